This design comes from an exercise in tuning for small area, a short achievable clock period and few clock cycles on the open sky130 flow, not from production work. In this exercise RTL edits were held to simulation tests only and were not proved equivalent to the original. Runs are listed by start time; runs that overlapped did not see each other's results, and the first one shown may already differ from the original design. Some runs may be left out. An edit can pass the tests and still lose a function that they never use. Power figures rest on the tool's default switching activity, not on a simulated workload.

## design.v

```verilog
module QUEEN(
    clk,
    rst_n,
    in_valid,
    col,
    row,
    in_valid_num,
    in_num,
    out_valid,
    out,
    );
input               clk, rst_n, in_valid,in_valid_num;
input       [3:0]   col,row;
input       [2:0]   in_num;
output reg          out_valid;
output reg  [3:0]   out;
parameter s_idle = 3'd0;
parameter s_input = 3'd1;
parameter s_cul = 3'd2;
parameter s_output = 3'd3;
parameter s_rst = 3'd4;
genvar NN;
genvar MM;
integer i;
wire [3:0] Row [11:0];
wire [3:0] Col [11:0];
wire [4:0] slash1[11:0][11:0];
wire [4:0] slash2[11:0][11:0];
assign Row[0] = 4'd0;
assign Row[1] = 4'd1;
assign Row[2] = 4'd2;
assign Row[3] = 4'd3;
assign Row[4] = 4'd4;
assign Row[5] = 4'd5;
assign Row[6] = 4'd6;
assign Row[7] = 4'd7;
assign Row[8] = 4'd8;
assign Row[9] = 4'd9;
assign Row[10] = 4'd10;
assign Row[11] = 4'd11;
assign Col[0] = 4'd0;
assign Col[1] = 4'd1;
assign Col[2] = 4'd2;
assign Col[3] = 4'd3;
assign Col[4] = 4'd4;
assign Col[5] = 4'd5;
assign Col[6] = 4'd6;
assign Col[7] = 4'd7;
assign Col[8] = 4'd8;
assign Col[9] = 4'd9;
assign Col[10] = 4'd10;
assign Col[11] = 4'd11;
assign slash1[0][0] = 5'd0;
assign slash1[0][1] = 5'd1;
assign slash1[1][0] = 5'd1;
assign slash1[0][2] = 5'd2;
assign slash1[1][1] = 5'd2;
assign slash1[2][0] = 5'd2;
assign slash1[0][3] = 5'd3;
assign slash1[2][1] = 5'd3;
assign slash1[1][2] = 5'd3;
assign slash1[3][0] = 5'd3;
assign slash1[0][4] = 5'd4;
assign slash1[1][3] = 5'd4;
assign slash1[2][2] = 5'd4;
assign slash1[3][1] = 5'd4;
assign slash1[4][0] = 5'd4;
assign slash1[0][5] = 5'd5;
assign slash1[1][4] = 5'd5;
assign slash1[2][3] = 5'd5;
assign slash1[3][2] = 5'd5;
assign slash1[4][1] = 5'd5;
assign slash1[5][0] = 5'd5;
assign slash1[0][6] = 5'd6;
assign slash1[1][5] = 5'd6;
assign slash1[2][4] = 5'd6;
assign slash1[3][3] = 5'd6;
assign slash1[4][2] = 5'd6;
assign slash1[5][1] = 5'd6;
assign slash1[6][0] = 5'd6;
assign slash1[0][7] = 5'd7;
assign slash1[1][6] = 5'd7;
assign slash1[2][5] = 5'd7;
assign slash1[3][4] = 5'd7;
assign slash1[4][3] = 5'd7;
assign slash1[5][2] = 5'd7;
assign slash1[6][1] = 5'd7;
assign slash1[7][0] = 5'd7;
assign slash1[0][8] = 5'd8;
assign slash1[1][7] = 5'd8;
assign slash1[2][6] = 5'd8;
assign slash1[3][5] = 5'd8;
assign slash1[4][4] = 5'd8;
assign slash1[5][3] = 5'd8;
assign slash1[6][2] = 5'd8;
assign slash1[7][1] = 5'd8;
assign slash1[8][0] = 5'd8;
assign slash1[0][9] = 5'd9;
assign slash1[1][8] = 5'd9;
assign slash1[2][7] = 5'd9;
assign slash1[3][6] = 5'd9;
assign slash1[4][5] = 5'd9;
assign slash1[5][4] = 5'd9;
assign slash1[6][3] = 5'd9;
assign slash1[7][2] = 5'd9;
assign slash1[8][1] = 5'd9;
assign slash1[9][0] = 5'd9;
assign slash1[0][10] = 5'd10;
assign slash1[1][9] = 5'd10;
assign slash1[2][8] = 5'd10;
assign slash1[3][7] = 5'd10;
assign slash1[4][6] = 5'd10;
assign slash1[5][5] = 5'd10;
assign slash1[6][4] = 5'd10;
assign slash1[7][3] = 5'd10;
assign slash1[8][2] = 5'd10;
assign slash1[9][1] = 5'd10;
assign slash1[10][0] = 5'd10;
assign slash1[0][11] = 5'd11;
assign slash1[1][10] = 5'd11;
assign slash1[2][9] = 5'd11;
assign slash1[3][8] = 5'd11;
assign slash1[4][7] = 5'd11;
assign slash1[5][6] = 5'd11;
assign slash1[6][5] = 5'd11;
assign slash1[7][4] = 5'd11;
assign slash1[8][3] = 5'd11;
assign slash1[9][2] = 5'd11;
assign slash1[10][1] = 5'd11;
assign slash1[11][0] = 5'd11;
assign slash1[1][11] = 5'd12;
assign slash1[2][10] = 5'd12;
assign slash1[3][9] = 5'd12;
assign slash1[4][8] = 5'd12;
assign slash1[5][7] = 5'd12;
assign slash1[6][6] = 5'd12;
assign slash1[7][5] = 5'd12;
assign slash1[8][4] = 5'd12;
assign slash1[9][3] = 5'd12;
assign slash1[10][2] = 5'd12;
assign slash1[11][1] = 5'd12;
assign slash1[2][11] = 5'd13;
assign slash1[3][10] = 5'd13;
assign slash1[4][9] = 5'd13;
assign slash1[5][8] = 5'd13;
assign slash1[6][7] = 5'd13;
assign slash1[7][6] = 5'd13;
assign slash1[8][5] = 5'd13;
assign slash1[9][4] = 5'd13;
assign slash1[10][3] = 5'd13;
assign slash1[11][2] = 5'd13;
assign slash1[3][11] = 5'd14;
assign slash1[4][10] = 5'd14;
assign slash1[5][9] = 5'd14;
assign slash1[6][8] = 5'd14;
assign slash1[7][7] = 5'd14;
assign slash1[8][6] = 5'd14;
assign slash1[9][5] = 5'd14;
assign slash1[10][4] = 5'd14;
assign slash1[11][3] = 5'd14;
assign slash1[4][11] = 5'd15;
assign slash1[5][10] = 5'd15;
assign slash1[6][9] = 5'd15;
assign slash1[7][8] = 5'd15;
assign slash1[8][7] = 5'd15;
assign slash1[9][6] = 5'd15;
assign slash1[10][5] = 5'd15;
assign slash1[11][4] = 5'd15;
assign slash1[5][11] = 5'd16;
assign slash1[6][10] = 5'd16;
assign slash1[7][9] = 5'd16;
assign slash1[8][8] = 5'd16;
assign slash1[9][7] = 5'd16;
assign slash1[10][6] = 5'd16;
assign slash1[11][5] = 5'd16;
assign slash1[6][11] = 5'd17;
assign slash1[7][10] = 5'd17;
assign slash1[8][9] = 5'd17;
assign slash1[9][8] = 5'd17;
assign slash1[10][7] = 5'd17;
assign slash1[11][6] = 5'd17;
assign slash1[7][11] = 5'd18;
assign slash1[8][10] = 5'd18;
assign slash1[9][9] = 5'd18;
assign slash1[10][8] = 5'd18;
assign slash1[11][7] = 5'd18;
assign slash1[8][11] = 5'd19;
assign slash1[9][10] = 5'd19;
assign slash1[10][9] = 5'd19;
assign slash1[11][8] = 5'd19;
assign slash1[9][11] = 5'd20;
assign slash1[10][10] = 5'd20;
assign slash1[11][9] = 5'd20;
assign slash1[10][11] = 5'd21;
assign slash1[11][10] = 5'd21;
assign slash1[11][11] = 5'd22;
assign slash2[0][11] = 5'd0;
assign slash2[0][10] = 5'd1;
assign slash2[1][11] = 5'd1;
assign slash2[0][9] = 5'd2;
assign slash2[1][10] = 5'd2;
assign slash2[2][11] = 5'd2;
assign slash2[0][8] = 5'd3;
assign slash2[1][9] = 5'd3;
assign slash2[2][10] = 5'd3;
assign slash2[3][11] = 5'd3;
assign slash2[0][7] = 5'd4;
assign slash2[1][8] = 5'd4;
assign slash2[2][9] = 5'd4;
assign slash2[3][10] = 5'd4;
assign slash2[4][11] = 5'd4;
assign slash2[0][6] = 5'd5;
assign slash2[1][7] = 5'd5;
assign slash2[2][8] = 5'd5;
assign slash2[3][9] = 5'd5;
assign slash2[4][10] = 5'd5;
assign slash2[5][11] = 5'd5;
assign slash2[0][5] = 5'd6;
assign slash2[1][6] = 5'd6;
assign slash2[2][7] = 5'd6;
assign slash2[3][8] = 5'd6;
assign slash2[4][9] = 5'd6;
assign slash2[5][10] = 5'd6;
assign slash2[6][11] = 5'd6;
assign slash2[0][4] = 5'd7;
assign slash2[1][5] = 5'd7;
assign slash2[2][6] = 5'd7;
assign slash2[3][7] = 5'd7;
assign slash2[4][8] = 5'd7;
assign slash2[5][9] = 5'd7;
assign slash2[6][10] = 5'd7;
assign slash2[7][11] = 5'd7;
assign slash2[0][3] = 5'd8;
assign slash2[1][4] = 5'd8;
assign slash2[2][5] = 5'd8;
assign slash2[3][6] = 5'd8;
assign slash2[4][7] = 5'd8;
assign slash2[5][8] = 5'd8;
assign slash2[6][9] = 5'd8;
assign slash2[7][10] = 5'd8;
assign slash2[8][11] = 5'd8;
assign slash2[0][2] = 5'd9;
assign slash2[1][3] = 5'd9;
assign slash2[2][4] = 5'd9;
assign slash2[3][5] = 5'd9;
assign slash2[4][6] = 5'd9;
assign slash2[5][7] = 5'd9;
assign slash2[6][8] = 5'd9;
assign slash2[7][9] = 5'd9;
assign slash2[8][10] = 5'd9;
assign slash2[9][11] = 5'd9;
assign slash2[0][1] = 5'd10;
assign slash2[1][2] = 5'd10;
assign slash2[2][3] = 5'd10;
assign slash2[3][4] = 5'd10;
assign slash2[4][5] = 5'd10;
assign slash2[5][6] = 5'd10;
assign slash2[6][7] = 5'd10;
assign slash2[7][8] = 5'd10;
assign slash2[8][9] = 5'd10;
assign slash2[9][10] = 5'd10;
assign slash2[10][11] = 5'd10;
assign slash2[0][0] = 5'd11;
assign slash2[1][1] = 5'd11;
assign slash2[2][2] = 5'd11;
assign slash2[3][3] = 5'd11;
assign slash2[4][4] = 5'd11;
assign slash2[5][5] = 5'd11;
assign slash2[6][6] = 5'd11;
assign slash2[7][7] = 5'd11;
assign slash2[8][8] = 5'd11;
assign slash2[9][9] = 5'd11;
assign slash2[10][10] = 5'd11;
assign slash2[11][11] = 5'd11;
assign slash2[1][0] = 5'd12;
assign slash2[2][1] = 5'd12;
assign slash2[3][2] = 5'd12;
assign slash2[4][3] = 5'd12;
assign slash2[5][4] = 5'd12;
assign slash2[6][5] = 5'd12;
assign slash2[7][6] = 5'd12;
assign slash2[8][7] = 5'd12;
assign slash2[9][8] = 5'd12;
assign slash2[10][9] = 5'd12;
assign slash2[11][10] = 5'd12;
assign slash2[2][0] = 5'd13;
assign slash2[3][1] = 5'd13;
assign slash2[4][2] = 5'd13;
assign slash2[5][3] = 5'd13;
assign slash2[6][4] = 5'd13;
assign slash2[7][5] = 5'd13;
assign slash2[8][6] = 5'd13;
assign slash2[9][7] = 5'd13;
assign slash2[10][8] = 5'd13;
assign slash2[11][9] = 5'd13;
assign slash2[3][0] = 5'd14;
assign slash2[4][1] = 5'd14;
assign slash2[5][2] = 5'd14;
assign slash2[6][3] = 5'd14;
assign slash2[7][4] = 5'd14;
assign slash2[8][5] = 5'd14;
assign slash2[9][6] = 5'd14;
assign slash2[10][7] = 5'd14;
assign slash2[11][8] = 5'd14;
assign slash2[4][0] = 5'd15;
assign slash2[5][1] = 5'd15;
assign slash2[6][2] = 5'd15;
assign slash2[7][3] = 5'd15;
assign slash2[8][4] = 5'd15;
assign slash2[9][5] = 5'd15;
assign slash2[10][6] = 5'd15;
assign slash2[11][7] = 5'd15;
assign slash2[5][0] = 5'd16;
assign slash2[6][1] = 5'd16;
assign slash2[7][2] = 5'd16;
assign slash2[8][3] = 5'd16;
assign slash2[9][4] = 5'd16;
assign slash2[10][5] = 5'd16;
assign slash2[11][6] = 5'd16;
assign slash2[6][0] = 5'd17;
assign slash2[7][1] = 5'd17;
assign slash2[8][2] = 5'd17;
assign slash2[9][3] = 5'd17;
assign slash2[10][4] = 5'd17;
assign slash2[11][5] = 5'd17;
assign slash2[7][0] = 5'd18;
assign slash2[8][1] = 5'd18;
assign slash2[9][2] = 5'd18;
assign slash2[10][3] = 5'd18;
assign slash2[11][4] = 5'd18;
assign slash2[8][0] = 5'd19;
assign slash2[9][1] = 5'd19;
assign slash2[10][2] = 5'd19;
assign slash2[11][3] = 5'd19;
assign slash2[9][0] = 5'd20;
assign slash2[10][1] = 5'd20;
assign slash2[11][2] = 5'd20;
assign slash2[10][0] = 5'd21;
assign slash2[11][1] = 5'd21;
assign slash2[11][0] = 5'd22;
reg [2:0] R_in_num;
reg [3:0] cnt; 
reg [3:0] Col_In [5:0];
reg [3:0] Row_In [5:0];
reg [3:0] Col_out[11:0];
reg [2:0] current_state;
reg [2:0] next_state;
wire able_[11:0][11:0];
reg [3:0]c_sel[11:0];
reg [4:0]slash1_sel[11:0];
reg [4:0]slash2_sel[11:0];
wire slash1_check_In_1[11:0][11:0];
wire slash1_check_In_2[11:0][11:0];
wire slash1_check_In_3[11:0][11:0];
wire slash1_check_In_4[11:0][11:0];
wire slash1_check_In_5[11:0][11:0];
wire slash1_check_In_6[11:0][11:0];
wire slash1_check_In[11:0][11:0];
wire slash1_check[11:0][11:0];
wire slash2_check_In_1[11:0][11:0];
wire slash2_check_In_2[11:0][11:0];
wire slash2_check_In_3[11:0][11:0];
wire slash2_check_In_4[11:0][11:0];
wire slash2_check_In_5[11:0][11:0];
wire slash2_check_In_6[11:0][11:0];
wire slash2_check_In[11:0][11:0];
wire slash2_check[11:0][11:0];
wire Mask_able[11:0][11:0];
wire stage1_able[11:0][10:0];
wire stage2_able[11:0][9:0];
wire stage3_able[11:0][8:0];
wire stage4_able[11:0][7:0];
wire stage5_able[11:0][6:0];
wire stage6_able[11:0][5:0];
wire stage7_able[11:0][4:0];
wire stage8_able[11:0][3:0];
wire stage9_able[11:0][2:0];
wire stage10_able[11:0][1:0];
wire stage11_able[11:0];
wire [3:0]c_ans[11:0];
wire able_1_slash1[11:0][10:0];
wire able_2_slash1[11:0][9:0];
wire able_3_slash1[11:0][8:0];
wire able_4_slash1[11:0][7:0];
wire able_5_slash1[11:0][6:0];
wire able_6_slash1[11:0][5:0];
wire able_7_slash1[11:0][4:0];
wire able_8_slash1[11:0][3:0];
wire able_9_slash1[11:0][2:0];
wire able_10_slash1[11:0][1:0];
wire able_11_slash1[11:0];
wire able_1_slash2[11:0][10:0];
wire able_2_slash2[11:0][9:0];
wire able_3_slash2[11:0][8:0];
wire able_4_slash2[11:0][7:0];
wire able_5_slash2[11:0][6:0];
wire able_6_slash2[11:0][5:0];
wire able_7_slash2[11:0][4:0];
wire able_8_slash2[11:0][3:0];
wire able_9_slash2[11:0][2:0];
wire able_10_slash2[11:0][1:0];
wire able_11_slash2[11:0];
wire able_row1[11:0][10:0];
wire able_row2[11:0][9:0];
wire able_row3[11:0][8:0];
wire able_row4[11:0][7:0];
wire able_row5[11:0][6:0];
wire able_row6[11:0][5:0];
wire able_row7[11:0][4:0];
wire able_row8[11:0][3:0];
wire able_row9[11:0][2:0];
wire able_row10[11:0][1:0];
wire able_row11[11:0];
wire [4:0] slash1_In[5:0];
wire [4:0] slash2_In[5:0];
wire r_in1[11:0];
wire r_in2[11:0];
wire r_in3[11:0];
wire r_in4[11:0];
wire r_in5[11:0];
wire r_in6[11:0];
wire c_in1[11:0];
wire c_in2[11:0];
wire c_in3[11:0];
wire c_in4[11:0];
wire c_in5[11:0];
wire c_in6[11:0];
wire r[11:0];
wire c[11:0];
wire [3:0]c_In[11:0];
reg [3:0]col_line[11:0];
reg [3:0]change_col;
reg [3:0]col_sel;
wire [4:0]s1_In[11:0];
wire [4:0]s2_In[11:0];
wire [4:0]s1_ans[11:0];
wire [4:0]s2_ans[11:0];
reg  [4:0]slash1_Ans_reg[11:0];
reg  [4:0]slash2_Ans_reg[11:0];
reg  [3:0]c_Ans_reg[11:0];
reg [3:0]row_sel[11:0];
reg [3:0]r_row_sel[11:0];
reg able_reg[11:0][11:0];
reg next_forword;
reg forword;
reg [11:0]loc_mask[11:0];
wire r_stage0[11:0];
wire slash1_check_stage0[11:0][10:0];
wire slash2_check_stage0[11:0][10:0];
wire col1_map[11:0][10:0];
reg able_reg1[11:0][10:0];
wire r_stage1[11:0];
wire slash1_check_stage1[11:0][9:0];
wire slash2_check_stage1[11:0][9:0];
wire col2_map[11:0][9:0];
reg able_reg2[11:0][9:0];
wire r_stage2[11:0];
wire slash1_check_stage2[11:0][8:0];
wire slash2_check_stage2[11:0][8:0];
wire col3_map[11:0][8:0];
reg able_reg3[11:0][8:0];
wire r_stage3[11:0];
wire slash1_check_stage3[11:0][7:0];
wire slash2_check_stage3[11:0][7:0];
wire col4_map[11:0][7:0];
reg able_reg4[11:0][7:0];
wire r_stage4[11:0];
wire slash1_check_stage4[11:0][6:0];
wire slash2_check_stage4[11:0][6:0];
wire col5_map[11:0][6:0];
reg able_reg5[11:0][6:0];
wire r_stage5[11:0];
wire slash1_check_stage5[11:0][5:0];
wire slash2_check_stage5[11:0][5:0];
wire col6_map[11:0][5:0];
reg able_reg6[11:0][5:0];
wire r_stage6[11:0];
wire slash1_check_stage6[11:0][4:0];
wire slash2_check_stage6[11:0][4:0];
wire col7_map[11:0][4:0];
reg able_reg7[11:0][4:0];
wire r_stage7[11:0];
wire slash1_check_stage7[11:0][3:0];
wire slash2_check_stage7[11:0][3:0];
wire col8_map[11:0][3:0];
reg able_reg8[11:0][3:0];
wire r_stage8[11:0];
wire slash1_check_stage8[11:0][2:0];
wire slash2_check_stage8[11:0][2:0];
wire col9_map[11:0][2:0];
reg able_reg9[11:0][2:0];
wire r_stage9[11:0];
wire slash1_check_stage9[11:0][1:0];
wire slash2_check_stage9[11:0][1:0];
wire col10_map[11:0][1:0];
reg able_reg10[11:0][1:0];
wire r_stage10[11:0];
wire slash1_check_stage10[11:0][0:0];
wire slash2_check_stage10[11:0][0:0];
wire col11_map[11:0][0:0];
reg able_reg11[11:0][0:0];
reg [3:0]next_col_sel;
reg in_rst;
wire [11:0]col_mask[11:0];
wire [2:0]check[11:0];
wire [11:0]Select_Mask[11:0];
wire T_S_L[11:0][11:0];
wire T_Select_Mask[11:0][11:0];
reg [15:0]spcnt;
always@(posedge clk or negedge rst_n)begin
	if(!rst_n)
        current_state <= s_idle;
    else
        current_state <= next_state;
end
always@(*)begin
	case(current_state)
		s_idle: if(in_valid) next_state = s_input;
				else next_state = s_idle;
		s_input:if (cnt == R_in_num) next_state = s_cul;
				else next_state = s_input;
		s_cul: if (col_sel == 4'd12) next_state = s_output;
				else next_state = s_cul;
		s_output:if (cnt == 4'd12) next_state = s_idle;
				else next_state = s_output;
		default: next_state = current_state;
	endcase 
end
always@(posedge clk or negedge rst_n)begin
	if(!rst_n)
        cnt <= 4'b0;
    else
		case(current_state)
			s_idle: cnt <= 4'd0;
			s_input: if(cnt == R_in_num) cnt <= 4'd0;
					else cnt <= cnt + 4'd1;
			s_cul:cnt <= 4'd0;
			s_output: if (cnt == 4'd12) cnt <= 4'd0;
					else cnt <= cnt + 4'd1;
			default: cnt <= cnt;
		endcase
end
always@(posedge clk or negedge rst_n)begin
	if(!rst_n)
        in_rst <= 1'b1;
    else
		case(current_state)
			s_idle: in_rst <= 4'd1;
			s_output: if (cnt == 4'd12) in_rst<= 1'd0;
					else in_rst<= 1'd1;			
			default: in_rst <= 4'd1;
		endcase
end
always@(posedge clk or negedge rst_n)begin
    if(!rst_n)
        R_in_num <= 3'b0;
    else
		case(current_state)
			s_idle: if(in_valid_num) R_in_num <= in_num;
					else R_in_num <= R_in_num;
			default: R_in_num <= R_in_num;
		endcase
end
always @(posedge clk or negedge rst_n) begin
    if(!rst_n )begin
        Col_In[0] <= 4'd15;
        Col_In[1] <= 4'd15;
        Col_In[2] <= 4'd15;
        Col_In[3] <= 4'd15;
		Col_In[4] <= 4'd15;
		Col_In[5] <= 4'd15;
    end
	else if (!in_rst) begin
		Col_In[0] <= 4'd15;
        Col_In[1] <= 4'd15;
        Col_In[2] <= 4'd15;
        Col_In[3] <= 4'd15;
		Col_In[4] <= 4'd15;
		Col_In[5] <= 4'd15;
	end
    else
		case(current_state)
			s_idle: if(in_valid)begin
						Col_In[0] <= col;
						Col_In[1] <= Col_In[0];
						Col_In[2] <= Col_In[1];
						Col_In[3] <= Col_In[2];
						Col_In[4] <= Col_In[3];
						Col_In[5] <= Col_In[4];
					end
					else begin 
						Col_In[0] <= Col_In[0];
						Col_In[1] <= Col_In[1];
						Col_In[2] <= Col_In[2];
						Col_In[3] <= Col_In[3];
						Col_In[4] <= Col_In[4];
						Col_In[5] <= Col_In[5];
					end
			s_input:if(in_valid)begin
						Col_In[0] <= col;
						Col_In[1] <= Col_In[0];
						Col_In[2] <= Col_In[1];
						Col_In[3] <= Col_In[2];
						Col_In[4] <= Col_In[3];
						Col_In[5] <= Col_In[4];
					end
					else begin 
						Col_In[0] <= Col_In[0];
						Col_In[1] <= Col_In[1];
						Col_In[2] <= Col_In[2];
						Col_In[3] <= Col_In[3];
						Col_In[4] <= Col_In[4];
						Col_In[5] <= Col_In[5];
					end
			default: begin 
						Col_In[0] <= Col_In[0];
						Col_In[1] <= Col_In[1];
						Col_In[2] <= Col_In[2];
						Col_In[3] <= Col_In[3];
						Col_In[4] <= Col_In[4];
						Col_In[5] <= Col_In[5];
					end
		endcase
end
always @(posedge clk or negedge rst_n) begin
    if(!rst_n)begin
        Row_In[0] <= 4'd15;
        Row_In[1] <= 4'd15;
        Row_In[2] <= 4'd15;
        Row_In[3] <= 4'd15;
		Row_In[4] <= 4'd15;
		Row_In[5] <= 4'd15;
    end   
	else if (!in_rst)begin
		Row_In[0] <= 4'd15;
        Row_In[1] <= 4'd15;
        Row_In[2] <= 4'd15;
        Row_In[3] <= 4'd15;
		Row_In[4] <= 4'd15;
		Row_In[5] <= 4'd15;
	end
    else
		case(current_state)
			s_idle: if(in_valid)begin
						Row_In[0] <= row;
						Row_In[1] <= Row_In[0];
						Row_In[2] <= Row_In[1];
						Row_In[3] <= Row_In[2];
						Row_In[4] <= Row_In[3];
						Row_In[5] <= Row_In[4];
					end
					else begin 
						Row_In[0] <= Row_In[0];
						Row_In[1] <= Row_In[1];
						Row_In[2] <= Row_In[2];
						Row_In[3] <= Row_In[3];
						Row_In[4] <= Row_In[4];
						Row_In[5] <= Row_In[5];
					end
			s_input:if(in_valid)begin
						Row_In[0] <= row;
						Row_In[1] <= Row_In[0];
						Row_In[2] <= Row_In[1];
						Row_In[3] <= Row_In[2];
						Row_In[4] <= Row_In[3];
						Row_In[5] <= Row_In[4];
					end
					else begin 
						Row_In[0] <= Row_In[0];
						Row_In[1] <= Row_In[1];
						Row_In[2] <= Row_In[2];
						Row_In[3] <= Row_In[3];
						Row_In[4] <= Row_In[4];
						Row_In[5] <= Row_In[5];
					end
			default: begin 
						Row_In[0] <= Row_In[0];
						Row_In[1] <= Row_In[1];
						Row_In[2] <= Row_In[2];
						Row_In[3] <= Row_In[3];
						Row_In[4] <= Row_In[4];
						Row_In[5] <= Row_In[5];
					end
		endcase
end
always@(posedge clk or negedge rst_n)begin
	if(!rst_n)begin
		out_valid <= 1'd0;
    end
	else if (!in_rst)
		out_valid <= 1'd0;
	else 	
	case(current_state)
		s_output : if (cnt == 4'd12) out_valid <= 1'd0;
			else out_valid <= 1'd1;
		default: out_valid <= 1'd0;
	endcase
end
reg [3:0]outdata[11:0];
always@(posedge clk or negedge rst_n)begin
	if(!rst_n)begin
		for (i = 0; i<12;i=i+1)
			outdata[i] <= 4'd15;
    end
	else if(!in_rst)begin
		for (i = 0; i<12;i=i+1)
			outdata[i] <= 4'd15;
    end
	else begin
		case(current_state)
		s_cul:
		for (i = 0; i<12;i=i+1)
			outdata[i] <= c_ans[i];
		default:
		for (i = 0; i<12;i=i+1)
			outdata[i] <= outdata[i] ;
		endcase
	end
end
always@(posedge clk or negedge rst_n)begin
	if (!rst_n)begin
		out <= 4'd0;
	end
	else if (!in_rst)begin
		out <= 4'd0;
	end
	else begin
		case(current_state)
			s_output : 
				case(cnt) 
					4'd0: out <= outdata[0];
					4'd1: out <= outdata[1];
					4'd2: out <= outdata[2];
					4'd3: out <= outdata[3];
					4'd4: out <= outdata[4];
					4'd5: out <= outdata[5];
					4'd6: out <= outdata[6];
					4'd7: out <= outdata[7];
					4'd8: out <= outdata[8];
					4'd9: out <= outdata[9];
					4'd10: out <= outdata[10];
					4'd11: out <= outdata[11];
					default:out <= 4'd0;
				endcase
			default: out <= 4'd0;
		endcase
	end
end
generate
for (NN=0 ; NN<12;NN=NN+1)begin
assign Select_Mask[0][NN] = able_[NN][0];
assign Select_Mask[1][NN] = col1_map[NN][0];
assign Select_Mask[2][NN] = col2_map[NN][0];
assign Select_Mask[3][NN] = col3_map[NN][0];
assign Select_Mask[4][NN] = col4_map[NN][0];
assign Select_Mask[5][NN] = col5_map[NN][0];
assign Select_Mask[6][NN] = col6_map[NN][0];
assign Select_Mask[7][NN] = col7_map[NN][0];
assign Select_Mask[8][NN] = col8_map[NN][0];
assign Select_Mask[9][NN] = col9_map[NN][0];
assign Select_Mask[10][NN] = col10_map[NN][0];
assign Select_Mask[11][NN] = col11_map[NN][0];
end 
endgenerate
generate
for (NN = 0;NN<12;NN=NN+1)begin
always@(*)begin
		case(current_state)
			s_cul:
			if (c[NN] == 1'd1)begin
				row_sel[NN]=4'd15;
			end
			else if (col_sel == Col[NN])begin
				if (T_Select_Mask[NN][0] == 1'b0)begin
					if (T_S_L[NN][0] == 1'd0)begin
						row_sel[NN] = 4'd0;
					end 
					else if (T_S_L[NN][1] == 1'd0)begin
						row_sel[NN] = 4'd1;
					end 
					else if (T_S_L[NN][2] == 1'd0)begin
						row_sel[NN] = 4'd2;
					end 
					else begin
						row_sel[NN] = 4'd3;
					end 
				end 
				else if (T_Select_Mask[NN][1] == 1'b0)begin
					if (T_S_L[NN][4] == 1'd0)begin
						row_sel[NN] = 4'd4;
					end 
					else if (T_S_L[NN][5] == 1'd0)begin
						row_sel[NN] = 4'd5;
					end 
					else if (T_S_L[NN][6] == 1'd0)begin
						row_sel[NN] = 4'd6; 
					end 
					else begin
						row_sel[NN] = 4'd7;
					end 
				end 
				else if (T_Select_Mask[NN][2] == 1'b0)begin
					if (T_S_L[NN][8] == 1'd0)begin
						row_sel[NN] = 4'd8;
					end 
					else if (T_S_L[NN][9] == 1'd0)begin
						row_sel[NN] = 4'd9;
					end 
					else if (T_S_L[NN][10] == 1'd0)begin
						row_sel[NN] = 4'd10;
					end 
					else begin
						row_sel[NN] = 4'd11;
					end 
				end 
				else 
					row_sel[NN] = 4'd12;
			end
			else begin
				row_sel[NN] =r_row_sel[NN];
			end
			default: row_sel[NN] = r_row_sel[NN];
		endcase
end
end
endgenerate
generate
for (NN=0;NN<12;NN=NN+1)begin
always@(posedge clk or negedge rst_n)begin
	if (!rst_n)begin
		r_row_sel[NN] <= 4'd15;
	end
	else if (!in_rst)begin
		r_row_sel[NN] <= 4'd15;
	end
	else begin
		case(current_state)
			s_cul:
			if (c[NN] == 1'd1)begin
				r_row_sel[NN]<=4'd15;
			end
			else if (col_sel == Col[NN])begin
				r_row_sel[NN] <= row_sel[NN];
			end
			else begin
				r_row_sel[NN] <= r_row_sel[NN];
			end
			default: r_row_sel[NN] <= r_row_sel[NN];
		endcase
	end
end
end
endgenerate
generate
for (MM=0; MM<12;MM=MM+1)begin
	for (NN=0; NN<12;NN=NN+1)begin
	assign T_S_L[NN][MM] = Select_Mask[NN][MM]|loc_mask[NN][MM];
	end
end
endgenerate
generate
for (NN=0; NN<12;NN=NN+1)begin
	assign T_Select_Mask[NN][0]= T_S_L[NN][0]&T_S_L[NN][1]&T_S_L[NN][2]&T_S_L[NN][3];
	assign T_Select_Mask[NN][1]= T_S_L[NN][4]&T_S_L[NN][5]&T_S_L[NN][6]&T_S_L[NN][7];
	assign T_Select_Mask[NN][2]= T_S_L[NN][8]&T_S_L[NN][9]&T_S_L[NN][10]&T_S_L[NN][11];
end
endgenerate
generate
for (NN=0; NN<12;NN=NN+1)begin
always@(posedge clk or negedge rst_n)begin
	if (!rst_n)begin
		slash1_sel[NN] <= 5'd31;
	end
	else if (!in_rst)begin
		slash1_sel[NN] <= 5'd31;
	end
	else begin
		case(current_state)
			s_cul:
			if (c[NN] == 1'd1)begin
				slash1_sel[NN]<=5'd31;
			end
			else if (col_sel == Col[NN])begin
				if (T_Select_Mask[NN][0] == 1'b0)begin
					if (T_S_L[NN][0] == 1'd0)begin
						slash1_sel[NN]<= slash1[0][NN]; 
					end 
					else if (T_S_L[NN][1] == 1'd0)begin
						slash1_sel[NN]<= slash1[1][NN]; 
					end 
					else if (T_S_L[NN][2] == 1'd0)begin
						slash1_sel[NN]<= slash1[2][NN]; 
					end 
					else begin
						slash1_sel[NN]<= slash1[3][NN]; 
					end 
				end 
				else if (T_Select_Mask[NN][1] == 1'b0)begin
					if (T_S_L[NN][4] == 1'd0)begin
						slash1_sel[NN]<= slash1[4][NN]; 
					end 
					else if (T_S_L[NN][5] == 1'd0)begin
						slash1_sel[NN]<= slash1[5][NN]; 
					end 
					else if (T_S_L[NN][6] == 1'd0)begin
						slash1_sel[NN]<= slash1[6][NN]; 
					end 
					else begin
						slash1_sel[NN]<= slash1[7][NN]; 
					end 
				end 
				else if (T_Select_Mask[NN][2] == 1'b0)begin
					if (T_S_L[NN][8] == 1'd0)begin
						slash1_sel[NN]<= slash1[8][NN]; 
					end 
					else if (T_S_L[NN][9] == 1'd0)begin
						slash1_sel[NN]<= slash1[9][NN]; 
					end 
					else if (T_S_L[NN][10] == 1'd0)begin
						slash1_sel[NN]<= slash1[10][NN]; 
					end 
					else begin
						slash1_sel[NN]<= slash1[11][NN]; 
					end 
				end 
				else 
					slash1_sel[NN]<= 5'd31; 
			end
			else begin
				slash1_sel[NN] <= slash1_sel[NN];
			end
			default: slash1_sel[NN] <= slash1_sel[NN];
		endcase
	end
end
end
endgenerate
generate
for (NN=0; NN<12;NN=NN+1)begin
always@(posedge clk or negedge rst_n)begin
	if (!rst_n )begin
		slash2_sel[NN] <= 5'd31;
	end
	else if (!in_rst)begin
		slash2_sel[NN] <= 5'd31;
	end
	else begin
		case(current_state)
			s_cul:
			if (c[NN] == 1'd1)begin
				slash2_sel[NN]<=5'd31;
			end
			else if (col_sel == Col[NN])begin
				if (T_Select_Mask[NN][0] == 1'b0)begin
					if (T_S_L[NN][0] == 1'd0)begin
						slash2_sel[NN]<= slash2[0][NN]; 
					end 
					else if (T_S_L[NN][1] == 1'd0)begin
						slash2_sel[NN]<= slash2[1][NN]; 
					end 
					else if (T_S_L[NN][2] == 1'd0)begin
						slash2_sel[NN]<= slash2[2][NN]; 
					end 
					else begin
						slash2_sel[NN]<= slash2[3][NN]; 
					end 
				end 
				else if (T_Select_Mask[NN][1] == 1'b0)begin
					if (T_S_L[NN][4] == 1'd0)begin
						slash2_sel[NN]<= slash2[4][NN]; 
					end 
					else if (T_S_L[NN][5] == 1'd0)begin
						slash2_sel[NN]<= slash2[5][NN]; 
					end 
					else if (T_S_L[NN][6] == 1'd0)begin
						slash2_sel[NN]<= slash2[6][NN]; 
					end 
					else begin
						slash2_sel[NN]<= slash2[7][NN]; 
					end 
				end 
				else if (T_Select_Mask[NN][2] == 1'b0)begin
					if (T_S_L[NN][8] == 1'd0)begin
						slash2_sel[NN]<= slash2[8][NN]; 
					end 
					else if (T_S_L[NN][9] == 1'd0)begin
						slash2_sel[NN]<= slash2[9][NN]; 
					end 
					else if (T_S_L[NN][10] == 1'd0)begin
						slash2_sel[NN]<= slash2[10][NN]; 
					end 
					else begin
						slash2_sel[NN]<= slash2[11][NN]; 
					end 
				end 
				else 
					slash2_sel[NN]<= 5'd31; 
			end
			else begin
				slash2_sel[NN] <= slash2_sel[NN];
			end
			default: slash2_sel[NN] <= slash2_sel[NN];
		endcase
	end
end
end
endgenerate
always@(posedge clk or negedge rst_n)begin
	if (!rst_n)begin
		col_sel <= 4'd15;
	end
	else if ( !in_rst)begin
		col_sel <= 4'd15;
	end
	else begin
		case(current_state)
			s_cul: col_sel <= next_col_sel;
			default col_sel <= col_sel ;
		endcase
	end
end
always@(*)begin
	case(col_sel)
	4'd0:begin
		next_col_sel = 4'd1;
	end
	4'd1:begin
		if(c[1]==1'd1)begin
			if (forword == 1'd0)
				next_col_sel = 4'd0;
			else 
				next_col_sel = 4'd2;
		end
		else if (row_sel[1] == 4'd12)
			next_col_sel = 4'd0;
		else 
			next_col_sel = 4'd2;
	end
	4'd2:begin
		if(c[2]==1'd1)begin
			if (forword == 1'd0)
				next_col_sel = 4'd1;
			else 
				next_col_sel = 4'd3;
		end
		else if (row_sel[2] == 4'd12)
			next_col_sel = 4'd1;
		else
			next_col_sel = 4'd3;
	end
	4'd3:begin
		if(c[3]==1'd1)begin
			if (forword == 1'd0)
				next_col_sel = 4'd2;
			else 
				next_col_sel = 4'd4;
		end
		else if (row_sel[3] == 4'd12)
			next_col_sel = 4'd2;
		else
			next_col_sel = 4'd4;
	end
	4'd4:begin
		if(c[4]==1'd1)begin
			if (forword == 1'd0)
				next_col_sel = 4'd3;
			else 
				next_col_sel = 4'd5;
		end
		else if (row_sel[4] == 4'd12)
			next_col_sel = 4'd3;
		else
			next_col_sel = 4'd5;
	end
	4'd5:begin
		if(c[5]==1'd1)begin
			if (forword == 1'd0)
				next_col_sel = 4'd4;
			else 
				next_col_sel = 4'd6;
		end
		else if (row_sel[5] == 4'd12)
			next_col_sel = 4'd4;
		else
			next_col_sel = 4'd6;
	end
	4'd6:begin
		if(c[6]==1'd1)begin
			if (forword == 1'd0)
				next_col_sel = 4'd5;
			else 
				next_col_sel = 4'd7;
		end
		else if (row_sel[6] == 4'd12)
			next_col_sel = 4'd5;
		else
			next_col_sel = 4'd7;
	end
	4'd7:begin
		if(c[7]==1'd1)begin
			if (forword == 1'd0)
				next_col_sel = 4'd6;
			else 
				next_col_sel = 4'd8;
		end
		else if (row_sel[7] == 4'd12)
			next_col_sel = 4'd6;
		else
			next_col_sel = 4'd8;
	end
	4'd8:begin
		if(c[8]==1'd1)begin
			if (forword == 1'd0)
				next_col_sel = 4'd7;
			else 
				next_col_sel = 4'd9;
		end
		else if (row_sel[8] == 4'd12)
			next_col_sel = 4'd7;
		else
			next_col_sel = 4'd9;
	end
	4'd9:begin
		if(c[9]==1'd1)begin
			if (forword == 1'd0)
				next_col_sel = 4'd8;
			else 
				next_col_sel = 4'd10;
		end
		else if (row_sel[9] == 4'd12)
			next_col_sel = 4'd8;
		else
			next_col_sel = 4'd10;
	end
	4'd10:begin
		if(c[10]==1'd1)begin
			if (forword == 1'd0)
				next_col_sel = 4'd9;
			else 
				next_col_sel = 4'd11;
		end
		else if (row_sel[10] == 4'd12)
			next_col_sel = 4'd9;
		else
			next_col_sel = 4'd11;
	end
	4'd11:begin
		if(c[11]==1'd1)begin
			if (forword == 1'd0)
				next_col_sel = 4'd12;
			else 
				next_col_sel = 4'd12;
		end
		else if (row_sel[11] == 4'd12)
			next_col_sel = 4'd10;
		else
			next_col_sel = 4'd12;
	end
	4'd15:begin
		next_col_sel = 4'd0;
	end
	default: next_col_sel = col_sel;
	endcase
end
always@(posedge clk or negedge rst_n)begin
	if (!rst_n )begin
		forword <= 1'd1;
	end
	else if (!in_rst)begin
		forword <= 1'd1;
	end
	else begin
		case(current_state)
			s_cul: forword <= next_forword;
			default: forword <= forword ;
		endcase
	end
end
always@(*)begin
	case(col_sel)
	4'd0:begin
		next_forword = 1'd1;
	end
	4'd1:begin
		if (c[1]==1'd1)
			next_forword = forword;
		else if (row_sel[1] == 4'd12)
			next_forword = 1'd0;
		else 
			next_forword = 1'd1;
	end
	4'd2:begin
		if (c[2]==1'd1)
			next_forword = forword;
		else if (row_sel[2] == 4'd12)
			next_forword = 1'd0;
		else
			next_forword = 1'd1;
	end
	4'd3:begin
		if (c[3]==1'd1)
			next_forword = forword;
		else if (row_sel[3] == 4'd12)
			next_forword = 1'd0;
		else 
			next_forword = 1'd1;
	end
	4'd4:begin
		if (c[4]==1'd1)
			next_forword = forword;
		else if (row_sel[4] == 4'd12)
			next_forword = 1'd0;
		else 
			next_forword = 1'd1;
	end
	4'd5:begin
		if (c[5]==1'd1)
			next_forword = forword;
		else if (row_sel[5] == 4'd12)
			next_forword = 1'd0;
		else 
			next_forword = 1'd1;
	end
	4'd6:begin
		if (c[6]==1'd1)
			next_forword = forword;
		else if (row_sel[6] == 4'd12)
			next_forword = 1'd0;
		else 
			next_forword = 1'd1;
	end
	4'd7:begin
		if (c[7]==1'd1)
			next_forword = forword;
		else if (row_sel[7] == 4'd12)
			next_forword = 1'd0;
		else 
			next_forword = 1'd1;
	end
	4'd8:begin
		if (c[8]==1'd1)
			next_forword = forword;
		else if (row_sel[8] == 4'd12)
			next_forword = 1'd0;
		else 
			next_forword = 1'd1;
	end
	4'd9:begin
		if (c[9]==1'd1)
			next_forword = forword;
		else if (row_sel[9] == 4'd12)
			next_forword = 1'd0;
		else 
			next_forword = 1'd1;
	end
	4'd10:begin
		if (c[10]==1'd1)
			next_forword = forword;
		else if (row_sel[10] == 4'd12)
			next_forword = 1'd0;
		else 
			next_forword = 1'd1;
	end
	4'd11:begin
		if (c[11]==1'd1)
			next_forword = forword;
		else if (row_sel[11] == 4'd12)
			next_forword = 1'd0;
		else 
			next_forword = 1'd1;
	end
	default: next_forword = forword;
	endcase
end
assign slash1_In[0] = Row_In[0] + Col_In[0];
assign slash1_In[1] = Row_In[1] + Col_In[1];
assign slash1_In[2] = Row_In[2] + Col_In[2];
assign slash1_In[3] = Row_In[3] + Col_In[3];
assign slash1_In[4] = Row_In[4] + Col_In[4];
assign slash1_In[5] = Row_In[5] + Col_In[5];
assign slash2_In[0] = (Row_In[0]==4'd15)? 5'd31:((5'd11 + {1'd0,Row_In[0]}) - {1'd0,Col_In[0]});
assign slash2_In[1] = (Row_In[1]==4'd15)? 5'd31:((5'd11 + {1'd0,Row_In[1]}) - {1'd0,Col_In[1]});
assign slash2_In[2] = (Row_In[2]==4'd15)? 5'd31:((5'd11 + {1'd0,Row_In[2]}) - {1'd0,Col_In[2]});
assign slash2_In[3] = (Row_In[3]==4'd15)? 5'd31:((5'd11 + {1'd0,Row_In[3]}) - {1'd0,Col_In[3]});
assign slash2_In[4] = (Row_In[4]==4'd15)? 5'd31:((5'd11 + {1'd0,Row_In[4]}) - {1'd0,Col_In[4]});
assign slash2_In[5] = (Row_In[5]==4'd15)? 5'd31:((5'd11 + {1'd0,Row_In[5]}) - {1'd0,Col_In[5]});
generate
for(MM=0;MM<12;MM=MM+1)begin
	assign c_in1[MM] = (Col_In[0] == Col[MM])? 1'd1:1'd0;
	assign c_in2[MM] = (Col_In[1] == Col[MM])? 1'd1:1'd0;
	assign c_in3[MM] = (Col_In[2] == Col[MM])? 1'd1:1'd0;
	assign c_in4[MM] = (Col_In[3] == Col[MM])? 1'd1:1'd0;
	assign c_in5[MM] = (Col_In[4] == Col[MM])? 1'd1:1'd0;
	assign c_in6[MM] = (Col_In[5] == Col[MM])? 1'd1:1'd0;
	assign c_In[MM] = ({4{c_in1[MM]}}&Row_In[0])|({4{c_in2[MM]}}&Row_In[1])|({4{c_in3[MM]}}&Row_In[2])|({4{c_in4[MM]}}&Row_In[3])|({4{c_in5[MM]}}&Row_In[4])|({4{c_in6[MM]}}&Row_In[5]);
	assign s1_In[MM] = ({5{c_in1[MM]}}&slash1_In[0])|({5{c_in2[MM]}}&slash1_In[1])|({5{c_in3[MM]}}&slash1_In[2])|({5{c_in4[MM]}}&slash1_In[3])|({5{c_in5[MM]}}&slash1_In[4])|({5{c_in6[MM]}}&slash1_In[5]);
	assign s2_In[MM] = ({5{c_in1[MM]}}&slash2_In[0])|({5{c_in2[MM]}}&slash2_In[1])|({5{c_in3[MM]}}&slash2_In[2])|({5{c_in4[MM]}}&slash2_In[3])|({5{c_in5[MM]}}&slash2_In[4])|({5{c_in6[MM]}}&slash2_In[5]);
	assign c[MM] = c_in1[MM]|c_in2[MM]|c_in3[MM]|c_in4[MM]|c_in5[MM]|c_in6[MM];
	assign c_ans[MM] = (c[MM] == 1'd1)? c_In[MM]:r_row_sel[MM];
	assign s1_ans[MM] = (c[MM] == 1'd1)? s1_In[MM]:slash1_sel[MM];
	assign s2_ans[MM] = (c[MM] == 1'd1)? s2_In[MM]:slash2_sel[MM];
end
endgenerate
generate
for(NN=0;NN<12;NN=NN+1)begin:Row_Check
	assign r_in1[NN] = (Row_In[0] == Row[NN])? 1'd1:1'd0;
	assign r_in2[NN] = (Row_In[1] == Row[NN])? 1'd1:1'd0;
	assign r_in3[NN] = (Row_In[2] == Row[NN])? 1'd1:1'd0;
	assign r_in4[NN] = (Row_In[3] == Row[NN])? 1'd1:1'd0;
	assign r_in5[NN] = (Row_In[4] == Row[NN])? 1'd1:1'd0;
	assign r_in6[NN] = (Row_In[5] == Row[NN])? 1'd1:1'd0;
	assign r[NN] = r_in1[NN]|r_in2[NN]|r_in3[NN]|r_in4[NN]|r_in5[NN]|r_in6[NN];
end
endgenerate
generate 
for (NN=0;NN<12;NN=NN+1) begin
always@(posedge clk or negedge rst_n)begin
	if(!rst_n)begin
		for (i=0;i<12;i=i+1)begin
			loc_mask[NN] <= 12'd0;
		end
    end
	else if(!in_rst)begin
		for (i=0;i<12;i=i+1)begin
			loc_mask[NN] <= 12'd0;
		end
    end
	else begin
		case(current_state)
		s_cul:
			case(r_row_sel[NN])
			4'd0:
				loc_mask[NN] <= 12'b0000_0000_0001;
			4'd1:
				loc_mask[NN] <= 12'b0000_0000_0011;
			4'd2:
				loc_mask[NN] <= 12'b0000_0000_0111;
			4'd3:
				loc_mask[NN] <= 12'b0000_0000_1111;
			4'd4:
				loc_mask[NN] <= 12'b0000_0001_1111;
			4'd5:
				loc_mask[NN] <= 12'b0000_0011_1111;
			4'd6:
				loc_mask[NN] <= 12'b0000_0111_1111;
			4'd7:
				loc_mask[NN] <= 12'b0000_1111_1111;
			4'd8:
				loc_mask[NN] <= 12'b0001_1111_1111;
			4'd9:
				loc_mask[NN] <= 12'b0011_1111_1111;
			4'd10:
				loc_mask[NN] <= 12'b0111_1111_1111;
			4'd11:
				loc_mask[NN] <= 12'b1111_1111_1111;
			4'd12:
				loc_mask[NN] <= 12'b0000_0000_0000;
			4'd15:
				loc_mask[NN] <= 12'b0000_0000_0000;
			default:loc_mask[NN]<=loc_mask[NN];
			endcase
		default:loc_mask[NN]<=loc_mask[NN];	
		endcase
	end
end
end
endgenerate
generate
for (NN=0;NN<12;NN=NN+1) begin: col_able
	for (MM=0;MM<12;MM=MM+1)begin: row_able
		assign slash1_check_In_1[NN][MM] = (slash1_In[0] == slash1[NN][MM])?1'd1:1'd0;
		assign slash1_check_In_2[NN][MM] = (slash1_In[1] == slash1[NN][MM])?1'd1:1'd0;
		assign slash1_check_In_3[NN][MM] = (slash1_In[2] == slash1[NN][MM])?1'd1:1'd0;
		assign slash1_check_In_4[NN][MM] = (slash1_In[3] == slash1[NN][MM])?1'd1:1'd0;
		assign slash1_check_In_5[NN][MM] = (slash1_In[4] == slash1[NN][MM])?1'd1:1'd0;
		assign slash1_check_In_6[NN][MM] = (slash1_In[5] == slash1[NN][MM])?1'd1:1'd0;
		assign slash1_check[NN][MM] = slash1_check_In_1[NN][MM]|slash1_check_In_2[NN][MM]|slash1_check_In_3[NN][MM]|slash1_check_In_4[NN][MM]|slash1_check_In_5[NN][MM]|slash1_check_In_6[NN][MM];
		assign slash2_check_In_1[NN][MM] = (slash2_In[0] == slash2[NN][MM])?1'd1:1'd0;
		assign slash2_check_In_2[NN][MM] = (slash2_In[1] == slash2[NN][MM])?1'd1:1'd0;
		assign slash2_check_In_3[NN][MM] = (slash2_In[2] == slash2[NN][MM])?1'd1:1'd0;
		assign slash2_check_In_4[NN][MM] = (slash2_In[3] == slash2[NN][MM])?1'd1:1'd0;
		assign slash2_check_In_5[NN][MM] = (slash2_In[4] == slash2[NN][MM])?1'd1:1'd0;
		assign slash2_check_In_6[NN][MM] = (slash2_In[5] == slash2[NN][MM])?1'd1:1'd0;
		assign slash2_check[NN][MM] = slash2_check_In_1[NN][MM]|slash2_check_In_2[NN][MM]|slash2_check_In_3[NN][MM]|slash2_check_In_4[NN][MM]|slash2_check_In_5[NN][MM]|slash2_check_In_6[NN][MM];
		assign able_[NN][MM] = slash1_check[NN][MM]|slash2_check[NN][MM]|r[NN]|c[MM];
	end
end
endgenerate
generate
for (NN=0;NN<12;NN=NN+1) begin
	for (MM=0;MM<12;MM=MM+1)begin
		always@(posedge clk or negedge rst_n)begin
			if(!rst_n)begin
				able_reg[NN][MM] <= 1'd0;
			end
			else if(!in_rst)begin
				able_reg[NN][MM] <= 1'd0;
			end
			else begin
				case(current_state)
				s_cul:
						able_reg[NN][MM] <= able_[NN][MM];
				default: able_reg[NN][MM] <= able_reg[NN][MM];
				endcase
			end
		end
	end
end
endgenerate
generate
for (MM=0;MM<12;MM=MM+1)begin :row_1
	assign r_stage0[MM] = (r_row_sel[0] == Row[MM])?1'd1:1'd0;
end
for (NN=0;NN<12;NN=NN+1) begin:col_1
	for (MM=0;MM<11;MM=MM+1)begin:col_1_0
		assign slash1_check_stage0[NN][MM] = (slash1_sel[0] == slash1[NN][MM+1])?1'd1:1'd0;
		assign slash2_check_stage0[NN][MM] = (slash2_sel[0] == slash2[NN][MM+1])?1'd1:1'd0;
		assign col1_map[NN][MM] = slash1_check_stage0[NN][MM]|slash2_check_stage0[NN][MM]|r_stage0[NN]|able_reg[NN][MM+1];
	end
end
for (NN=0;NN<12;NN=NN+1) begin
	for (MM=0;MM<11;MM=MM+1)begin
always@(posedge clk or negedge rst_n)begin
	if(!rst_n)begin
		able_reg1[NN][MM] <= 1'd0;
    end
	else if( !in_rst)begin
		able_reg1[NN][MM] <= 1'd0;
    end
	else begin
		case(current_state)
		s_cul:
			able_reg1[NN][MM] <= col1_map[NN][MM];
		default: able_reg1[NN][MM] <= able_reg1[NN][MM];
		endcase
	end
end
	end
end
endgenerate
generate
for (MM=0;MM<12;MM=MM+1)begin
	assign r_stage1[MM] = (r_row_sel[1] == Row[MM])?1'd1:1'd0;
end
endgenerate
generate
for (NN=0;NN<12;NN=NN+1) begin
	for (MM=0;MM<10;MM=MM+1)begin
		assign slash1_check_stage1[NN][MM] = (slash1_sel[1] == slash1[NN][MM+2])?1'd1:1'd0;
		assign slash2_check_stage1[NN][MM] = (slash2_sel[1] == slash2[NN][MM+2])?1'd1:1'd0;
		assign col2_map[NN][MM] = slash1_check_stage1[NN][MM]|slash2_check_stage1[NN][MM]|r_stage1[NN]|able_reg1[NN][MM+1];
	end
end
endgenerate
generate
for (NN=0;NN<12;NN=NN+1) begin
	for (MM=0;MM<10;MM=MM+1)begin
always@(posedge clk or negedge rst_n)begin
	if(!rst_n)begin
		able_reg2[NN][MM] <= 1'd0;
    end
	else if( !in_rst)begin
		able_reg2[NN][MM] <= 1'd0;
    end
	else begin
		case(current_state)
		s_cul:
			able_reg2[NN][MM] <= col2_map[NN][MM];
		default: able_reg2[NN][MM] <= able_reg2[NN][MM];
		endcase
	end
end
	end
end
endgenerate
generate
for (MM=0;MM<12;MM=MM+1)begin
	assign r_stage2[MM] = (r_row_sel[2] == Row[MM])?1'd1:1'd0;
end
endgenerate
generate
for (NN=0;NN<12;NN=NN+1) begin
	for (MM=0;MM<9;MM=MM+1)begin: row_able
		assign slash1_check_stage2[NN][MM] = (slash1_sel[2] == slash1[NN][MM+3])?1'd1:1'd0;
		assign slash2_check_stage2[NN][MM] = (slash2_sel[2] == slash2[NN][MM+3])?1'd1:1'd0;
		assign col3_map[NN][MM] = slash1_check_stage2[NN][MM]|slash2_check_stage2[NN][MM]|r_stage2[NN]|able_reg2[NN][MM+1];
	end
end
endgenerate
generate
for (NN=0;NN<12;NN=NN+1) begin
	for (MM=0;MM<9;MM=MM+1)begin
always@(posedge clk or negedge rst_n)begin
	if(!rst_n)begin
		able_reg3[NN][MM] <= 1'd0;
    end
	else if( !in_rst)begin
		able_reg3[NN][MM] <= 1'd0;
    end
	else begin
		case(current_state)
		s_cul:
			able_reg3[NN][MM] <= col3_map[NN][MM];
		default: able_reg3[NN][MM] <= able_reg3[NN][MM];
		endcase
	end
end
	end
end
endgenerate
generate
for (MM=0;MM<12;MM=MM+1)begin
	assign r_stage3[MM] = (r_row_sel[3] == Row[MM])?1'd1:1'd0;
end
endgenerate
generate
for (NN=0;NN<12;NN=NN+1) begin
	for (MM=0;MM<8;MM=MM+1)begin: row_able
		assign slash1_check_stage3[NN][MM] = (slash1_sel[3] == slash1[NN][MM+4])?1'd1:1'd0;
		assign slash2_check_stage3[NN][MM] = (slash2_sel[3] == slash2[NN][MM+4])?1'd1:1'd0;
		assign col4_map[NN][MM] = slash1_check_stage3[NN][MM]|slash2_check_stage3[NN][MM]|r_stage3[NN]|able_reg3[NN][MM+1];
	end
end
endgenerate
generate
for (NN=0;NN<12;NN=NN+1) begin
	for (MM=0;MM<8;MM=MM+1)begin
always@(posedge clk or negedge rst_n)begin
	if(!rst_n)begin
		able_reg4[NN][MM] <= 1'd0;
    end
	else if(!in_rst)begin
		able_reg4[NN][MM] <= 1'd0;
    end
	else begin
		case(current_state)
		s_cul:
			able_reg4[NN][MM] <= col4_map[NN][MM];
		default: able_reg4[NN][MM] <= able_reg4[NN][MM];
		endcase
	end
end
	end
end
endgenerate
generate
for (MM=0;MM<12;MM=MM+1)begin
	assign r_stage4[MM] = (r_row_sel[4] == Row[MM])?1'd1:1'd0;
end
endgenerate
generate
for (NN=0;NN<12;NN=NN+1) begin
	for (MM=0;MM<7;MM=MM+1)begin: row_able
		assign slash1_check_stage4[NN][MM] = (slash1_sel[4] == slash1[NN][MM+5])?1'd1:1'd0;
		assign slash2_check_stage4[NN][MM] = (slash2_sel[4] == slash2[NN][MM+5])?1'd1:1'd0;
		assign col5_map[NN][MM] = slash1_check_stage4[NN][MM]|slash2_check_stage4[NN][MM]|r_stage4[NN]|able_reg4[NN][MM+1];
	end
end
endgenerate
generate
for (NN=0;NN<12;NN=NN+1) begin
	for (MM=0;MM<7;MM=MM+1)begin
always@(posedge clk or negedge rst_n)begin
	if(!rst_n )begin
		able_reg5[NN][MM] <= 1'd0;
    end
	else if(!in_rst)begin
		able_reg5[NN][MM] <= 1'd0;
    end
	else begin
		case(current_state)
		s_cul:
			able_reg5[NN][MM] <= col5_map[NN][MM];
		default: able_reg5[NN][MM] <= able_reg5[NN][MM];
		endcase
	end
end
	end
end
endgenerate
generate
for (MM=0;MM<12;MM=MM+1)begin
	assign r_stage5[MM] = (r_row_sel[5] == Row[MM])?1'd1:1'd0;
end
endgenerate
generate
for (NN=0;NN<12;NN=NN+1) begin
	for (MM=0;MM<6;MM=MM+1)begin: row_able
		assign slash1_check_stage5[NN][MM] = (slash1_sel[5] == slash1[NN][MM+6])?1'd1:1'd0;
		assign slash2_check_stage5[NN][MM] = (slash2_sel[5] == slash2[NN][MM+6])?1'd1:1'd0;
		assign col6_map[NN][MM] = slash1_check_stage5[NN][MM]|slash2_check_stage5[NN][MM]|r_stage5[NN]|able_reg5[NN][MM+1];
	end
end
endgenerate
generate
for (NN=0;NN<12;NN=NN+1) begin
	for (MM=0;MM<6;MM=MM+1)begin
always@(posedge clk or negedge rst_n)begin
	if(!rst_n)begin
		able_reg6[NN][MM] <= 1'd0;
    end
	else if(!in_rst)begin
		able_reg6[NN][MM] <= 1'd0;
    end
	else begin
		case(current_state)
		s_cul:
			able_reg6[NN][MM] <= col6_map[NN][MM];
		default: able_reg6[NN][MM] <= able_reg6[NN][MM];
		endcase
	end
end
	end
end
endgenerate
generate
for (MM=0;MM<12;MM=MM+1)begin
	assign r_stage6[MM] = (r_row_sel[6] == Row[MM])?1'd1:1'd0;
end
endgenerate
generate
for (NN=0;NN<12;NN=NN+1) begin
	for (MM=0;MM<5;MM=MM+1)begin: row_able
		assign slash1_check_stage6[NN][MM] = (slash1_sel[6] == slash1[NN][MM+7])?1'd1:1'd0;
		assign slash2_check_stage6[NN][MM] = (slash2_sel[6] == slash2[NN][MM+7])?1'd1:1'd0;
		assign col7_map[NN][MM] = slash1_check_stage6[NN][MM]|slash2_check_stage6[NN][MM]|r_stage6[NN]|able_reg6[NN][MM+1];
	end
end
endgenerate
generate
for (NN=0;NN<12;NN=NN+1) begin
	for (MM=0;MM<5;MM=MM+1)begin
always@(posedge clk or negedge rst_n)begin
	if(!rst_n)begin
		able_reg7[NN][MM] <= 1'd0;
    end
	else if(!in_rst)begin
		able_reg7[NN][MM] <= 1'd0;
    end
	else begin
		case(current_state)
		s_cul:
			able_reg7[NN][MM] <= col7_map[NN][MM];
		default: able_reg7[NN][MM] <= able_reg7[NN][MM];
		endcase
	end
end
	end
end
endgenerate
generate
for (MM=0;MM<12;MM=MM+1)begin
	assign r_stage7[MM] = (r_row_sel[7] == Row[MM])?1'd1:1'd0;
end
endgenerate
generate
for (NN=0;NN<12;NN=NN+1) begin
	for (MM=0;MM<4;MM=MM+1)begin: row_able
		assign slash1_check_stage7[NN][MM] = (slash1_sel[7] == slash1[NN][MM+8])?1'd1:1'd0;
		assign slash2_check_stage7[NN][MM] = (slash2_sel[7] == slash2[NN][MM+8])?1'd1:1'd0;
		assign col8_map[NN][MM] = slash1_check_stage7[NN][MM]|slash2_check_stage7[NN][MM]|r_stage7[NN]|able_reg7[NN][MM+1];
	end
end
endgenerate
generate
for (NN=0;NN<12;NN=NN+1) begin
	for (MM=0;MM<4;MM=MM+1)begin
always@(posedge clk or negedge rst_n)begin
	if(!rst_n)begin
		able_reg8[NN][MM] <= 1'd0;
    end
	else if(!in_rst)begin
		able_reg8[NN][MM] <= 1'd0;
    end
	else begin
		case(current_state)
		s_cul:
			able_reg8[NN][MM] <= col8_map[NN][MM];
		default: able_reg8[NN][MM] <= able_reg8[NN][MM];
		endcase
	end
end
	end
end
endgenerate
generate
for (MM=0;MM<12;MM=MM+1)begin
	assign r_stage8[MM] = (r_row_sel[8] == Row[MM])?1'd1:1'd0;
end
endgenerate
generate
for (NN=0;NN<12;NN=NN+1) begin
	for (MM=0;MM<3;MM=MM+1)begin: row_able
		assign slash1_check_stage8[NN][MM] = (slash1_sel[8] == slash1[NN][MM+9])?1'd1:1'd0;
		assign slash2_check_stage8[NN][MM] = (slash2_sel[8] == slash2[NN][MM+9])?1'd1:1'd0;
		assign col9_map[NN][MM] = slash1_check_stage8[NN][MM]|slash2_check_stage8[NN][MM]|r_stage8[NN]|able_reg8[NN][MM+1];
	end
end
endgenerate
generate
for (NN=0;NN<12;NN=NN+1) begin
	for (MM=0;MM<3;MM=MM+1)begin
always@(posedge clk or negedge rst_n)begin
	if(!rst_n)begin
		able_reg9[NN][MM] <= 1'd0;
    end
	else if(!in_rst)begin
		able_reg9[NN][MM] <= 1'd0;
    end
	else begin
		case(current_state)
		s_cul:
			able_reg9[NN][MM] <= col9_map[NN][MM];
		default: able_reg9[NN][MM] <= able_reg9[NN][MM];
		endcase
	end
end
	end
end
endgenerate
generate
for (MM=0;MM<12;MM=MM+1)begin
	assign r_stage9[MM] = (r_row_sel[9] == Row[MM])?1'd1:1'd0;
end
endgenerate
generate
for (NN=0;NN<12;NN=NN+1) begin
	for (MM=0;MM<2;MM=MM+1)begin: row_able
		assign slash1_check_stage9[NN][MM] = (slash1_sel[9] == slash1[NN][MM+10])?1'd1:1'd0;
		assign slash2_check_stage9[NN][MM] = (slash2_sel[9] == slash2[NN][MM+10])?1'd1:1'd0;
		assign col10_map[NN][MM] = slash1_check_stage9[NN][MM]|slash2_check_stage9[NN][MM]|r_stage9[NN]|able_reg9[NN][MM+1];
	end
end
endgenerate
generate
for (NN=0;NN<12;NN=NN+1) begin
	for (MM=0;MM<2;MM=MM+1)begin
always@(posedge clk or negedge rst_n)begin
	if(!rst_n)begin
		able_reg10[NN][MM] <= 1'd0;
    end
	else if(!in_rst)begin
		able_reg10[NN][MM] <= 1'd0;
    end
	else begin
		case(current_state)
		s_cul:
			able_reg10[NN][MM] <= col10_map[NN][MM];
		default: able_reg10[NN][MM] <= able_reg10[NN][MM];
		endcase
	end
end
	end
end
endgenerate
generate
for (MM=0;MM<12;MM=MM+1)begin
	assign r_stage10[MM] = (r_row_sel[10] == Row[MM])?1'd1:1'd0;
end
endgenerate
generate
for (NN=0;NN<12;NN=NN+1) begin
	for (MM=0;MM<1;MM=MM+1)begin: row_able
		assign slash1_check_stage10[NN][MM] = (slash1_sel[10] == slash1[NN][MM+11])?1'd1:1'd0;
		assign slash2_check_stage10[NN][MM] = (slash2_sel[10] == slash2[NN][MM+11])?1'd1:1'd0;
		assign col11_map[NN][MM] = slash1_check_stage10[NN][MM]|slash2_check_stage10[NN][MM]|r_stage10[NN]|able_reg10[NN][MM+1];
	end
end
endgenerate
generate
for (NN=0;NN<12;NN=NN+1) begin
	for (MM=0;MM<1;MM=MM+1)begin
always@(posedge clk or negedge rst_n)begin
	if(!rst_n)begin
		able_reg11[NN][MM] <= 1'd0;
    end
	else if(!in_rst)begin
		able_reg11[NN][MM] <= 1'd0;
    end
	else begin
		case(current_state)
		s_cul:
			able_reg11[NN][MM] <= col11_map[NN][MM];
		default: able_reg11[NN][MM] <= able_reg11[NN][MM];
		endcase
	end
end
	end
end
endgenerate
endmodule 
```

## run.sh

```bash
#!/bin/bash
# synth_recipe.tcl (not shown) runs the flow's synth.tcl, then flattens the netlist and writes it again
# the make line also repeats each setting of config.mk as NAME=value (left out here)
make -C /OpenROAD-flow-scripts/flow DESIGN_CONFIG=/design/flow/config.mk WORK_HOME=/design/flow/orfs CLKGATE_MAP_FILE= SYNTH_SCRIPT=/design/flow/synth_recipe.tcl finish
```

## config.mk

```make
export PLATFORM = sky130hd
export DESIGN_NAME = QUEEN
export DESIGN_NICKNAME = QUEEN
export VERILOG_FILES = /design/flow/design.v
export SDC_FILE = /design/flow/constraint.sdc
export NUM_CORES = 4
export LEC_CHECK = 0
export CAP_MARGIN = 20
export CORE_MARGIN = 2
export CORE_UTILIZATION = 40
export SLEW_MARGIN = 20
```

## constraint.sdc

```tcl
create_clock -name core_clock -period 6.0 [get_ports {clk}]
set_input_delay 1.2000 -clock core_clock [delete_from_list [all_inputs] [get_ports {clk}]]
set_output_delay 1.2000 -clock core_clock [all_outputs]
set_load 0.01 [all_outputs]
```

==> results by group, run 1 <==
Critical path
  – Largest stage delay, worst path: 840 ps
  – Cell Chain, Critical Path: inv_1, ha_1, inv_1, ha_1, a21o_1, a21oi_1, xnor2_1, or4b_2, nand4_1, nor3_1, a21oi_1, nand2_1, o221ai_1, o22a_1
  – Crit-path slowest cell: dfstp_2
  – Maximum fanout along the worst path: 20
  – Crit end category: flop
  – Startpoint types: flop
  – Worst Path Required: between 6000 and 7000 ps
  – Setup CP Type: flop to flop
  – Arr. time, crit path: 5470 ps
  – FF-to-FF path depth: 14

Synthesis
  – Syn. warnings: 21
  – Mapped Nets: 8422
  – Number of synthesized register bits: 1208
  – Post-synthesis sequential area ratio: 0.433
  – Synth top area share: 0.337
  – Syn avg cell area: 8.49 sq um
  – Post-synth top area cell: dfrtp_1
  – Post-Synthesis Cells: 8303
  – Post-synth EDFFs: 0
  – Primary FF master, synth: dfrtp_1
  – Synth unique cells: 120
  – Cell Area, Synth: between 70000 and 80000 sq um
  – Area contributors post-synth: dfrtp_1 (34%), dfstp_2 (9.6%), nor2_1 (6.1%), o21ai_0 (6.1%), a31oi_1 (4.4%)
  – Async SR Flop Fraction: 1.00

STA
  – Setup Skew: between 30 and 40 ps
  – Worst slew pin tran: around 1200 ps
  – Slew headroom: 0.173
  – # setup viols final: 0
  – Final Hold Vio Count: 0
  – Fmax: around 0.21 GHz
  – Tcrit/Tclk final: 0.788
  – RSZ-0062 raised after global routing: no
  – Setup TNS: 0 ps
  – Post-layout min period: approximately 4700 ps
  – Pins Over Slew Limit: 0

CTS
  – Total CTS buffers: about 140
  – Sink Count: around 1200
  – Setup bufs post-CTS: 0
  – CTS resizes: 0
  – TritonCTS clock tree: done
  – Worst-Skew Late Latency: about 800 ps
  – Max clock buf depth: 3
  – H-tree lvl count: 4
  – Reg clk slew, reported paths: 60 ps
  – CTS root buffer: clkbuf_16
  – Hold Buf Count CTS: 0

Place
  – HPWL Detailed: 252000 um
  – PortBufs: 19
  – Final GP Congestion: between 1 and 1.5

Die
  – Die Y: 424 um
  – CORE AREA: 176000 sq um
  – Initial Util: 0.401
  – DIE AREA: 180000 sq um
  – Top Ports: 20
  – Rows: 154
  – Die Wd: 424 um

Detailed routing
  – Initial DRC Count: 10700
  – Final antenna-violating net count: 0
  – Residual DRC: 0
  – Via density: roughly 7
  – First-pass DRT Iterations: 12
  – Routed length per instance: 32.5 um
  – DR vias: between 70000 and 80000
  – Final WL: ~340000 um

Job
  – Max-cap violation count: 0

Finish
  – Share of cells above drive strength 1: 0.107
  – Layout Nets: around 8000
  – Area Overhead vs Synth: 10.5%
  – Max reg flops: 144

Global route
  – First-pass GRT wire length: 492000 um
  – Largest net degree at the start of global routing: 196
  – Antenna violations before repair: 7
  – Vias in the first global route: 68600
  – Gr ovfl total: 0
  – Total GRT Usage: 0.369

Hold path
  – Worst hold path class: input pin to asynchronous set/reset pin

Run status
  – Status: finished clean
-- through the flow --
| step | worst slack [ps] | std cells | utilization | hold WS (ps) | cell area (sq um) |
|---|---|---|---|---|---|
| 6_report | 1270 | 10500 | 0.443 | 434 | 77900 |
| 5_1_grt | 965 | 10500 | 0.443 | 491 | 77900 |
| 4_1_cts | 1330 | 10500 | 0.443 | 461 | 77900 |
| 3_5_place_dp | 1320 | 10200 | 0.415 | 459 | 73000 |
| 3_3_place_gp | 1350 | 10200 | 0.415 | 457 | 73000 |
| 2_1_floorplan | 1810 | 8303 | - | 433 | 70500 |
-- cells in the mapped netlist (92+ instances only) --
cell / instances
nand2b_1: 137
dfstp_2: 258
nor3_1: 289
o21ai_0: 856
nor2_1: 1147
a22oi_1: 176
nand4_1: 103
inv_1: 116
nor2b_1: 130
clkbuf_1: 506
a21oi_1: 396
nor4_1: 131
dfrtp_1: 950
o211ai_1: 107
nand2_1: 691
a31oi_1: 498
ha_1: 92
nand3_1: 212
-- metal layers --
metal	share of wire	vias to the layer above	global-route usage
li1	-	30600	-
met1	0.40	35900	0.492
met2	0.43	4685	0.548
met3	0.10	1059	0.0848
met4	0.069	8	0.214
met5	0.00016	-	0
-- layout make-up --
type	instances	area [sq um]
timing repair buffer	197	1740
fill	17600	97800
clock buffer	203	4200
tap	2340	2930
multi-input combinational	6373	37400
antenna	3	7.51
sequential	1208	30600
clock inverter	58	662
inverter	117	444
-- critical path, delay by kind of cell, from the launching register on --
kind	cells	cell delay, ps
DFF	1	840
buffers and inverters	2	320
adders and majority gates	2	760
AOI/OAI and AO/OA	5	1270
and+or+nand+nor	4	1320
xor gates and xnor gates	1	170
-- kinds of logic (layout without fill, tap and decap cells) --
logic type / after synthesis / after routing / synth area share
other: 0 / 3 / 0
XOR/XNOR: 28 / 28 / 0.00348
adder cells (fa/ha/maj): 104 / 104 / 0.0197
AO/OA/AOI/OAI: 2764 / 2764 / 0.252
AND/OR/NAND/NOR: 3463 / 3463 / 0.250
multiplexers: 14 / 14 / 0.00213
flip-flops: 1208 / 1208 / 0.433
buffers and inverters: 722 / 575 / 0.0398
-- cell usage in the layout (no fill, tap or decap), types with 56 or more instances in the layout --
cell | netlist | final
dfrtp_1 | 950 | 950
o211ai_1 | 107 | 107
nor2b_1 | 130 | 128
o41ai_1 | 79 | 79
nand2_1 | 691 | 689
nor4b_1 | 79 | 75
nand2b_1 | 137 | 137
a31oi_1 | 498 | 496
nand3_1 | 212 | 212
a211oi_1 | 66 | 64
nand4_1 | 103 | 103
a22oi_1 | 176 | 176
nor4_1 | 131 | 125
buf_4 | 3 | 160
nor2_1 | 1147 | 1145
clkbuf_16 | 0 | 150
dfstp_2 | 258 | 257
o21ai_0 | 856 | 856
o22ai_1 | 56 | 56
or3_1 | 70 | 70
a41oi_1 | 77 | 77
inv_1 | 116 | 116
and3_1 | 69 | 69
ha_1 | 92 | 92
a21oi_1 | 396 | 394
nor3_1 | 289 | 288
-- final timing paths --
check | from | endpoint | slack, ps
worst max-delay path | Row_In[4][2]$_DFFE_PN1P_ | slash2_sel[0][0]$_DFFE_PN1P_ | 1270
worst min-delay path | rst_n | able_reg5[2]$_DFFE_PN0N_ | 430
worst max register to register | Row_In[4][2]$_DFFE_PN1P_ | slash2_sel[0][0]$_DFFE_PN1P_ | 1270
worst min register to register | outdata[6][0]$_DFFE_PN1N_ | outdata[6][0]$_DFFE_PN1N_ | 480
max in group asynchronous | rst_n | out[0]$_DFF_PN0_ | 4090
min in group core_clock | outdata[6][0]$_DFFE_PN1N_ | outdata[6][0]$_DFFE_PN1N_ | 480
Testbench counts, summed over its fixed seeds: cycles 477,553.
Power of run 1 is not shown: the default activity estimate is doubtful for this run.
==> run 2: changes to the inputs <==
==> design.v (replaced) <==
module QUEEN(
    clk,
    rst_n,
    in_valid,
    col,
    row,
    in_valid_num,
    in_num,
    out_valid,
    out
);
input               clk, rst_n, in_valid, in_valid_num;
input       [3:0]   col, row;
input       [2:0]   in_num;
output reg          out_valid;
output reg  [3:0]   out;
localparam S_IDLE = 2'd0, S_IN = 2'd1, S_SRCH = 2'd2, S_OUT = 2'd3;
reg  [1:0]  state;
reg  [2:0]  left;             
reg  [11:0] given;
reg  [11:0] M [0:11];
reg  [11:0] c;                
reg  [11:0] n;                
integer i, j, k;
reg [11:0] q  [0:11];
reg [11:0] nx [0:11];
reg [11:0] more;
reg [11:0] R;
reg [22:0] D1, D2;
always @(*) begin
    for (j = 0; j < 12; j = j + 1) begin
        q[j][0] = M[j][0];
        for (i = 1; i < 12; i = i + 1)
            q[j][i] = M[j][i] & ~|(M[j] & ((12'd1 << i) - 12'd1));
        nx[j] = M[j] & ~q[j];
        more[j] = |nx[j];
    end
    R = 12'd0; D1 = 23'd0; D2 = 23'd0;
    for (j = 0; j < 12; j = j + 1)
        for (i = 0; i < 12; i = i + 1) begin
            R[i] = R[i] | q[j][i];
            D1[i + j] = D1[i + j] | q[j][i];
            D2[i - j + 11] = D2[i - j + 11] | q[j][i];
        end
end
reg [11:0] avc, avn;
reg [11:0] attk;
always @(*) begin
    avc = 12'hfff; avn = 12'hfff;
    for (k = 0; k < 12; k = k + 1) begin
        for (i = 0; i < 12; i = i + 1)
            attk[i] = R[i] | D1[i + k] | D2[i - k + 11];
        if (c[k]) avc = avc & ~attk;
        if (n[k]) avn = avn & ~attk;
    end
end
reg [11:0] dsel;
always @(*) begin
    dsel = 12'd0;
    for (k = 0; k < 12; k = k + 1)
        for (i = k + 1; i < 12; i = i + 1)
            if (c[k] & n[i]) dsel[i - k] = 1'b1;
end
reg [11:0] ok;
reg        okr;
always @(*) begin
    for (i = 0; i < 12; i = i + 1) begin
        okr = 1'b0;
        for (j = 0; j < 12; j = j + 1)
            if (j != i)
                okr = okr | (avn[j] & ~dsel[(j > i) ? (j - i) : (i - j)]);
        ok[i] = okr | ~|n;
    end
end
wire [11:0] cand = avc & ok;
wire        has  = |cand;
reg [11:0] nf  [0:11];
reg [11:0] nf2 [0:11];
reg [11:0] rest;
always @(*) begin
    for (i = 0; i < 12; i = i + 1) begin
        rest = ~given & ~((12'd2 << i) - 12'd1);
        nf[i]  = rest & ~(rest - 12'd1);
        rest = rest & ~nf[i];
        nf2[i] = rest & ~(rest - 12'd1);
    end
end
reg [11:0] given_nx;
reg [11:0] f1, f2, restf;
always @(*) begin
    restf = ~given_nx;
    f1 = restf & ~(restf - 12'd1);
    restf = restf & ~f1;
    f2 = restf & ~(restf - 12'd1);
end
reg [11:0] below, popv, jsel, above_j;
reg [11:0] c_pop, n_pop, n_adv;
always @(*) begin
    below = 12'd0;
    for (k = 0; k < 12; k = k + 1)
        for (i = 0; i < k; i = i + 1)
            if (c[k]) below[i] = 1'b1;
    popv = more & below & ~given;
    jsel = 12'd0;
    for (i = 0; i < 12; i = i + 1)
        if (popv[i]) jsel = 12'd1 << i;
    above_j = 12'd0;
    for (k = 0; k < 12; k = k + 1)
        for (i = k + 1; i < 12; i = i + 1)
            if (jsel[k]) above_j[i] = 1'b1;
    c_pop = 12'd0; n_pop = 12'd0; n_adv = 12'd0;
    for (k = 0; k < 12; k = k + 1) begin
        if (jsel[k]) begin c_pop = c_pop | nf[k]; n_pop = n_pop | nf2[k]; end
        if (n[k]) n_adv = n_adv | nf[k];
    end
end
reg [11:0] qo;
reg [3:0]  qenc;
always @(*) begin
    qo = 12'd0;
    for (k = 0; k < 12; k = k + 1)
        if (c[k]) qo = qo | q[k];
    qenc = 4'd0;
    for (i = 0; i < 12; i = i + 1)
        if (qo[i]) qenc = qenc | i[3:0];
end
wire [3:0] q0enc = {q[0][8]|q[0][9]|q[0][10]|q[0][11],
                    q[0][4]|q[0][5]|q[0][6]|q[0][7],
                    q[0][2]|q[0][3]|q[0][6]|q[0][7]|q[0][10]|q[0][11],
                    q[0][1]|q[0][3]|q[0][5]|q[0][7]|q[0][9]|q[0][11]};
wire [11:0] col_oh = 12'd1 << col;
wire [11:0] row_oh = 12'd1 << row;
wire        first  = (state == S_IDLE || state == S_IN) && in_valid && in_valid_num;
wire        take   = (state == S_IN) && in_valid;
always @(*) given_nx = first ? col_oh : (given | col_oh);
wire        last_in = first ? (in_num == 3'd1) : (left == 3'd1);
wire done = (state == S_SRCH) && has && ~|n;
always @(posedge clk or negedge rst_n) begin
    if (!rst_n) begin
        state <= S_IDLE;
        out_valid <= 1'b0;
        out <= 4'd0;
    end else begin
        case (state)
        S_IDLE: if (first) state <= (in_num == 3'd1) ? S_SRCH : S_IN;
        S_IN:   if (in_valid && last_in) state <= S_SRCH;
        S_SRCH: if (done) begin
                    state <= S_OUT;
                    out_valid <= 1'b1;
                    out <= q0enc;
                end
        S_OUT:  if (~|c) begin
                    state <= S_IDLE;
                    out_valid <= 1'b0;
                    out <= 4'd0;
                end else
                    out <= qenc;
        endcase
    end
end
always @(posedge clk) begin
    if (first || take) begin
        left <= first ? in_num - 3'd1 : left - 3'd1;
        given <= given_nx;
        c <= f1;
        n <= f2;
    end else if (state == S_SRCH) begin
        if (has) begin
            c <= done ? 12'd2 : n;
            n <= n_adv;
        end else begin
            c <= c_pop;
            n <= n_pop;
        end
    end else if (state == S_OUT)
        c <= {c[10:0], 1'b0};
end
genvar g;
generate
for (g = 0; g < 12; g = g + 1) begin : col_g
    always @(posedge clk) begin
        if (first)
            M[g] <= col_oh[g] ? row_oh : 12'd0;
        else if (take) begin
            if (col_oh[g]) M[g] <= row_oh;
        end else if (state == S_SRCH) begin
            if (has) begin
                if (c[g]) M[g] <= cand;
            end else if (jsel[g])
                M[g] <= nx[g];
            else if (above_j[g] & ~given[g])
                M[g] <= 12'd0;
        end
    end
end
endgenerate
endmodule
==> run 2 against run 1 <==
Against the previous run: the layout now fails its checks (setup timing); worst hold slack better by 83 ps; sequential share of layout area is 20 points lower; fmax is 22% lower; routed wire length is 57% lower; final cell count is 62% lower; worst setup slack worse by 1300 ps; critical endpoint is now M[7][8]$_DFFE_PP_; largest cell class unchanged.
==> results by group, run 2 <==
Finish
  – Most common cell after layout, fill and taps aside: buf_4
  – Reg area: 5640 sq um (-82%)
  – Share of cells above drive strength 1: 0.323 (+0.216)
  – Fill count: 4657 (-73%)
  – Util after Layout: 0.568 (+0.125)
  – Most frequent cells in the layout: buf_4 (771), nor2_1 (187), nand2_1 (186)
  – Layout Nets: 3283 (-60%)
  – Area Overhead vs Synth: 40.4%
  – Top reg by flops: M
  – Max reg flops: 144 (unchanged)
  – Area occupied by multi-input gates: 14500 sq um (-61%)
  – Final instance area: 29200 sq um (-63%)

Synthesis
  – Synth unique cells: 109 (-9.2%)
  – Post-synthesis sequential area ratio: 0.271 (-0.162)
  – Cell Area, Synth: 20800 sq um (-71%)
  – Syn avg cell area: 7.93 sq um (-6.7%)
  – Post-Synthesis Cells: 2624 (-68%)
  – Area contributors post-synth: edfxtp_1 (26%), o31ai_1 (4.4%), o221ai_1 (3.8%), o21ai_0 (3.6%), nor2_1 (3.4%)
  – Synth top area share: 0.263 (-0.0743)
  – Most common library cells after synthesis: nor2_1 (189), nand2_1 (186), edfxtp_1 (182), clkbuf_1 (150), o21ai_0 (150)
  – Syn. warnings: 6 (-71%)
  – Primary FF master, synth: edfxtp_1
  – Mapped Nets: 2647 (-69%)
  – Post-synth top area cell: edfxtp_1
  – Count leader, synth: nor2_1
  – Post-synth EDFFs: 182 (+182)
  – Number of synthesized register bits: 189 (-84%)
  – Async SR Flop Fraction: 0.0370 (-0.963)

CTS
  – H-tree lvl count: 4 (unchanged)
  – Sink Count: 189 (-84%)
  – Reg clk slew, reported paths: 100 ps (+40 ps)
  – Total CTS buffers: 17 (-88%)
  – TritonCTS clock tree: done
  – CTS root buffer: clkbuf_16
  – Max clock buf depth: 2 (-1)
  – Hold Buf Count CTS: 0 (unchanged)
  – Worst-Skew Late Latency: 530 ps (-290 ps)

Die
  – Top Ports: 20 (unchanged)
  – DIE AREA: 53800 sq um (-70%)
  – Die Wd: 232 um (-45%)
  – Rows: 83 (-46%)
  – CORE AREA: 51400 sq um (-71%)
  – Initial Util: 0.405 (+0.00329)
  – Die Y: 232 um (-45%)

Run status
  – Failing Checks: setup timing
  – Status: finished with violations

Place
  – HPWL Detailed: 110000 um (-56%)
  – Final GP Congestion: 1.14 (+12%)
  – Area post-placement: 27300 sq um (-63%)
  – PortBufs: 19 (unchanged)

Detailed routing
  – Via density: 7.61 (+11%)
  – Final WL: 146000 um (-57%)
  – Initial DRC Count: 5699 (-47%)
  – First-pass DRT Iterations: 22 (+10)
  – Final antenna-violating net count: 0 (unchanged)
  – Residual DRC: 0 (unchanged)
  – Routed length per instance: 36.8 um (+13%)
  – DR vias: 30200 (-58%)

STA
  – Worst slew pin tran: 1290 ps (+59.3 ps)
  – Setup TNS: -594 ps (-594 ps)
  – Post-layout min period: 6060 ps (+1340 ps)
  – Setup ws final: -63.2 ps (-1340 ps)
  – # setup viols final: 24 (+24)
  – Min Hold Slack: 517 ps (+83.2 ps)
  – Tcrit/Tclk final: 1.01 (+0.223)
  – Final Hold Vio Count: 0 (unchanged)
  – Fmax: 0.165 GHz (-22%)
  – Setup Skew: 25.8 ps (-7.79 ps)
  – Slew headroom: 0.130 (-0.0430)
  – Pins Over Slew Limit: 0 (unchanged)

Critical path
  – Cell Chain, Critical Path: or4_4, buf_4, or3_4, nand4_1, buf_4, or2_4, buf_6, nor3_1, o2111a_1, and3_4, a222oi_1, nor4b_2, a31oi_2, buf_4, nor4_4, nand3_4, buf_12, or4_4, a32oi_4, buf_6
  – Startpoint types: flop
  – CP startpoint: M[4][2]$_DFFE_PP_
  – CP top delay family: simple AND/OR/NAND/NOR gates
  – Crit end category: flop
  – Bufs and invs on worst path: 6 (+4)
  – Most numerous cell on the critical path: buf_4
  – Maximum fanout along the worst path: 9 (-55%)
  – Worst Path Required: 6230 ps (-510 ps)
  – R2R Path Start: M[4][2]$_DFFE_PP_
  – Arr. time, crit path: 6290 ps (+820 ps)
  – Setup CP Type: flop to flop
  – Largest stage delay, worst path: 570 ps (-270 ps)
  – Crit-path slowest cell: or4_4

Hold path
  – Worst hold path class: flop to flop
  – HP Start: out[2]$_DFFE_PN0P_

Global route
  – Antenna violations before repair: 9 (+2)
  – Largest net degree at the start of global routing: 43 (-78%)
  – Vias in the first global route: 27800 (-59%)
  – Gr ovfl total: 0 (unchanged)
  – Total GRT Usage: 0.526 (+0.157)
  – First-pass GRT wire length: 202000 um (-59%)

Power and ir drop
  – Lkg Pwr: 11.3 nW
  – Max VDD drop: around 0.35 mV
  – Final Power: about 0.019 W
  – Power Density: 638 nW/um^2

Job
  – Max-cap violation count: 0 (unchanged)
==> run 2: cell types whose count changed in the layout (fill, tap and decap cells not counted), moves of 100 or more <==
cell,previous run,this run
dfrtp_1,950,7
a21oi_1,394,101
a22oi_1,176,36
nand2_1,689,186
clkbuf_16,150,18
edfxtp_1,0,182
buf_4,160,771
a31oi_1,496,30
o211ai_1,107,7
nand2b_1,137,20
dfstp_2,257,0
nor2_1,1145,187
nor3_1,288,110
o21ai_0,856,148
==> run 2: repair_timing <==
item	CTS	global route
pin swaps	5	40
buffers inserted	11	51
endpoints found under the setup margin	274	281
gates resized for setup	47	106
cloned	1	1
==> run 2: final timing paths <==
kind / slack (ps) / to / cells after the start
max: -60 / M[7][8]$_DFFE_PP_ / 20
min: 520 / out[2]$_DFFE_PN0P_ / 1
max reg2reg: -60 / M[7][8]$_DFFE_PP_ / 20
min reg2reg: 520 / out[2]$_DFFE_PN0P_ / 1
max in group asynchronous: 4700 / state[0]$_DFFE_PN0P_ / 1
min in group asynchronous: 980 / out[2]$_DFFE_PN0P_ / 1
==> run 2: area by class of cell <==
type	count	share of cell area
multi-input cells	2114	0.498
repair buffers	858	0.247
flip-flops and latches	189	0.193
well taps	680	0.0291
clock buffers	17	0.0146
inverters	80	0.0103
clock inverters	15	0.00797
diodes	9	0.000771
==> run 2: per-layer routing <==
metal	GRT usage	share of wire	vias to the layer above
met2	0.733	0.39	3015
met4	0.434	0.11	4
met5	0	0.00053	-
li1	-	-	12000
met3	0.233	0.16	988
met1	0.619	0.34	14200
==> run 2: where the power goes <==
part	internal (W)	total (W)	switching (W)
combinational	0.00555	0.0143	0.00871
clock	0.000620	0.00134	0.000715
sequential	0.00230	0.00305	0.000747
total	0.00847	0.0186	0.0102
==> run 2: through the flow <==
step | std cells | setup slack (ps)
floorplan | 2624 | 270
global placement | 3858 | -968
detailed placement | 3858 | -907
CTS | 3902 | 2.08
global route | 3953 | -51.9
finish | 3962 | -63.2
==> run 2: logic make-up (layout without fill, tap and decap cells) <==
family / after synthesis / count (layout) / synth area share
and+or+nand+nor: 1128 / 1128 / 0.306
other: 0 / 9 / 0
xor gates and xnor gates: 17 / 17 / 0.00716
AOI/OAI and AO/OA: 912 / 912 / 0.322
muxes: 20 / 20 / 0.0102
adders and majority gates: 37 / 37 / 0.0188
DFF: 189 / 189 / 0.271
buffers and inverters: 321 / 970 / 0.0643
Testbench counts for the RTL of run 2, summed over its fixed seeds: cycles 150,352.
==> run 3: changes to the inputs <==
--- a/design.v
+++ b/design.v
@@ -16,2 +16,3 @@
 output reg  [3:0]   out;
+localparam FC2 = 1;
 localparam S_IDLE = 2'd0, S_IN = 2'd1, S_SRCH = 2'd2, S_OUT = 2'd3;
@@ -23,3 +24,16 @@
 reg  [11:0] n;                
+reg  [11:0] n2;               
 integer i, j, k;
+function [11:0] lowbit;
+    input [11:0] x;
+    integer b;
+    reg seen;
+    begin
+        seen = 1'b0;
+        for (b = 0; b < 12; b = b + 1) begin
+            lowbit[b] = x[b] & ~seen;
+            seen = seen | x[b];
+        end
+    end
+endfunction
 reg [11:0] q  [0:11];
@@ -31,5 +45,3 @@
     for (j = 0; j < 12; j = j + 1) begin
-        q[j][0] = M[j][0];
-        for (i = 1; i < 12; i = i + 1)
-            q[j][i] = M[j][i] & ~|(M[j] & ((12'd1 << i) - 12'd1));
+        q[j] = lowbit(M[j]);
         nx[j] = M[j] & ~q[j];
@@ -45,6 +57,6 @@
 end
-reg [11:0] avc, avn;
+reg [11:0] avc, avn, avn2;
 reg [11:0] attk;
 always @(*) begin
-    avc = 12'hfff; avn = 12'hfff;
+    avc = 12'hfff; avn = 12'hfff; avn2 = 12'hfff;
     for (k = 0; k < 12; k = k + 1) begin
@@ -54,20 +66,25 @@
         if (n[k]) avn = avn & ~attk;
-    end
-end
-reg [11:0] dsel;
-always @(*) begin
-    dsel = 12'd0;
+        if (n2[k]) avn2 = avn2 & ~attk;
+    end
+end
+reg [11:0] dsel, dsel2;
+always @(*) begin
+    dsel = 12'd0; dsel2 = 12'd0;
     for (k = 0; k < 12; k = k + 1)
-        for (i = k + 1; i < 12; i = i + 1)
+        for (i = k + 1; i < 12; i = i + 1) begin
             if (c[k] & n[i]) dsel[i - k] = 1'b1;
+            if (c[k] & n2[i]) dsel2[i - k] = 1'b1;
+        end
 end
 reg [11:0] ok;
-reg        okr;
+reg        okr, okr2;
 always @(*) begin
     for (i = 0; i < 12; i = i + 1) begin
-        okr = 1'b0;
+        okr = 1'b0; okr2 = 1'b0;
         for (j = 0; j < 12; j = j + 1)
-            if (j != i)
+            if (j != i) begin
                 okr = okr | (avn[j] & ~dsel[(j > i) ? (j - i) : (i - j)]);
-        ok[i] = okr | ~|n;
+                okr2 = okr2 | (avn2[j] & ~dsel2[(j > i) ? (j - i) : (i - j)]);
+            end
+        ok[i] = (okr | ~|n) & (FC2 == 0 || okr2 || ~|n2);
     end
@@ -76,41 +93,27 @@
 wire        has  = |cand;
-reg [11:0] nf  [0:11];
-reg [11:0] nf2 [0:11];
-reg [11:0] rest;
-always @(*) begin
-    for (i = 0; i < 12; i = i + 1) begin
-        rest = ~given & ~((12'd2 << i) - 12'd1);
-        nf[i]  = rest & ~(rest - 12'd1);
-        rest = rest & ~nf[i];
-        nf2[i] = rest & ~(rest - 12'd1);
-    end
-end
-reg [11:0] given_nx;
-reg [11:0] f1, f2, restf;
-always @(*) begin
-    restf = ~given_nx;
-    f1 = restf & ~(restf - 12'd1);
-    restf = restf & ~f1;
-    f2 = restf & ~(restf - 12'd1);
-end
-reg [11:0] below, popv, jsel, above_j;
-reg [11:0] c_pop, n_pop, n_adv;
-always @(*) begin
-    below = 12'd0;
-    for (k = 0; k < 12; k = k + 1)
-        for (i = 0; i < k; i = i + 1)
-            if (c[k]) below[i] = 1'b1;
-    popv = more & below & ~given;
-    jsel = 12'd0;
-    for (i = 0; i < 12; i = i + 1)
-        if (popv[i]) jsel = 12'd1 << i;
-    above_j = 12'd0;
-    for (k = 0; k < 12; k = k + 1)
-        for (i = k + 1; i < 12; i = i + 1)
-            if (jsel[k]) above_j[i] = 1'b1;
-    c_pop = 12'd0; n_pop = 12'd0; n_adv = 12'd0;
-    for (k = 0; k < 12; k = k + 1) begin
-        if (jsel[k]) begin c_pop = c_pop | nf[k]; n_pop = n_pop | nf2[k]; end
-        if (n[k]) n_adv = n_adv | nf[k];
-    end
+wire [11:0] free = ~given;
+reg  [11:0] above_n, n_adv;
+always @(*) begin
+    above_n = 12'd0;
+    for (i = 1; i < 12; i = i + 1)
+        above_n[i] = above_n[i - 1] | n[i - 1];
+    n_adv = lowbit(free & above_n & ~n2);
+end
+reg [11:0] below, popv, jsel, above_j, A, c_pop, n_pop, n2_pop;
+reg        hi;
+always @(*) begin
+    below[11] = 1'b0;
+    for (i = 10; i >= 0; i = i - 1)
+        below[i] = below[i + 1] | c[i + 1];
+    popv = more & below & free;
+    hi = 1'b0;
+    for (i = 11; i >= 0; i = i - 1) begin
+        above_j[i] = ~hi & ~popv[i];
+        jsel[i] = popv[i] & ~hi;
+        hi = hi | popv[i];
+    end
+    A = free & above_j;
+    c_pop = lowbit(A);
+    n_pop = lowbit(A & ~c_pop);
+    n2_pop = lowbit(A & ~c_pop & ~n_pop);
 end
@@ -134,3 +137,6 @@
 wire        take   = (state == S_IN) && in_valid;
-always @(*) given_nx = first ? col_oh : (given | col_oh);
+wire [11:0] given_nx = first ? col_oh : (given | col_oh);
+wire [11:0] f1 = lowbit(~given_nx);
+wire [11:0] f2 = lowbit(~given_nx & ~f1);
+wire [11:0] f3 = lowbit(~given_nx & ~f1 & ~f2);
 wire        last_in = first ? (in_num == 3'd1) : (left == 3'd1);
@@ -166,2 +172,3 @@
         n <= f2;
+        n2 <= f3;
     end else if (state == S_SRCH) begin
@@ -169,3 +176,4 @@
             c <= done ? 12'd2 : n;
-            n <= n_adv;
+            n <= n2;
+            n2 <= n_adv;
         end else begin
@@ -173,2 +181,3 @@
             n <= n_pop;
+            n2 <= n2_pop;
         end
@@ -190,3 +199,3 @@
                 M[g] <= nx[g];
-            else if (above_j[g] & ~given[g])
+            else if (above_j[g] & free[g])
                 M[g] <= 12'd0;
==> run 3 against run 2 <==
Against the previous run: still fails the layout checks on setup timing; clock power hardly changed; worst hold slack better by 10 ps; die area is 12% higher; core utilization is 3.5 points lower; synthesized cell count is 14% higher; sequential share of layout area hardly changed; routed wire length is 15% higher; register-to-register slack worse by 40 ps; sequential power is 8.2% higher; critical endpoint is now M[8][2]$_DFFE_PP_; critical path type unchanged.
==> results by group, run 3 <==
Finish
  – Fill count: 5362 (+15%)
  – Max reg flops: 144 (unchanged)
  – Reg area: 5940 sq um (+5.3%)
  – Area occupied by multi-input gates: 16400 sq um (+13%)
  – Layout Nets: 3520 (+7.2%)
  – Final instance area: 30800 sq um (+5.3%)
  – Share of cells above drive strength 1: 0.282 (-0.0409)
  – Most common cell after layout, fill and taps aside: buf_4
  – Most frequent cells in the layout: buf_4 (690), nand2_1 (246), o21ai_0 (199)
  – Util after Layout: 0.533 (-0.0353)
  – Top reg by flops: M
  – Area Overhead vs Synth: 31.6%

STA
  – Min Hold Slack: 527 ps (+9.97 ps)
  – Slew headroom: 0.102 (-0.0280)
  – Fmax: 0.164 GHz (-0.66%)
  – Tcrit/Tclk final: 1.02 (+0.00672)
  – Setup Skew: 20.5 ps (-5.28 ps)
  – Final Hold Vio Count: 0 (unchanged)
  – # setup viols final: 84 (+250%)
  – RSZ-0062 raised after global routing: yes
  – Worst slew pin tran: 1350 ps (+54.0 ps)
  – Pins Over Slew Limit: 0 (unchanged)
  – Setup ws final: -103 ps (-40.3 ps)
  – Post-layout min period: 6100 ps (+40.3 ps)

Global route
  – Gr ovfl total: 0 (unchanged)
  – Total GRT Usage: 0.536 (+0.00928)
  – Vias in the first global route: 30700 (+10%)
  – First-pass GRT wire length: 230000 um (+14%)
  – Antenna violations before repair: 10 (+1)
  – Largest net degree at the start of global routing: 62 (+44%)

CTS
  – TritonCTS clock tree: done
  – Total CTS buffers: 17 (unchanged)
  – Sink Count: 199 (+5.3%)
  – H-tree lvl count: 4 (unchanged)
  – Hold Buf Count CTS: 0 (unchanged)
  – Reg clk slew, reported paths: 100 ps (about the same)
  – Worst-Skew Late Latency: 520 ps (about the same)
  – Max clock buf depth: 2 (unchanged)
  – CTS root buffer: clkbuf_16

Critical path
  – R2R Path Start: M[5][2]$_DFFE_PP_
  – Reg2reg setup slack: -100 ps (-40 ps)
  – Maximum fanout along the worst path: 12 (+3)
  – Worst Path Required: 6290 ps (+60 ps)
  – Setup CP Type: flop to flop
  – CP startpoint: M[5][2]$_DFFE_PP_
  – Crit end category: flop
  – Arr. time, crit path: 6400 ps (+110 ps)
  – Startpoint types: flop
  – R2r endpoint: M[8][2]$_DFFE_PP_
  – FF-to-FF path depth: 24 (+20%)

Synthesis
  – Post-synth top area cell: edfxtp_1
  – Async SR Flop Fraction: 0.0352 (-0.00186)
  – Post-synth EDFFs: 192 (+5.5%)
  – Primary FF master, synth: edfxtp_1
  – Post-synthesis sequential area ratio: 0.254 (-0.0170)
  – Post-Synthesis Cells: 2992 (+14%)
  – Most common library cells after synthesis: nand2_1 (248), o21ai_0 (203), nor2_1 (201), edfxtp_1 (192), clkbuf_1 (165)
  – Syn. warnings: 4 (-2)
  – Count leader, synth: nand2_1
  – Number of synthesized register bits: 199 (+5.3%)
  – Mapped Nets: 3015 (+14%)
  – Synth top area share: 0.247 (-0.0161)
  – Synth unique cells: 108 (-0.92%)
  – Cell Area, Synth: 23400 sq um (+12%)
  – Syn avg cell area: 7.81 sq um (-1.4%)
  – Area contributors post-synth: edfxtp_1 (25%), o21ai_0 (4.3%), nand2_1 (4.0%), a21oi_1 (3.2%), nor2_1 (3.2%)

Place
  – HPWL Detailed: 129000 um (+17%)
  – Area post-placement: 29100 sq um (+6.7%)
  – Final GP Congestion: 1.16 (+1.8%)
  – PortBufs: 19 (unchanged)
  – Pre-CTS WS: -509 ps (+398 ps)

Detailed routing
  – Final antenna-violating net count: 0 (unchanged)
  – Via density: 7.81 (+2.6%)
  – Residual DRC: 0 (unchanged)
  – DR vias: 33500 (+11%)
  – Initial DRC Count: 7519 (+32%)
  – First-pass DRT Iterations: 14 (-36%)
  – Routed length per instance: 39.1 um (+6.1%)
  – Final WL: 167000 um (+15%)

Hold path
  – Worst Hold Depth: 1 (unchanged)
  – Worst hold endpoint: out[1]$_DFFE_PN0P_
  – Worst hold path class: flop to flop
  – HP Start: out[1]$_DFFE_PN0P_

Die
  – DIE AREA: 60400 sq um (+12%)
  – Die Y: 246 um (+5.9%)
  – Initial Util: 0.405 (+0.000492)
  – Die Wd: 246 um (+5.9%)
  – Top Ports: 20 (unchanged)
  – Rows: 88 (+6.0%)
  – CORE AREA: 57700 sq um (+12%)

Job
  – Max-cap violation count: 0 (unchanged)

Power and ir drop
  – Lkg Pwr: 11.5 nW (+1.6%)
  – Power Density: 583 nW/um^2 (-8.7%)
  – Max VDD drop: 0.390 mV (+10%)

Run status
  – Status: finished with violations
  – Failing Checks: setup timing
run 3: worst max-delay path, stage by stage (launching register included):
cell and delay, ps:
edfxtp_1 360, buf_4 160, nor4_4 40, buf_4 160, buf_4 130, and4_2 330, or4b_4 570, or2_4 320
or4_4 570, buf_4 180, a221oi_2 260, nand3_2 210, buf_4 220, buf_4 150, o221a_2 310, a41oi_2 190
buf_4 170, o21ai_0 160, and4_1 240, nand2_2 90, buf_12 160, buf_4 130, nor4_1 40, o32a_2 520
buf_12 190
run 3: through the flow:
step	TNS [ps]	power, W	std cells
3_5_place_dp	-64930	0.0151	4191
6_report	-3700	0.0179	4283
4_1_cts	-34.7	0.0165	4237
3_3_place_gp	-72580	0.0150	4190
2_1_floorplan	0	0.00890	2992
5_1_grt	-5490	0.0180	4276
run 3: layout make-up:
| cell class | count | area share |
|---|---|---|
| multi-input cells | 2422 | 0.534 |
| repair buffers | 767 | 0.210 |
| flip-flops and latches | 199 | 0.193 |
| well taps | 765 | 0.0311 |
| clock buffers | 17 | 0.0138 |
| inverters | 90 | 0.0110 |
| clock inverters | 15 | 0.00708 |
| diodes | 8 | 0.000651 |
run 3: how the worst max path moves through the flow:
| stage | slack [ps] | end |
|---|---|---|
| after floorplan | 390 | M[7][0]$_DFFE_PP_ |
| after global placement | -570 | M[5][1]$_DFFE_PP_ |
| after detailed placement | -510 | M[5][5]$_DFFE_PP_ |
| after CTS | -4 | M[9][9]$_DFFE_PP_ |
| after global routing | -160 | M[5][1]$_DFFE_PP_ |
| final | -100 | M[8][2]$_DFFE_PP_ |
run 3: cells by family after synthesis:
kind of cell,synth area share
adders and majority gates,0.0158
DFF,0.254
and+or+nand+nor,0.316
xor gates and xnor gates,0.00674
AOI/OAI and AO/OA,0.326
buffers and inverters,0.0716
muxes,0.00979
run 3: repair_timing:
action / 4_1_cts / 5_1_grt
buffers inserted: 14 / 37
gates cloned: 0 / 1
pin swaps: 12 / 30
endpoints found under the setup margin: 299 / 301
gates resized for setup: 37 / 87
run 3: routing by layer:
layer	global-route usage	routed length, um
met3	0.237	28800
met2	0.728	64100
met4	0.381	15400
met1	0.668	59100
met5	0	69
run 3: power breakdown:
part           total (W)  switching (W)  internal, W  leakage, nW
clock            0.00132       0.000731     0.000585        0.308
sequential       0.00330        0.00102      0.00228         1.95
combinational     0.0133        0.00859      0.00471         9.24
total             0.0179         0.0103      0.00758         11.5
Testbench counts for the RTL of run 3, summed over its fixed seeds: cycles 123,316.
==> run 4: changes to the inputs <==
--- a/design.v
+++ b/design.v
@@ -23,2 +23,3 @@
 reg  [11:0] c;                
+reg  [11:0] act;              
 reg  [11:0] n;                
@@ -52,5 +53,5 @@
         for (i = 0; i < 12; i = i + 1) begin
-            R[i] = R[i] | q[j][i];
-            D1[i + j] = D1[i + j] | q[j][i];
-            D2[i - j + 11] = D2[i - j + 11] | q[j][i];
+            R[i] = R[i] | (q[j][i] & act[j]);
+            D1[i + j] = D1[i + j] | (q[j][i] & act[j]);
+            D2[i - j + 11] = D2[i - j + 11] | (q[j][i] & act[j]);
         end
@@ -101,9 +102,6 @@
 end
-reg [11:0] below, popv, jsel, above_j, A, c_pop, n_pop, n2_pop;
+reg [11:0] popv, jsel, above_j, A, c_pop, n_pop, n2_pop;
 reg        hi;
 always @(*) begin
-    below[11] = 1'b0;
-    for (i = 10; i >= 0; i = i - 1)
-        below[i] = below[i + 1] | c[i + 1];
-    popv = more & below & free;
+    popv = more & act & free;
     hi = 1'b0;
@@ -119,11 +117,7 @@
 end
-reg [11:0] qo;
 reg [3:0]  qenc;
 always @(*) begin
-    qo = 12'd0;
-    for (k = 0; k < 12; k = k + 1)
-        if (c[k]) qo = qo | q[k];
     qenc = 4'd0;
     for (i = 0; i < 12; i = i + 1)
-        if (qo[i]) qenc = qenc | i[3:0];
+        if (R[i]) qenc = qenc | i[3:0];
 end
@@ -157,3 +151,3 @@
                 end
-        S_OUT:  if (~|c) begin
+        S_OUT:  if (~|act) begin
                     state <= S_IDLE;
@@ -173,7 +167,9 @@
         n2 <= f3;
+        act <= given_nx;
     end else if (state == S_SRCH) begin
         if (has) begin
-            c <= done ? 12'd2 : n;
+            c <= n;
             n <= n2;
             n2 <= n_adv;
+            act <= done ? 12'd2 : (act | c);
         end else begin
@@ -182,5 +178,6 @@
             n2 <= n2_pop;
+            act <= given | ~above_j;
         end
     end else if (state == S_OUT)
-        c <= {c[10:0], 1'b0};
+        act <= {act[10:0], 1'b0};
 end
@@ -190,13 +187,9 @@
     always @(posedge clk) begin
-        if (first)
-            M[g] <= col_oh[g] ? row_oh : 12'd0;
-        else if (take) begin
+        if (first || take) begin
             if (col_oh[g]) M[g] <= row_oh;
         end else if (state == S_SRCH) begin
-            if (has) begin
-                if (c[g]) M[g] <= cand;
-            end else if (jsel[g])
+            if (c[g])
+                M[g] <= cand;
+            else if (jsel[g] & ~has)
                 M[g] <= nx[g];
-            else if (above_j[g] & free[g])
-                M[g] <= 12'd0;
         end
--- a/config.mk
+++ b/config.mk
@@ -7,2 +7,3 @@
 export LEC_CHECK = 0
+export ABC_AREA = 1
 export CAP_MARGIN = 20
@@ -10,2 +11,3 @@
 export CORE_UTILIZATION = 40
+export SETUP_SLACK_MARGIN = 0.15
 export SLEW_MARGIN = 20
==> run 4 against run 3 <==
Against the previous run: the run now finishes clean; synthesized cell count rose by 21%; core utilization fell by 7.6 points; critical endpoint is now M[1][9]$_DFFE_PP_; global-route usage fell by 8.6 points; sequential share of layout area rose by 5.0 points; worst setup slack improved by 450 ps; via count fell by 13%; sequential cell count rose by 12; count of clock-buffer cells in the layout rose by 22; critical path depth rose by 1; clock skew rose by 41 ps; die area fell by 1.8%.
==> results by group, run 4 <==
Run status
  – Status: finished clean

Place
  – Pre-CTS WS: 351 ps (+860 ps)
  – Area post-placement: 25000 sq um (-14%)
  – PortBufs: 19 (unchanged)
  – Final GP Congestion: 1.11 (-4.4%)
  – HPWL Detailed: 107000 um (-17%)

Detailed routing
  – First-pass DRT Iterations: 7 (-7)
  – Routed length per instance: 30.5 um (-22%)
  – Via density: 6.49 (-17%)
  – Residual DRC: 0 (unchanged)
  – DR vias: 29000 (-13%)
  – Final antenna-violating net count: 0 (unchanged)
  – Final WL: 136000 um (-18%)
  – Initial DRC Count: 4607 (-39%)

Synthesis
  – Most common library cells after synthesis: nand2_1 (927), nor2_1 (492), nand3_1 (428), inv_1 (383), edfxtp_1 (204)
  – Post-Synthesis Cells: 3612 (+21%)
  – Async SR Flop Fraction: 0.0332 (-0.00200)
  – Number of synthesized register bits: 211 (+6.0%)
  – Cell Area, Synth: 23000 sq um (-1.8%)
  – Post-synth EDFFs: 204 (+6.3%)
  – Area contributors post-synth: edfxtp_1 (27%), nand2_1 (15%), nand3_1 (9.3%), nor2_1 (8.0%), inv_1 (6.3%)
  – Syn. warnings: 4 (unchanged)
  – Mapped Nets: 3635 (+21%)
  – Count leader, synth: nand2_1
  – Primary FF master, synth: edfxtp_1
  – Synth top area share: 0.267 (+0.0203)
  – Post-synth top area cell: edfxtp_1
  – Post-synthesis sequential area ratio: 0.275 (+0.0204)
  – Synth unique cells: 66 (-39%)
  – Syn avg cell area: 6.35 sq um (-19%)

Finish
  – Most common cell after layout, fill and taps aside: nand2_1
  – Share of cells above drive strength 1: 0.128 (-0.154)
  – Area Overhead vs Synth: 12.8%
  – Most frequent cells in the layout: nand2_1 (926), nor2_1 (486), nand3_1 (425)
  – Final instance area: 25900 sq um (-16%)
  – Layout Nets: 3725 (+5.8%)
  – Top reg by flops: M
  – Max reg flops: 144 (unchanged)
  – Util after Layout: 0.457 (-0.0758)

STA
  – Fmax: 0.177 GHz (+8.0%)
  – RSZ-0062 raised after global routing: no
  – Pins Over Slew Limit: 0 (unchanged)
  – # setup viols final: 0 (-100%)
  – Setup ws final: 350 ps (+454 ps)
  – Setup Skew: 61.9 ps (+41.4 ps)
  – Final Hold Vio Count: 0 (unchanged)
  – Setup TNS: 0 ps (+3700 ps)
  – Slew headroom: 0.175 (+0.0728)
  – Tcrit/Tclk final: 0.942 (-0.0757)
  – Worst slew pin tran: 1230 ps (-113 ps)
  – Post-layout min period: 5650 ps (-454 ps)

Global route
  – Vias in the first global route: 27000 (-12%)
  – Gr ovfl total: 0 (unchanged)
  – Largest net degree at the start of global routing: 40 (-35%)
  – Total GRT Usage: 0.449 (-0.0865)
  – First-pass GRT wire length: 193000 um (-16%)
  – Antenna violations before repair: 6 (-4)

Hold path
  – Worst hold path class: flop to flop

Job
  – Max-cap violation count: 0 (unchanged)

Die
  – Die Y: 244 um (-0.90%)
  – Top Ports: 20 (unchanged)
  – Die Wd: 244 um (-0.90%)
  – Rows: 87 (-1.1%)
  – CORE AREA: 56600 sq um (-1.9%)
  – Initial Util: 0.405 (about the same)
  – DIE AREA: 59300 sq um (-1.8%)

CTS
  – Reg clk slew, reported paths: 60 ps (-40 ps)
  – H-tree lvl count: 1 (-3)
  – CTS root buffer: clkbuf_16
  – TritonCTS clock tree: done
  – Worst-Skew Late Latency: 620 ps (+100 ps)
  – Total CTS buffers: 26 (+9)
  – Hold Buf Count CTS: 0 (unchanged)
  – Sink Count: 211 (+6.0%)
  – Max clock buf depth: 3 (+1)

Critical path
  – Crit end category: flop
  – Setup CP Type: flop to flop
  – Startpoint types: flop
  – Arr. time, crit path: 5930 ps (-470 ps)
  – Worst Path Required: 6280 ps (about the same)
  – Reg2reg setup slack: 350 ps (+450 ps)
  – Maximum fanout along the worst path: 15 (+3)
## run 4: changes by cell type after synthesis, sizes merged, moves of 82 or more
cell and delta:
nand3 +320, inv +323, or3 -83, a22oi -82, nand2 +720, nor2 +383
## run 4: area by class of cell
cell class              instances  area, sq um
repair buffers                217         1800
inverters                     416         1570
fillers                      6147        30700
multi-input cells            2830        14500
diodes                          2         5.00
clock buffers                  39          709
flip-flops and latches        211         6300
well taps                     756          946
clock inverters                 6         43.8
## run 4: final timing paths
kind,startpoint,cells after the start,endpoint
hold reg to reg,out[1]$_DFFE_PN0P_,2,out[1]$_DFFE_PN0P_
hold / removal,out[1]$_DFFE_PN0P_,2,out[1]$_DFFE_PN0P_
setup reg to reg,M[8][1]$_DFFE_PP_,25,M[1][9]$_DFFE_PP_
min in group asynchronous,rst_n,1,out[2]$_DFFE_PN0P_
setup / recovery,M[8][1]$_DFFE_PP_,25,M[1][9]$_DFFE_PP_
max in group asynchronous,rst_n,1,out[1]$_DFFE_PN0P_
## run 4: timing repair
item                       in CTS  in global routing
buffers inserted                0                  4
gates resized for setup         0                 19
setup endpoints to repair       0                121
## run 4: cell families (layout without fill, tap and decap cells)
group                    after synthesis  count (layout)  synth area share
multiplexers                           1               1          0.000436
XOR/XNOR                               2               2          0.000763
AO/OA/AOI/OAI                        506             506             0.148
buffers and inverters                571             678            0.0977
other                                  0               2                 0
AND/OR/NAND/NOR                     2313            2313             0.474
adder cells (fa/ha/maj)                8               8           0.00436
flip-flops                           211             211             0.275
## run 4: routing by layer
metal,track usage,part of all wire,vias up
met5,0.00817,0.00061,-
met4,0.229,0.062,4
met3,0.145,0.15,539
met2,0.648,0.40,2335
met1,0.598,0.39,13500
li1,-,-,12600
## run 4: worst max-delay path: stages (launching register included)
cell and delay [ps]:
edfxtp_1 440, nor2_2 220, nand4_2 150, nor2_2 230, nand4_1 180, nor2_1 170
nand4_1 410, nand3_1 560, nor2_1 240, a21oi_1 300, nor2_4 120, nand2_2 130
nor2_1 50, nor3_1 260, nand2_1 150, nand3_2 140, nand2_1 70, nor2_2 120
buf_12 110, nand3_2 180, inv_2 130, buf_12 180, buf_4 200, a31oi_1 90
nor2_1 270, buf_12 190
## run 4: stage by stage
step	instances	hold slack [ps]
global placement	4426	481
finish	4477	494
floorplan	3612	500
detailed placement	4426	478
CTS	4471	495
global route	4475	516
Testbench counts for the RTL of run 4, summed over its fixed seeds: cycles 123,316.
Power of run 4 is not shown: the default activity estimate is doubtful for this run.
==> run 5: changes to the inputs <==
--- a/design.v
+++ b/design.v
@@ -58,6 +58,6 @@
 end
-reg [11:0] avc, avn, avn2;
+reg [11:0] avc, avn, avn2, rowok;
 reg [11:0] attk;
 always @(*) begin
-    avc = 12'hfff; avn = 12'hfff; avn2 = 12'hfff;
+    avc = 12'hfff; avn = 12'hfff; avn2 = 12'hfff; rowok = 12'd0;
     for (k = 0; k < 12; k = k + 1) begin
@@ -68,4 +68,6 @@
         if (n2[k]) avn2 = avn2 & ~attk;
-    end
-end
+        if (~act[k] & ~given[k]) rowok = rowok | ~attk;
+    end
+end
+wire dead = |(~R & ~rowok);
 reg [11:0] dsel, dsel2;
@@ -93,3 +95,3 @@
 wire [11:0] cand = avc & ok;
-wire        has  = |cand;
+wire        has  = |cand & ~dead;
 wire [11:0] free = ~given;
@@ -136,3 +138,4 @@
 wire        last_in = first ? (in_num == 3'd1) : (left == 3'd1);
-wire done = (state == S_SRCH) && has && ~|n;
+wire srch = (state == S_SRCH);
+wire done = srch && has && ~|n;
 always @(posedge clk or negedge rst_n) begin
@@ -183,2 +186,4 @@
 end
+wire [11:0] wsel = srch ? c : ((first || take) ? col_oh : 12'd0);
+wire [11:0] wbus = srch ? cand : row_oh;
 genvar g;
@@ -187,10 +192,6 @@
     always @(posedge clk) begin
-        if (first || take) begin
-            if (col_oh[g]) M[g] <= row_oh;
-        end else if (state == S_SRCH) begin
-            if (c[g])
-                M[g] <= cand;
-            else if (jsel[g] & ~has)
-                M[g] <= nx[g];
-        end
+        if (wsel[g])
+            M[g] <= wbus;
+        else if (srch & jsel[g] & ~has)
+            M[g] <= nx[g];
     end
--- a/config.mk
+++ b/config.mk
@@ -11,3 +11,3 @@
 export CORE_UTILIZATION = 40
-export SETUP_SLACK_MARGIN = 0.15
+export SETUP_SLACK_MARGIN = 1.0
 export SLEW_MARGIN = 20
==> run 5 against run 4 <==
Against the previous run: clock skew is 22 ps lower; still clean on timing, DRC and antenna; area after synthesis is 6.5% higher; critical path depth is 7 lower; design area is 13% higher; routed wire length is 10% higher; fmax is 11% higher; die area is 6.4% higher; final cell count is 12% higher; count of clock-buffer cells in the layout is 7 lower; register-to-register slack better by 580 ps; worst setup slack better by 580 ps.
==> results by group, run 5 <==
Critical path
  – Setup CP Type: flop to flop
  – Bufs and invs on worst path: 8 (+3)
  – Crit-path slowest cell: clkinv_1
  – CP startpoint: act[2]$_DFFE_PP_
  – Worst Path Required: 6350 ps (+70 ps)
  – CP top delay family: buffers and inverters
  – WP depth: 18 (-28%)
  – Maximum fanout along the worst path: 10 (-5)
  – Arr. time, crit path: 5420 ps (-510 ps)
  – R2r endpoint: M[7][6]$_DFFE_PP_
  – FF-to-FF path depth: 18 (-28%)
  – Cell Chain, Critical Path: buf_4, buf_4, nor2_1, clkinv_1, o22ai_1, nor3_1, o21ai_0, o32ai_1, buf_4, nor3_1, nand2_1, nor2_2, nand2_8, inv_4, buf_12, o41ai_4, buf_4, clkbuf_16
  – Crit end category: flop
  – R2R Path Start: act[2]$_DFFE_PP_
  – Most numerous cell on the critical path: buf_4
  – Startpoint types: flop
  – Largest stage delay, worst path: 820 ps (+260 ps)
  – Reg2reg setup slack: 930 ps (+580 ps)

Synthesis
  – Post-synth top area cell: edfxtp_1
  – Syn avg cell area: 6.11 sq um (-3.9%)
  – Async SR Flop Fraction: 0.0332 (unchanged)
  – Syn. warnings: 4 (unchanged)
  – Post-Synthesis Cells: 4001 (+11%)
  – Count leader, synth: nand2_1
  – Most common library cells after synthesis: nand2_1 (1130), nor2_1 (529), inv_1 (468), nand3_1 (429), o21ai_0 (240)
  – Cell Area, Synth: 24400 sq um (+6.5%)
  – Primary FF master, synth: edfxtp_1
  – Post-synth EDFFs: 204 (unchanged)
  – Area contributors post-synth: edfxtp_1 (25%), nand2_1 (17%), nand3_1 (8.8%), nor2_1 (8.1%), inv_1 (7.2%)
  – Synth unique cells: 68 (+3.0%)
  – Mapped Nets: 4024 (+11%)
  – Synth top area share: 0.251 (-0.0162)
  – Post-synthesis sequential area ratio: 0.258 (-0.0167)
  – Number of synthesized register bits: 211 (unchanged)

Global route
  – Met3 usage: 0.159 (+0.0142)
  – Antenna violations before repair: 9 (+3)
  – Vias in the first global route: 28900 (+7.1%)
  – Total GRT Usage: 0.462 (+0.0125)
  – First-pass GRT wire length: 210000 um (+8.5%)
  – Gr ovfl total: 0 (unchanged)
  – Largest net degree at the start of global routing: 65 (+63%)
  – Global route hottest layer: met2
  – Global-route met1 utilization: 0.606 (+0.00868)
  – M2 GR Usage: 0.658 (+0.00994)

Hold path
  – Worst hold endpoint: out[2]$_DFFE_PN0P_
  – HP Start: out[2]$_DFFE_PN0P_
  – Worst hold path class: flop to flop
  – Worst Hold Depth: 2 (unchanged)

Place
  – HPWL Detailed: 117000 um (+9.9%)
  – Final GP Congestion: 1.11 (+0.38%)
  – PortBufs: 19 (unchanged)
  – Placed Instances: 4816 (+8.8%)

STA
  – Post-layout min period: 5070 ps (-580 ps)
  – Pins Over Slew Limit: 0 (unchanged)
  – Worst slew pin tran: 1260 ps (+26.7 ps)
  – Setup Skew: 39.9 ps (-22.0 ps)
  – Slew headroom: 0.160 (-0.0155)
  – RSZ-0062 raised after global routing: yes
  – Setup TNS: 0 ps (unchanged)
  – Fmax: 0.197 GHz (+11%)
  – Tcrit/Tclk final: 0.845 (-0.0966)
  – # setup viols final: 0 (unchanged)
  – Final Hold Vio Count: 0 (unchanged)

CTS
  – Sink Count: 211 (unchanged)
  – H-tree lvl count: 1 (unchanged)
  – Hold Buf Count CTS: 0 (unchanged)
  – Worst-Skew Late Latency: 620 ps (about the same)
  – Reg clk slew, reported paths: 70 ps (about the same)
  – Max clock buf depth: 3 (unchanged)
  – CTS root buffer: clkbuf_16
  – TritonCTS clock tree: done
  – Total CTS buffers: 26 (unchanged)

Die
  – Initial Util: 0.405 (-0.000568)
  – Rows: 90 (+3.4%)
  – CORE AREA: 60400 sq um (+6.6%)
  – Die Y: 251 um (+3.1%)
  – Die Wd: 251 um (+3.1%)
  – DIE AREA: 63100 sq um (+6.4%)
  – Top Ports: 20 (unchanged)

Detailed routing
  – Residual DRC: 0 (unchanged)
  – First-pass DRT Iterations: 10 (+3)
  – Final WL: 150000 um (+10%)
  – Routed length per instance: 30.1 um (-1.2%)
  – Via density: 6.39 (-1.4%)
  – Initial DRC Count: 5407 (+17%)
  – DR vias: 31900 (+9.9%)
  – Final antenna-violating net count: 0 (unchanged)

Finish
  – Max reg flops: 144 (unchanged)
  – Most common cell after layout, fill and taps aside: nand2_1
  – Area Overhead vs Synth: 20.1%
  – Fill count: 6390 (+4.0%)
  – Share of cells above drive strength 1: 0.163 (+0.0344)
  – Reg area: 6300 sq um (unchanged)
  – Layout Nets: 4211 (+13%)
  – Top reg by flops: M
  – Post-route insts no fill: 4992 (+12%)
  – Area occupied by multi-input gates: 16500 sq um (+14%)
  – Most frequent cells in the layout: nand2_1 (1105), nor2_1 (499), inv_1 (460)

Job
  – Max-cap violation count: 0 (unchanged)

Run status
  – Status: finished clean
-- run 5: cell types whose count changed after synthesis, sizes merged, moves of 9 or more --
cell     delta
nor3       -13
o2111ai     +9
nand2     +188
o221ai    -106
o211ai     -12
clkbuf     -11
inv        +83
o22ai      +41
o21ai     +107
nand4       +9
nor2       +50
a22o       -10
-- run 5: timing repair --
action	CTS	global route
pin swaps	8	48
cloned	0	3
setup endpoints to repair	229	292
resized for setup	30	167
buffers inserted	31	92
hold endpoints to repair	0	0
-- run 5: kinds of logic (layout without fill, tap and decap cells) --
family / Yosys count / in the layout / share of synthesized area
DFF: 211 / 211 / 0.258
muxes: 2 / 2 / 0.000819
xor gates and xnor gates: 2 / 2 / 0.000717
adders and majority gates: 8 / 8 / 0.00410
buffers and inverters: 650 / 855 / 0.105
and+or+nand+nor: 2549 / 2549 / 0.486
other: 0 / 4 / 0
AOI/OAI and AO/OA: 579 / 579 / 0.146
-- run 5: worst min-delay path, stage by stage, from the launching register on --
cell and delay [ps]:
dfrtp_1 340, nand2_1 50, o21ai_0 60
-- run 5: worst max path at each step --
stage / end / slack [ps]
after floorplan: M[7][0]$_SDFFCE_PN0P_ / 1770
after CTS: out_valid$_DFFE_PN0P_ / 990
after global routing: M[7][6]$_DFFE_PP_ / 940
after detailed placement: out_valid$_DFFE_PN0P_ / 590
after global placement: act[2]$_DFFE_PP_ / 630
final: M[7][6]$_DFFE_PP_ / 930
-- run 5: routing by layer --
layer  wire length, um  vias up
met3             22200      660
met4             10900        6
met5               261        -
met1             57300    14700
li1                  -    13900
met2             59700     2627
-- run 5: area by class of cell --
class                      instances  area share
tap                              782      0.0333
inverter                         503      0.0651
clock buffer                      32      0.0229
timing repair buffer             306      0.0944
sequential                       211       0.215
antenna                            4    0.000341
multi-input combinational       3140       0.563
clock inverter                    14     0.00635
-- run 5: stage by stage --
stage,instance area (sq um),worst slack (ps),hold slack [ps],util
finish,29400,930,494,0.486
global route,29300,945,529,0.486
CTS,27700,995,501,0.459
detailed placement,26300,595,480,0.437
global placement,26300,630,489,0.436
floorplan,24400,1770,513,-
Testbench counts for the RTL of run 5, summed over its fixed seeds: cycles 113,035.
Power of run 5 is not shown: the default activity estimate is doubtful for this run.
==> run 6: changes to the inputs <==
--- a/config.mk
+++ b/config.mk
@@ -11,3 +11,3 @@
 export CORE_UTILIZATION = 40
-export SETUP_SLACK_MARGIN = 1.0
+export SETUP_SLACK_MARGIN = 0.6
 export SLEW_MARGIN = 20
==> run 6 against run 5 <==
Against the previous run: count of clock-buffer cells in the layout did not move; via count fell by 2.0%; global-route usage fell by 0.093 points; core utilization fell by 2.6 points; synthesized cell count did not move; fmax fell by 3.6%; first-iteration DRC count fell by 7.7%; routed wire length fell by 0.89%; non-clock buffer count fell by 85; sequential share of layout area rose by 1.2 points; die area did not move; largest cell class unchanged.
==> results by group, run 6 <==
Synthesis
  – Count leader, synth: nand2_1
  – Synth unique cells: 68 (unchanged)
  – Synth top area share: 0.251 (unchanged)
  – Cell Area, Synth: 24400 sq um (unchanged)
  – Post-Synthesis Cells: 4001 (unchanged)
  – Post-synth EDFFs: 204 (unchanged)
  – Mapped Nets: 4024 (unchanged)
  – Post-synthesis sequential area ratio: 0.258 (unchanged)
  – Post-synth top area cell: edfxtp_1
  – Area contributors post-synth: edfxtp_1 (25%), nand2_1 (17%), nand3_1 (8.8%), nor2_1 (8.1%), inv_1 (7.2%)
  – Primary FF master, synth: edfxtp_1
  – Syn avg cell area: 6.11 sq um (unchanged)
  – Most common library cells after synthesis: nand2_1 (1130), nor2_1 (529), inv_1 (468), nand3_1 (429), o21ai_0 (240)
  – Async SR Flop Fraction: 0.0332 (unchanged)
  – Syn. warnings: 4 (unchanged)
  – Number of synthesized register bits: 211 (unchanged)

Die
  – Die Y: 251 um (unchanged)
  – Rows: 90 (unchanged)
  – Top Ports: 20 (unchanged)
  – Die Wd: 251 um (unchanged)
  – Initial Util: 0.405 (unchanged)
  – CORE AREA: 60400 sq um (unchanged)
  – DIE AREA: 63100 sq um (unchanged)

STA
  – Post-layout min period: 5260 ps (+190 ps)
  – Fmax: 0.190 GHz (-3.6%)
  – Worst slew pin tran: 1190 ps (-74.9 ps)
  – Tcrit/Tclk final: 0.877 (+0.0317)
  – Setup TNS: 0 ps (unchanged)
  – # setup viols final: 0 (unchanged)
  – Setup Skew: 40.3 ps (+0.397 ps)
  – Slew headroom: 0.210 (+0.0499)
  – Pins Over Slew Limit: 0 (unchanged)
  – RSZ-0062 raised after global routing: yes
  – Final Hold Vio Count: 0 (unchanged)

CTS
  – H-tree lvl count: 1 (unchanged)
  – Hold Buf Count CTS: 0 (unchanged)
  – Reg clk slew, reported paths: 60 ps (about the same)
  – TritonCTS clock tree: done
  – CTS root buffer: clkbuf_16
  – Worst-Skew Late Latency: 620 ps (about the same)
  – Total CTS buffers: 26 (unchanged)
  – Max clock buf depth: 3 (unchanged)
  – Sink Count: 211 (unchanged)

Finish
  – Layout Nets: 4126 (-2.0%)
  – Share of cells above drive strength 1: 0.123 (-0.0394)
  – Most common cell after layout, fill and taps aside: nand2_1
  – Max reg flops: 144 (unchanged)
  – Most frequent cells in the layout: nand2_1 (1124), nor2_1 (523), inv_1 (466)
  – Area occupied by multi-input gates: 15800 sq um (-4.4%)
  – Fill count: 6515 (+2.0%)
  – Reg area: 6300 sq um (unchanged)
  – Final instance area: 27800 sq um (-5.4%)
  – Top reg by flops: M
  – Area Overhead vs Synth: 13.6%

Detailed routing
  – Routed length per instance: 30.3 um (+0.76%)
  – Via density: 6.37 (-0.38%)
  – Residual DRC: 0 (unchanged)
  – Initial DRC Count: 4992 (-7.7%)
  – DR vias: 31300 (-2.0%)
  – First-pass DRT Iterations: 9 (-1)
  – Final antenna-violating net count: 0 (unchanged)
  – Final WL: 149000 um (-0.89%)

Global route
  – Total GRT Usage: 0.461 (-0.000934)
  – First-pass GRT wire length: 209000 um (-0.25%)
  – Antenna violations before repair: 3 (-6)
  – Largest net degree at the start of global routing: 65 (unchanged)
  – Gr ovfl total: 0 (unchanged)
  – Vias in the first global route: 28700 (-0.68%)

Run status
  – Status: finished clean

Critical path
  – Reg2reg setup slack: 740 ps (-190 ps)
  – Crit end category: flop
  – Arr. time, crit path: 5590 ps (+170 ps)
  – R2R Path Start: act[8]$_DFFE_PP_
  – Maximum fanout along the worst path: 16 (+6)
  – CP startpoint: act[8]$_DFFE_PP_
  – Setup CP Type: flop to flop
  – Worst Path Required: 6330 ps (-20 ps)
  – Startpoint types: flop

Place
  – PortBufs: 19 (unchanged)
  – Area post-placement: 26300 sq um (unchanged)
  – HPWL Detailed: 117000 um (unchanged)
  – Final GP Congestion: 1.11 (unchanged)

Hold path
  – Worst hold path class: flop to flop
  – HP Start: out[2]$_DFFE_PN0P_

Job
  – Max-cap violation count: 0 (unchanged)
## run 6: cell types whose count changed in the layout (fill, tap and decap cells not counted), moves of 12 or more
cell / before / now
nand3_1: 385 / 422
nand2_2: 43 / 26
nor2_4: 76 / 49
nand3_2: 59 / 40
nand3_4: 25 / 7
nand2_1: 1105 / 1124
buf_4: 253 / 184
buf_12: 30 / 18
nor2_1: 499 / 523
## run 6: kinds of logic (layout without fill, tap and decap cells)
| logic type | count (synthesis) | in the layout | share of synthesized area |
|---|---|---|---|
| fa+ha+maj | 8 | 8 | 0.00410 |
| mux | 2 | 2 | 0.000819 |
| simple gates | 2549 | 2549 | 0.486 |
| buf+inv | 650 | 770 | 0.105 |
| xor+xnor | 2 | 2 | 0.000717 |
| other cells | 0 | 7 | 0 |
| compound gates | 579 | 579 | 0.146 |
| flops | 211 | 211 | 0.258 |
## run 6: final cells by class
type                       count  area share
sequential                   211       0.227
tap                          782      0.0352
clock inverter                14     0.00671
antenna                        7    0.000631
timing repair buffer         221      0.0696
inverter                     503      0.0681
clock buffer                  32      0.0242
multi-input combinational   3140       0.569
## run 6: final timing paths
kind | depth (start not counted) | to
worst max-delay path | 21 | M[10][2]$_DFFE_PP_
worst min-delay path | 2 | out[2]$_DFFE_PN0P_
worst max register to register | 21 | M[10][2]$_DFFE_PP_
worst min register to register | 2 | out[2]$_DFFE_PN0P_
max in group asynchronous | 1 | state[0]$_DFFE_PN0P_
min in group asynchronous | 1 | out[0]$_DFFE_PN0P_
## run 6: worst max-delay path, stage by stage (launching register included)
cell and delay (ps):
edfxtp_1 550, buf_4 270, nand2_1 150, nand2_1 70, nor3_1 150, nand4_1 260
inv_1 450, nand4_1 420, buf_4 290, o22ai_1 140, nor3_1 80, o21ai_0 210
o32ai_1 220, buf_4 200, nor3_1 150, nand2_1 100, nor2_1 380, nand2_4 210
inv_2 170, buf_12 200, o21ai_1 70, buf_4 200
## run 6: metrics by stage
step	setup WS, ps	hold slack, ps	utilization	instances
after global routing	596	529	0.460	4903
after floorplan	1770	513	-	4001
after CTS	673	501	0.451	4862
final	740	495	0.460	4910
after detailed placement	595	480	0.437	4816
after global placement	630	489	0.436	4816
## run 6: per-layer routing
layer	wire [um]	part of all wire	global-route usage
met4	10200	0.069	0.256
met1	57400	0.39	0.607
met5	115	0.00077	0
met2	59100	0.40	0.657
met3	22100	0.15	0.156
## run 6: timing repair
action / in CTS / in global routing
resized for setup: 1 / 36
endpoints found under the setup margin: 18 / 227
pin swaps: 0 / 10
setup buffers: 0 / 41
Power of run 6 is not shown: the default activity estimate is doubtful for this run.
==> run 7: changes to the inputs <==
--- a/design.v
+++ b/design.v
@@ -24,4 +24,3 @@
 reg  [11:0] act;              
-reg  [11:0] n;                
-reg  [11:0] n2;               
+wire [11:0] n, n2;            
 integer i, j, k;
@@ -97,10 +96,11 @@
 wire [11:0] free = ~given;
-reg  [11:0] above_n, n_adv;
+reg  [11:0] above_c;
 always @(*) begin
-    above_n = 12'd0;
+    above_c = 12'd0;
     for (i = 1; i < 12; i = i + 1)
-        above_n[i] = above_n[i - 1] | n[i - 1];
-    n_adv = lowbit(free & above_n & ~n2);
+        above_c[i] = above_c[i - 1] | c[i - 1];
 end
-reg [11:0] popv, jsel, above_j, A, c_pop, n_pop, n2_pop;
+assign n  = lowbit(free & above_c);
+assign n2 = lowbit(free & above_c & ~n);
+reg [11:0] popv, jsel, above_j, A, c_pop;
 reg        hi;
@@ -116,4 +116,2 @@
     c_pop = lowbit(A);
-    n_pop = lowbit(A & ~c_pop);
-    n2_pop = lowbit(A & ~c_pop & ~n_pop);
 end
@@ -135,4 +133,2 @@
 wire [11:0] f1 = lowbit(~given_nx);
-wire [11:0] f2 = lowbit(~given_nx & ~f1);
-wire [11:0] f3 = lowbit(~given_nx & ~f1 & ~f2);
 wire        last_in = first ? (in_num == 3'd1) : (left == 3'd1);
@@ -168,4 +164,2 @@
         c <= f1;
-        n <= f2;
-        n2 <= f3;
         act <= given_nx;
@@ -174,4 +168,2 @@
             c <= n;
-            n <= n2;
-            n2 <= n_adv;
             act <= done ? 12'd2 : (act | c);
@@ -179,4 +171,2 @@
             c <= c_pop;
-            n <= n_pop;
-            n2 <= n2_pop;
             act <= given | ~above_j;
==> run 7 against run 6 <==
Against the previous run: still clean; global-route usage is 2.6 points higher; register-to-register slack got worse by 140 ps; worst setup slack worse by 140 ps; critical path type unchanged; critical endpoint is now act[6]$_DFFE_PP_.
==> results by group, run 7 <==
Run status
  – Status: finished clean

Die
  – DIE AREA: 60800 sq um (-3.7%)
  – Die Y: 246 um (-1.9%)
  – Rows: 88 (-2.2%)
  – Top Ports: 20 (unchanged)
  – Initial Util: 0.406 (+0.00122)
  – Die Wd: 246 um (-1.9%)
  – CORE AREA: 57900 sq um (-4.0%)

STA
  – Final Hold Vio Count: 0 (unchanged)
  – # setup viols final: 0 (unchanged)
  – RSZ-0062 raised after global routing: no
  – Slew headroom: 0.181 (-0.0288)
  – Pins Over Slew Limit: 0 (unchanged)
  – Fmax: 0.185 GHz (-2.6%)
  – Worst slew pin tran: 1210 ps (+27.3 ps)
  – Post-layout min period: 5400 ps (+142 ps)
  – Min Hold Slack: 484 ps (-11.3 ps)
  – Setup TNS: 0 ps (unchanged)
  – Tcrit/Tclk final: 0.900 (+0.0237)
  – Setup Skew: 25.7 ps (-14.5 ps)

Job
  – Max-cap violation count: 0 (unchanged)

Synthesis
  – Post-synth top area cell: edfxtp_1
  – Count leader, synth: nand2_1
  – Post-Synthesis Cells: 4158 (+3.9%)
  – Area contributors post-synth: edfxtp_1 (23%), nand2_1 (21%), nand3_1 (11%), nor2_1 (11%), inv_1 (8.0%)
  – Primary FF master, synth: edfxtp_1
  – Most common library cells after synthesis: nand2_1 (1291), nor2_1 (661), nand3_1 (508), inv_1 (503), o21ai_0 (220)
  – Async SR Flop Fraction: 0.0368 (+0.00367)
  – Syn. warnings: 4 (unchanged)
  – Synth unique cells: 57 (-16%)
  – Mapped Nets: 4181 (+3.9%)
  – Number of synthesized register bits: 190 (-10%)
  – Cell Area, Synth: 23500 sq um (-3.8%)
  – Post-synthesis sequential area ratio: 0.241 (-0.0167)
  – Synth top area share: 0.234 (-0.0170)
  – Syn avg cell area: 5.66 sq um (-7.4%)
  – Post-synth EDFFs: 183 (-10%)

CTS
  – Max clock buf depth: 2 (-1)
  – Worst-Skew Late Latency: 520 ps (-100 ps)
  – H-tree lvl count: 4 (+3)
  – Reg clk slew, reported paths: 80 ps (+20 ps)
  – CTS root buffer: clkbuf_16
  – Total CTS buffers: 17 (-35%)
  – TritonCTS clock tree: done
  – Hold Buf Count CTS: 0 (unchanged)
  – Sink Count: 190 (-10%)

Detailed routing
  – Metal2 WL: 59200 um (+0.17%)
  – Highest Signal Layer: met5
  – Via density: 6.31 (-0.97%)
  – Final antenna-violating net count: 0 (unchanged)
  – Routed length per instance: 29.5 um (-2.9%)
  – Initial DRC Count: 5704 (+14%)
  – Metal1 wirelength: 57100 um (-0.56%)
  – First-pass DRT Iterations: 8 (-1)
  – DR vias: 32200 (+3.1%)
  – Residual DRC: 0 (unchanged)
  – Final WL: 151000 um (+1.1%)
  – Met3 Routed Length: 22900 um (+3.3%)

Finish
  – Top reg by flops: M
  – Area Overhead vs Synth: 16.0%
  – Most frequent cells in the layout: nand2_1 (1276), nor2_1 (621), inv_1 (501)
  – Share of cells above drive strength 1: 0.124 (+0.000348)
  – Most common cell after layout, fill and taps aside: nand2_1
  – Max reg flops: 144 (unchanged)
  – Layout Nets: 4355 (+5.6%)
  – Util after Layout: 0.471 (+0.0110)

Critical path
  – Most numerous cell on the critical path: nand2_1
  – Maximum fanout along the worst path: 10 (-6)
  – Largest stage delay, worst path: 580 ps (+30 ps)
  – Crit-path slowest cell: nor3_1
  – Arr. time, crit path: 5580 ps (about the same)
  – Crit end category: flop
  – Worst Path Required: 6180 ps (-150 ps)
  – Startpoint types: flop
  – Setup CP Type: flop to flop

Place
  – PortBufs: 19 (unchanged)
  – Final GP Congestion: 1.17 (+5.3%)
  – HPWL Detailed: 121000 um (+2.9%)

Global route
  – Largest net degree at the start of global routing: 38 (-42%)
  – Gr ovfl total: 0 (unchanged)
  – Total GRT Usage: 0.487 (+0.0259)
  – Antenna violations before repair: 4 (+1)
  – Vias in the first global route: 29200 (+1.6%)
  – First-pass GRT wire length: 210000 um (+0.32%)

Hold path
  – Worst hold path class: flop to flop
==> run 7: path summary, 6_finish.rpt <==
kind / start / endpoint / slack (ps) / cells past startpoint
min in group asynchronous: rst_n / out[1]$_DFFE_PN0P_ / 960 / 1
worst max register to register: act[4]$_DFFE_PP_ / act[6]$_DFFE_PP_ / 600 / 28
worst min-delay path: out_valid$_DFFE_PN0P_ / out_valid$_DFFE_PN0P_ / 480 / 2
worst min register to register: out_valid$_DFFE_PN0P_ / out_valid$_DFFE_PN0P_ / 480 / 2
max in group asynchronous: rst_n / out[2]$_DFFE_PN0P_ / 4810 / 1
worst max-delay path: act[4]$_DFFE_PP_ / act[6]$_DFFE_PP_ / 600 / 28
==> run 7: through the flow <==
step	cells	worst slack [ps]	cell area [sq um]
CTS	5067	635	26400
finish	5113	598	27300
detailed placement	5033	534	25800
floorplan	4158	1880	23500
global route	5109	626	27300
global placement	5033	466	25800
==> run 7: critical path, delay by kind of cell, from the launching register on <==
family	cells	cell delay, ps
buf+inv	4	710
simple gates	24	3780
flops	1	560
==> run 7: cells by family after synthesis <==
logic type | share of synthesized area
compound gates | 0.115
xor+xnor | 0.000745
fa+ha+maj | 0.00426
buf+inv | 0.114
flops | 0.241
mux | 0.000426
simple gates | 0.525
==> run 7: cell type report <==
cell class / count / area [sq um]
Clock buffer: 18 / 429
Sequential cell: 190 / 5670
Timing Repair Buffer: 290 / 2340
Fill cell: 6334 / 30600
Tap cell: 765 / 957
Antenna cell: 4 / 10.0
Clock inverter: 13 / 153
Inverter: 536 / 2020
Multi-Input combinational cell: 3297 / 15700
==> run 7: what timing repair did <==
item / CTS / global route
endpoints found under the setup margin: 30 / 242
gates resized for setup: 2 / 127
pin swaps: 1 / 20
buffers inserted: 3 / 42
==> run 7: per-layer routing <==
layer,up-vias,GRT usage
li1,14100,-
met1,14800,0.632
met2,2707,0.684
met3,682,0.175
met4,8,0.293
met5,-,0.00735
Testbench counts for the RTL of run 7, summed over its fixed seeds: cycles 113,035.
Power of run 7 is not shown: the default activity estimate is doubtful for this run.
==> run 8: changes to the inputs <==
--- a/config.mk
+++ b/config.mk
@@ -11,3 +11,3 @@
 export CORE_UTILIZATION = 40
-export SETUP_SLACK_MARGIN = 0.6
+export SETUP_SLACK_MARGIN = 0.8
 export SLEW_MARGIN = 20
==> run 8 against run 7 <==
Against the previous run: critical endpoint unchanged; critical path depth stayed put; clock skew is 0.56 ps higher; final cell count is 0.82% higher; design area is 1.9% higher; global-route usage is 0.070 points higher; synthesized cell count stayed put; largest cell class unchanged; sequential cell count stayed put; non-clock buffer count is 44 higher; worst hold slack better by 4.6 ps; via count is 1.1% higher; die area stayed put; core utilization is 0.91 points higher.
==> results by group, run 8 <==
Run status
  – Status: finished clean

Die
  – Initial Util: 0.406 (unchanged)
  – Die Y: 246 um (unchanged)
  – Rows: 88 (unchanged)
  – Die Wd: 246 um (unchanged)
  – Top Ports: 20 (unchanged)
  – CORE AREA: 57900 sq um (unchanged)
  – DIE AREA: 60800 sq um (unchanged)

Place
  – Final GP Congestion: 1.17 (unchanged)
  – HPWL Detailed: 121000 um (unchanged)
  – Area post-placement: 25800 sq um (unchanged)
  – PortBufs: 19 (unchanged)

Synthesis
  – Syn avg cell area: 5.66 sq um (unchanged)
  – Primary FF master, synth: edfxtp_1
  – Most common library cells after synthesis: nand2_1 (1291), nor2_1 (661), nand3_1 (508), inv_1 (503), o21ai_0 (220)
  – Post-Synthesis Cells: 4158 (unchanged)
  – Synth top area share: 0.234 (unchanged)
  – Post-synth EDFFs: 183 (unchanged)
  – Syn. warnings: 4 (unchanged)
  – Count leader, synth: nand2_1
  – Synth unique cells: 57 (unchanged)
  – Async SR Flop Fraction: 0.0368 (unchanged)
  – Post-synth top area cell: edfxtp_1
  – Post-synthesis sequential area ratio: 0.241 (unchanged)
  – Mapped Nets: 4181 (unchanged)
  – Cell Area, Synth: 23500 sq um (unchanged)
  – Number of synthesized register bits: 190 (unchanged)
  – Area contributors post-synth: edfxtp_1 (23%), nand2_1 (21%), nand3_1 (11%), nor2_1 (11%), inv_1 (8.0%)

Global route
  – Gr ovfl total: 0 (unchanged)
  – Largest net degree at the start of global routing: 38 (unchanged)
  – Antenna violations before repair: 2 (-2)
  – First-pass GRT wire length: 211000 um (+0.31%)
  – Vias in the first global route: 29300 (+0.49%)
  – Total GRT Usage: 0.487 (+0.000698)

CTS
  – Max clock buf depth: 2 (unchanged)
  – Total CTS buffers: 17 (unchanged)
  – Reg clk slew, reported paths: 80 ps (about the same)
  – Worst-Skew Late Latency: 510 ps (about the same)
  – TritonCTS clock tree: done
  – Sink Count: 190 (unchanged)
  – Hold Buf Count CTS: 0 (unchanged)
  – CTS root buffer: clkbuf_16
  – H-tree lvl count: 4 (unchanged)

Detailed routing
  – First-pass DRT Iterations: 8 (unchanged)
  – Final antenna-violating net count: 0 (unchanged)
  – DR vias: 32600 (+1.1%)
  – Initial DRC Count: 5342 (-6.3%)
  – Via density: 6.33 (+0.30%)
  – Final WL: 151000 um (+0.57%)
  – Routed length per instance: 29.4 um (-0.25%)
  – Residual DRC: 0 (unchanged)

Finish
  – Area Overhead vs Synth: 18.3%
  – Top reg by flops: M
  – Share of cells above drive strength 1: 0.141 (+0.0170)
  – Max reg flops: 144 (unchanged)
  – Layout Nets: 4399 (+1.0%)
  – Most common cell after layout, fill and taps aside: nand2_1
  – Most frequent cells in the layout: nand2_1 (1272), nor2_1 (602), inv_1 (499)
  – Fill count: 6301 (-0.52%)
  – Final instance area: 27800 sq um (+1.9%)

Critical path
  – Arr. time, crit path: 5380 ps (-200 ps)
  – Maximum fanout along the worst path: 10 (unchanged)
  – Crit end category: flop
  – Crit-path slowest cell: edfxtp_1
  – Largest stage delay, worst path: 620 ps (+40 ps)
  – Most numerous cell on the critical path: nand2_1
  – Setup CP Type: flop to flop
  – Worst Path Required: 6170 ps (about the same)
  – Startpoint types: flop
  – Reg2reg setup slack: 790 ps (+190 ps)

STA
  – Final Hold Vio Count: 0 (unchanged)
  – Pins Over Slew Limit: 0 (unchanged)
  – Worst slew pin tran: 1230 ps (+17.3 ps)
  – Slew headroom: 0.169 (-0.0117)
  – Fmax: 0.192 GHz (+3.7%)
  – Setup TNS: 0 ps (unchanged)
  – Setup Skew: 26.3 ps (+0.558 ps)
  – Post-layout min period: 5210 ps (-193 ps)
  – RSZ-0062 raised after global routing: no
  – Tcrit/Tclk final: 0.868 (-0.0321)
  – # setup viols final: 0 (unchanged)

Job
  – Max-cap violation count: 0 (unchanged)

Hold path
  – Worst hold path class: flop to flop
[run 8: cell types whose count changed in the layout (fill, tap and decap cells not counted), sizes merged]
cell,before,now
clkinvlp,1,3
inv,532,529
diode,4,2
buf,271,315
clkinv,15,16
[run 8: path summary, 6_finish.rpt]
path / cells after the start / startpoint / endpoint
worst max register to register: 28 / act[9]$_DFFE_PP_ / act[6]$_DFFE_PP_
max in group asynchronous: 1 / rst_n / out[2]$_DFFE_PN0P_
worst min-delay path: 2 / out_valid$_DFFE_PN0P_ / out_valid$_DFFE_PN0P_
worst min register to register: 2 / out_valid$_DFFE_PN0P_ / out_valid$_DFFE_PN0P_
min in group asynchronous: 1 / rst_n / out[1]$_DFFE_PN0P_
worst max-delay path: 28 / act[9]$_DFFE_PP_ / act[6]$_DFFE_PP_
[run 8: layout make-up]
class / count / area, sq um / area share
flip-flops and latches: 190 / 5670 / 0.204
inverters: 536 / 2030 / 0.0731
clock inverters: 13 / 153 / 0.00549
well taps: 765 / 957 / 0.0344
repair buffers: 334 / 2650 / 0.0953
clock buffers: 18 / 429 / 0.0154
diodes: 2 / 5.00 / 0.000180
multi-input cells: 3297 / 15900 / 0.572
[run 8: timing repair]
action,CTS,global route
gates resized for setup,31,156
setup endpoints to repair,170,301
pin swaps,4,31
setup buffers,12,77
[run 8: worst max-delay path, delay by kind of cell (launching register included)]
family / cells / cell delay [ps]
simple gates: 25 / 3750
flops: 1 / 620
buf+inv: 3 / 460
[run 8: layer usage]
| layer | part of all wire | vias up | global-route usage | routed length [um] |
|---|---|---|---|---|
| li1 | - | 14200 | - | - |
| met1 | 0.37 | 15000 | 0.628 | 56700 |
| met2 | 0.39 | 2782 | 0.688 | 59700 |
| met3 | 0.15 | 671 | 0.177 | 23200 |
| met4 | 0.078 | 2 | 0.295 | 11800 |
| met5 | 0.00040 | - | 0.0114 | 60 |
[run 8: logic make-up after synthesis]
logic type	count (synthesis)	synth area share
flops	190	0.241
fa+ha+maj	8	0.00426
buf+inv	671	0.114
xor+xnor	2	0.000745
mux	1	0.000426
compound gates	463	0.115
simple gates	2823	0.525
[run 8: through the flow]
stage	instances	setup WS [ps]	hold WS, ps	util
finish	5155	790	489	0.480
global route	5153	729	507	0.480
CTS	5076	807	486	0.459
detailed placement	5033	534	463	0.445
global placement	5033	466	465	0.445
floorplan	4158	1880	492	-
Power of run 8 is not shown: the default activity estimate is doubtful for this run.
==> run 9: changes to the inputs <==
--- a/design.v
+++ b/design.v
@@ -24,3 +24,3 @@
 reg  [11:0] act;              
-wire [11:0] n, n2;            
+wire [11:0] n;                
 integer i, j, k;
@@ -57,6 +57,7 @@
 end
-reg [11:0] avc, avn, avn2, rowok;
+reg [11:0] avc, rowok;
 reg [11:0] attk;
+reg        colx;
 always @(*) begin
-    avc = 12'hfff; avn = 12'hfff; avn2 = 12'hfff; rowok = 12'd0;
+    avc = 12'hfff; rowok = 12'd0; colx = 1'b0;
     for (k = 0; k < 12; k = k + 1) begin
@@ -65,31 +66,10 @@
         if (c[k]) avc = avc & ~attk;
-        if (n[k]) avn = avn & ~attk;
-        if (n2[k]) avn2 = avn2 & ~attk;
-        if (~act[k] & ~given[k]) rowok = rowok | ~attk;
+        if (~act[k] & ~given[k]) begin
+            rowok = rowok | ~attk;
+            colx = colx | &attk;
+        end
     end
 end
-wire dead = |(~R & ~rowok);
-reg [11:0] dsel, dsel2;
-always @(*) begin
-    dsel = 12'd0; dsel2 = 12'd0;
-    for (k = 0; k < 12; k = k + 1)
-        for (i = k + 1; i < 12; i = i + 1) begin
-            if (c[k] & n[i]) dsel[i - k] = 1'b1;
-            if (c[k] & n2[i]) dsel2[i - k] = 1'b1;
-        end
-end
-reg [11:0] ok;
-reg        okr, okr2;
-always @(*) begin
-    for (i = 0; i < 12; i = i + 1) begin
-        okr = 1'b0; okr2 = 1'b0;
-        for (j = 0; j < 12; j = j + 1)
-            if (j != i) begin
-                okr = okr | (avn[j] & ~dsel[(j > i) ? (j - i) : (i - j)]);
-                okr2 = okr2 | (avn2[j] & ~dsel2[(j > i) ? (j - i) : (i - j)]);
-            end
-        ok[i] = (okr | ~|n) & (FC2 == 0 || okr2 || ~|n2);
-    end
-end
-wire [11:0] cand = avc & ok;
+wire dead = |(~R & ~rowok) | colx;
+wire [11:0] cand = avc;
 wire        has  = |cand & ~dead;
@@ -103,3 +83,2 @@
 assign n  = lowbit(free & above_c);
-assign n2 = lowbit(free & above_c & ~n);
 reg [11:0] popv, jsel, above_j, A, c_pop;
--- a/config.mk
+++ b/config.mk
@@ -11,3 +11,3 @@
 export CORE_UTILIZATION = 40
-export SETUP_SLACK_MARGIN = 0.8
+export SETUP_SLACK_MARGIN = 1.5
 export SLEW_MARGIN = 20
==> run 9 against run 8 <==
Against the previous run: still clean; critical path type unchanged; count of clock-buffer cells in the layout unchanged; design area is 20% lower; first-iteration DRC count fell by 20%; fmax grew 12%; largest cell class unchanged; sequential cell count stayed put.
==> results by group, run 9 <==
Critical path
  – Worst Path Required: 6310 ps (+140 ps)
  – Startpoint types: flop
  – CP top delay family: simple AND/OR/NAND/NOR gates
  – Most numerous cell on the critical path: nand2_1
  – Largest stage delay, worst path: 460 ps (-160 ps)
  – Arr. time, crit path: 4960 ps (-420 ps)
  – Setup CP Type: flop to flop
  – Crit-path slowest cell: edfxtp_1
  – Bufs and invs on worst path: 4 (+1)
  – Maximum fanout along the worst path: 8 (-2)
  – Crit end category: flop

STA
  – Setup TNS: 0 ps (unchanged)
  – Setup ws final: 1350 ps (+564 ps)
  – Tcrit/Tclk final: 0.774 (-0.0940)
  – Pins Over Slew Limit: 0 (unchanged)
  – # setup viols final: 0 (unchanged)
  – Slew headroom: 0.271 (+0.102)
  – Fmax: 0.215 GHz (+12%)
  – Post-layout min period: 4650 ps (-564 ps)
  – Setup Skew: 20.9 ps (-5.40 ps)
  – Worst slew pin tran: 1090 ps (-140 ps)
  – RSZ-0062 raised after global routing: yes
  – Final Hold Vio Count: 0 (unchanged)

Global route
  – Total GRT Usage: 0.459 (-0.0287)
  – First-pass GRT wire length: 162000 um (-23%)
  – Vias in the first global route: 22300 (-24%)
  – Largest net degree at the start of global routing: 39 (+2.6%)
  – Gr ovfl total: 0 (unchanged)
  – Antenna violations before repair: 8 (+6)

Run status
  – Status: finished clean

Power and ir drop
  – Lkg Pwr: 10.9 nW
  – Power Density: 616 nW/um^2
  – Max VDD drop: 0.323 mV

CTS
  – Hold Buf Count CTS: 0 (unchanged)
  – Sink Count: 190 (unchanged)
  – Max clock buf depth: 2 (unchanged)
  – Total CTS buffers: 17 (unchanged)
  – H-tree lvl count: 4 (unchanged)
  – Reg clk slew, reported paths: 80 ps (about the same)
  – Worst-Skew Late Latency: 510 ps (about the same)
  – CTS root buffer: clkbuf_16
  – TritonCTS clock tree: done

Place
  – HPWL Detailed: 90800 um (-25%)
  – Pre-CTS WS: 797 ps (+262 ps)
  – PortBufs: 19 (unchanged)
  – Final GP Congestion: 1.25 (+7.1%)
  – Area post-placement: 20500 sq um (-20%)

Job
  – Max-cap violation count: 0 (unchanged)

Die
  – Die Y: 225 um (-8.9%)
  – Top Ports: 20 (unchanged)
  – CORE AREA: 47800 sq um (-17%)
  – Initial Util: 0.407 (+0.000820)
  – DIE AREA: 50500 sq um (-17%)
  – Rows: 80 (-9.1%)
  – Die Wd: 225 um (-8.9%)

Synthesis
  – Primary FF master, synth: edfxtp_1
  – Post-Synthesis Cells: 3131 (-25%)
  – Synth unique cells: 60 (+5.3%)
  – XOR/XNOR Fraction of Synth Area: 0.000900 (+0.000155)
  – Mux cell area share after synthesis: 0.000514 (+0.0000885)
  – Post-synth top area cell: edfxtp_1
  – Post-synthesis sequential area ratio: 0.291 (+0.0502)
  – Area contributors post-synth: edfxtp_1 (28%), nand2_1 (18%), nor2_1 (9.7%), nand3_1 (8.6%), inv_1 (7.4%)
  – Synth top area share: 0.282 (+0.0486)
  – Post-synthesis adder-cell area fraction: 0.00514 (+0.000885)
  – Synth Area in Simple Gates: 0.507 (-0.0186)
  – Post-synthesis compound-gate area fraction: 0.0913 (-0.0233)
  – Count leader, synth: nand2_1
  – Cell Area, Synth: 19500 sq um (-17%)
  – Syn. warnings: 4 (unchanged)
  – Syn avg cell area: 6.22 sq um (+9.9%)
  – Post-synth EDFFs: 183 (unchanged)
  – Number of synthesized register bits: 190 (unchanged)
  – Mapped Nets: 3154 (-25%)
  – Async SR Flop Fraction: 0.0368 (unchanged)
  – Largest family of logic cells by synthesized area: simple AND/OR/NAND/NOR gates
  – Most common library cells after synthesis: nand2_1 (911), nor2_1 (505), inv_1 (383), nand3_1 (334), o21ai_0 (187)

Finish
  – Top reg by flops: M
  – Util after Layout: 0.463 (-0.0171)
  – Fill count: 5098 (-19%)
  – Most common cell after layout, fill and taps aside: nand2_1
  – Reg area: 5670 sq um (unchanged)
  – Final instance area: 22200 sq um (-20%)
  – Layout Nets: 3251 (-26%)
  – Area Overhead vs Synth: 13.8%
  – Share of cells above drive strength 1: 0.137 (-0.00357)
  – Most frequent cells in the layout: nand2_1 (895), nor2_1 (476), inv_1 (377)
  – Area occupied by multi-input gates: 12200 sq um (-23%)
  – Max reg flops: 144 (unchanged)

Detailed routing
  – First-pass DRT Iterations: 10 (+2)
  – Initial DRC Count: 4255 (-20%)
  – DR vias: 24800 (-24%)
  – Final WL: 118000 um (-22%)
  – Final antenna-violating net count: 0 (unchanged)
  – Residual DRC: 0 (unchanged)
  – Via density: 6.42 (+1.4%)
  – Routed length per instance: 30.6 um (+4.0%)

Hold path
  – Worst hold path class: flop to flop
==> run 9: cell count changes after synthesis, moves of 37 or more <==
cell and delta:
o22ai_1 -37, inv_1 -120, nand2_1 -380, nand4_1 -65, nand3_1 -174, nor2_1 -156
==> run 9: final timing paths <==
check / slack (ps) / from / cells after the start / endpoint
max in group asynchronous: 4810 / rst_n / 1 / out[3]$_DFFE_PN0P_
min in group asynchronous: 950 / rst_n / 1 / state[0]$_DFFE_PN0P_
setup / recovery: 1350 / M[5][0]$_SDFFCE_PN0P_ / 29 / act[5]$_DFFE_PP_
hold reg to reg: 480 / out_valid$_DFFE_PN0P_ / 2 / out_valid$_DFFE_PN0P_
hold / removal: 480 / out_valid$_DFFE_PN0P_ / 2 / out_valid$_DFFE_PN0P_
setup reg to reg: 1350 / M[5][0]$_SDFFCE_PN0P_ / 29 / act[5]$_DFFE_PP_
==> run 9: report_power, final <==
group / switching (W) / total, W / internal [W]
clock network: 0.000617 / 0.00116 / 0.000545
registers: 0.000734 / 0.00286 / 0.00213
logic: 0.00715 / 0.00964 / 0.00249
==> run 9: area by class of cell <==
class	count	area share
Inverter	409	0.0712
Timing Repair Buffer	170	0.0630
Multi-Input combinational cell	2440	0.550
Antenna cell	4	0.000452
Clock buffer	18	0.0194
Sequential cell	190	0.256
Tap cell	615	0.0347
Clock inverter	13	0.00570
==> run 9: per-layer routing <==
metal	global-route usage	share of wire	up-vias
met5	0.0127	0.00092	-
li1	-	-	10500
met4	0.279	0.078	6
met2	0.640	0.39	2245
met3	0.203	0.17	582
met1	0.576	0.37	11500
==> run 9: metrics by stage <==
step | instances | power (W) | hold slack, ps
final | 3859 | 0.0137 | 483
after global placement | 3748 | 0.0112 | 468
after CTS | 3807 | 0.0126 | 485
after detailed placement | 3748 | 0.0111 | 464
after global routing | 3857 | 0.0139 | 520
after floorplan | 3131 | 0.00754 | 505
==> run 9: tightest hold or removal path: stages, from the launching register on <==
cell and delay, ps:
dfrtp_1 350, nand2_1 50, nand2_1 50
==> run 9: timing repair <==
item / 4_1_cts / 5_1_grt
pin swaps: 4 / 14
endpoints found under the setup margin: 194 / 199
buffers inserted: 28 / 46
resized for setup: 22 / 96
cloned: 0 / 1
==> run 9: cell families after synthesis <==
kind of cell	Yosys count
simple gates	2102
buf+inv	502
compound gates	326
flops	190
fa+ha+maj	8
xor+xnor	2
mux	1
Testbench counts for the RTL of run 9, summed over its fixed seeds: cycles 142,657.
==> run 10: changes to the inputs <==
--- a/config.mk
+++ b/config.mk
@@ -11,3 +11,3 @@
 export CORE_UTILIZATION = 40
-export SETUP_SLACK_MARGIN = 1.5
+export SETUP_SLACK_MARGIN = 1.8
 export SLEW_MARGIN = 20
==> run 10 against run 9 <==
Against the previous run: still clean on timing, DRC and antenna; total power grew 7.0%; via count is 3.0% higher; synthesized cell count did not move; critical endpoint is now M[1][6]$_DFFE_PP_; largest cell class unchanged.
==> results by group, run 10 <==
Synthesis
  – Cell Area, Synth: 19500 sq um (unchanged)
  – Syn avg cell area: 6.22 sq um (unchanged)
  – Number of synthesized register bits: 190 (unchanged)
  – Most common library cells after synthesis: nand2_1 (911), nor2_1 (505), inv_1 (383), nand3_1 (334), o21ai_0 (187)
  – Mapped Nets: 3154 (unchanged)
  – Count leader, synth: nand2_1
  – Post-Synthesis Cells: 3131 (unchanged)
  – Async SR Flop Fraction: 0.0368 (unchanged)
  – Area contributors post-synth: edfxtp_1 (28%), nand2_1 (18%), nor2_1 (9.7%), nand3_1 (8.6%), inv_1 (7.4%)
  – Synth top area share: 0.282 (unchanged)
  – Post-synth top area cell: edfxtp_1
  – Synth unique cells: 60 (unchanged)
  – Syn. warnings: 4 (unchanged)
  – Primary FF master, synth: edfxtp_1
  – Post-synth EDFFs: 183 (unchanged)
  – Post-synthesis sequential area ratio: 0.291 (unchanged)

Critical path
  – Cell Chain, Critical Path: buf_4, nand3b_1, nand3_1, nor2_1, nand3_1, nor2_2, nand3_1, nor2_2, nand2_2, nor2_1, nand2_1, nand2_1, nand2_1, nor2_1, nand2_1, nor2_1, a32o_1, inv_1, o21ai_0
  – Largest stage delay, worst path: 490 ps (+30 ps)
  – Crit-path slowest cell: inv_1
  – Setup CP Type: flop to flop
  – Startpoint types: flop
  – Crit end category: flop
  – Worst Path Required: 6330 ps (+20 ps)
  – Maximum fanout along the worst path: 10 (+2)
  – Arr. time, crit path: 4590 ps (-370 ps)

Finish
  – Share of cells above drive strength 1: 0.216 (+0.0786)
  – Area occupied by multi-input gates: 13100 sq um (+7.8%)
  – Most frequent cells in the layout: nand2_1 (856), nor2_1 (415), inv_1 (368)
  – Layout Nets: 3368 (+3.6%)
  – Reg area: 5670 sq um (unchanged)
  – Most common cell after layout, fill and taps aside: nand2_1
  – Fill count: 4931 (-3.3%)
  – Area Overhead vs Synth: 24.4%
  – Top reg by flops: M
  – Post-route insts no fill: 3976 (+3.0%)
  – Max reg flops: 144 (unchanged)

Detailed routing
  – Final WL: 120000 um (+2.0%)
  – Initial DRC Count: 4482 (+5.3%)
  – First-pass DRT Iterations: 10 (unchanged)
  – Routed length per instance: 30.3 um (-1.0%)
  – Final antenna-violating net count: 0 (unchanged)
  – Via density: 6.41 (about the same)
  – Residual DRC: 0 (unchanged)
  – DR vias: 25500 (+3.0%)

CTS
  – H-tree lvl count: 4 (unchanged)
  – CTS root buffer: clkbuf_16
  – TritonCTS clock tree: done
  – Reg clk slew, reported paths: 80 ps (about the same)
  – Max clock buf depth: 2 (unchanged)
  – Hold Buf Count CTS: 0 (unchanged)
  – Sink Count: 190 (unchanged)
  – Worst-Skew Late Latency: 510 ps (about the same)
  – Total CTS buffers: 17 (unchanged)

Die
  – Top Ports: 20 (unchanged)
  – Rows: 80 (unchanged)
  – Die Wd: 225 um (unchanged)
  – DIE AREA: 50500 sq um (unchanged)
  – CORE AREA: 47800 sq um (unchanged)
  – Die Y: 225 um (unchanged)
  – Initial Util: 0.407 (unchanged)

STA
  – Min Hold Slack: 485 ps (+2.67 ps)
  – Setup Skew: 17.7 ps (-3.20 ps)
  – # setup viols final: 0 (unchanged)
  – Final Hold Vio Count: 0 (unchanged)
  – RSZ-0062 raised after global routing: yes
  – Tcrit/Tclk final: 0.711 (-0.0638)
  – Setup TNS: 0 ps (unchanged)
  – Pins Over Slew Limit: 0 (unchanged)
  – Slew headroom: 0.279 (+0.00816)
  – Post-layout min period: 4260 ps (-383 ps)
  – Worst slew pin tran: 1080 ps (-12.2 ps)
  – Fmax: 0.235 GHz (+9.0%)

Global route
  – Largest net degree at the start of global routing: 39 (unchanged)
  – Total GRT Usage: 0.464 (+0.00502)
  – Gr ovfl total: 0 (unchanged)
  – M2 GR Usage: 0.640 (about the same)
  – Met3 usage: 0.203 (about the same)
  – First-pass GRT wire length: 164000 um (+1.2%)
  – Global-route met1 utilization: 0.584 (+0.00794)
  – Antenna violations before repair: 10 (+2)
  – Global route hottest layer: met2
  – Vias in the first global route: 22600 (+1.3%)

Power and ir drop
  – Max VDD drop: 0.360 mV (+11%)
  – Power Density: 603 nW/um^2 (-2.1%)
  – Lkg Pwr: 11.8 nW (+7.9%)

Hold path
  – Worst hold path class: flop to flop

Place
  – Final GP Congestion: 1.25 (unchanged)
  – HPWL Detailed: 90800 um (unchanged)
  – PortBufs: 19 (unchanged)
  – Placed Instances: 3748 (unchanged)

Run status
  – Status: finished clean

Job
  – Max-cap violation count: 0 (unchanged)
run 10: cell counts after synthesis:
Identical to the previous run, type by type.
run 10: final cells by class:
cell class                      count  area share
Multi-Input combinational cell   2442       0.542
Sequential cell                   190       0.234
Timing Repair Buffer              285       0.102
Inverter                          409      0.0673
Tap cell                          615      0.0318
Clock buffer                       18      0.0177
Clock inverter                     13     0.00522
Antenna cell                        4    0.000413
run 10: critical path, delay by kind of cell, from the launching register on:
family	cells	cell delay (ps)
buffers and inverters	2	680
DFF	1	450
AOI/OAI and AO/OA	2	760
and+or+nand+nor	15	2180
run 10: cells by family (layout without fill, tap and decap cells):
kind of cell / after synthesis / count (layout) / share of synthesized area
other: 0 / 4 / 0
and+or+nand+nor: 2102 / 2105 / 0.507
AOI/OAI and AO/OA: 326 / 326 / 0.0913
buffers and inverters: 502 / 725 / 0.104
muxes: 1 / 1 / 0.000514
DFF: 190 / 190 / 0.291
adders and majority gates: 8 / 8 / 0.00514
xor gates and xnor gates: 2 / 2 / 0.000900
run 10: path summary, 6_finish.rpt:
check	start	to	slack, ps	cells after the start
worst min-delay path	out_valid$_DFFE_PN0P_	out_valid$_DFFE_PN0P_	490	2
worst max register to register	M[2][1]$_DFFE_PP_	M[1][6]$_DFFE_PP_	1740	19
worst max-delay path	M[2][1]$_DFFE_PP_	M[1][6]$_DFFE_PP_	1740	19
worst min register to register	out_valid$_DFFE_PN0P_	out_valid$_DFFE_PN0P_	490	2
min in group asynchronous	rst_n	state[0]$_DFFE_PN0P_	950	1
max in group asynchronous	rst_n	out[0]$_DFFE_PN0P_	4810	1
run 10: report_power, final:
group	internal [W]	switching, W	leakage (nW)
Combinational	0.00302	0.00768	9.70
Clock	0.000545	0.000615	0.272
Sequential	0.00213	0.000617	1.80
Total	0.00570	0.00891	11.8
run 10: per-stage QoR:
| step | instance area, sq um | power [W] | worst slack (ps) | util |
|---|---|---|---|---|
| global placement | 20500 | 0.0112 | 644 | 0.429 |
| global route | 24200 | 0.0149 | 1660 | 0.506 |
| detailed placement | 20500 | 0.0111 | 797 | 0.429 |
| floorplan | 19500 | 0.00754 | 2420 | - |
| finish | 24200 | 0.0146 | 1740 | 0.506 |
| CTS | 22000 | 0.0129 | 1800 | 0.461 |
run 10: layer usage:
metal,vias to the layer above,share of wire
met5,-,0.0010
met4,14,0.085
met3,638,0.17
met2,2245,0.38
met1,11900,0.36
li1,10700,-
run 10: what timing repair did:
action / CTS / global route
endpoints found under the hold margin: 0 / 0
pin swaps: 15 / 90
resized for setup: 105 / 285
setup endpoints to repair: 266 / 216
cloned: 1 / 4
setup buffers: 65 / 123

afterwards: timing with drivers on the ports:
The results above use ideal ports. As a check the final layouts listed here were re-extracted and re-timed, cells and wires unchanged.
Step 1: set_driving_cell puts a clkbuf_16 on clk and a buf_2 on each other input, an assumption about the parent block.
Step 2 also shifts input and output timing later by t, the mid clock arrival at the registers, as if the neighbouring blocks saw the same clock.
Slacks: ideal / step 1 / step 2; pairs: ideal / step 1.
| run | t, ns | setup slack, ns | latest minus earliest clock arrival (ns) | worst slew at a driven data input, ns |
|---|---|---|---|---|
| run 1 | 0.880 | 1.275 / 1.275 / 1.275 | 0.044 / 0.044 | 0.06 |
| run 2 | 0.579 | -0.063 / -0.063 / -0.063 | 0.025 / 0.026 | 0.06 |
| run 3 | 0.573 | -0.103 / -0.103 / -0.103 | 0.021 / 0.021 | 0.04 |
| run 4 | 0.650 | 0.350 / 0.350 / 0.350 | 0.062 / 0.062 | 0.04 |
| run 5 | 0.664 | 0.930 / 0.930 / 0.930 | 0.039 / 0.040 | 0.05 |
| run 6 | 0.669 | 0.740 / 0.740 / 0.740 | 0.041 / 0.040 | 0.05 |
| run 7 | 0.566 | 0.598 / 0.598 / 0.598 | 0.026 / 0.026 | 0.06 |
| run 8 | 0.560 | 0.790 / 0.790 / 0.790 | 0.026 / 0.027 | 0.06 |
| run 9 | 0.561 | 1.354 / 1.354 / 1.354 | 0.021 / 0.021 | 0.04 |
| run 10 | 0.561 | 1.737 / 1.737 / 1.398 | 0.018 / 0.018 | 0.04 |
For run 10, which loses most, drivers alone change the setup slack by 0.000 ns; drivers and shift together by -0.339 ns.
